Background: an optimization exercise with open tools, aiming at small area, a short achievable clock period and few clock cycles. Do not read the settings as production practice. Only simulation tests tie the RTL to the original design; equivalence was not proved. The runs stand in the order in which they began. Some may have run side by side, so a run need not build on the results above it, and the first need not be the original design. Not every run is shown, and edits may drop behaviour that the tests do not exercise. No activity file was given, so power comes from the tool's default toggle rates.

==> flow/config.mk <==
export PLATFORM = sky130hd
export DESIGN_NAME = dense2_fc_top
export DESIGN_NICKNAME = dense2_fc_top
export VERILOG_FILES = /design/flow/design.v
export SDC_FILE = /design/flow/constraint.sdc
export NUM_CORES = 4
export LEC_CHECK = 0
export CAP_MARGIN = 20
export CORE_MARGIN = 2
export CORE_UTILIZATION = 40
export SLEW_MARGIN = 20
export SYNTH_MEMORY_MAX_BITS = 65536
==> flow/constraint.sdc <==
create_clock -name core_clock -period 15.0 [get_ports {clk}]
set_input_delay 3.0000 -clock core_clock [delete_from_list [all_inputs] [get_ports {clk}]]
set_output_delay 3.0000 -clock core_clock [all_outputs]
set_load 0.01 [all_outputs]
==> flow/design.v <==
module weights_rom_dense_layer_2x_128_to_9 (
    input wire [10:0] addr, 
    output reg signed [7:0] data) ;
    reg signed [7:0] rom [0:1151] ; 
    initial
        begin
            rom[0] = 8'hce ;
            rom[1] = 8'hd2 ;
            rom[2] = 8'h29 ;
            rom[3] = 8'he6 ;
            rom[4] = 8'h37 ;
            rom[5] = 8'h35 ;
            rom[6] = 8'h40 ;
            rom[7] = 8'h38 ;
            rom[8] = 8'hc6 ;
            rom[9] = 8'hbc ;
            rom[10] = 8'h37 ;
            rom[11] = 8'h97 ;
            rom[12] = 8'h30 ;
            rom[13] = 8'h3e ;
            rom[14] = 8'h35 ;
            rom[15] = 8'h46 ;
            rom[16] = 8'h49 ;
            rom[17] = 8'hed ;
            rom[18] = 8'h95 ;
            rom[19] = 8'ha8 ;
            rom[20] = 8'h20 ;
            rom[21] = 8'had ;
            rom[22] = 8'hea ;
            rom[23] = 8'he0 ;
            rom[24] = 8'hcf ;
            rom[25] = 8'he5 ;
            rom[26] = 8'h2c ;
            rom[27] = 8'h15 ;
            rom[28] = 8'hd4 ;
            rom[29] = 8'h14 ;
            rom[30] = 8'hb2 ;
            rom[31] = 8'h35 ;
            rom[32] = 8'h15 ;
            rom[33] = 8'hd0 ;
            rom[34] = 8'h29 ;
            rom[35] = 8'hc6 ;
            rom[36] = 8'hf7 ;
            rom[37] = 8'h12 ;
            rom[38] = 8'hd6 ;
            rom[39] = 8'h30 ;
            rom[40] = 8'h41 ;
            rom[41] = 8'hfe ;
            rom[42] = 8'h40 ;
            rom[43] = 8'he3 ;
            rom[44] = 8'h05 ;
            rom[45] = 8'he1 ;
            rom[46] = 8'hf7 ;
            rom[47] = 8'h09 ;
            rom[48] = 8'h47 ;
            rom[49] = 8'hf2 ;
            rom[50] = 8'h31 ;
            rom[51] = 8'h03 ;
            rom[52] = 8'h2e ;
            rom[53] = 8'h43 ;
            rom[54] = 8'h3d ;
            rom[55] = 8'h35 ;
            rom[56] = 8'hd9 ;
            rom[57] = 8'hf4 ;
            rom[58] = 8'hcf ;
            rom[59] = 8'hed ;
            rom[60] = 8'hdf ;
            rom[61] = 8'h36 ;
            rom[62] = 8'hea ;
            rom[63] = 8'he3 ;
            rom[64] = 8'hdc ;
            rom[65] = 8'he4 ;
            rom[66] = 8'h4c ;
            rom[67] = 8'hdb ;
            rom[68] = 8'h52 ;
            rom[69] = 8'heb ;
            rom[70] = 8'hde ;
            rom[71] = 8'h68 ;
            rom[72] = 8'hdf ;
            rom[73] = 8'hdd ;
            rom[74] = 8'hee ;
            rom[75] = 8'hf1 ;
            rom[76] = 8'he8 ;
            rom[77] = 8'he0 ;
            rom[78] = 8'hec ;
            rom[79] = 8'h56 ;
            rom[80] = 8'h00 ;
            rom[81] = 8'h05 ;
            rom[82] = 8'he7 ;
            rom[83] = 8'hea ;
            rom[84] = 8'hda ;
            rom[85] = 8'h2f ;
            rom[86] = 8'h40 ;
            rom[87] = 8'hc8 ;
            rom[88] = 8'he1 ;
            rom[89] = 8'h1f ;
            rom[90] = 8'hc3 ;
            rom[91] = 8'hb7 ;
            rom[92] = 8'h1c ;
            rom[93] = 8'h1e ;
            rom[94] = 8'h35 ;
            rom[95] = 8'h48 ;
            rom[96] = 8'hd8 ;
            rom[97] = 8'h36 ;
            rom[98] = 8'hcf ;
            rom[99] = 8'hca ;
            rom[100] = 8'he5 ;
            rom[101] = 8'h37 ;
            rom[102] = 8'he1 ;
            rom[103] = 8'h47 ;
            rom[104] = 8'hec ;
            rom[105] = 8'h3d ;
            rom[106] = 8'he0 ;
            rom[107] = 8'hef ;
            rom[108] = 8'h51 ;
            rom[109] = 8'h42 ;
            rom[110] = 8'h13 ;
            rom[111] = 8'h54 ;
            rom[112] = 8'h33 ;
            rom[113] = 8'hdd ;
            rom[114] = 8'h13 ;
            rom[115] = 8'hd4 ;
            rom[116] = 8'hd8 ;
            rom[117] = 8'hda ;
            rom[118] = 8'hd9 ;
            rom[119] = 8'hf0 ;
            rom[120] = 8'hc5 ;
            rom[121] = 8'hb6 ;
            rom[122] = 8'h30 ;
            rom[123] = 8'h31 ;
            rom[124] = 8'h3f ;
            rom[125] = 8'h32 ;
            rom[126] = 8'hb4 ;
            rom[127] = 8'h33 ;
            rom[128] = 8'hc9 ;
            rom[129] = 8'hd1 ;
            rom[130] = 8'haf ;
            rom[131] = 8'ha4 ;
            rom[132] = 8'h08 ;
            rom[133] = 8'hd3 ;
            rom[134] = 8'h1a ;
            rom[135] = 8'h17 ;
            rom[136] = 8'hd0 ;
            rom[137] = 8'h17 ;
            rom[138] = 8'hbd ;
            rom[139] = 8'h97 ;
            rom[140] = 8'hf1 ;
            rom[141] = 8'h43 ;
            rom[142] = 8'he3 ;
            rom[143] = 8'hde ;
            rom[144] = 8'hcd ;
            rom[145] = 8'hdc ;
            rom[146] = 8'h2f ;
            rom[147] = 8'hee ;
            rom[148] = 8'h30 ;
            rom[149] = 8'hed ;
            rom[150] = 8'hf6 ;
            rom[151] = 8'h97 ;
            rom[152] = 8'h18 ;
            rom[153] = 8'h25 ;
            rom[154] = 8'hd5 ;
            rom[155] = 8'h1c ;
            rom[156] = 8'h1e ;
            rom[157] = 8'hd9 ;
            rom[158] = 8'ha1 ;
            rom[159] = 8'h9f ;
            rom[160] = 8'h1f ;
            rom[161] = 8'hcd ;
            rom[162] = 8'h0e ;
            rom[163] = 8'h17 ;
            rom[164] = 8'hd1 ;
            rom[165] = 8'h19 ;
            rom[166] = 8'hed ;
            rom[167] = 8'hd4 ;
            rom[168] = 8'hc5 ;
            rom[169] = 8'h90 ;
            rom[170] = 8'h37 ;
            rom[171] = 8'h44 ;
            rom[172] = 8'he4 ;
            rom[173] = 8'hde ;
            rom[174] = 8'hdb ;
            rom[175] = 8'h29 ;
            rom[176] = 8'hc9 ;
            rom[177] = 8'hf6 ;
            rom[178] = 8'h39 ;
            rom[179] = 8'hbd ;
            rom[180] = 8'he4 ;
            rom[181] = 8'h4a ;
            rom[182] = 8'hfd ;
            rom[183] = 8'h21 ;
            rom[184] = 8'hf1 ;
            rom[185] = 8'h29 ;
            rom[186] = 8'hd8 ;
            rom[187] = 8'h3b ;
            rom[188] = 8'h58 ;
            rom[189] = 8'he3 ;
            rom[190] = 8'h19 ;
            rom[191] = 8'hb8 ;
            rom[192] = 8'h1e ;
            rom[193] = 8'h18 ;
            rom[194] = 8'hb9 ;
            rom[195] = 8'h24 ;
            rom[196] = 8'he0 ;
            rom[197] = 8'h21 ;
            rom[198] = 8'hcc ;
            rom[199] = 8'h9a ;
            rom[200] = 8'hdc ;
            rom[201] = 8'hbb ;
            rom[202] = 8'h29 ;
            rom[203] = 8'hf2 ;
            rom[204] = 8'h1d ;
            rom[205] = 8'h1b ;
            rom[206] = 8'hb6 ;
            rom[207] = 8'hfd ;
            rom[208] = 8'h43 ;
            rom[209] = 8'hd5 ;
            rom[210] = 8'hee ;
            rom[211] = 8'h00 ;
            rom[212] = 8'hca ;
            rom[213] = 8'ha0 ;
            rom[214] = 8'hdd ;
            rom[215] = 8'ha9 ;
            rom[216] = 8'hc6 ;
            rom[217] = 8'h04 ;
            rom[218] = 8'h81 ;
            rom[219] = 8'h04 ;
            rom[220] = 8'h2f ;
            rom[221] = 8'hed ;
            rom[222] = 8'h35 ;
            rom[223] = 8'h2e ;
            rom[224] = 8'h21 ;
            rom[225] = 8'h14 ;
            rom[226] = 8'hd3 ;
            rom[227] = 8'hb0 ;
            rom[228] = 8'h39 ;
            rom[229] = 8'hd5 ;
            rom[230] = 8'he1 ;
            rom[231] = 8'hc7 ;
            rom[232] = 8'hba ;
            rom[233] = 8'h15 ;
            rom[234] = 8'h1d ;
            rom[235] = 8'h1a ;
            rom[236] = 8'h1d ;
            rom[237] = 8'hc2 ;
            rom[238] = 8'hb2 ;
            rom[239] = 8'hb9 ;
            rom[240] = 8'h2c ;
            rom[241] = 8'h52 ;
            rom[242] = 8'h29 ;
            rom[243] = 8'hea ;
            rom[244] = 8'h4c ;
            rom[245] = 8'hf3 ;
            rom[246] = 8'hf4 ;
            rom[247] = 8'h47 ;
            rom[248] = 8'he5 ;
            rom[249] = 8'h3c ;
            rom[250] = 8'hf5 ;
            rom[251] = 8'hf8 ;
            rom[252] = 8'hfe ;
            rom[253] = 8'h33 ;
            rom[254] = 8'h42 ;
            rom[255] = 8'hf1 ;
            rom[256] = 8'h3e ;
            rom[257] = 8'h01 ;
            rom[258] = 8'hff ;
            rom[259] = 8'h57 ;
            rom[260] = 8'h2c ;
            rom[261] = 8'hee ;
            rom[262] = 8'h35 ;
            rom[263] = 8'hf0 ;
            rom[264] = 8'h38 ;
            rom[265] = 8'he6 ;
            rom[266] = 8'h38 ;
            rom[267] = 8'hd6 ;
            rom[268] = 8'h35 ;
            rom[269] = 8'he4 ;
            rom[270] = 8'hd7 ;
            rom[271] = 8'hb5 ;
            rom[272] = 8'h2d ;
            rom[273] = 8'hcd ;
            rom[274] = 8'h2e ;
            rom[275] = 8'h1c ;
            rom[276] = 8'hda ;
            rom[277] = 8'h28 ;
            rom[278] = 8'hcb ;
            rom[279] = 8'hc6 ;
            rom[280] = 8'h41 ;
            rom[281] = 8'h0c ;
            rom[282] = 8'hd3 ;
            rom[283] = 8'hdd ;
            rom[284] = 8'h4d ;
            rom[285] = 8'hdf ;
            rom[286] = 8'hd3 ;
            rom[287] = 8'hec ;
            rom[288] = 8'h3e ;
            rom[289] = 8'h27 ;
            rom[290] = 8'h16 ;
            rom[291] = 8'hc5 ;
            rom[292] = 8'hb6 ;
            rom[293] = 8'hd3 ;
            rom[294] = 8'h1b ;
            rom[295] = 8'h03 ;
            rom[296] = 8'hc5 ;
            rom[297] = 8'h17 ;
            rom[298] = 8'hb0 ;
            rom[299] = 8'h08 ;
            rom[300] = 8'h4c ;
            rom[301] = 8'h46 ;
            rom[302] = 8'hef ;
            rom[303] = 8'hc6 ;
            rom[304] = 8'hc8 ;
            rom[305] = 8'hd2 ;
            rom[306] = 8'hbd ;
            rom[307] = 8'hc3 ;
            rom[308] = 8'h01 ;
            rom[309] = 8'h42 ;
            rom[310] = 8'hf6 ;
            rom[311] = 8'hd6 ;
            rom[312] = 8'h2a ;
            rom[313] = 8'h3e ;
            rom[314] = 8'hd8 ;
            rom[315] = 8'h35 ;
            rom[316] = 8'h05 ;
            rom[317] = 8'h2d ;
            rom[318] = 8'heb ;
            rom[319] = 8'hb3 ;
            rom[320] = 8'hef ;
            rom[321] = 8'h02 ;
            rom[322] = 8'he9 ;
            rom[323] = 8'hcf ;
            rom[324] = 8'hd8 ;
            rom[325] = 8'hd4 ;
            rom[326] = 8'heb ;
            rom[327] = 8'he3 ;
            rom[328] = 8'h5e ;
            rom[329] = 8'h43 ;
            rom[330] = 8'h32 ;
            rom[331] = 8'hcd ;
            rom[332] = 8'h38 ;
            rom[333] = 8'h04 ;
            rom[334] = 8'h3c ;
            rom[335] = 8'hde ;
            rom[336] = 8'h3c ;
            rom[337] = 8'hcc ;
            rom[338] = 8'he7 ;
            rom[339] = 8'hf4 ;
            rom[340] = 8'hdf ;
            rom[341] = 8'hc1 ;
            rom[342] = 8'h3f ;
            rom[343] = 8'h2a ;
            rom[344] = 8'h4e ;
            rom[345] = 8'hff ;
            rom[346] = 8'h41 ;
            rom[347] = 8'hcb ;
            rom[348] = 8'had ;
            rom[349] = 8'hf5 ;
            rom[350] = 8'hcb ;
            rom[351] = 8'hd5 ;
            rom[352] = 8'hc6 ;
            rom[353] = 8'h32 ;
            rom[354] = 8'h35 ;
            rom[355] = 8'h3b ;
            rom[356] = 8'hcf ;
            rom[357] = 8'h2a ;
            rom[358] = 8'hd2 ;
            rom[359] = 8'h24 ;
            rom[360] = 8'hc7 ;
            rom[361] = 8'hba ;
            rom[362] = 8'h1e ;
            rom[363] = 8'h1f ;
            rom[364] = 8'hca ;
            rom[365] = 8'h17 ;
            rom[366] = 8'h29 ;
            rom[367] = 8'h04 ;
            rom[368] = 8'h2c ;
            rom[369] = 8'had ;
            rom[370] = 8'hde ;
            rom[371] = 8'hc5 ;
            rom[372] = 8'hd5 ;
            rom[373] = 8'h3b ;
            rom[374] = 8'h34 ;
            rom[375] = 8'h35 ;
            rom[376] = 8'hec ;
            rom[377] = 8'h3d ;
            rom[378] = 8'hcf ;
            rom[379] = 8'hc0 ;
            rom[380] = 8'h0b ;
            rom[381] = 8'ha0 ;
            rom[382] = 8'h24 ;
            rom[383] = 8'h13 ;
            rom[384] = 8'h1a ;
            rom[385] = 8'hbc ;
            rom[386] = 8'h18 ;
            rom[387] = 8'hbe ;
            rom[388] = 8'h42 ;
            rom[389] = 8'hb8 ;
            rom[390] = 8'hf8 ;
            rom[391] = 8'hef ;
            rom[392] = 8'hff ;
            rom[393] = 8'h04 ;
            rom[394] = 8'hfe ;
            rom[395] = 8'h49 ;
            rom[396] = 8'hed ;
            rom[397] = 8'h48 ;
            rom[398] = 8'hfc ;
            rom[399] = 8'h42 ;
            rom[400] = 8'hfb ;
            rom[401] = 8'h54 ;
            rom[402] = 8'hfa ;
            rom[403] = 8'heb ;
            rom[404] = 8'hf1 ;
            rom[405] = 8'hf5 ;
            rom[406] = 8'h69 ;
            rom[407] = 8'heb ;
            rom[408] = 8'h23 ;
            rom[409] = 8'h62 ;
            rom[410] = 8'hed ;
            rom[411] = 8'hf5 ;
            rom[412] = 8'hf6 ;
            rom[413] = 8'h27 ;
            rom[414] = 8'he4 ;
            rom[415] = 8'h43 ;
            rom[416] = 8'he3 ;
            rom[417] = 8'h53 ;
            rom[418] = 8'hf1 ;
            rom[419] = 8'h41 ;
            rom[420] = 8'h23 ;
            rom[421] = 8'hd6 ;
            rom[422] = 8'h2a ;
            rom[423] = 8'hde ;
            rom[424] = 8'h29 ;
            rom[425] = 8'hed ;
            rom[426] = 8'h1d ;
            rom[427] = 8'hcc ;
            rom[428] = 8'hc4 ;
            rom[429] = 8'h0e ;
            rom[430] = 8'h21 ;
            rom[431] = 8'h03 ;
            rom[432] = 8'h26 ;
            rom[433] = 8'hfd ;
            rom[434] = 8'hb4 ;
            rom[435] = 8'hce ;
            rom[436] = 8'h1d ;
            rom[437] = 8'hcd ;
            rom[438] = 8'hb1 ;
            rom[439] = 8'h25 ;
            rom[440] = 8'h0c ;
            rom[441] = 8'hca ;
            rom[442] = 8'hfa ;
            rom[443] = 8'h2f ;
            rom[444] = 8'h06 ;
            rom[445] = 8'hcf ;
            rom[446] = 8'h2e ;
            rom[447] = 8'hfc ;
            rom[448] = 8'h2b ;
            rom[449] = 8'hcc ;
            rom[450] = 8'h06 ;
            rom[451] = 8'hcd ;
            rom[452] = 8'h2e ;
            rom[453] = 8'hd7 ;
            rom[454] = 8'he9 ;
            rom[455] = 8'h36 ;
            rom[456] = 8'hd4 ;
            rom[457] = 8'h1d ;
            rom[458] = 8'hdf ;
            rom[459] = 8'hd0 ;
            rom[460] = 8'he5 ;
            rom[461] = 8'hd6 ;
            rom[462] = 8'hf8 ;
            rom[463] = 8'h31 ;
            rom[464] = 8'h2c ;
            rom[465] = 8'h37 ;
            rom[466] = 8'h44 ;
            rom[467] = 8'hca ;
            rom[468] = 8'hd0 ;
            rom[469] = 8'hcf ;
            rom[470] = 8'hbd ;
            rom[471] = 8'h02 ;
            rom[472] = 8'hd5 ;
            rom[473] = 8'h2c ;
            rom[474] = 8'hdf ;
            rom[475] = 8'hc3 ;
            rom[476] = 8'he3 ;
            rom[477] = 8'h09 ;
            rom[478] = 8'h2f ;
            rom[479] = 8'h29 ;
            rom[480] = 8'hb9 ;
            rom[481] = 8'hc7 ;
            rom[482] = 8'h35 ;
            rom[483] = 8'hf9 ;
            rom[484] = 8'h36 ;
            rom[485] = 8'h19 ;
            rom[486] = 8'h39 ;
            rom[487] = 8'h38 ;
            rom[488] = 8'hb3 ;
            rom[489] = 8'hc2 ;
            rom[490] = 8'he2 ;
            rom[491] = 8'h58 ;
            rom[492] = 8'he8 ;
            rom[493] = 8'hef ;
            rom[494] = 8'he4 ;
            rom[495] = 8'he4 ;
            rom[496] = 8'hd4 ;
            rom[497] = 8'he9 ;
            rom[498] = 8'h66 ;
            rom[499] = 8'h5a ;
            rom[500] = 8'h56 ;
            rom[501] = 8'h44 ;
            rom[502] = 8'he6 ;
            rom[503] = 8'hf1 ;
            rom[504] = 8'hd6 ;
            rom[505] = 8'h0a ;
            rom[506] = 8'h3a ;
            rom[507] = 8'hdb ;
            rom[508] = 8'h3f ;
            rom[509] = 8'hf6 ;
            rom[510] = 8'hcc ;
            rom[511] = 8'h42 ;
            rom[512] = 8'hdb ;
            rom[513] = 8'heb ;
            rom[514] = 8'h2d ;
            rom[515] = 8'hde ;
            rom[516] = 8'h33 ;
            rom[517] = 8'hda ;
            rom[518] = 8'h3e ;
            rom[519] = 8'h07 ;
            rom[520] = 8'h21 ;
            rom[521] = 8'h19 ;
            rom[522] = 8'h0a ;
            rom[523] = 8'hc3 ;
            rom[524] = 8'h1b ;
            rom[525] = 8'hc5 ;
            rom[526] = 8'hfe ;
            rom[527] = 8'ha2 ;
            rom[528] = 8'he7 ;
            rom[529] = 8'hc0 ;
            rom[530] = 8'h35 ;
            rom[531] = 8'hf0 ;
            rom[532] = 8'hea ;
            rom[533] = 8'hd7 ;
            rom[534] = 8'h1e ;
            rom[535] = 8'he5 ;
            rom[536] = 8'hfd ;
            rom[537] = 8'h43 ;
            rom[538] = 8'h51 ;
            rom[539] = 8'h0a ;
            rom[540] = 8'hf0 ;
            rom[541] = 8'hde ;
            rom[542] = 8'h21 ;
            rom[543] = 8'h1d ;
            rom[544] = 8'hd9 ;
            rom[545] = 8'hc8 ;
            rom[546] = 8'hf0 ;
            rom[547] = 8'h2c ;
            rom[548] = 8'h01 ;
            rom[549] = 8'h0f ;
            rom[550] = 8'ha6 ;
            rom[551] = 8'hc4 ;
            rom[552] = 8'h31 ;
            rom[553] = 8'h2f ;
            rom[554] = 8'h2d ;
            rom[555] = 8'h2d ;
            rom[556] = 8'h38 ;
            rom[557] = 8'hcd ;
            rom[558] = 8'hbe ;
            rom[559] = 8'heb ;
            rom[560] = 8'hf6 ;
            rom[561] = 8'hb0 ;
            rom[562] = 8'h04 ;
            rom[563] = 8'h38 ;
            rom[564] = 8'h4b ;
            rom[565] = 8'h44 ;
            rom[566] = 8'hd0 ;
            rom[567] = 8'h2f ;
            rom[568] = 8'h21 ;
            rom[569] = 8'h43 ;
            rom[570] = 8'he5 ;
            rom[571] = 8'hcc ;
            rom[572] = 8'hc7 ;
            rom[573] = 8'h26 ;
            rom[574] = 8'hdf ;
            rom[575] = 8'h2e ;
            rom[576] = 8'hc0 ;
            rom[577] = 8'h29 ;
            rom[578] = 8'h03 ;
            rom[579] = 8'h3e ;
            rom[580] = 8'h1c ;
            rom[581] = 8'h34 ;
            rom[582] = 8'h2d ;
            rom[583] = 8'hdc ;
            rom[584] = 8'hb1 ;
            rom[585] = 8'hd8 ;
            rom[586] = 8'hc8 ;
            rom[587] = 8'h2a ;
            rom[588] = 8'hfd ;
            rom[589] = 8'h37 ;
            rom[590] = 8'h32 ;
            rom[591] = 8'h45 ;
            rom[592] = 8'hff ;
            rom[593] = 8'h30 ;
            rom[594] = 8'h1b ;
            rom[595] = 8'h35 ;
            rom[596] = 8'hc3 ;
            rom[597] = 8'hb0 ;
            rom[598] = 8'hc7 ;
            rom[599] = 8'h44 ;
            rom[600] = 8'h27 ;
            rom[601] = 8'h2a ;
            rom[602] = 8'hfe ;
            rom[603] = 8'hf8 ;
            rom[604] = 8'hd8 ;
            rom[605] = 8'h06 ;
            rom[606] = 8'h31 ;
            rom[607] = 8'h4d ;
            rom[608] = 8'h3a ;
            rom[609] = 8'he9 ;
            rom[610] = 8'h21 ;
            rom[611] = 8'h28 ;
            rom[612] = 8'hc5 ;
            rom[613] = 8'he2 ;
            rom[614] = 8'hb6 ;
            rom[615] = 8'h1c ;
            rom[616] = 8'hd2 ;
            rom[617] = 8'h1b ;
            rom[618] = 8'hb8 ;
            rom[619] = 8'h22 ;
            rom[620] = 8'hdf ;
            rom[621] = 8'hd2 ;
            rom[622] = 8'h31 ;
            rom[623] = 8'hf9 ;
            rom[624] = 8'h1a ;
            rom[625] = 8'h3b ;
            rom[626] = 8'h32 ;
            rom[627] = 8'hdc ;
            rom[628] = 8'h3e ;
            rom[629] = 8'hde ;
            rom[630] = 8'h15 ;
            rom[631] = 8'h01 ;
            rom[632] = 8'hd0 ;
            rom[633] = 8'hc2 ;
            rom[634] = 8'hba ;
            rom[635] = 8'hba ;
            rom[636] = 8'hbb ;
            rom[637] = 8'h19 ;
            rom[638] = 8'hb8 ;
            rom[639] = 8'h07 ;
            rom[640] = 8'h2f ;
            rom[641] = 8'hc2 ;
            rom[642] = 8'h23 ;
            rom[643] = 8'h1b ;
            rom[644] = 8'h32 ;
            rom[645] = 8'h0d ;
            rom[646] = 8'hca ;
            rom[647] = 8'hc5 ;
            rom[648] = 8'hfa ;
            rom[649] = 8'hed ;
            rom[650] = 8'he5 ;
            rom[651] = 8'h17 ;
            rom[652] = 8'h28 ;
            rom[653] = 8'hec ;
            rom[654] = 8'h2c ;
            rom[655] = 8'hc3 ;
            rom[656] = 8'h0c ;
            rom[657] = 8'hd6 ;
            rom[658] = 8'he1 ;
            rom[659] = 8'h00 ;
            rom[660] = 8'hf8 ;
            rom[661] = 8'h44 ;
            rom[662] = 8'h53 ;
            rom[663] = 8'he1 ;
            rom[664] = 8'hd7 ;
            rom[665] = 8'h02 ;
            rom[666] = 8'h40 ;
            rom[667] = 8'he0 ;
            rom[668] = 8'hfa ;
            rom[669] = 8'h4a ;
            rom[670] = 8'he2 ;
            rom[671] = 8'h61 ;
            rom[672] = 8'hf9 ;
            rom[673] = 8'hee ;
            rom[674] = 8'he4 ;
            rom[675] = 8'he4 ;
            rom[676] = 8'hfb ;
            rom[677] = 8'hd7 ;
            rom[678] = 8'he3 ;
            rom[679] = 8'h61 ;
            rom[680] = 8'h0c ;
            rom[681] = 8'hc1 ;
            rom[682] = 8'h0b ;
            rom[683] = 8'h1c ;
            rom[684] = 8'hcf ;
            rom[685] = 8'h20 ;
            rom[686] = 8'h16 ;
            rom[687] = 8'hd2 ;
            rom[688] = 8'hc0 ;
            rom[689] = 8'hd5 ;
            rom[690] = 8'he3 ;
            rom[691] = 8'h47 ;
            rom[692] = 8'hdf ;
            rom[693] = 8'hec ;
            rom[694] = 8'hdc ;
            rom[695] = 8'hd6 ;
            rom[696] = 8'hd8 ;
            rom[697] = 8'hde ;
            rom[698] = 8'hd2 ;
            rom[699] = 8'h3f ;
            rom[700] = 8'hec ;
            rom[701] = 8'h3c ;
            rom[702] = 8'hc9 ;
            rom[703] = 8'h03 ;
            rom[704] = 8'h35 ;
            rom[705] = 8'he8 ;
            rom[706] = 8'hba ;
            rom[707] = 8'hd9 ;
            rom[708] = 8'h26 ;
            rom[709] = 8'hea ;
            rom[710] = 8'h01 ;
            rom[711] = 8'h47 ;
            rom[712] = 8'h3d ;
            rom[713] = 8'h11 ;
            rom[714] = 8'he3 ;
            rom[715] = 8'h40 ;
            rom[716] = 8'h36 ;
            rom[717] = 8'hf0 ;
            rom[718] = 8'hf8 ;
            rom[719] = 8'hf2 ;
            rom[720] = 8'hdc ;
            rom[721] = 8'hfc ;
            rom[722] = 8'h25 ;
            rom[723] = 8'h0c ;
            rom[724] = 8'h32 ;
            rom[725] = 8'h40 ;
            rom[726] = 8'hd9 ;
            rom[727] = 8'h49 ;
            rom[728] = 8'hd5 ;
            rom[729] = 8'h1f ;
            rom[730] = 8'hbb ;
            rom[731] = 8'hce ;
            rom[732] = 8'h26 ;
            rom[733] = 8'h25 ;
            rom[734] = 8'hd4 ;
            rom[735] = 8'h13 ;
            rom[736] = 8'h34 ;
            rom[737] = 8'h2b ;
            rom[738] = 8'hcd ;
            rom[739] = 8'hbd ;
            rom[740] = 8'h02 ;
            rom[741] = 8'h2c ;
            rom[742] = 8'hdd ;
            rom[743] = 8'he0 ;
            rom[744] = 8'h4e ;
            rom[745] = 8'hd7 ;
            rom[746] = 8'hef ;
            rom[747] = 8'h29 ;
            rom[748] = 8'hd6 ;
            rom[749] = 8'h15 ;
            rom[750] = 8'hb9 ;
            rom[751] = 8'hbb ;
            rom[752] = 8'h0e ;
            rom[753] = 8'hfe ;
            rom[754] = 8'hd0 ;
            rom[755] = 8'hc8 ;
            rom[756] = 8'h13 ;
            rom[757] = 8'h1f ;
            rom[758] = 8'h17 ;
            rom[759] = 8'hde ;
            rom[760] = 8'hfe ;
            rom[761] = 8'h02 ;
            rom[762] = 8'h2d ;
            rom[763] = 8'hda ;
            rom[764] = 8'hd8 ;
            rom[765] = 8'h08 ;
            rom[766] = 8'h13 ;
            rom[767] = 8'hd9 ;
            rom[768] = 8'h10 ;
            rom[769] = 8'hf1 ;
            rom[770] = 8'h3e ;
            rom[771] = 8'h47 ;
            rom[772] = 8'hea ;
            rom[773] = 8'hdb ;
            rom[774] = 8'hd0 ;
            rom[775] = 8'he0 ;
            rom[776] = 8'hc5 ;
            rom[777] = 8'h58 ;
            rom[778] = 8'h4d ;
            rom[779] = 8'h4d ;
            rom[780] = 8'h08 ;
            rom[781] = 8'h44 ;
            rom[782] = 8'h40 ;
            rom[783] = 8'he5 ;
            rom[784] = 8'h27 ;
            rom[785] = 8'hda ;
            rom[786] = 8'h3c ;
            rom[787] = 8'h2f ;
            rom[788] = 8'hdb ;
            rom[789] = 8'hed ;
            rom[790] = 8'hcd ;
            rom[791] = 8'hfa ;
            rom[792] = 8'hc8 ;
            rom[793] = 8'h1e ;
            rom[794] = 8'hdd ;
            rom[795] = 8'hda ;
            rom[796] = 8'h24 ;
            rom[797] = 8'he9 ;
            rom[798] = 8'h13 ;
            rom[799] = 8'he2 ;
            rom[800] = 8'h21 ;
            rom[801] = 8'he8 ;
            rom[802] = 8'h25 ;
            rom[803] = 8'h05 ;
            rom[804] = 8'hcc ;
            rom[805] = 8'hde ;
            rom[806] = 8'h33 ;
            rom[807] = 8'hc4 ;
            rom[808] = 8'hc2 ;
            rom[809] = 8'hfd ;
            rom[810] = 8'hcd ;
            rom[811] = 8'h3e ;
            rom[812] = 8'h34 ;
            rom[813] = 8'h19 ;
            rom[814] = 8'hf1 ;
            rom[815] = 8'hfe ;
            rom[816] = 8'he6 ;
            rom[817] = 8'hb7 ;
            rom[818] = 8'hec ;
            rom[819] = 8'h41 ;
            rom[820] = 8'hdb ;
            rom[821] = 8'hda ;
            rom[822] = 8'hcf ;
            rom[823] = 8'h06 ;
            rom[824] = 8'h1f ;
            rom[825] = 8'h24 ;
            rom[826] = 8'h3a ;
            rom[827] = 8'h2f ;
            rom[828] = 8'hca ;
            rom[829] = 8'hc1 ;
            rom[830] = 8'he4 ;
            rom[831] = 8'hcd ;
            rom[832] = 8'h3b ;
            rom[833] = 8'he9 ;
            rom[834] = 8'h2c ;
            rom[835] = 8'h37 ;
            rom[836] = 8'h3c ;
            rom[837] = 8'he2 ;
            rom[838] = 8'he0 ;
            rom[839] = 8'he9 ;
            rom[840] = 8'hcd ;
            rom[841] = 8'h39 ;
            rom[842] = 8'he1 ;
            rom[843] = 8'hdb ;
            rom[844] = 8'hce ;
            rom[845] = 8'hd2 ;
            rom[846] = 8'h2e ;
            rom[847] = 8'hc4 ;
            rom[848] = 8'hdc ;
            rom[849] = 8'h49 ;
            rom[850] = 8'hda ;
            rom[851] = 8'h1d ;
            rom[852] = 8'hc7 ;
            rom[853] = 8'h2a ;
            rom[854] = 8'hce ;
            rom[855] = 8'hee ;
            rom[856] = 8'hca ;
            rom[857] = 8'hc0 ;
            rom[858] = 8'heb ;
            rom[859] = 8'hd3 ;
            rom[860] = 8'hea ;
            rom[861] = 8'h3d ;
            rom[862] = 8'hec ;
            rom[863] = 8'hdb ;
            rom[864] = 8'h39 ;
            rom[865] = 8'he7 ;
            rom[866] = 8'h22 ;
            rom[867] = 8'he1 ;
            rom[868] = 8'h10 ;
            rom[869] = 8'hfc ;
            rom[870] = 8'hbf ;
            rom[871] = 8'h87 ;
            rom[872] = 8'h92 ;
            rom[873] = 8'hf1 ;
            rom[874] = 8'hef ;
            rom[875] = 8'h3f ;
            rom[876] = 8'h15 ;
            rom[877] = 8'hfe ;
            rom[878] = 8'hd2 ;
            rom[879] = 8'hbe ;
            rom[880] = 8'hd9 ;
            rom[881] = 8'hf0 ;
            rom[882] = 8'he8 ;
            rom[883] = 8'hcd ;
            rom[884] = 8'hd9 ;
            rom[885] = 8'heb ;
            rom[886] = 8'hdc ;
            rom[887] = 8'he7 ;
            rom[888] = 8'h4e ;
            rom[889] = 8'h3f ;
            rom[890] = 8'h51 ;
            rom[891] = 8'h7b ;
            rom[892] = 8'h15 ;
            rom[893] = 8'h2d ;
            rom[894] = 8'h65 ;
            rom[895] = 8'h77 ;
            rom[896] = 8'hf8 ;
            rom[897] = 8'hdd ;
            rom[898] = 8'h49 ;
            rom[899] = 8'h58 ;
            rom[900] = 8'he1 ;
            rom[901] = 8'hcd ;
            rom[902] = 8'hcb ;
            rom[903] = 8'hec ;
            rom[904] = 8'hf0 ;
            rom[905] = 8'hd7 ;
            rom[906] = 8'h26 ;
            rom[907] = 8'h29 ;
            rom[908] = 8'hc5 ;
            rom[909] = 8'h12 ;
            rom[910] = 8'hd8 ;
            rom[911] = 8'h45 ;
            rom[912] = 8'h4e ;
            rom[913] = 8'h27 ;
            rom[914] = 8'h1b ;
            rom[915] = 8'h69 ;
            rom[916] = 8'h75 ;
            rom[917] = 8'h5a ;
            rom[918] = 8'h63 ;
            rom[919] = 8'h32 ;
            rom[920] = 8'h1c ;
            rom[921] = 8'ha3 ;
            rom[922] = 8'h25 ;
            rom[923] = 8'h22 ;
            rom[924] = 8'h2a ;
            rom[925] = 8'h73 ;
            rom[926] = 8'h91 ;
            rom[927] = 8'h17 ;
            rom[928] = 8'h70 ;
            rom[929] = 8'h79 ;
            rom[930] = 8'h27 ;
            rom[931] = 8'h32 ;
            rom[932] = 8'h16 ;
            rom[933] = 8'hd5 ;
            rom[934] = 8'h66 ;
            rom[935] = 8'hbf ;
            rom[936] = 8'hd3 ;
            rom[937] = 8'haa ;
            rom[938] = 8'h2c ;
            rom[939] = 8'hce ;
            rom[940] = 8'h31 ;
            rom[941] = 8'he3 ;
            rom[942] = 8'hdc ;
            rom[943] = 8'he8 ;
            rom[944] = 8'h39 ;
            rom[945] = 8'hed ;
            rom[946] = 8'hfe ;
            rom[947] = 8'h43 ;
            rom[948] = 8'h24 ;
            rom[949] = 8'hc1 ;
            rom[950] = 8'h39 ;
            rom[951] = 8'h05 ;
            rom[952] = 8'hf8 ;
            rom[953] = 8'hee ;
            rom[954] = 8'h35 ;
            rom[955] = 8'h04 ;
            rom[956] = 8'hda ;
            rom[957] = 8'h27 ;
            rom[958] = 8'hce ;
            rom[959] = 8'hc2 ;
            rom[960] = 8'h0d ;
            rom[961] = 8'hac ;
            rom[962] = 8'hb5 ;
            rom[963] = 8'h22 ;
            rom[964] = 8'hc6 ;
            rom[965] = 8'hf3 ;
            rom[966] = 8'hac ;
            rom[967] = 8'h0e ;
            rom[968] = 8'h14 ;
            rom[969] = 8'hd2 ;
            rom[970] = 8'h34 ;
            rom[971] = 8'hde ;
            rom[972] = 8'h35 ;
            rom[973] = 8'hda ;
            rom[974] = 8'hca ;
            rom[975] = 8'hdf ;
            rom[976] = 8'h2e ;
            rom[977] = 8'hd5 ;
            rom[978] = 8'h3b ;
            rom[979] = 8'he5 ;
            rom[980] = 8'h4b ;
            rom[981] = 8'h52 ;
            rom[982] = 8'hd8 ;
            rom[983] = 8'he1 ;
            rom[984] = 8'hd2 ;
            rom[985] = 8'hd8 ;
            rom[986] = 8'hd4 ;
            rom[987] = 8'hc4 ;
            rom[988] = 8'h4e ;
            rom[989] = 8'h5a ;
            rom[990] = 8'hb0 ;
            rom[991] = 8'h00 ;
            rom[992] = 8'h10 ;
            rom[993] = 8'hc0 ;
            rom[994] = 8'h15 ;
            rom[995] = 8'h07 ;
            rom[996] = 8'hf4 ;
            rom[997] = 8'h19 ;
            rom[998] = 8'haf ;
            rom[999] = 8'haa ;
            rom[1000] = 8'hc9 ;
            rom[1001] = 8'h52 ;
            rom[1002] = 8'hf0 ;
            rom[1003] = 8'hd6 ;
            rom[1004] = 8'he7 ;
            rom[1005] = 8'hdc ;
            rom[1006] = 8'hf3 ;
            rom[1007] = 8'h08 ;
            rom[1008] = 8'h5c ;
            rom[1009] = 8'h58 ;
            rom[1010] = 8'h4e ;
            rom[1011] = 8'h4e ;
            rom[1012] = 8'hd4 ;
            rom[1013] = 8'hd5 ;
            rom[1014] = 8'hd9 ;
            rom[1015] = 8'hc5 ;
            rom[1016] = 8'he7 ;
            rom[1017] = 8'hc7 ;
            rom[1018] = 8'h59 ;
            rom[1019] = 8'h52 ;
            rom[1020] = 8'hae ;
            rom[1021] = 8'hca ;
            rom[1022] = 8'h14 ;
            rom[1023] = 8'hdd ;
            rom[1024] = 8'hbd ;
            rom[1025] = 8'h0c ;
            rom[1026] = 8'h0e ;
            rom[1027] = 8'h1f ;
            rom[1028] = 8'hca ;
            rom[1029] = 8'h2c ;
            rom[1030] = 8'he4 ;
            rom[1031] = 8'he7 ;
            rom[1032] = 8'hed ;
            rom[1033] = 8'hff ;
            rom[1034] = 8'h3d ;
            rom[1035] = 8'hfd ;
            rom[1036] = 8'h0a ;
            rom[1037] = 8'h46 ;
            rom[1038] = 8'h14 ;
            rom[1039] = 8'he9 ;
            rom[1040] = 8'hdf ;
            rom[1041] = 8'h2d ;
            rom[1042] = 8'hd7 ;
            rom[1043] = 8'hd3 ;
            rom[1044] = 8'hfb ;
            rom[1045] = 8'h16 ;
            rom[1046] = 8'he1 ;
            rom[1047] = 8'hce ;
            rom[1048] = 8'h57 ;
            rom[1049] = 8'hcb ;
            rom[1050] = 8'h2b ;
            rom[1051] = 8'hb7 ;
            rom[1052] = 8'h39 ;
            rom[1053] = 8'hf2 ;
            rom[1054] = 8'h29 ;
            rom[1055] = 8'hd1 ;
            rom[1056] = 8'hf3 ;
            rom[1057] = 8'he0 ;
            rom[1058] = 8'h34 ;
            rom[1059] = 8'he4 ;
            rom[1060] = 8'h0c ;
            rom[1061] = 8'hae ;
            rom[1062] = 8'he4 ;
            rom[1063] = 8'he9 ;
            rom[1064] = 8'h21 ;
            rom[1065] = 8'h11 ;
            rom[1066] = 8'hca ;
            rom[1067] = 8'hd3 ;
            rom[1068] = 8'h33 ;
            rom[1069] = 8'hb1 ;
            rom[1070] = 8'hdc ;
            rom[1071] = 8'hfd ;
            rom[1072] = 8'hdc ;
            rom[1073] = 8'hf0 ;
            rom[1074] = 8'h1c ;
            rom[1075] = 8'h29 ;
            rom[1076] = 8'h53 ;
            rom[1077] = 8'h33 ;
            rom[1078] = 8'hfa ;
            rom[1079] = 8'hd9 ;
            rom[1080] = 8'h02 ;
            rom[1081] = 8'h21 ;
            rom[1082] = 8'hf0 ;
            rom[1083] = 8'h1a ;
            rom[1084] = 8'hc6 ;
            rom[1085] = 8'hfb ;
            rom[1086] = 8'ha9 ;
            rom[1087] = 8'hc9 ;
            rom[1088] = 8'h04 ;
            rom[1089] = 8'hf7 ;
            rom[1090] = 8'he0 ;
            rom[1091] = 8'h50 ;
            rom[1092] = 8'h37 ;
            rom[1093] = 8'h46 ;
            rom[1094] = 8'hed ;
            rom[1095] = 8'h06 ;
            rom[1096] = 8'h42 ;
            rom[1097] = 8'h07 ;
            rom[1098] = 8'hec ;
            rom[1099] = 8'hc2 ;
            rom[1100] = 8'heb ;
            rom[1101] = 8'hc9 ;
            rom[1102] = 8'h13 ;
            rom[1103] = 8'hd3 ;
            rom[1104] = 8'hc5 ;
            rom[1105] = 8'h14 ;
            rom[1106] = 8'hce ;
            rom[1107] = 8'h0c ;
            rom[1108] = 8'h37 ;
            rom[1109] = 8'h34 ;
            rom[1110] = 8'hde ;
            rom[1111] = 8'h35 ;
            rom[1112] = 8'he8 ;
            rom[1113] = 8'h3d ;
            rom[1114] = 8'he0 ;
            rom[1115] = 8'h21 ;
            rom[1116] = 8'he3 ;
            rom[1117] = 8'h36 ;
            rom[1118] = 8'hc1 ;
            rom[1119] = 8'h2d ;
            rom[1120] = 8'h3d ;
            rom[1121] = 8'h2d ;
            rom[1122] = 8'hcd ;
            rom[1123] = 8'h01 ;
            rom[1124] = 8'hcb ;
            rom[1125] = 8'hdd ;
            rom[1126] = 8'h49 ;
            rom[1127] = 8'hd2 ;
            rom[1128] = 8'h0e ;
            rom[1129] = 8'h38 ;
            rom[1130] = 8'hc5 ;
            rom[1131] = 8'h44 ;
            rom[1132] = 8'hf2 ;
            rom[1133] = 8'hea ;
            rom[1134] = 8'hf2 ;
            rom[1135] = 8'h23 ;
            rom[1136] = 8'h22 ;
            rom[1137] = 8'hdc ;
            rom[1138] = 8'hd9 ;
            rom[1139] = 8'h44 ;
            rom[1140] = 8'h32 ;
            rom[1141] = 8'h1d ;
            rom[1142] = 8'hda ;
            rom[1143] = 8'hee ;
            rom[1144] = 8'h2b ;
            rom[1145] = 8'hc7 ;
            rom[1146] = 8'hdd ;
            rom[1147] = 8'hba ;
            rom[1148] = 8'hba ;
            rom[1149] = 8'h2f ;
            rom[1150] = 8'he4 ;
            rom[1151] = 8'hdb ;
        end
    always
        @(*)
        begin
            data <=  rom[addr] ;
        end
endmodule
module biases_rom_dense_layer_2x_128_to_9 (
    input wire [3:0] addr, 
    output reg signed [7:0] data) ;
    reg signed [7:0] rom [0:8] ; 
    initial
        begin
            rom[0] = 8'h22 ;
            rom[1] = 8'h94 ;
            rom[2] = 8'h4b ;
            rom[3] = 8'h7f ;
            rom[4] = 8'h08 ;
            rom[5] = 8'h00 ;
            rom[6] = 8'h7f ;
            rom[7] = 8'hd3 ;
            rom[8] = 8'hb5 ;
        end
    always
        @(*)
        begin
            data = rom[addr] ;
        end
endmodule
module dense_layer_2x_128_to_9 (
    input wire clk, 
    input wire resetn, 
    input wire start, 
    input wire [3:0] read_addr, 
    output wire [31:0] read_data, 
    output reg done, 
    output reg dense_start, 
    output reg [6:0] dense_read_addr, 
    input wire [3:0] dense_read_data, 
    input wire dense_done, 
    output wire [10:0] weight_addr, 
    input wire signed [7:0] weight_data, 
    output reg [3:0] bias_addr, 
    input wire signed [7:0] bias_data) ;
    localparam IDLE = 4'd0 ;  
    localparam LOAD_BIASES = 4'd1 ; 
    localparam LOAD_WEIGHTS = 4'd2 ; 
    localparam WAIT_PREV = 4'd3 ; 
    localparam LOAD_INPUT = 4'd4 ; 
    localparam COMPUTE = 4'd5 ; 
    localparam STORE = 4'd6 ; 
    localparam DONE_STATE = 4'd7 ; 
    reg [3:0] state ;  
    localparam IN_DIM = 128 ; 
    localparam OUT_DIM = 9 ; 
    localparam TOTAL_WEIGHTS = (IN_DIM * OUT_DIM) ;  
    reg signed [7:0] biases [0:(OUT_DIM - 1)] ; 
    reg signed [7:0] input_vector [0:(IN_DIM - 1)] ; 
    reg [31:0] output_bram [0:(OUT_DIM - 1)] ;  
    integer i ; 
    reg [3:0] load_bias_idx ; 
    reg [3:0] out_idx ; 
    reg [7:0] in_idx ; 
    reg signed [31:0] sum ;  
    assign read_data = output_bram[read_addr] ;  
    assign weight_addr = ((out_idx * IN_DIM) + in_idx) ;  
    always
        @(posedge clk)
        begin
            if ((!resetn)) 
                begin
                    state <=  IDLE ;
                    done <=  0 ;
                    load_bias_idx <=  0 ;
                    dense_start <=  0 ;
                    dense_read_addr <=  0 ;
                    out_idx <=  0 ;
                    in_idx <=  0 ;
                    sum <=  0 ;
                    bias_addr <=  0 ;
                    for (i = 0 ; (i < IN_DIM) ; i = (i + 1))
                        input_vector[i] <=  0 ;
                    for (i = 0 ; (i < OUT_DIM) ; i = (i + 1))
                        output_bram[i] <=  32'd0 ;
                end
            else
                begin
                    case (state)
                    IDLE : 
                        begin
                            done <=  0 ;
                            if (start) 
                                begin
                                    load_bias_idx <=  0 ;
                                    bias_addr <=  0 ;
                                    state <=  LOAD_BIASES ;
                                end
                        end
                    LOAD_BIASES : 
                        begin
                            bias_addr <=  (load_bias_idx + 1) ;
                            biases[load_bias_idx] <=  bias_data ;
                            if ((load_bias_idx == (OUT_DIM - 1))) 
                                begin
                                    dense_start <=  1 ;
                                    state <=  WAIT_PREV ;
                                end
                            else
                                begin
                                    load_bias_idx <=  (load_bias_idx + 1) ;
                                end
                        end
                    WAIT_PREV : 
                        begin
                            dense_start <=  0 ;
                            if (dense_done) 
                                begin
                                    in_idx <=  0 ;
                                    dense_read_addr <=  0 ;
                                    state <=  LOAD_INPUT ;
                                end
                        end
                    LOAD_INPUT : 
                        begin
                            if ((in_idx < IN_DIM)) 
                                begin
                                    dense_read_addr <=  (in_idx + 1) ;
                                    input_vector[in_idx] <=  dense_read_data ;
                                    in_idx <=  (in_idx + 1) ;
                                end
                            else
                                begin
                                    in_idx <=  0 ;
                                    out_idx <=  0 ;
                                    state <=  COMPUTE ;
                                end
                        end
                    COMPUTE : 
                        begin
                            if ((out_idx < OUT_DIM)) 
                                begin
                                    if ((in_idx < IN_DIM)) 
                                        begin
                                            sum <=  (((in_idx == 0) ? biases[out_idx] : sum) + (weight_data * input_vector[in_idx])) ;
                                            in_idx <=  (in_idx + 1) ;
                                        end
                                    else
                                        begin
                                            output_bram[out_idx] <=  sum ;
                                            out_idx <=  (out_idx + 1) ;
                                            in_idx <=  0 ;
                                        end
                                end
                            else
                                begin
                                    state <=  STORE ;
                                end
                        end
                    STORE : 
                        begin
                            done <=  1 ;
                            state <=  DONE_STATE ;
                        end
                    DONE_STATE : 
                        begin
                            done <=  1 ;
                            if (start) 
                                begin
                                    done <=  0 ;
                                    load_bias_idx <=  0 ;
                                    bias_addr <=  0 ;
                                    state <=  LOAD_BIASES ;
                                end
                        end
                    default : 
                        state <=  IDLE ;
                    endcase 
                end
        end
endmodule
module dense2_fc_top (
    input  wire        clk,
    input  wire        resetn,
    input  wire        start,
    input  wire [3:0]  read_addr,
    output wire [31:0] read_data,
    output wire        done,
    output wire        dense_start,
    input  wire        dense_done,
    output wire [6:0]  dense_read_addr,
    input  wire [3:0]  dense_read_data
);
    wire [10:0] weight_addr;
    wire signed [7:0] weight_data;
    wire [3:0] bias_addr;
    wire signed [7:0] bias_data;
    dense_layer_2x_128_to_9 u_dense (
        .clk(clk),
        .resetn(resetn),
        .start(start),
        .read_addr(read_addr),
        .read_data(read_data),
        .done(done),
        .dense_start(dense_start),
        .dense_read_addr(dense_read_addr),
        .dense_read_data(dense_read_data),
        .dense_done(dense_done),
        .weight_addr(weight_addr),
        .weight_data(weight_data),
        .bias_addr(bias_addr),
        .bias_data(bias_data)
    );
    weights_rom_dense_layer_2x_128_to_9 u_wrom (
        .addr(weight_addr),
        .data(weight_data)
    );
    biases_rom_dense_layer_2x_128_to_9 u_brom (
        .addr(bias_addr),
        .data(bias_data)
    );
endmodule
==> flow/run.sh <==
#!/bin/bash
# synth_recipe.tcl (not shown) runs the flow's synth.tcl, then flattens the netlist and writes it again
# the make line also repeats each setting of config.mk as NAME=value (left out here)
make -C /OpenROAD-flow-scripts/flow DESIGN_CONFIG=/design/flow/config.mk WORK_HOME=/design/flow/orfs CLKGATE_MAP_FILE= SYNTH_SCRIPT=/design/flow/synth_recipe.tcl finish
==> impl_metrics.csv, run 1 <==
group,metric,value,unit
routing,wl,287,mm
power_and_ir_drop,p_int,5.94,mW
routing,drtPass1Iterations,9,
timing,hold_violations,0,
grt,use_met1,44.1,%
cells_and_area,nFillCells,14900,
grt,met3_usage,12.4,%
die,die_w,406,um
place,gp_congestion,1.14,
power_and_ir_drop,power,8.20,mW
clocking,postCtsSetupRepairBufs,0,
worst_setup_path,r2r_start,"u_dense.in_idx[1]",
worst_setup_path,rrSetupSlack,1.90,ns
power_and_ir_drop,clockPowerShare,35.3,%
timing,finalCritPeriodShare,87.3,%
die,io_pins,53,
clocking,cts_buffers,119,
job,cap_violations,0,
die,num_rows,147,
worst_setup_path,cp_common_cell,"ha_1",
place,io_buffers,52,
routing,drtIter0Drc,7906,
grt,grt_max_degree,121,
worst_hold_path,hp-start,"u_dense.bias_addr[0]",
worst_hold_path,hold_end,"u_dense.bias_addr[0]",
power_and_ir_drop,p_leak,24.5,nW
power_and_ir_drop,power_frac_comb,18.0,%
die,chipHeight,406,um
worst_setup_path,cp.arrival,13.70,ns
logic_synthesis,yosysSeqAreaShare,53.4,%
timing,rsz0062_at_grt,"no",
cells_and_area,num-nets-final,5691,
routing,antenna_violating_nets_post_route,0,
timing,max_freq,76.3,MHz
logic_synthesis,synth_flop_cell,"edfxtp_1",
worst_setup_path,cp-end-kind,"register",
worst_setup_path,critPathRequiredTime,15.60,ns
cells_and_area,syn_to_final_growth,11.3,%
logic_synthesis,ys_ff_latch,1179,
timing,fin_skew,0.0919,ns
die,fp.coreArea,161000,um^2
timing,fin_crit,13.10,ns
logic_synthesis,syn_area_per_cell,11.5,um^2
worst_hold_path,min_path_type,"register to register",
clocking,cts_tree,"done",
power_and_ir_drop,p_switching,2.26,mW
timing,slew-limit-headroom,7.46,%
power_and_ir_drop,power_density,114,nW/um^2
logic_synthesis,synth_cells,5632,
worst_setup_path,r2r-end,"u_dense.sum[28]",
worst_setup_path,startpoint_type,"register",
grt,grt_busiest_layer,"met2",
worst_setup_path,path_class,"register to register",
clocking,clock_path_buffers,3,
grt,first_global_vias,49800,
worst_setup_path,max_stage_delay,0.96,ns
worst_hold_path,hold_depth,2,
logic_synthesis,yosysWarnings,3,
logic_synthesis,syn_area,64700,um^2
timing,tightestPinTransition,1.39,ns
timing,slew_viol_final,0,
cells_and_area,layout_commonest_cell,"edfxtp_1",
logic_synthesis,synth_edf_count,1096,
routing,viasPerCell,6.63,
cells_and_area,drive_gt1_share,15.1,%
timing,setup_viol_count_final,0,
place,dp_hpwl,191,mm
grt,grt_usage,34.7,%
clocking,clock_latency,0.79,ns
routing,post_drt_wl_per_cell,36.6,um
clocking,htree_levels,3,
grt,grt_pass1_wl,399,mm
worst_setup_path,worstSetupStartpoint,"u_dense.in_idx[1]",
cells_and_area,layout_common_cells,"1096 x edfxtp_1, 792 x nor2_1, 429 x o21ai_0",
die,dieArea,165000,um^2
routing,drc_errors,0,
status,run_status,"timing/DRC/antenna clean",
power_and_ir_drop,seq_power_share,46.7,%
power_and_ir_drop,p_sw_share,27.6,%
grt,grt_overflow_total,0,
clocking,clock-root-buffer,"clkbuf_16",
worst_setup_path,slowest_stage,"a2111oi_1",
worst_setup_path,crit_fanout,20,
power_and_ir_drop,irDropWorstVdd,0.000104,V
logic_synthesis,async_flop_share,0,%
logic_synthesis,synth_cell_types,87,
clocking,cts.sinks,1179,
clocking,cts_resized,0,
grt,grtUsageMet2,51.0,%
grt,antenna_found_initial,24,
worst_setup_path,r2r_cells,40,
timing,fin_setup_tns,0,ns
clocking,clk_pin_slew_worst_paths,0.08,ns
clocking,holdBufCountCts,0,
routing,via_count,52000,
die,start_util,40.3,%
## worst max path at each step
stage / to / slack, ns / cells after the start
final: u_dense.sum[28] / 1.90 / 40
after global routing: u_dense.sum[28] / 1.96 / 40
after CTS: u_dense.sum[28] / 2.99 / 40
after detailed placement: u_dense.sum[28] / 3.04 / 40
after global placement: u_dense.sum[28] / 2.49 / 40
after floorplan: u_dense.sum[27] / 5.00 / 40
## layout make-up
class | count | area [um^2] | share of cell area [%]
Clock inverter | 72 | 661 | 0.918
Clock buffer | 152 | 3140 | 4.37
Multi-Input combinational cell | 3933 | 28400 | 39.5
Antenna cell | 24 | 60.1 | 0.0834
Sequential cell | 1179 | 34600 | 48.1
Inverter | 82 | 309 | 0.429
Timing Repair Buffer | 245 | 2060 | 2.87
Tap cell | 2160 | 2700 | 3.75
## sequential cells by signal (all words and copies together) (netlist names), named ones only
signal	count
u_dense.input_vector	512
u_dense.output_bram	512
u_dense.biases	72
u_dense.sum	32
u_dense.bias_data	8
u_dense.in_idx	8
u_dense.dense_read_addr	7
u_dense.bias_addr	4
u_dense.load_bias_idx	4
u_dense.out_idx	4
u_dense.state	3
u_dense.dense_start	1
u_dense.done	1
## cells by family (layout without fill, tap and decap cells)
group | after synthesis | in the layout | synth area share (%)
other | 1 | 152 | 0.00580
buffers and inverters | 647 | 551 | 3.82
AO/OA/AOI/OAI | 1293 | 1293 | 12.7
flip-flops | 1179 | 1179 | 53.4
adder cells (fa/ha/maj) | 120 | 120 | 2.54
multiplexers | 387 | 387 | 13.0
XOR/XNOR | 47 | 47 | 0.636
AND/OR/NAND/NOR | 1958 | 1958 | 13.9
## per-layer routing
layer,wire length (um),share of wire [%]
met4,20700,7.2
met1,109000,38
met5,119,0.041
met3,33500,12
met2,124000,43
## stage by stage
| step | hold slack, ns | std cells | cell area, um^2 | util, % | setup slack, ns |
|---|---|---|---|---|---|
| after CTS | 0.542 | 7814 | 71800 | 44.7 | 2.99 |
| after detailed placement | 0.526 | 7590 | 67900 | 42.3 | 3.04 |
| after global routing | 0.586 | 7824 | 71900 | 44.8 | 1.96 |
| after global placement | 0.513 | 7589 | 67900 | 42.3 | 2.49 |
| final | 0.527 | 7847 | 72000 | 44.8 | 1.90 |
| after floorplan | 0.470 | 5759 | 65200 | - | 5.00 |
## power groups by stage
stage	logic, mW	clock network (mW)	registers (mW)
final	1.48	2.90	3.83
after global routing	1.59	3.07	3.84
after CTS	1.45	2.94	3.83
after detailed placement	1.44	0	3.90
after global placement	1.45	0	3.89
after floorplan	1.06	0	3.85
## critical path: cells and delay by family (launching register included)
family / cells / cell delay, ns
mux: 1 / 0.22
flops: 1 / 0.37
buf+inv: 4 / 1.28
xor+xnor: 1 / 0.15
compound gates: 17 / 5.03
simple gates: 10 / 3.07
fa+ha+maj: 7 / 2.73
## Yosys cell counts, drive strengths merged (46+ instances only)
cell type	n	area, um^2
a211oi	55	423
a21oi	274	1370
a31oi	83	534
and2	59	369
and3	317	1990
buf	97	404
clkbuf	468	1760
dfxtp	83	1660
edfxtp	1096	32900
ha	100	1250
inv	79	297
mux4	360	8110
nand2	428	1610
nand2b	46	288
nand3	98	490
nor2	805	3020
nor2b	51	319
nor3	76	385
o211ai	67	508
o21ai	438	2190
Testbench counts, summed over its fixed seeds: cycles 31,272.
==> run 2: changes to the inputs <==
==> flow/design.v (replaced) <==
module weights_rom_dense_layer_2x_128_to_9 (
    input  wire [6:0]  addr,
    output reg  [71:0] data);
    always @(*) begin
        case (addr)
        7'd0: data = 72'hbdf8102fdb1a3ec9ce;
        7'd1: data = 72'h0cddf1c2ebbc01d1d2;
        7'd2: data = 72'h0e493e232d18ffaf29;
        7'd3: data = 72'h1f58471bdebe57a4e6;
        7'd4: data = 72'hcae1ea3233422c0837;
        7'd5: data = 72'h2ccddb0ddab8eed335;
        7'd6: data = 72'he4cbd0ca3ef8351a40;
        7'd7: data = 72'he7ece0c507eff01738;
        7'd8: data = 72'hedf0c5fa21ff38d0c6;
        7'd9: data = 72'hffd758ed1904e617bc;
        7'd10: data = 72'h3d264de50afe38bd37;
        7'd11: data = 72'hfd294d17c349d69797;
        7'd12: data = 72'h0ac508281bed35f130;
        7'd13: data = 72'h461244ecc548e4433e;
        7'd14: data = 72'h14d8402cfefcd7e335;
        7'd15: data = 72'he945e5c3a242b5de46;
        7'd16: data = 72'hdf4e270ce7fb2dcd49;
        7'd17: data = 72'h2d27dad6c054cddced;
        7'd18: data = 72'hd71b3ce135fa2e2f95;
        7'd19: data = 72'hd3692f00f0eb1ceea8;
        7'd20: data = 72'hfb75dbf8eaf1da3020;
        7'd21: data = 72'h165aed44d7f528edad;
        7'd22: data = 72'he163cd531e69cbf6ea;
        7'd23: data = 72'hce32fae1e5ebc697e0;
        7'd24: data = 72'h571cc8d7fd234118cf;
        7'd25: data = 72'hcba31e0243620c25e5;
        7'd26: data = 72'h2b25dd4051edd3d52c;
        7'd27: data = 72'hb722dae00af5dd1c15;
        7'd28: data = 72'h392a24faf0f64d1ed4;
        7'd29: data = 72'hf273e94ade27dfd914;
        7'd30: data = 72'h299113e221e4d3a1b2;
        7'd31: data = 72'hd117e2611d43ec9f35;
        7'd32: data = 72'hf37021f9d9e33e1f15;
        7'd33: data = 72'he079e8eec85327cdd0;
        7'd34: data = 72'h342725e4f0f1160e29;
        7'd35: data = 72'he43205e42c41c517c6;
        7'd36: data = 72'h0c16ccfb0123b6d1f7;
        7'd37: data = 72'haed5ded70fd6d31912;
        7'd38: data = 72'he46633e3a62a1bedd6;
        7'd39: data = 72'he9bfc461c4de03d430;
        7'd40: data = 72'h21d3c20c3129c5c541;
        7'd41: data = 72'h11aafdc12fed1790fe;
        7'd42: data = 72'hca2ccd0b2d1db03740;
        7'd43: data = 72'hd3ce3e1c2dcc0844e3;
        7'd44: data = 72'h333134cf38c44ce405;
        7'd45: data = 72'hb1e31920cd0e46dee1;
        7'd46: data = 72'hdcdcf116be21efdbf7;
        7'd47: data = 72'hfde8fed2eb03c62909;
        7'd48: data = 72'hdc39e6c0f626c8c947;
        7'd49: data = 72'hf0edb7d5b0fdd2f6f2;
        7'd50: data = 72'h1cfeece304b4bd3931;
        7'd51: data = 72'h2943414738cec3bd03;
        7'd52: data = 72'h5324dbdf4b1d01e42e;
        7'd53: data = 72'h33c1daec44cd424a43;
        7'd54: data = 72'hfa39cfdcd0b1f6fd3d;
        7'd55: data = 72'hd90506d62f25d62135;
        7'd56: data = 72'h02f81fd8210c2af1d9;
        7'd57: data = 72'h21ee24de43ca3e29f4;
        7'd58: data = 72'hf0353ad2e5fad8d8cf;
        7'd59: data = 72'h1a042f3fcc2f353bed;
        7'd60: data = 72'hc6dacaecc7060558df;
        7'd61: data = 72'hfb27c13c26cf2de336;
        7'd62: data = 72'ha9cee4c9df2eeb19ea;
        7'd63: data = 72'hc9c2cd032efcb3b8e3;
        7'd64: data = 72'h040d3b35c02bef1edc;
        7'd65: data = 72'hf7ace9e829cc0218e4;
        7'd66: data = 72'he0b52cba0306e9b94c;
        7'd67: data = 72'h502237d93ecdcf24db;
        7'd68: data = 72'h37c63c261c2ed8e052;
        7'd69: data = 72'h46f3e2ea34d7d421eb;
        7'd70: data = 72'hedace0012de9ebccde;
        7'd71: data = 72'h060ee947dc36e39a68;
        7'd72: data = 72'h4214cd3db1d45edcdf;
        7'd73: data = 72'h07d23911d81d43bbdd;
        7'd74: data = 72'hec34e1e3c8df3229ee;
        7'd75: data = 72'hc2dedb402ad0cdf2f1;
        7'd76: data = 72'heb35ce36fde5381de8;
        7'd77: data = 72'hc9dad2f037d6041be0;
        7'd78: data = 72'h13ca2ef832f83cb6ec;
        7'd79: data = 72'hd3dfc4f24531defd56;
        7'd80: data = 72'hc52edcdcff2c3c4300;
        7'd81: data = 72'h14d549fc3037ccd505;
        7'd82: data = 72'hce3bda251b44e7eee7;
        7'd83: data = 72'h0ce51d0c35caf400ea;
        7'd84: data = 72'h374bc732c3d0dfcada;
        7'd85: data = 72'h34522a40b0cfc1a02f;
        7'd86: data = 72'hded8ced9c7bd3fdd40;
        7'd87: data = 72'h35e1ee4944022aa9c8;
        7'd88: data = 72'he8d2cad527d54ec6e1;
        7'd89: data = 72'h3dd8c01f2a2cff041f;
        7'd90: data = 72'he0d4ebbbfedf4181c3;
        7'd91: data = 72'h21c4d3cef8c3cb04b7;
        7'd92: data = 72'he34eea26d8e3ad2f1c;
        7'd93: data = 72'h365a3d250609f5ed1e;
        7'd94: data = 72'hc1b0ecd4312fcb3535;
        7'd95: data = 72'h2d00db134d29d52e48;
        7'd96: data = 72'h3d1039343ab9c621d8;
        7'd97: data = 72'h2dc0e72be9c7321436;
        7'd98: data = 72'hcd1522cd213535d3cf;
        7'd99: data = 72'h0107e1bd28f93bb0ca;
        7'd100: data = 72'hcbf41002c536cf39e5;
        7'd101: data = 72'hdd19fc2ce2192ad537;
        7'd102: data = 72'h49afbfddb639d2e1e1;
        7'd103: data = 72'hd2aa87e01c3824c747;
        7'd104: data = 72'h0ec9924ed2b3c7baec;
        7'd105: data = 72'h3852f1d71bc2ba153d;
        7'd106: data = 72'hc5f0efefb8e21e1de0;
        7'd107: data = 72'h44d63f2922581f1aef;
        7'd108: data = 72'hf2e715d6dfe8ca1d51;
        7'd109: data = 72'headcfe15d2ef17c242;
        7'd110: data = 72'hf2f3d2b931e429b213;
        7'd111: data = 72'h2308bebbf9e404b954;
        7'd112: data = 72'h225cd90e1ad42c2c33;
        7'd113: data = 72'hdc58f0fe3be9ad52dd;
        7'd114: data = 72'hd94ee8d03266de2913;
        7'd115: data = 72'h444ecdc8dc5ac5ead4;
        7'd116: data = 72'h32d4d9133e56d54cd8;
        7'd117: data = 72'h1dd5eb1fde443bf3da;
        7'd118: data = 72'hdad9dc1715e634f4d9;
        7'd119: data = 72'heec5e7de01f13547f0;
        7'd120: data = 72'h2be74efed0d6ece5c5;
        7'd121: data = 72'hc7c73f02c20a3d3cb6;
        7'd122: data = 72'hdd59512dba3acff530;
        7'd123: data = 72'hba527bdabadbc0f831;
        7'd124: data = 72'hbaae15d8bb3f0bfe3f;
        7'd125: data = 72'h2fca2d0819f6a03332;
        7'd126: data = 72'he4146513b8cc2442b4;
        7'd127: data = 72'hdbdd77d9074213f133;
        default: data = 72'h0;
        endcase
    end
endmodule
module biases_rom_dense_layer_2x_128_to_9 (
    output wire [71:0] data);
    assign data = 72'hb5d37f00087f4b9422;
endmodule
module dense_layer_2x_128_to_9 (
    input  wire        clk,
    input  wire        resetn,
    input  wire        start,
    input  wire [3:0]  read_addr,
    output wire [31:0] read_data,
    output reg         done,
    output reg         dense_start,
    output wire [6:0]  dense_read_addr,
    input  wire [3:0]  dense_read_data,
    input  wire        dense_done,
    output wire [6:0]  weight_addr,
    input  wire [71:0] weight_data,
    input  wire [71:0] bias_data);
    localparam AW = 17;
    reg        waiting;    
    reg        running;    
    reg  [6:0] idx;        
    wire go    = start & ~waiting & ~running;
    wire step  = running | (waiting & dense_done);
    wire last  = (idx == 7'd127);
    assign dense_read_addr = idx;
    assign weight_addr     = idx;
    always @(posedge clk) begin
        if (!resetn) begin
            waiting     <= 1'b0;
            running     <= 1'b0;
            done        <= 1'b0;
            dense_start <= 1'b0;
            idx         <= 7'd0;
        end else begin
            dense_start <= go;
            if (go)
                waiting <= 1'b1;
            else if (dense_done)
                waiting <= 1'b0;
            if (waiting & dense_done)
                running <= 1'b1;
            else if (last)
                running <= 1'b0;
            if (go)
                done <= 1'b0;
            else if (step & last)
                done <= 1'b1;
            if (step)
                idx <= idx + 7'd1;
        end
    end
    wire signed [4:0] x = {1'b0, dense_read_data & {4{waiting | running}}};
    wire load = go | (waiting & ~dense_done);
    wire signed [AW-1:0] acc [0:8];
    genvar o;
    generate
        for (o = 0; o < 9; o = o + 1) begin : g_out
            wire signed [7:0] w = weight_data[8*o +: 8];
            wire signed [7:0] b = bias_data[8*o +: 8];
            reg  signed [AW-1:0] sum;
            always @(posedge clk)
                if (load)
                    sum <= b;
                else
                    sum <= sum + w * x;
            assign acc[o] = sum;
        end
    endgenerate
    wire signed [AW-1:0] sel = read_addr[3] ? acc[8] : acc[read_addr[2:0]];
    assign read_data = {{(32-AW){sel[AW-1]}}, sel};
endmodule
module dense2_fc_top (
    input  wire        clk,
    input  wire        resetn,
    input  wire        start,
    input  wire [3:0]  read_addr,
    output wire [31:0] read_data,
    output wire        done,
    output wire        dense_start,
    input  wire        dense_done,
    output wire [6:0]  dense_read_addr,
    input  wire [3:0]  dense_read_data
);
    wire [6:0]  weight_addr;
    wire [71:0] weight_data;
    wire [71:0] bias_data;
    dense_layer_2x_128_to_9 u_dense (
        .clk(clk),
        .resetn(resetn),
        .start(start),
        .read_addr(read_addr),
        .read_data(read_data),
        .done(done),
        .dense_start(dense_start),
        .dense_read_addr(dense_read_addr),
        .dense_read_data(dense_read_data),
        .dense_done(dense_done),
        .weight_addr(weight_addr),
        .weight_data(weight_data),
        .bias_data(bias_data)
    );
    weights_rom_dense_layer_2x_128_to_9 u_wrom (
        .addr(weight_addr),
        .data(weight_data)
    );
    biases_rom_dense_layer_2x_128_to_9 u_brom (
        .data(bias_data)
    );
endmodule
==> run 2 against run 1 <==
Compared with the run above:
- count of clock-buffer cells in the layout is 105 lower
- clock power down 72%
- still clean
- power shrank 47%
- non-clock buffer count shrank 54
- wire length decreased by 31%
==> impl_metrics.csv, run 2 <==
group,metric,value,unit
logic_synthesis,yosysTopAreaCell,"ha_1",
logic_synthesis,synthTopCellsByArea,"ha_1 15%, dfxtp_1 14%, fa_1 9.4%, a21oi_1 5.2%, nand2_1 4.5%",
power_and_ir_drop,p_leak,16.8,nW
logic_synthesis,synth_cells,4569,
routing,via_count,37400,
worst_setup_path,rrSetupSlack,8.28,ns
logic_synthesis,synth_top_area_share,14.6,%
place,io_buffers,52,
die,fp.coreArea,85400,um^2
timing,setup_viol_count_final,0,
worst_setup_path,crit_fanout,41,
cells_and_area,syn_to_final_growth,8.47,%
grt,grt_usage,43.5,%
cells_and_area,num-nets-final,5071,
logic_synthesis,synth_top_family_by_area,"compound AO/OA/AOI/OAI gates",
logic_synthesis,synth_compound_area_share,27.2,%
die,num_rows,107,
clocking,clk_pin_slew_worst_paths,0.05,ns
logic_synthesis,muxShareOfSynthArea,1.75,%
power_and_ir_drop,power,4.34,mW
clocking,holdBufCountCts,0,
worst_setup_path,max_stage_delay,0.69,ns
logic_synthesis,yosysWarnings,2,
die,die_w,298,um
place,gp_congestion,1.13,
cells_and_area,largest_reg_flops,153,
cells_and_area,layout_commonest_cell,"nand2_1",
worst_setup_path,path_cells,"buf_2 > nor2_1 > nand2_1 > o21ai_0 > o21ai_1 > clkdlybuf4s50_1",
timing,slew-limit-headroom,6.96,%
clocking,clock_latency,0.59,ns
timing,slew_viol_final,0,
clocking,clock-root-buffer,"clkbuf_16",
timing,hold_violations,0,
power_and_ir_drop,p_sw_share,46.5,%
logic_synthesis,synthXorXnorAreaFrac,5.42,%
logic_synthesis,async_flop_share,0,%
power_and_ir_drop,clockPowerShare,18.9,%
worst_setup_path,cp-end-kind,"output port",
routing,drtPass1Iterations,9,
routing,drc_errors,0,
worst_setup_path,path_class,"input pin to output port",
power_and_ir_drop,p_switching,2.02,mW
routing,antenna_violating_nets_post_route,0,
clocking,htree_levels,2,
timing,rsz0062_at_grt,"no",
worst_setup_path,slowest_stage,"clkdlybuf4s50_1",
cells_and_area,fin_cells,5675,
cells_and_area,nFillCells,9000,
logic_synthesis,yosysSeqAreaShare,13.7,%
timing,max_freq,111,MHz
timing,fin_setup_tns,0,ns
clocking,cts_buffers,34,
routing,post_drt_wl_per_cell,34.7,um
timing,finalCritPeriodShare,60.1,%
logic_synthesis,synth_flop_cell,"dfxtp_1",
die,start_util,40.5,%
logic_synthesis,syn_area,34600,um^2
power_and_ir_drop,seq_power_share,22.9,%
worst_setup_path,cp.arrival,6.01,ns
grt,grt_pass1_wl,276,mm
worst_setup_path,startpoint_type,"input pin",
clocking,cts_tree,"done",
grt,grt_max_degree,139,
logic_synthesis,ys_ff_latch,236,
worst_setup_path,critPathRequiredTime,12.00,ns
clocking,postCtsSetupRepairBufs,0,
timing,fin_skew,0.0574,ns
timing,setup_slack,5.99,ns
power_and_ir_drop,p_int,2.32,mW
place,placedCellCount,5594,
place,dp_hpwl,142,mm
cells_and_area,drive_gt1_share,7.35,%
die,io_pins,53,
logic_synthesis,synth_most_common_cell,"nand2_1",
job,cap_violations,0,
clocking,cts_resized,0,
logic_synthesis,synth_edf_count,0,
clocking,cts.sinks,236,
cells_and_area,layout_common_cells,"418 x nand2_1, 401 x ha_1, 388 x inv_1",
grt,antenna_found_initial,27,
power_and_ir_drop,irDropWorstVdd,0.000103,V
power_and_ir_drop,power_density,116,nW/um^2
logic_synthesis,synthAdderAreaFrac,24.0,%
grt,grt_overflow_total,0,
power_and_ir_drop,power_frac_comb,58.2,%
die,dieArea,88700,um^2
cells_and_area,regMostFlops,"u_dense.g_out.sum",
clocking,clock_path_buffers,3,
worst_hold_path,min_path_type,"register to register",
timing,tightestPinTransition,1.38,ns
logic_synthesis,yosys-top-cells-count,"418 x nand2_1, 403 x ha_1, 388 x inv_1",
timing,fin_crit,9.01,ns
die,chipHeight,298,um
routing,drtIter0Drc,4986,
status,run_status,"timing/DRC/antenna clean",
logic_synthesis,syn_area_per_cell,7.56,um^2
routing,wl,197,mm
routing,viasPerCell,6.60,
logic_synthesis,synth_cell_types,94,
logic_synthesis,synth_simple_gate_area_share,19.3,%
place,dp_slack,5.70,ns
grt,first_global_vias,35400,
## run 2: cell types whose count changed after synthesis, sizes merged, moves of 303 or more
cell / previous run / this run
clkbuf: 468 / 123
edfxtp: 1096 / 0
ha: 100 / 403
inv: 79 / 396
mux4: 360 / 16
nor2: 805 / 314
## run 2: final timing paths
check,startpoint,to,depth (start not counted)
worst max-delay path,read_addr[2],read_data[20],6
worst min-delay path,u_dense.done,u_dense.done,2
worst max register to register,u_dense.waiting,u_dense.g_out[3].sum[16],21
worst min register to register,u_dense.done,u_dense.done,2
## run 2: stage by stage
| stage | utilization (%) | hold slack (ns) | cell area, um^2 |
|---|---|---|---|
| after global routing | 43.8 | 0.503 | 37400 |
| final | 43.9 | 0.481 | 37500 |
| after detailed placement | 42.4 | 0.474 | 36200 |
| after global placement | 42.4 | 0.464 | 36200 |
| after CTS | 43.7 | 0.487 | 37300 |
| after floorplan | - | 0.521 | 34600 |
## run 2: per-layer routing
layer | track usage, % | vias to the layer above | routed length [um]
met3 | 17.7 | 943 | 23900
met5 | 0.271 | - | 135
met1 | 51.6 | 17800 | 74300
li1 | - | 16200 | -
met4 | 35.3 | 22 | 20400
met2 | 61.3 | 2440 | 78100
## run 2: layout make-up
cell class	instances	area, um^2	share of cell area (%)
clock inverter	11	151	0.404
inverter	396	1500	4.00
tap	1144	1430	3.82
timing repair buffer	191	1600	4.26
multi-input combinational	3635	27100	72.3
antenna	15	37.5	0.100
sequential	236	4720	12.6
clock buffer	47	930	2.48
## run 2: worst max-delay path, delay by kind of cell
family,cells,cell delay [ns]
AND/OR/NAND/NOR,2,0.80
buffers and inverters,2,1.33
AO/OA/AOI/OAI,2,0.86
## run 2: power groups by stage
stage	Combinational (mW)	Clock, mW	Sequential [mW]
2_1_floorplan	1.83	0	0.894
3_3_place_gp	2.43	0	1.00
3_5_place_dp	2.45	0	1.01
4_1_cts	2.47	0.841	0.993
5_1_grt	2.80	0.863	1.00
6_report	2.52	0.822	0.991
## run 2: kinds of logic (layout without fill, tap and decap cells)
group,Yosys count,after routing
AO/OA/AOI/OAI,1440,1440
XOR/XNOR,213,213
adder cells (fa/ha/maj),565,565
buffers and inverters,698,645
flip-flops,236,236
multiplexers,40,40
other,0,15
AND/OR/NAND/NOR,1377,1377
Testbench counts for the RTL of run 2, summed over its fixed seeds: cycles 3,096.
==> run 3: changes to the inputs <==
--- a/flow/design.v
+++ b/flow/design.v
@@ -157,6 +157,7 @@
     reg        waiting;    
     reg        running;    
+    reg        fin;        
     reg  [6:0] idx;        
-    wire go    = start & ~waiting & ~running;
+    wire go    = start & ~waiting & ~running & ~fin;
     wire step  = running | (waiting & dense_done);
     wire last  = (idx == 7'd127);
@@ -167,4 +168,5 @@
             waiting     <= 1'b0;
             running     <= 1'b0;
+            fin         <= 1'b0;
             done        <= 1'b0;
             dense_start <= 1'b0;
@@ -180,7 +182,8 @@
             else if (last)
                 running <= 1'b0;
+            fin <= step & last;
             if (go)
                 done <= 1'b0;
-            else if (step & last)
+            else if (fin)
                 done <= 1'b1;
             if (step)
@@ -188,18 +191,24 @@
         end
     end
-    wire signed [4:0] x = {1'b0, dense_read_data & {4{waiting | running}}};
-    wire load = go | (waiting & ~dense_done);
+    reg  [3:0]  x_r;
+    reg  [71:0] w_r;
+    always @(posedge clk) begin
+        x_r <= step ? dense_read_data : 4'd0;
+        w_r <= weight_data;
+    end
     wire signed [AW-1:0] acc [0:8];
     genvar o;
     generate
         for (o = 0; o < 9; o = o + 1) begin : g_out
-            wire signed [7:0] w = weight_data[8*o +: 8];
+            wire signed [7:0] w = w_r[8*o +: 8];
             wire signed [7:0] b = bias_data[8*o +: 8];
             reg  signed [AW-1:0] sum;
+            wire [AW-1:0] next;
+            mac_unit u_mac (.acc(sum), .w(w), .x(x_r), .y(next));
             always @(posedge clk)
-                if (load)
+                if (go)
                     sum <= b;
                 else
-                    sum <= sum + w * x;
+                    sum <= next;
             assign acc[o] = sum;
         end
@@ -208,4 +217,132 @@
     assign read_data = {{(32-AW){sel[AW-1]}}, sel};
 endmodule
+module mac_unit (
+    input  wire [16:0] acc,
+    input  wire [7:0]  w,
+    input  wire [3:0]  x,
+    output wire [16:0] y);
+    wire pp0_0 = w[0] & x[0];
+    wire pp0_1 = w[1] & x[0];
+    wire pp0_2 = w[2] & x[0];
+    wire pp0_3 = w[3] & x[0];
+    wire pp0_4 = w[4] & x[0];
+    wire pp0_5 = w[5] & x[0];
+    wire pp0_6 = w[6] & x[0];
+    wire pn0 = ~(w[7] & x[0]);
+    wire pp1_0 = w[0] & x[1];
+    wire pp1_1 = w[1] & x[1];
+    wire pp1_2 = w[2] & x[1];
+    wire pp1_3 = w[3] & x[1];
+    wire pp1_4 = w[4] & x[1];
+    wire pp1_5 = w[5] & x[1];
+    wire pp1_6 = w[6] & x[1];
+    wire pn1 = ~(w[7] & x[1]);
+    wire pp2_0 = w[0] & x[2];
+    wire pp2_1 = w[1] & x[2];
+    wire pp2_2 = w[2] & x[2];
+    wire pp2_3 = w[3] & x[2];
+    wire pp2_4 = w[4] & x[2];
+    wire pp2_5 = w[5] & x[2];
+    wire pp2_6 = w[6] & x[2];
+    wire pn2 = ~(w[7] & x[2]);
+    wire pp3_0 = w[0] & x[3];
+    wire pp3_1 = w[1] & x[3];
+    wire pp3_2 = w[2] & x[3];
+    wire pp3_3 = w[3] & x[3];
+    wire pp3_4 = w[4] & x[3];
+    wire pp3_5 = w[5] & x[3];
+    wire pp3_6 = w[6] & x[3];
+    wire pn3 = ~(w[7] & x[3]);
+    wire s1 = pp0_3 ^ pp1_2;
+    wire c2 = pp0_3 & pp1_2;
+    wire s3 = pp0_4 ^ pp1_3 ^ pp2_2;
+    wire c4 = (pp0_4 & pp1_3) | (pp0_4 & pp2_2) | (pp1_3 & pp2_2);
+    wire s5 = pp0_5 ^ pp1_4 ^ pp2_3;
+    wire c6 = (pp0_5 & pp1_4) | (pp0_5 & pp2_3) | (pp1_4 & pp2_3);
+    wire s7 = pp0_6 ^ pp1_5 ^ pp2_4;
+    wire c8 = (pp0_6 & pp1_5) | (pp0_6 & pp2_4) | (pp1_5 & pp2_4);
+    wire s9 = pn0 ^ pp1_6 ^ pp2_5;
+    wire c10 = (pn0 & pp1_6) | (pn0 & pp2_5) | (pp1_6 & pp2_5);
+    wire s11 = pp3_4 ^ acc[7];
+    wire c12 = pp3_4 & acc[7];
+    wire s13 = pn1 ^ pp2_6 ^ pp3_5;
+    wire c14 = (pn1 & pp2_6) | (pn1 & pp3_5) | (pp2_6 & pp3_5);
+    wire s15 = pp0_2 ^ pp1_1;
+    wire c16 = pp0_2 & pp1_1;
+    wire s17 = s1 ^ pp2_1 ^ pp3_0;
+    wire c18 = (s1 & pp2_1) | (s1 & pp3_0) | (pp2_1 & pp3_0);
+    wire s19 = c2 ^ s3 ^ pp3_1;
+    wire c20 = (c2 & s3) | (c2 & pp3_1) | (s3 & pp3_1);
+    wire s21 = c4 ^ s5 ^ pp3_2;
+    wire c22 = (c4 & s5) | (c4 & pp3_2) | (s5 & pp3_2);
+    wire s23 = c6 ^ s7 ^ pp3_3;
+    wire c24 = (c6 & s7) | (c6 & pp3_3) | (s7 & pp3_3);
+    wire s25 = c8 ^ s9 ^ s11;
+    wire c26 = (c8 & s9) | (c8 & s11) | (s9 & s11);
+    wire s27 = c10 ^ c12 ^ s13;
+    wire c28 = (c10 & c12) | (c10 & s13) | (c12 & s13);
+    wire s29 = c14 ^ pn2 ^ pp3_6;
+    wire c30 = (c14 & pn2) | (c14 & pp3_6) | (pn2 & pp3_6);
+    wire s31 = pp0_1 ^ pp1_0;
+    wire c32 = pp0_1 & pp1_0;
+    wire s33 = s15 ^ pp2_0 ^ acc[2];
+    wire c34 = (s15 & pp2_0) | (s15 & acc[2]) | (pp2_0 & acc[2]);
+    wire s35 = c16 ^ s17 ^ acc[3];
+    wire c36 = (c16 & s17) | (c16 & acc[3]) | (s17 & acc[3]);
+    wire s37 = c18 ^ s19 ^ acc[4];
+    wire c38 = (c18 & s19) | (c18 & acc[4]) | (s19 & acc[4]);
+    wire s39 = c20 ^ s21 ^ acc[5];
+    wire c40 = (c20 & s21) | (c20 & acc[5]) | (s21 & acc[5]);
+    wire s41 = c22 ^ s23 ^ acc[6];
+    wire c42 = (c22 & s23) | (c22 & acc[6]) | (s23 & acc[6]);
+    wire s43 = c24 ^ s25 ^ 1'b1;
+    wire c44 = (c24 & s25) | (c24 & 1'b1) | (s25 & 1'b1);
+    wire s45 = c26 ^ s27 ^ acc[8];
+    wire c46 = (c26 & s27) | (c26 & acc[8]) | (s27 & acc[8]);
+    wire s47 = c28 ^ s29 ^ acc[9];
+    wire c48 = (c28 & s29) | (c28 & acc[9]) | (s29 & acc[9]);
+    wire s49 = c30 ^ pn3 ^ acc[10];
+    wire c50 = (c30 & pn3) | (c30 & acc[10]) | (pn3 & acc[10]);
+    wire s51 = pp0_0 ^ acc[0];
+    wire c52 = pp0_0 & acc[0];
+    wire s53 = s31 ^ acc[1] ^ c52;
+    wire c54 = (s31 & acc[1]) | (s31 & c52) | (acc[1] & c52);
+    wire s55 = c32 ^ s33 ^ c54;
+    wire c56 = (c32 & s33) | (c32 & c54) | (s33 & c54);
+    wire s57 = c34 ^ s35 ^ c56;
+    wire c58 = (c34 & s35) | (c34 & c56) | (s35 & c56);
+    wire s59 = c36 ^ s37 ^ c58;
+    wire c60 = (c36 & s37) | (c36 & c58) | (s37 & c58);
+    wire s61 = c38 ^ s39 ^ c60;
+    wire c62 = (c38 & s39) | (c38 & c60) | (s39 & c60);
+    wire s63 = c40 ^ s41 ^ c62;
+    wire c64 = (c40 & s41) | (c40 & c62) | (s41 & c62);
+    wire s65 = c42 ^ s43 ^ c64;
+    wire c66 = (c42 & s43) | (c42 & c64) | (s43 & c64);
+    wire s67 = c44 ^ s45 ^ c66;
+    wire c68 = (c44 & s45) | (c44 & c66) | (s45 & c66);
+    wire s69 = c46 ^ s47 ^ c68;
+    wire c70 = (c46 & s47) | (c46 & c68) | (s47 & c68);
+    wire s71 = c48 ^ s49 ^ c70;
+    wire c72 = (c48 & s49) | (c48 & c70) | (s49 & c70);
+    wire [5:0] hi   = acc[16:11];
+    wire [5:0] hi_p, hi_m;
+    assign hi_p[0] = ~hi[0];
+    assign hi_m[0] = ~hi[0];
+    assign hi_p[1] = hi[1] ^ (&hi[0:0]);
+    assign hi_m[1] = hi[1] ^ ~(|hi[0:0]);
+    assign hi_p[2] = hi[2] ^ (&hi[1:0]);
+    assign hi_m[2] = hi[2] ^ ~(|hi[1:0]);
+    assign hi_p[3] = hi[3] ^ (&hi[2:0]);
+    assign hi_m[3] = hi[3] ^ ~(|hi[2:0]);
+    assign hi_p[4] = hi[4] ^ (&hi[3:0]);
+    assign hi_m[4] = hi[4] ^ ~(|hi[3:0]);
+    assign hi_p[5] = hi[5] ^ (&hi[4:0]);
+    assign hi_m[5] = hi[5] ^ ~(|hi[4:0]);
+    wire up   = c50 & c72;
+    wire hold = c50 ^ c72;
+    wire [5:0] hi_n = up ? hi_p : hold ? hi : hi_m;
+    assign y = {hi_n, s71, s69, s67, s65, s63, s61, s59, s57, s55, s53, s51};
+endmodule
 module dense2_fc_top (
     input  wire        clk,
--- a/flow/config.mk
+++ b/flow/config.mk
@@ -6,4 +6,5 @@
 export NUM_CORES = 4
 export LEC_CHECK = 0
+export ABC_AREA = 1
 export CAP_MARGIN = 20
 export CORE_MARGIN = 2
==> run 3 against run 2 <==
Compared with the run above:
- sequential share of layout area is 3.7 points higher
- die area decreased by 20%
- via count fell by 14%
- register-to-register slack lost 0.04 ns
- clock skew shrank 0.043 ns
- wire length fell by 18%
- clock power decreased by 5.8%
- critical path type unchanged
- critical endpoint is now read_data[18]
==> impl_metrics.csv, run 3 <==
group,metric,value,unit
cells_and_area,layout_common_cells,"1480 x nand2_1, 690 x inv_1, 495 x nand3_1",
timing,setup_viol_count_final,0,
logic_synthesis,synth_cell_types,39,
worst_setup_path,worstSetupStartpoint,"read_addr[0]",
cells_and_area,regMostFlops,"u_dense.g_out.sum",
timing,fin_setup_tns,0,ns
clocking,cts.sinks,241,
worst_setup_path,rrSetupSlack,8.24,ns
routing,post_drt_wl_per_cell,30.3,um
logic_synthesis,synth_most_common_cell,"nand2_1",
logic_synthesis,synth_top_area_share,20.0,%
worst_setup_path,startpoint_type,"input pin",
power_and_ir_drop,power_density,142,nW/um^2
grt,first_global_vias,30000,
logic_synthesis,yosysWarnings,2,
routing,antenna_violating_nets_post_route,0,
routing,drtPass1Iterations,10,
worst_setup_path,cp-end-kind,"output port",
routing,drtIter0Drc,5509,
place,io_buffers,52,
timing,tightestPinTransition,1.14,ns
routing,routed-wl-met2,59.3,mm
grt,grt_usage,44.9,%
worst_setup_path,r2r_start,"u_dense.x_r[0]",
logic_synthesis,async_flop_share,0,%
clocking,clk_pin_slew_worst_paths,0.06,ns
clocking,cts_buffers,31,
worst_setup_path,critPathRequiredTime,12.00,ns
status,run_status,"timing/DRC/antenna clean",
die,fp.coreArea,68600,um^2
timing,whs,0.460,ns
clocking,htree_levels,1,
logic_synthesis,synth_flop_cell,"dfxtp_1",
logic_synthesis,synthTopCellsByArea,"nand2_1 20%, fa_1 20%, dfxtp_1 17%, inv_1 9.4%, nand3_1 8.9%",
grt,grt_pass1_wl,225,mm
die,num_rows,96,
worst_setup_path,cp_common_cell,"clkdlybuf4s50_1",
routing,wl_met3,25.2,mm
grt,grt_max_degree,114,
worst_setup_path,max_stage_delay,0.81,ns
die,die_w,267,um
die,start_util,40.4,%
cells_and_area,num-nets-final,4741,
logic_synthesis,yosysSeqAreaShare,17.4,%
timing,slew_viol_final,0,
routing,viasPerCell,6.00,
power_and_ir_drop,p_leak,16.0,nW
die,chipHeight,267,um
cells_and_area,design_area,29700,um^2
clocking,cts_tree,"done",
job,cap_violations,0,
worst_setup_path,critPathBufInv,3,
worst_setup_path,crit_fanout,26,
power_and_ir_drop,power,4.22,mW
worst_setup_path,slowest_stage,"clkdlybuf4s50_1",
cells_and_area,layout_commonest_cell,"nand2_1",
worst_setup_path,cp.arrival,6.55,ns
worst_hold_path,hold_end,"u_dense.g_out[1].sum[16]",
timing,max_freq,105,MHz
worst_hold_path,hold_depth,2,
worst_setup_path,path_cells,"clkdlybuf4s50_1 > nor2_1 > nand2_1 > o21ai_0 > o22ai_1 > clkbuf_4 > clkdlybuf4s50_1",
die,dieArea,71400,um^2
worst_setup_path,path_class,"input pin to output port",
place,place_area,28600,um^2
cells_and_area,drive_gt1_share,4.26,%
grt,grt_overflow_total,0,
logic_synthesis,synth_edf_count,0,
clocking,postCtsSetupRepairBufs,0,
routing,drc_errors,0,
clocking,holdBufCountCts,0,
clocking,clock_path_buffers,3,
cells_and_area,largest_reg_flops,153,
routing,wl_met1,65.5,mm
timing,fin_skew,0.0146,ns
place,dp_hpwl,122,mm
timing,fin_crit,9.55,ns
logic_synthesis,syn_area,27700,um^2
timing,hold_violations,0,
worst_setup_path,cp_top_family,"buffers and inverters",
cells_and_area,syn_to_final_growth,7.08,%
worst_setup_path,r2r_cells,27,
routing,via_count,32000,
worst_setup_path,r2r-end,"u_dense.g_out[7].sum[14]",
clocking,clock_latency,0.59,ns
routing,routed.top_layer,"met5",
logic_synthesis,syn_area_per_cell,6.19,um^2
worst_hold_path,min_path_type,"register to register",
timing,setup_slack,5.45,ns
power_and_ir_drop,irDropWorstVdd,0.000170,V
grt,antenna_found_initial,14,
routing,wl,162,mm
clocking,cts_resized,0,
worst_hold_path,hp-start,"u_dense.g_out[1].sum[16]",
logic_synthesis,yosys-top-cells-count,"1480 x nand2_1, 692 x inv_1, 495 x nand3_1",
logic_synthesis,ys_ff_latch,241,
die,io_pins,53,
timing,slew-limit-headroom,24.0,%
logic_synthesis,yosysTopAreaCell,"nand2_1",
timing,rsz0062_at_grt,"no",
place,dp_slack,5.21,ns
place,gp_congestion,1.16,
clocking,clock-root-buffer,"clkbuf_16",
cells_and_area,nFillCells,7632,
timing,finalCritPeriodShare,63.6,%
logic_synthesis,synth_cells,4476,
run 3: cell count changes after synthesis, sizes merged, moves of 122 or more:
| cell | delta |
|---|---|
| xnor2 | -125 |
| inv | +304 |
| and2 | -237 |
| nand2 | +1085 |
| a21oi | -207 |
| nand3 | +382 |
| nor2 | +165 |
| nor3 | -122 |
| o21ai | -175 |
| ha | -312 |
run 3: final cells by class:
cell class / count / area, um^2 / area share (%)
clock inverter: 13 / 164 / 0.552
inverter: 701 / 2650 / 8.91
multi-input combinational: 3297 / 19100 / 64.3
clock buffer: 43 / 881 / 2.97
tap: 931 / 1160 / 3.93
timing repair buffer: 96 / 876 / 2.95
sequential: 241 / 4840 / 16.3
antenna: 12 / 30.0 / 0.101
run 3: power breakdown:
part,switching (mW),internal (mW),leakage [nW]
clock network,0.313,0.460,0.496
registers,0.229,0.853,2.01
logic,1.55,0.808,13.5
run 3: cells by family (layout without fill, tap and decap cells):
family                     Yosys count  count (layout)  share of synthesized area, %
buffers and inverters              938             853                          13.8
other                                0              12                             0
adders and majority gates          361             361                          23.6
AOI/OAI and AO/OA                  365             365                          6.89
and+or+nand+nor                   2571            2571                          38.3
DFF                                241             241                          17.4
run 3: stage by stage:
stage | util (%) | cells
6_report | 43.3 | 5334
3_3_place_gp | 41.7 | 5265
4_1_cts | 43.2 | 5321
3_5_place_dp | 41.7 | 5265
2_1_floorplan | - | 4476
5_1_grt | 43.2 | 5322
run 3: worst max path at each step:
stage          depth (start not counted)             to
4_1_cts                                9  read_data[18]
2_1_floorplan                         10  read_data[17]
3_3_place_gp                           9  read_data[28]
6_report                               7  read_data[18]
3_5_place_dp                           9  read_data[18]
5_1_grt                                7  read_data[29]
run 3: worst min-delay path: cells and delay by family (launching register included):
kind	cells	cell delay [ns]
flip-flops	1	0.33
AND/OR/NAND/NOR	2	0.10
run 3: per-layer routing:
| layer | up-vias | track usage, % |
|---|---|---|
| li1 | 13500 | - |
| met1 | 15400 | 60.2 |
| met2 | 2489 | 57.8 |
| met3 | 598 | 21.9 |
| met4 | 24 | 23.7 |
| met5 | - | 4.44 |
Testbench counts for the RTL of run 3, summed over its fixed seeds: cycles 3,120.
==> run 4: changes to the inputs <==
==> flow/design.v (replaced) <==
module weights_rom_dense_layer_2x_128_to_9 (
    input  wire [6:0]  addr,
    output reg  [71:0] data);
    wire [6:0] naddr = ~addr;
    always @(*) begin
        case (naddr)
        7'd127: data = 72'hbdf8102fdb1a3ec9ce;
        7'd126: data = 72'h0cddf1c2ebbc01d1d2;
        7'd125: data = 72'h0e493e232d18ffaf29;
        7'd124: data = 72'h1f58471bdebe57a4e6;
        7'd123: data = 72'hcae1ea3233422c0837;
        7'd122: data = 72'h2ccddb0ddab8eed335;
        7'd121: data = 72'he4cbd0ca3ef8351a40;
        7'd120: data = 72'he7ece0c507eff01738;
        7'd119: data = 72'hedf0c5fa21ff38d0c6;
        7'd118: data = 72'hffd758ed1904e617bc;
        7'd117: data = 72'h3d264de50afe38bd37;
        7'd116: data = 72'hfd294d17c349d69797;
        7'd115: data = 72'h0ac508281bed35f130;
        7'd114: data = 72'h461244ecc548e4433e;
        7'd113: data = 72'h14d8402cfefcd7e335;
        7'd112: data = 72'he945e5c3a242b5de46;
        7'd111: data = 72'hdf4e270ce7fb2dcd49;
        7'd110: data = 72'h2d27dad6c054cddced;
        7'd109: data = 72'hd71b3ce135fa2e2f95;
        7'd108: data = 72'hd3692f00f0eb1ceea8;
        7'd107: data = 72'hfb75dbf8eaf1da3020;
        7'd106: data = 72'h165aed44d7f528edad;
        7'd105: data = 72'he163cd531e69cbf6ea;
        7'd104: data = 72'hce32fae1e5ebc697e0;
        7'd103: data = 72'h571cc8d7fd234118cf;
        7'd102: data = 72'hcba31e0243620c25e5;
        7'd101: data = 72'h2b25dd4051edd3d52c;
        7'd100: data = 72'hb722dae00af5dd1c15;
        7'd99: data = 72'h392a24faf0f64d1ed4;
        7'd98: data = 72'hf273e94ade27dfd914;
        7'd97: data = 72'h299113e221e4d3a1b2;
        7'd96: data = 72'hd117e2611d43ec9f35;
        7'd95: data = 72'hf37021f9d9e33e1f15;
        7'd94: data = 72'he079e8eec85327cdd0;
        7'd93: data = 72'h342725e4f0f1160e29;
        7'd92: data = 72'he43205e42c41c517c6;
        7'd91: data = 72'h0c16ccfb0123b6d1f7;
        7'd90: data = 72'haed5ded70fd6d31912;
        7'd89: data = 72'he46633e3a62a1bedd6;
        7'd88: data = 72'he9bfc461c4de03d430;
        7'd87: data = 72'h21d3c20c3129c5c541;
        7'd86: data = 72'h11aafdc12fed1790fe;
        7'd85: data = 72'hca2ccd0b2d1db03740;
        7'd84: data = 72'hd3ce3e1c2dcc0844e3;
        7'd83: data = 72'h333134cf38c44ce405;
        7'd82: data = 72'hb1e31920cd0e46dee1;
        7'd81: data = 72'hdcdcf116be21efdbf7;
        7'd80: data = 72'hfde8fed2eb03c62909;
        7'd79: data = 72'hdc39e6c0f626c8c947;
        7'd78: data = 72'hf0edb7d5b0fdd2f6f2;
        7'd77: data = 72'h1cfeece304b4bd3931;
        7'd76: data = 72'h2943414738cec3bd03;
        7'd75: data = 72'h5324dbdf4b1d01e42e;
        7'd74: data = 72'h33c1daec44cd424a43;
        7'd73: data = 72'hfa39cfdcd0b1f6fd3d;
        7'd72: data = 72'hd90506d62f25d62135;
        7'd71: data = 72'h02f81fd8210c2af1d9;
        7'd70: data = 72'h21ee24de43ca3e29f4;
        7'd69: data = 72'hf0353ad2e5fad8d8cf;
        7'd68: data = 72'h1a042f3fcc2f353bed;
        7'd67: data = 72'hc6dacaecc7060558df;
        7'd66: data = 72'hfb27c13c26cf2de336;
        7'd65: data = 72'ha9cee4c9df2eeb19ea;
        7'd64: data = 72'hc9c2cd032efcb3b8e3;
        7'd63: data = 72'h040d3b35c02bef1edc;
        7'd62: data = 72'hf7ace9e829cc0218e4;
        7'd61: data = 72'he0b52cba0306e9b94c;
        7'd60: data = 72'h502237d93ecdcf24db;
        7'd59: data = 72'h37c63c261c2ed8e052;
        7'd58: data = 72'h46f3e2ea34d7d421eb;
        7'd57: data = 72'hedace0012de9ebccde;
        7'd56: data = 72'h060ee947dc36e39a68;
        7'd55: data = 72'h4214cd3db1d45edcdf;
        7'd54: data = 72'h07d23911d81d43bbdd;
        7'd53: data = 72'hec34e1e3c8df3229ee;
        7'd52: data = 72'hc2dedb402ad0cdf2f1;
        7'd51: data = 72'heb35ce36fde5381de8;
        7'd50: data = 72'hc9dad2f037d6041be0;
        7'd49: data = 72'h13ca2ef832f83cb6ec;
        7'd48: data = 72'hd3dfc4f24531defd56;
        7'd47: data = 72'hc52edcdcff2c3c4300;
        7'd46: data = 72'h14d549fc3037ccd505;
        7'd45: data = 72'hce3bda251b44e7eee7;
        7'd44: data = 72'h0ce51d0c35caf400ea;
        7'd43: data = 72'h374bc732c3d0dfcada;
        7'd42: data = 72'h34522a40b0cfc1a02f;
        7'd41: data = 72'hded8ced9c7bd3fdd40;
        7'd40: data = 72'h35e1ee4944022aa9c8;
        7'd39: data = 72'he8d2cad527d54ec6e1;
        7'd38: data = 72'h3dd8c01f2a2cff041f;
        7'd37: data = 72'he0d4ebbbfedf4181c3;
        7'd36: data = 72'h21c4d3cef8c3cb04b7;
        7'd35: data = 72'he34eea26d8e3ad2f1c;
        7'd34: data = 72'h365a3d250609f5ed1e;
        7'd33: data = 72'hc1b0ecd4312fcb3535;
        7'd32: data = 72'h2d00db134d29d52e48;
        7'd31: data = 72'h3d1039343ab9c621d8;
        7'd30: data = 72'h2dc0e72be9c7321436;
        7'd29: data = 72'hcd1522cd213535d3cf;
        7'd28: data = 72'h0107e1bd28f93bb0ca;
        7'd27: data = 72'hcbf41002c536cf39e5;
        7'd26: data = 72'hdd19fc2ce2192ad537;
        7'd25: data = 72'h49afbfddb639d2e1e1;
        7'd24: data = 72'hd2aa87e01c3824c747;
        7'd23: data = 72'h0ec9924ed2b3c7baec;
        7'd22: data = 72'h3852f1d71bc2ba153d;
        7'd21: data = 72'hc5f0efefb8e21e1de0;
        7'd20: data = 72'h44d63f2922581f1aef;
        7'd19: data = 72'hf2e715d6dfe8ca1d51;
        7'd18: data = 72'headcfe15d2ef17c242;
        7'd17: data = 72'hf2f3d2b931e429b213;
        7'd16: data = 72'h2308bebbf9e404b954;
        7'd15: data = 72'h225cd90e1ad42c2c33;
        7'd14: data = 72'hdc58f0fe3be9ad52dd;
        7'd13: data = 72'hd94ee8d03266de2913;
        7'd12: data = 72'h444ecdc8dc5ac5ead4;
        7'd11: data = 72'h32d4d9133e56d54cd8;
        7'd10: data = 72'h1dd5eb1fde443bf3da;
        7'd9: data = 72'hdad9dc1715e634f4d9;
        7'd8: data = 72'heec5e7de01f13547f0;
        7'd7: data = 72'h2be74efed0d6ece5c5;
        7'd6: data = 72'hc7c73f02c20a3d3cb6;
        7'd5: data = 72'hdd59512dba3acff530;
        7'd4: data = 72'hba527bdabadbc0f831;
        7'd3: data = 72'hbaae15d8bb3f0bfe3f;
        7'd2: data = 72'h2fca2d0819f6a03332;
        7'd1: data = 72'he4146513b8cc2442b4;
        7'd0: data = 72'hdbdd77d9074213f133;
        default: data = 72'h0;
        endcase
    end
endmodule
module biases_rom_dense_layer_2x_128_to_9 (
    output wire [71:0] data);
    assign data = 72'hb5d37f00087f4b9422;
endmodule
module dense_layer_2x_128_to_9 (
    input  wire        clk,
    input  wire        resetn,
    input  wire        start,
    input  wire [3:0]  read_addr,
    output wire [31:0] read_data,
    output reg         done,
    output reg         dense_start,
    output wire [6:0]  dense_read_addr,
    input  wire [3:0]  dense_read_data,
    input  wire        dense_done,
    output wire [6:0]  weight_addr,
    input  wire [71:0] weight_data,
    input  wire [71:0] bias_data);
    localparam AW = 17;
    reg        waiting;    
    reg        running;    
    reg        fin;        
    reg  [6:0] idx;        
    reg  [6:0] a_r;        
    wire go    = start & ~waiting & ~running & ~fin;
    wire step  = running | (waiting & dense_done);
    wire last  = (idx == 7'd127);
    assign dense_read_addr = idx;
    assign weight_addr     = a_r;
    always @(posedge clk) begin
        if (!resetn) begin
            waiting     <= 1'b0;
            running     <= 1'b0;
            fin         <= 1'b0;
            done        <= 1'b0;
            dense_start <= 1'b0;
            idx         <= 7'd0;
        end else begin
            dense_start <= go;
            if (go)
                waiting <= 1'b1;
            else if (dense_done)
                waiting <= 1'b0;
            if (waiting & dense_done)
                running <= 1'b1;
            else if (last)
                running <= 1'b0;
            fin <= step & last;
            if (go)
                done <= 1'b0;
            else if (fin)
                done <= 1'b1;
            if (step)
                idx <= idx + 7'd1;
        end
    end
    reg  [3:0]  x_r;
    always @(posedge clk) begin
        x_r <= step ? dense_read_data : 4'd0;
        a_r <= idx;
    end
    wire signed [AW-1:0] acc [0:8];
    genvar o;
    generate
        for (o = 0; o < 9; o = o + 1) begin : g_out
            wire signed [7:0] w = weight_data[8*o +: 8];
            wire signed [7:0] b = bias_data[8*o +: 8];
            reg  signed [AW-1:0] sum;
            wire [AW-1:0] next;
            mac_unit u_mac (.acc(sum), .w(w), .x(x_r), .y(next));
            always @(posedge clk)
                if (go)
                    sum <= b;
                else
                    sum <= next;
            assign acc[o] = sum;
        end
    endgenerate
    wire signed [AW-1:0] sel = read_addr[3] ? acc[8] : acc[read_addr[2:0]];
    assign read_data = {{(32-AW){sel[AW-1]}}, sel};
endmodule
module mac_unit (
    input  wire [16:0] acc,
    input  wire [7:0]  w,
    input  wire [3:0]  x,
    output wire [16:0] y);
    wire pp0_0 = w[0] & x[0];
    wire pp0_1 = w[1] & x[0];
    wire pp0_2 = w[2] & x[0];
    wire pp0_3 = w[3] & x[0];
    wire pp0_4 = w[4] & x[0];
    wire pp0_5 = w[5] & x[0];
    wire pp0_6 = w[6] & x[0];
    wire pn0 = ~(w[7] & x[0]);
    wire pp1_0 = w[0] & x[1];
    wire pp1_1 = w[1] & x[1];
    wire pp1_2 = w[2] & x[1];
    wire pp1_3 = w[3] & x[1];
    wire pp1_4 = w[4] & x[1];
    wire pp1_5 = w[5] & x[1];
    wire pp1_6 = w[6] & x[1];
    wire pn1 = ~(w[7] & x[1]);
    wire pp2_0 = w[0] & x[2];
    wire pp2_1 = w[1] & x[2];
    wire pp2_2 = w[2] & x[2];
    wire pp2_3 = w[3] & x[2];
    wire pp2_4 = w[4] & x[2];
    wire pp2_5 = w[5] & x[2];
    wire pp2_6 = w[6] & x[2];
    wire pn2 = ~(w[7] & x[2]);
    wire pp3_0 = w[0] & x[3];
    wire pp3_1 = w[1] & x[3];
    wire pp3_2 = w[2] & x[3];
    wire pp3_3 = w[3] & x[3];
    wire pp3_4 = w[4] & x[3];
    wire pp3_5 = w[5] & x[3];
    wire pp3_6 = w[6] & x[3];
    wire pn3 = ~(w[7] & x[3]);
    wire s1 = pp0_3 ^ pp1_2;
    wire c2 = pp0_3 & pp1_2;
    wire s3 = pp0_4 ^ pp1_3 ^ pp2_2;
    wire c4 = (pp0_4 & pp1_3) | (pp0_4 & pp2_2) | (pp1_3 & pp2_2);
    wire s5 = pp0_5 ^ pp1_4 ^ pp2_3;
    wire c6 = (pp0_5 & pp1_4) | (pp0_5 & pp2_3) | (pp1_4 & pp2_3);
    wire s7 = pp0_6 ^ pp1_5 ^ pp2_4;
    wire c8 = (pp0_6 & pp1_5) | (pp0_6 & pp2_4) | (pp1_5 & pp2_4);
    wire s9 = pn0 ^ pp1_6 ^ pp2_5;
    wire c10 = (pn0 & pp1_6) | (pn0 & pp2_5) | (pp1_6 & pp2_5);
    wire s11 = pp3_4 ^ acc[7];
    wire c12 = pp3_4 & acc[7];
    wire s13 = pn1 ^ pp2_6 ^ pp3_5;
    wire c14 = (pn1 & pp2_6) | (pn1 & pp3_5) | (pp2_6 & pp3_5);
    wire s15 = pp0_2 ^ pp1_1;
    wire c16 = pp0_2 & pp1_1;
    wire s17 = s1 ^ pp2_1 ^ pp3_0;
    wire c18 = (s1 & pp2_1) | (s1 & pp3_0) | (pp2_1 & pp3_0);
    wire s19 = c2 ^ s3 ^ pp3_1;
    wire c20 = (c2 & s3) | (c2 & pp3_1) | (s3 & pp3_1);
    wire s21 = c4 ^ s5 ^ pp3_2;
    wire c22 = (c4 & s5) | (c4 & pp3_2) | (s5 & pp3_2);
    wire s23 = c6 ^ s7 ^ pp3_3;
    wire c24 = (c6 & s7) | (c6 & pp3_3) | (s7 & pp3_3);
    wire s25 = c8 ^ s9 ^ s11;
    wire c26 = (c8 & s9) | (c8 & s11) | (s9 & s11);
    wire s27 = c10 ^ c12 ^ s13;
    wire c28 = (c10 & c12) | (c10 & s13) | (c12 & s13);
    wire s29 = c14 ^ pn2 ^ pp3_6;
    wire c30 = (c14 & pn2) | (c14 & pp3_6) | (pn2 & pp3_6);
    wire s31 = pp0_1 ^ pp1_0;
    wire c32 = pp0_1 & pp1_0;
    wire s33 = s15 ^ pp2_0 ^ acc[2];
    wire c34 = (s15 & pp2_0) | (s15 & acc[2]) | (pp2_0 & acc[2]);
    wire s35 = c16 ^ s17 ^ acc[3];
    wire c36 = (c16 & s17) | (c16 & acc[3]) | (s17 & acc[3]);
    wire s37 = c18 ^ s19 ^ acc[4];
    wire c38 = (c18 & s19) | (c18 & acc[4]) | (s19 & acc[4]);
    wire s39 = c20 ^ s21 ^ acc[5];
    wire c40 = (c20 & s21) | (c20 & acc[5]) | (s21 & acc[5]);
    wire s41 = c22 ^ s23 ^ acc[6];
    wire c42 = (c22 & s23) | (c22 & acc[6]) | (s23 & acc[6]);
    wire s43 = c24 ^ s25 ^ 1'b1;
    wire c44 = (c24 & s25) | (c24 & 1'b1) | (s25 & 1'b1);
    wire s45 = c26 ^ s27 ^ acc[8];
    wire c46 = (c26 & s27) | (c26 & acc[8]) | (s27 & acc[8]);
    wire s47 = c28 ^ s29 ^ acc[9];
    wire c48 = (c28 & s29) | (c28 & acc[9]) | (s29 & acc[9]);
    wire s49 = c30 ^ pn3 ^ acc[10];
    wire c50 = (c30 & pn3) | (c30 & acc[10]) | (pn3 & acc[10]);
    wire g0_0 = pp0_0 & acc[0];
    wire p0_0 = pp0_0 ^ acc[0];
    wire g1_1 = s31 & acc[1];
    wire p1_1 = s31 ^ acc[1];
    wire g2_2 = c32 & s33;
    wire p2_2 = c32 ^ s33;
    wire g3_3 = c34 & s35;
    wire p3_3 = c34 ^ s35;
    wire g4_4 = c36 & s37;
    wire p4_4 = c36 ^ s37;
    wire g5_5 = c38 & s39;
    wire p5_5 = c38 ^ s39;
    wire g6_6 = c40 & s41;
    wire p6_6 = c40 ^ s41;
    wire g7_7 = c42 & s43;
    wire p7_7 = c42 ^ s43;
    wire g8_8 = c44 & s45;
    wire p8_8 = c44 ^ s45;
    wire g9_9 = c46 & s47;
    wire p9_9 = c46 ^ s47;
    wire g10_10 = c48 & s49;
    wire p10_10 = c48 ^ s49;
    wire g1_0 = g1_1 | (p1_1 & g0_0);
    wire g3_2 = g3_3 | (p3_3 & g2_2);
    wire p3_2 = p3_3 & p2_2;
    wire g5_4 = g5_5 | (p5_5 & g4_4);
    wire p5_4 = p5_5 & p4_4;
    wire g7_6 = g7_7 | (p7_7 & g6_6);
    wire p7_6 = p7_7 & p6_6;
    wire g9_8 = g9_9 | (p9_9 & g8_8);
    wire p9_8 = p9_9 & p8_8;
    wire g3_0 = g3_2 | (p3_2 & g1_0);
    wire g7_4 = g7_6 | (p7_6 & g5_4);
    wire p7_4 = p7_6 & p5_4;
    wire g7_0 = g7_4 | (p7_4 & g3_0);
    wire g5_0 = g5_4 | (p5_4 & g3_0);
    wire g9_0 = g9_8 | (p9_8 & g7_0);
    wire g2_0 = g2_2 | (p2_2 & g1_0);
    wire g4_0 = g4_4 | (p4_4 & g3_0);
    wire g6_0 = g6_6 | (p6_6 & g5_0);
    wire g8_0 = g8_8 | (p8_8 & g7_0);
    wire g10_0 = g10_10 | (p10_10 & g9_0);
    wire [5:0] hi   = acc[16:11];
    wire up = c50 & g10_0;
    wire dn = ~(c50 | g10_0);
    wire [5:0] hi_n;
    assign hi_n[0] = hi[0] ^ (up | dn);
    assign hi_n[1] = hi[1] ^ ((up & (&hi[0:0])) | (dn & ~(|hi[0:0])));
    assign hi_n[2] = hi[2] ^ ((up & (&hi[1:0])) | (dn & ~(|hi[1:0])));
    assign hi_n[3] = hi[3] ^ ((up & (&hi[2:0])) | (dn & ~(|hi[2:0])));
    assign hi_n[4] = hi[4] ^ ((up & (&hi[3:0])) | (dn & ~(|hi[3:0])));
    assign hi_n[5] = hi[5] ^ ((up & (&hi[4:0])) | (dn & ~(|hi[4:0])));
    assign y = {hi_n, (p10_10 ^ g9_0), (p9_9 ^ g8_0), (p8_8 ^ g7_0), (p7_7 ^ g6_0), (p6_6 ^ g5_0), (p5_5 ^ g4_0), (p4_4 ^ g3_0), (p3_3 ^ g2_0), (p2_2 ^ g1_0), (p1_1 ^ g0_0), (p0_0)};
endmodule
module dense2_fc_top (
    input  wire        clk,
    input  wire        resetn,
    input  wire        start,
    input  wire [3:0]  read_addr,
    output wire [31:0] read_data,
    output wire        done,
    output wire        dense_start,
    input  wire        dense_done,
    output wire [6:0]  dense_read_addr,
    input  wire [3:0]  dense_read_data
);
    wire [6:0]  weight_addr;
    wire [71:0] weight_data;
    wire [71:0] bias_data;
    dense_layer_2x_128_to_9 u_dense (
        .clk(clk),
        .resetn(resetn),
        .start(start),
        .read_addr(read_addr),
        .read_data(read_data),
        .done(done),
        .dense_start(dense_start),
        .dense_read_addr(dense_read_addr),
        .dense_read_data(dense_read_data),
        .dense_done(dense_done),
        .weight_addr(weight_addr),
        .weight_data(weight_data),
        .bias_data(bias_data)
    );
    weights_rom_dense_layer_2x_128_to_9 u_wrom (
        .addr(weight_addr),
        .data(weight_data)
    );
    biases_rom_dense_layer_2x_128_to_9 u_brom (
        .data(bias_data)
    );
endmodule
==> flow/flow/run.sh (new file) <==
#!/bin/bash
# Layout flow: the standard synthesis, then netopt.py removes inverters
# that the adder extraction left around full adders (a full adder is
# self-dual, so inverting all its pins keeps its function); then the standard
# floorplan-to-finish steps, with repair_timing aiming for extra setup margin
# on the worst path (TNS_END_PERCENT 0 in config.mk keeps it to that path).
set -euo pipefail
R=$PWD/orfs/results/${FLOW_PLATFORM}/dense2_fc_top/base
bash standard.sh synth > synth.log 2>&1
cp $R/1_2_yosys.v 1_2_yosys.orig.v
python3 flow/netopt.py 1_2_yosys.orig.v $R/1_2_yosys.v > netopt.log 2>&1
rm -f $R/1_synth.odb
bash standard.sh synth > synth_odb.log 2>&1
export SETUP_SLACK_MARGIN=10
bash standard.sh > layout.log 2>&1
==> flow/flow/netopt.py (new file) <==
#!/usr/bin/env python3
"""Remove redundant inverters around full adders in a mapped sky130hd netlist.

A full adder is self-dual: fa(~a, ~b, ~c) = (~cout, ~sum). Where inverting all of
an adder's inputs and outputs saves inverters, the adder is flipped. Inverters
fed by inverters are bypassed and inverters without loads are removed. The
function of every register input and output port is unchanged.

usage: netopt.py IN.v OUT.v
"""
import re, sys
from collections import defaultdict

src = open(sys.argv[1]).read()
cell_re = re.compile(r'^([ \t]*)(sky130_fd_sc_hd__\w+)\s+(\S+)\s*\((.*?)\);[ \t]*\n', re.S | re.M)
pin_re = re.compile(r'\.(\w+)\(\s*(.*?)\s*\)\s*(?:,|$)', re.S)
OUTPINS = {'X', 'Y', 'Q', 'Q_N', 'SUM', 'COUT', 'HI', 'LO'}

cells = []
segs = []
pos = 0
for m in cell_re.finditer(src):
    segs.append(src[pos:m.start()])
    segs.append(len(cells))
    cells.append({'type': m.group(2), 'name': m.group(3), 'indent': m.group(1),
                  'pins': dict(pin_re.findall(m.group(4))), 'order': [p for p, _ in pin_re.findall(m.group(4))],
                  'alive': True})
    pos = m.end()
tail = src[pos:]

# nets that are module ports keep their values
port_names = set()
for m in re.finditer(r'^\s*(?:output|input)\s+(?:wire\s+)?(?:\[[^\]]*\]\s*)?(.+?);', src, re.M):
    for n in m.group(1).split(','):
        port_names.add(n.strip())
def protected(n):
    base = n.split('[')[0].strip()
    return base in port_names or n.strip() in port_names

drv = {}
loads = defaultdict(set)
for i, c in enumerate(cells):
    for p, n in c['pins'].items():
        if p in OUTPINS:
            drv[n] = (i, p)
        else:
            loads[n].add((i, p))

def connect(i, p, n):
    old = cells[i]['pins'][p]
    if p in OUTPINS:
        if drv.get(old) == (i, p):
            del drv[old]
        drv[n] = (i, p)
    else:
        loads[old].discard((i, p))
        loads[n].add((i, p))
    cells[i]['pins'][p] = n

def kill(i):
    c = cells[i]
    c['alive'] = False
    for p, n in c['pins'].items():
        if p in OUTPINS:
            if drv.get(n) == (i, p):
                del drv[n]
        else:
            loads[n].discard((i, p))

def is_inv(i):
    c = cells[i]
    return c['alive'] and re.match(r'sky130_fd_sc_hd__(clk)?inv_\d+$', c['type']) is not None

cnt = [0]
def fresh():
    cnt[0] += 1
    return '_netopt_n%d_' % cnt[0]

def new_inv(a, y):
    cnt[0] += 1
    i = len(cells)
    cells.append({'type': 'sky130_fd_sc_hd__inv_1', 'name': '_netopt_i%d_' % cnt[0], 'indent': '  ',
                  'pins': {'A': a, 'Y': y}, 'order': ['A', 'Y'], 'alive': True})
    segs.append(i)
    drv[y] = (i, 'Y')
    loads[a].add((i, 'A'))
    return i

def complement(n):
    d = drv.get(n)
    if d and is_inv(d[0]):
        return cells[d[0]]['pins']['A']
    for i, p in loads.get(n, ()):
        if is_inv(i):
            return cells[i]['pins']['Y']
    return None

def out_invs_only(n):
    ls = loads.get(n, set())
    if protected(n) or not ls:
        return None
    if not all(is_inv(i) for i, _ in ls):
        return None
    if any(protected(cells[i]['pins']['Y']) for i, _ in ls):
        return None
    return [i for i, _ in ls]

def gain(i):
    c = cells[i]
    g = 0
    for p in ('A', 'B', 'CIN'):
        n = c['pins'][p]
        d = drv.get(n)
        k = complement(n)
        if k is None:
            g -= 1
        elif d and is_inv(d[0]) and len(loads[n]) == 1 and not protected(n):
            g += 1
    for p in ('COUT', 'SUM'):
        invs = out_invs_only(c['pins'][p])
        g += len(invs) if invs else -1
    return g

def flip(i):
    c = cells[i]
    for p in ('A', 'B', 'CIN'):
        n = c['pins'][p]
        k = complement(n)
        if k is None:
            k = fresh()
            new_inv(n, k)
        connect(i, p, k)
        d = drv.get(n)
        if d and is_inv(d[0]) and not loads[n] and not protected(n):
            kill(d[0])
    for p in ('COUT', 'SUM'):
        n = c['pins'][p]
        invs = out_invs_only(n)
        m = fresh()
        connect(i, p, m)
        if invs:
            for j in invs:
                y = cells[j]['pins']['Y']
                kill(j)
                for (l, q) in list(loads[y]):
                    connect(l, q, m)
        else:
            new_inv(m, n)

flips = 0
changed = True
while changed:
    changed = False
    for i in range(len(cells)):
        c = cells[i]
        if c['alive'] and c['type'].startswith('sky130_fd_sc_hd__fa_') and gain(i) > 0:
            flip(i)
            flips += 1
            changed = True

# bypass inverter pairs, drop dead inverters
changed = True
while changed:
    changed = False
    for i in range(len(cells)):
        if not is_inv(i):
            continue
        a, y = cells[i]['pins']['A'], cells[i]['pins']['Y']
        if not loads.get(y) and not protected(y):
            kill(i); changed = True; continue
        d = drv.get(a)
        if d and is_inv(d[0]) and not protected(y):
            s = cells[d[0]]['pins']['A']
            for (l, q) in list(loads[y]):
                connect(l, q, s)
            kill(i); changed = True

out = []
newwires = set()
for s in segs:
    if isinstance(s, str):
        out.append(s); continue
    c = cells[s]
    if not c['alive']:
        continue
    for p, n in c['pins'].items():
        if n.startswith('_netopt_n'):
            newwires.add(n)
    body = ',\n'.join('    .%s(%s%s)' % (p, c['pins'][p], ' ' if c['pins'][p].startswith('\\') else '')
                       for p in c['order'])
    out.append('%s%s %s (\n%s\n  );\n' % (c['indent'], c['type'], c['name'], body))
text = ''.join(out)
# new cells went after the last original one, before endmodule
text = text + tail
decl = ''.join('  wire %s;\n' % w for w in sorted(newwires))
text = re.sub(r'(module\s+\S+\s*\([^;]*\);\n)', lambda m: m.group(1) + decl, text, count=1)
open(sys.argv[2], 'w').write(text)
sys.stderr.write('netopt: %d adders flipped, %d inverters left of %d\n' % (
    flips, sum(1 for i in range(len(cells)) if is_inv(i)),
    sum(1 for c in cells if re.match(r'sky130_fd_sc_hd__(clk)?inv_\d+$', c['type']) and not c['name'].startswith('_netopt'))))
==> flow/standard.sh (new file) <==
#!/bin/bash
# synth_recipe.tcl (not shown) runs the flow's synth.tcl, then flattens the netlist and writes it again
# the make line also repeats each setting of config.mk as NAME=value (left out here)
make -C /OpenROAD-flow-scripts/flow DESIGN_CONFIG=/design/flow/config.mk WORK_HOME=/design/flow/orfs CLKGATE_MAP_FILE= SYNTH_SCRIPT=/design/flow/synth_recipe.tcl "${@:-finish}"
--- a/flow/config.mk
+++ b/flow/config.mk
@@ -12,2 +12,3 @@
 export SLEW_MARGIN = 20
 export SYNTH_MEMORY_MAX_BITS = 65536
+export TNS_END_PERCENT = 0
removed: flow/run.sh
==> run 4 against run 3 <==
Compared with the run above:
- critical path depth is 5 higher
- setup slack improved by 2.3 ns
- count of clock-buffer cells in the layout decreased by 25
- cell count decreased by 6.4%
- maximum frequency up 31%
- sequential share of layout area fell by 4.0 points
- clock skew is 0.015 ns higher
- global-route usage increased by 6.0 points
- die area shrank 5.4%
- register-to-register slack got worse by 0.46 ns
- wire length grew 6.7%
- first-iteration DRC count is 1.8% lower
==> impl_metrics.csv, run 4 <==
group,metric,value,unit
worst_hold_path,min_path_type,"register to register",
cells_and_area,syn_to_final_growth,9.51,%
die,io_pins,53,
status,run_status,"timing/DRC/antenna clean",
worst_setup_path,cp.arrival,4.26,ns
routing,antenna_violating_nets_post_route,0,
timing,fin_crit,7.26,ns
timing,slew-limit-headroom,15.4,%
grt,grt_usage,50.9,%
die,fp.coreArea,64600,um^2
routing,routed-wl-met2,63.6,mm
die,die_w,260,um
place,gp_congestion,1.23,
cells_and_area,num-nets-final,4530,
cells_and_area,layout_commonest_cell,"nand2_1",
routing,via_count,32200,
routing,drtIter0Drc,5409,
worst_setup_path,slowest_stage,"clkinvlp_4",
timing,rsz0062_at_grt,"yes",
clocking,clock-root-buffer,"clkbuf_16",
logic_synthesis,yosysWarnings,2,
die,chipHeight,260,um
logic_synthesis,synth_cells,4167,
timing,setup_viol_count_final,0,
logic_synthesis,syn_area_per_cell,6.28,um^2
timing,max_freq,138,MHz
job,cap_violations,0,
cells_and_area,regMostFlops,"u_dense.g_out.sum",
place,dp_hpwl,131,mm
grt,first_global_vias,30000,
grt,grt_pass1_wl,237,mm
die,start_util,40.5,%
clocking,holdBufCountCts,0,
grt,antenna_found_initial,22,
routing,post_drt_wl_per_cell,34.6,um
worst_setup_path,cp_common_cell,"nand2_1",
timing,fin_setup_tns,0,ns
cells_and_area,layout_common_cells,"1219 x nand2_1, 594 x nand3_1, 459 x inv_1",
worst_setup_path,path_class,"input pin to output port",
die,num_rows,93,
routing,drtPass1Iterations,8,
clocking,clock_path_buffers,2,
timing,tightestPinTransition,1.27,ns
routing,wl_met3,28.8,mm
cells_and_area,nFillCells,7025,
clocking,htree_levels,4,
cells_and_area,largest_reg_flops,153,
place,io_buffers,52,
die,dieArea,67500,um^2
routing,wl_met1,64.1,mm
clocking,clock_latency,0.50,ns
power_and_ir_drop,p_leak,14.0,nW
timing,slew_viol_final,0,
routing,routed.top_layer,"met5",
worst_setup_path,cp-end-kind,"output port",
timing,hold_violations,0,
timing,whs,0.395,ns
power_and_ir_drop,power_density,130,nW/um^2
worst_setup_path,crit_fanout,5,
timing,fin_skew,0.0297,ns
routing,viasPerCell,6.45,
cells_and_area,drive_gt1_share,7.93,%
worst_setup_path,startpoint_type,"input pin",
grt,grt_max_degree,72,
grt,grt_overflow_total,0,
clocking,cts.sinks,176,
cells_and_area,utilization,44.4,%
clocking,cts_tree,"done",
routing,drc_errors,0,
worst_setup_path,critPathRequiredTime,12.00,ns
clocking,cts_buffers,17,
worst_setup_path,max_stage_delay,0.18,ns
logic_synthesis,syn_area,26200,um^2
routing,wl,173,mm
clocking,clk_pin_slew_worst_paths,0.09,ns
power_and_ir_drop,irDropWorstVdd,0.000127,V
worst_setup_path,path_cells,"buf_12 > clkinvlp_4 > nand3_4 > buf_6 > inv_8 > nand2_4 > o21ai_2 > nor2_1 > nand4_1 > nand2_1 > nand2_1 > buf_2",
timing,finalCritPeriodShare,48.4,%
## run 4: per-stage QoR
step,std cells,setup WS (ns),area (um^2),power [mW]
after floorplan,4167,7.96,26400,2.36
after global placement,4912,6.63,27300,3.09
final,4990,7.74,28700,3.72
after CTS,4967,7.76,28200,3.64
after global routing,4979,7.71,28600,4.03
after detailed placement,4912,6.59,27300,3.14
## run 4: worst max-delay path: cells and delay by family
family | cells | cell delay (ns)
AND/OR/NAND/NOR | 6 | 0.62
AO/OA/AOI/OAI | 1 | 0.04
buffers and inverters | 5 | 0.58
## run 4: cell type report
class                   count  area, um^2  share of cell area [%]
diodes                     14        35.0                   0.122
repair buffers            141        1230                    4.28
clock buffers              18         439                    1.53
repair inverters            2        16.3                  0.0567
multi-input cells        3283       20300                    70.7
clock inverters            14         163                   0.567
inverters                 487        1910                    6.65
well taps                 855        1070                    3.73
flip-flops and latches    176        3540                    12.3
## run 4: path summary, 6_finish.rpt
check / start / to / slack, ns / depth (start not counted)
max: read_addr[0] / read_data[7] / 7.74 / 12
min: u_dense.idx[6] / u_dense.a_r[6] / 0.39 / 0
max reg2reg: u_dense.a_r[2] / u_dense.g_out[0].sum[15] / 7.78 / 31
min reg2reg: u_dense.idx[6] / u_dense.a_r[6] / 0.39 / 0
## run 4: routing by layer
metal	up-vias	GRT usage, %
li1	13300	-
met5	-	2.92
met4	24	34.6
met2	2766	66.3
met3	845	29.1
met1	15300	62.2
## run 4: timing repair
action | in CTS | in global routing
gates resized for setup | 185 | 131
endpoints found under the setup margin | 169 | 167
pin swaps | 17 | 19
setup buffers | 18 | 9
cloned | 5 | 0
## run 4: where the power goes
group | internal, mW | total (mW) | switching, mW
clock network | 0.242 | 0.488 | 0.245
registers | 0.653 | 0.843 | 0.190
logic | 0.853 | 2.39 | 1.53
total | 1.75 | 3.72 | 1.97
Testbench counts for the RTL of run 4, summed over its fixed seeds: cycles 3,120.
==> run 5: changes to the inputs <==
--- a/flow/design.v
+++ b/flow/design.v
@@ -160,10 +160,9 @@
     reg        fin;        
     reg  [6:0] idx;        
-    reg  [6:0] a_r;        
     wire go    = start & ~waiting & ~running & ~fin;
     wire step  = running | (waiting & dense_done);
-    wire last  = (idx == 7'd127);
-    assign dense_read_addr = idx;
-    assign weight_addr     = a_r;
+    wire last  = (idx == 7'd126);
+    assign dense_read_addr = idx + 7'd1;
+    assign weight_addr     = idx;
     always @(posedge clk) begin
         if (!resetn) begin
@@ -173,5 +172,5 @@
             done        <= 1'b0;
             dense_start <= 1'b0;
-            idx         <= 7'd0;
+            idx         <= 7'd127;
         end else begin
             dense_start <= go;
@@ -194,8 +193,6 @@
     end
     reg  [3:0]  x_r;
-    always @(posedge clk) begin
+    always @(posedge clk)
         x_r <= step ? dense_read_data : 4'd0;
-        a_r <= idx;
-    end
     wire signed [AW-1:0] acc [0:8];
     genvar o;
--- a/flow/config.mk
+++ b/flow/config.mk
@@ -9,5 +9,5 @@
 export CAP_MARGIN = 20
 export CORE_MARGIN = 2
-export CORE_UTILIZATION = 40
+export CORE_UTILIZATION = 60
 export SLEW_MARGIN = 20
 export SYNTH_MEMORY_MAX_BITS = 65536
==> run 5 against run 4 <==
Compared with the run above:
- the run now fails in global routing (5_1_grt)
- synthesized cell count decreased by 2.4%
- synthesized area down 2.0%
==> impl_metrics.csv, run 5 <==
group,metric,value,unit
status,run_status,"stopped before the end",
status,stop_stage,"global routing (5_1_grt)",
status,first-error,"[ERROR GRT-0116] Global routing finished with congestion. Check the congestion regions in the DRC Viewer.",
logic_synthesis,synth_cells,4065,
place,io_buffers,52,
die,io_pins,53,
clocking,holdBufCountCts,0,
place,dp_hpwl,110,mm
grt,grt_usage,74.5,%
clocking,clock-root-buffer,"clkbuf_16",
place,dp_slack,6.07,ns
die,chipHeight,211,um
grt,grt_overflow_total,95,
die,num_rows,75,
clocking,htree_levels,4,
grt,grt_max_degree,84,
clocking,cts_buffers,17,
logic_synthesis,syn_area_per_cell,6.31,um^2
logic_synthesis,yosysWarnings,2,
grt,grt_pass1_wl,241,mm
clocking,clock_path_buffers,2,
die,start_util,61.0,%
grt,first_global_vias,35300,
logic_synthesis,syn_area,25700,um^2
die,die_w,211,um
place,gp_congestion,1.48,
==> run 5: worst min-delay path by stage <==
stage | cells past startpoint | endpoint | slack, ns | start
3_5_place_dp | 1 | u_dense.g_out[6].sum[15] | 0.45 | u_dense.g_out[6].sum[15]
3_3_place_gp | 1 | u_dense.g_out[5].sum[15] | 0.44 | u_dense.g_out[5].sum[15]
2_1_floorplan | 1 | u_dense.g_out[5].sum[14] | 0.42 | u_dense.g_out[5].sum[14]
4_1_cts | 1 | u_dense.g_out[6].sum[15] | 0.46 | u_dense.g_out[6].sum[15]
==> run 5: what timing repair did <==
item,4_1_cts
resized for setup,243
setup endpoints to repair,172
cloned,2
pin swaps,9
buffers inserted,26
==> run 5: per-stage QoR <==
stage / power, mW / area [um^2] / std cells / utilization (%)
2_1_floorplan: 3.18 / 25900 / 4065 / -
3_3_place_gp: 4.21 / 26300 / 4483 / 62.6
3_5_place_dp: 4.47 / 26300 / 4483 / 62.6
4_1_cts: 5.03 / 27300 / 4543 / 64.8
==> run 5: routing by layer <==
layer | overflow | global-route usage (%)
met4 | 32 | 67.5
met3 | 5 | 61.4
met1 | 2 | 75.5
met2 | 56 | 90.2
met5 | 0 | 40.5
==> run 5: power by group through the flow <==
stage / clock network, mW / logic [mW] / registers (mW)
after floorplan: 0 / 2.45 / 0.727
after global placement: 0 / 3.42 / 0.790
after detailed placement: 0 / 3.67 / 0.800
after CTS: 0.462 / 3.77 / 0.795
Testbench counts for the RTL of run 5, summed over its fixed seeds: cycles 3,120.
==> run 6: changes to the inputs <==
--- a/flow/design.v
+++ b/flow/design.v
@@ -160,9 +160,10 @@
     reg        fin;        
     reg  [6:0] idx;        
+    reg  [6:0] a_r;        
     wire go    = start & ~waiting & ~running & ~fin;
     wire step  = running | (waiting & dense_done);
-    wire last  = (idx == 7'd126);
-    assign dense_read_addr = idx + 7'd1;
-    assign weight_addr     = idx;
+    wire last  = (idx == 7'd127);
+    assign dense_read_addr = idx;
+    assign weight_addr     = a_r;
     always @(posedge clk) begin
         if (!resetn) begin
@@ -172,5 +173,5 @@
             done        <= 1'b0;
             dense_start <= 1'b0;
-            idx         <= 7'd127;
+            idx         <= 7'd0;
         end else begin
             dense_start <= go;
@@ -193,6 +194,8 @@
     end
     reg  [3:0]  x_r;
-    always @(posedge clk)
+    always @(posedge clk) begin
         x_r <= step ? dense_read_data : 4'd0;
+        a_r <= idx;
+    end
     wire signed [AW-1:0] acc [0:8];
     genvar o;
==> run 6 against run 5 <==
Compared with the run above:
- the flow again stops in global routing (5_1_grt)
- synthesized cell count is 2.5% higher
- synthesized area is 2.1% higher
==> impl_metrics.csv, run 6 <==
group,metric,value,unit
status,run_status,"stopped before the end",
status,stop_stage,"global routing (5_1_grt)",
status,first-error,"[ERROR GRT-0116] Global routing finished with congestion. Check the congestion regions in the DRC Viewer.",
logic_synthesis,yosysWarnings,2,
die,io_pins,53,
die,die_w,213,um
grt,first_global_vias,34700,
place,gp_congestion,1.41,
die,chipHeight,213,um
place,dp_slack,6.52,ns
grt,grt_overflow_total,26,
logic_synthesis,syn_area_per_cell,6.28,um^2
place,dp_hpwl,113,mm
die,num_rows,76,
logic_synthesis,syn_area,26200,um^2
logic_synthesis,synth_cells,4167,
clocking,htree_levels,4,
clocking,clock_path_buffers,2,
clocking,clock-root-buffer,"clkbuf_16",
clocking,holdBufCountCts,0,
clocking,cts_buffers,17,
place,io_buffers,52,
grt,grt_pass1_wl,243,mm
die,start_util,60.8,%
grt,grt_usage,74.7,%
grt,grt_max_degree,77,
-- run 6: timing repair --
| item | in CTS |
|---|---|
| endpoints found under the setup margin | 165 |
| gates cloned | 4 |
| setup buffers | 27 |
| resized for setup | 233 |
| pin swaps | 10 |
-- run 6: metal layers --
layer	GRT usage [%]	GRT overflow
met5	44.7	0
met4	67.5	13
met3	60.5	2
met2	88.7	11
met1	77.4	0
-- run 6: worst max path at each step --
stage | from | to | slack, ns | cells past startpoint
2_1_floorplan | read_addr[1] | read_data[17] | 7.96 | 9
3_3_place_gp | read_addr[1] | read_data[13] | 6.56 | 8
3_5_place_dp | read_addr[1] | read_data[13] | 6.52 | 8
4_1_cts | read_addr[0] | read_data[6] | 7.84 | 10
-- run 6: metrics by stage --
| step | hold WS, ns | power, mW | instance area, um^2 | instances | util [%] |
|---|---|---|---|---|---|
| 3_3_place_gp | 0.378 | 2.99 | 26800 | 4622 | 62.2 |
| 3_5_place_dp | 0.376 | 3.18 | 26800 | 4622 | 62.2 |
| 4_1_cts | 0.386 | 3.72 | 27800 | 4685 | 64.6 |
| 2_1_floorplan | 0.393 | 2.36 | 26400 | 4167 | - |
-- run 6: power by group through the flow --
stage | Sequential, mW | Combinational, mW | Clock, mW
after CTS | 0.826 | 2.45 | 0.445
after detailed placement | 0.829 | 2.35 | 0
after global placement | 0.825 | 2.16 | 0
after floorplan | 0.742 | 1.62 | 0
Testbench counts for the RTL of run 6, summed over its fixed seeds: cycles 3,120.
==> run 7: changes to the inputs <==
--- a/flow/design.v
+++ b/flow/design.v
@@ -160,10 +160,9 @@
     reg        fin;        
     reg  [6:0] idx;        
-    reg  [6:0] a_r;        
     wire go    = start & ~waiting & ~running & ~fin;
     wire step  = running | (waiting & dense_done);
     wire last  = (idx == 7'd127);
     assign dense_read_addr = idx;
-    assign weight_addr     = a_r;
+    assign weight_addr     = idx;
     always @(posedge clk) begin
         if (!resetn) begin
@@ -194,7 +193,8 @@
     end
     reg  [3:0]  x_r;
+    reg  [71:0] w_r;
     always @(posedge clk) begin
         x_r <= step ? dense_read_data : 4'd0;
-        a_r <= idx;
+        w_r <= weight_data;
     end
     wire signed [AW-1:0] acc [0:8];
@@ -202,5 +202,5 @@
     generate
         for (o = 0; o < 9; o = o + 1) begin : g_out
-            wire signed [7:0] w = weight_data[8*o +: 8];
+            wire signed [7:0] w = w_r[8*o +: 8];
             wire signed [7:0] b = bias_data[8*o +: 8];
             reg  signed [AW-1:0] sum;
@@ -305,49 +305,29 @@
     wire s49 = c30 ^ pn3 ^ acc[10];
     wire c50 = (c30 & pn3) | (c30 & acc[10]) | (pn3 & acc[10]);
-    wire g0_0 = pp0_0 & acc[0];
-    wire p0_0 = pp0_0 ^ acc[0];
-    wire g1_1 = s31 & acc[1];
-    wire p1_1 = s31 ^ acc[1];
-    wire g2_2 = c32 & s33;
-    wire p2_2 = c32 ^ s33;
-    wire g3_3 = c34 & s35;
-    wire p3_3 = c34 ^ s35;
-    wire g4_4 = c36 & s37;
-    wire p4_4 = c36 ^ s37;
-    wire g5_5 = c38 & s39;
-    wire p5_5 = c38 ^ s39;
-    wire g6_6 = c40 & s41;
-    wire p6_6 = c40 ^ s41;
-    wire g7_7 = c42 & s43;
-    wire p7_7 = c42 ^ s43;
-    wire g8_8 = c44 & s45;
-    wire p8_8 = c44 ^ s45;
-    wire g9_9 = c46 & s47;
-    wire p9_9 = c46 ^ s47;
-    wire g10_10 = c48 & s49;
-    wire p10_10 = c48 ^ s49;
-    wire g1_0 = g1_1 | (p1_1 & g0_0);
-    wire g3_2 = g3_3 | (p3_3 & g2_2);
-    wire p3_2 = p3_3 & p2_2;
-    wire g5_4 = g5_5 | (p5_5 & g4_4);
-    wire p5_4 = p5_5 & p4_4;
-    wire g7_6 = g7_7 | (p7_7 & g6_6);
-    wire p7_6 = p7_7 & p6_6;
-    wire g9_8 = g9_9 | (p9_9 & g8_8);
-    wire p9_8 = p9_9 & p8_8;
-    wire g3_0 = g3_2 | (p3_2 & g1_0);
-    wire g7_4 = g7_6 | (p7_6 & g5_4);
-    wire p7_4 = p7_6 & p5_4;
-    wire g7_0 = g7_4 | (p7_4 & g3_0);
-    wire g5_0 = g5_4 | (p5_4 & g3_0);
-    wire g9_0 = g9_8 | (p9_8 & g7_0);
-    wire g2_0 = g2_2 | (p2_2 & g1_0);
-    wire g4_0 = g4_4 | (p4_4 & g3_0);
-    wire g6_0 = g6_6 | (p6_6 & g5_0);
-    wire g8_0 = g8_8 | (p8_8 & g7_0);
-    wire g10_0 = g10_10 | (p10_10 & g9_0);
+    wire s51 = pp0_0 ^ acc[0];
+    wire c52 = pp0_0 & acc[0];
+    wire s53 = s31 ^ acc[1] ^ c52;
+    wire c54 = (s31 & acc[1]) | (s31 & c52) | (acc[1] & c52);
+    wire s55 = c32 ^ s33 ^ c54;
+    wire c56 = (c32 & s33) | (c32 & c54) | (s33 & c54);
+    wire s57 = c34 ^ s35 ^ c56;
+    wire c58 = (c34 & s35) | (c34 & c56) | (s35 & c56);
+    wire s59 = c36 ^ s37 ^ c58;
+    wire c60 = (c36 & s37) | (c36 & c58) | (s37 & c58);
+    wire s61 = c38 ^ s39 ^ c60;
+    wire c62 = (c38 & s39) | (c38 & c60) | (s39 & c60);
+    wire s63 = c40 ^ s41 ^ c62;
+    wire c64 = (c40 & s41) | (c40 & c62) | (s41 & c62);
+    wire s65 = c42 ^ s43 ^ c64;
+    wire c66 = (c42 & s43) | (c42 & c64) | (s43 & c64);
+    wire s67 = c44 ^ s45 ^ c66;
+    wire c68 = (c44 & s45) | (c44 & c66) | (s45 & c66);
+    wire s69 = c46 ^ s47 ^ c68;
+    wire c70 = (c46 & s47) | (c46 & c68) | (s47 & c68);
+    wire s71 = c48 ^ s49 ^ c70;
+    wire c72 = (c48 & s49) | (c48 & c70) | (s49 & c70);
     wire [5:0] hi   = acc[16:11];
-    wire up = c50 & g10_0;
-    wire dn = ~(c50 | g10_0);
+    wire up = c50 & c72;
+    wire dn = ~(c50 | c72);
     wire [5:0] hi_n;
     assign hi_n[0] = hi[0] ^ (up | dn);
@@ -357,5 +337,5 @@
     assign hi_n[4] = hi[4] ^ ((up & (&hi[3:0])) | (dn & ~(|hi[3:0])));
     assign hi_n[5] = hi[5] ^ ((up & (&hi[4:0])) | (dn & ~(|hi[4:0])));
-    assign y = {hi_n, (p10_10 ^ g9_0), (p9_9 ^ g8_0), (p8_8 ^ g7_0), (p7_7 ^ g6_0), (p6_6 ^ g5_0), (p5_5 ^ g4_0), (p4_4 ^ g3_0), (p3_3 ^ g2_0), (p2_2 ^ g1_0), (p1_1 ^ g0_0), (p0_0)};
+    assign y = {hi_n, s71, s69, s67, s65, s63, s61, s59, s57, s55, s53, s51};
 endmodule
 module dense2_fc_top (
==> flow/flow/run.sh (replaced) <==
#!/bin/bash
# Layout flow: the standard synthesis, then two netlist clean-ups that keep
# every register and the logic function:
#  - netopt.py removes inverters that the adder extraction left around full
#    adders (a full adder is self-dual, so inverting all its pins keeps its
#    function);
#  - remap_rom.tcl re-maps the weight ROM's logic (the cone feeding the w_r
#    registers) with a stronger area script (rom.abc);
# then the standard floorplan-to-finish steps, with repair_timing aiming for
# extra setup margin on the worst path (TNS_END_PERCENT 0 in config.mk keeps it
# to that path).
set -euo pipefail
R=$PWD/orfs/results/${FLOW_PLATFORM}/dense2_fc_top/base
L=$PWD/orfs/logs/${FLOW_PLATFORM}/dense2_fc_top/base
YOSYS=$(command -v yosys || echo $FLOW_HOME/../tools/install/yosys/bin/yosys)
bash standard.sh synth > synth.log 2>&1
cp $R/1_2_yosys.v 1_2_yosys.orig.v
python3 flow/netopt.py 1_2_yosys.orig.v 1_2_yosys.netopt.v > netopt.log 2>&1
export LIB=$FLOW_HOME/platforms/${FLOW_PLATFORM}/lib/sky130_fd_sc_hd__tt_025C_1v80.lib
export DONT_USE="$(grep -o -- '-dont_use [^ ]*' $L/1_2_yosys.log | sort -u | tr '\n' ' ')"
export ROM_ABC=$PWD/flow/rom.abc IN_V=1_2_yosys.netopt.v OUT_V=$R/1_2_yosys.v
$YOSYS -c flow/remap_rom.tcl > remap_rom.log 2>&1
rm -f $R/1_synth.odb
bash standard.sh synth > synth_odb.log 2>&1
export SETUP_SLACK_MARGIN=10
bash standard.sh > layout.log 2>&1
==> flow/flow/remap_rom.tcl (new file) <==
# Re-map the weight ROM's logic (the cone that feeds the w_r registers, up to
# the address registers) with a stronger area-oriented ABC script. Every other
# cell, all registers included, is kept as it is.
yosys read_liberty -ignore_miss_func $::env(LIB)
yosys read_verilog $::env(IN_V)
yosys hierarchy -top $::env(FLOW_TOP)
yosys cd $::env(FLOW_TOP)
yosys select -set wr t:sky130_fd_sc_hd__dfxtp_1 n:*w_r* %i
yosys select -set dn @wr %ci:+\[D\] @wr %d
yosys select -set cone @dn %ci*:-sky130_fd_sc_hd__dfxtp_1\[D,CLK\] t:* %i t:sky130_fd_sc_hd__dfxtp_1 %d
yosys select -count @cone
yosys select -set keep t:* @cone %d
yosys setattr -set keep_hierarchy 1 @keep
yosys cd ..
yosys flatten
yosys opt_clean -purge
yosys abc -liberty $::env(LIB) {*}$::env(DONT_USE) -script $::env(ROM_ABC) $::env(FLOW_TOP)/t:\$_*
yosys opt_clean -purge
yosys hilomap -singleton -hicell sky130_fd_sc_hd__conb_1 HI -locell sky130_fd_sc_hd__conb_1 LO
yosys opt_clean -purge
yosys stat -liberty $::env(LIB)
yosys select $::env(FLOW_TOP)
yosys write_verilog -noattr -noexpr -nohex -nodec -selected $::env(OUT_V)
==> flow/flow/rom.abc (new file) <==
strash
&get -n
&fraig -x
&put
dc2
dch -f
map -a
strash
dch -f
map -a
topo
--- a/flow/config.mk
+++ b/flow/config.mk
@@ -9,5 +9,5 @@
 export CAP_MARGIN = 20
 export CORE_MARGIN = 2
-export CORE_UTILIZATION = 60
+export CORE_UTILIZATION = 40
 export SLEW_MARGIN = 20
 export SYNTH_MEMORY_MAX_BITS = 65536
==> run 7 against run 6 <==
Compared with the run above:
- now clean on timing, DRC and antenna
- synthesized area down 8.3%
- synthesized cell count fell by 19%
==> impl_metrics.csv, run 7 <==
group,metric,value,unit
clocking,cts_buffers,31,
clocking,clock_latency,0.65,ns
clocking,cts_tree,"done",
routing,post_drt_wl_per_cell,38.4,um
timing,fin_crit,7.21,ns
timing,slew-limit-headroom,12.7,%
die,start_util,40.6,%
timing,fin_setup_tns,0,ns
timing,rsz0062_at_grt,"yes",
worst_setup_path,critPathRequiredTime,12.00,ns
worst_setup_path,cp_common_cell,"nand2_1",
timing,slew_viol_final,0,
worst_hold_path,min_path_type,"register to register",
worst_setup_path,r2r_start,"u_dense.x_r[1]",
cells_and_area,nFillCells,6005,
cells_and_area,fin_cells,4352,
grt,grt_usage,53.6,%
power_and_ir_drop,power_density,146,nW/um^2
worst_hold_path,hold_depth,1,
logic_synthesis,syn_area,24000,um^2
cells_and_area,design_area,28000,um^2
place,placedCellCount,4219,
cells_and_area,regMostFlops,"u_dense.g_out.sum",
worst_setup_path,worstSetupStartpoint,"read_addr[2]",
clocking,clock_path_buffers,3,
routing,viasPerCell,6.82,
timing,max_freq,139,MHz
clocking,cts.sinks,241,
timing,finalCritPeriodShare,48.1,%
place,io_buffers,52,
timing,tightestPinTransition,1.30,ns
die,die_w,249,um
job,cap_violations,0,
routing,drtPass1Iterations,14,
worst_setup_path,max_stage_delay,0.22,ns
worst_setup_path,startpoint_type,"input pin",
routing,drtIter0Drc,5455,
cells_and_area,syn_to_final_growth,16.6,%
grt,antenna_found_initial,30,
timing,setup_viol_count_final,0,
timing,fin_skew,0.0455,ns
logic_synthesis,syn_area_per_cell,7.11,um^2
worst_hold_path,hp-start,"u_dense.g_out[6].sum[14]",
routing,wl,167,mm
cells_and_area,drive_gt1_share,9.73,%
timing,setup_slack,7.79,ns
worst_setup_path,slowest_stage,"clkdlybuf4s15_2",
cells_and_area,layout_commonest_cell,"nand2_1",
routing,antenna_violating_nets_post_route,0,
cells_and_area,layout_common_cells,"605 x nand2_1, 461 x nor2_1, 412 x inv_1",
grt,grt_max_degree,72,
power_and_ir_drop,p_leak,12.0,nW
worst_setup_path,crit_fanout,8,
place,dp_slack,6.19,ns
worst_setup_path,path_class,"input pin to output port",
status,run_status,"timing/DRC/antenna clean",
routing,via_count,29700,
place,place_area,26000,um^2
worst_setup_path,r2r_cells,24,
die,io_pins,53,
routing,drc_errors,0,
logic_synthesis,synth_cells,3378,
timing,hold_violations,0,
clocking,clk_pin_slew_worst_paths,0.06,ns
clocking,holdBufCountCts,0,
die,dieArea,62000,um^2
worst_setup_path,cp-end-kind,"output port",
worst_setup_path,path_cells,"buf_16 > inv_12 > nand3_4 > buf_12 > nor2_2 > nor3_2 > nand3_2 > nand2_1 > nand2_1 > clkdlybuf4s15_2",
worst_setup_path,cp.arrival,4.21,ns
clocking,clock-root-buffer,"clkbuf_16",
die,num_rows,89,
die,chipHeight,249,um
cells_and_area,utilization,47.4,%
logic_synthesis,yosysWarnings,2,
grt,grt_overflow_total,0,
grt,grt_pass1_wl,230,mm
place,gp_congestion,1.26,
grt,first_global_vias,28500,
power_and_ir_drop,irDropWorstVdd,0.000150,V
cells_and_area,largest_reg_flops,153,
cells_and_area,num-nets-final,3894,
die,fp.coreArea,59100,um^2
place,dp_hpwl,121,mm
clocking,htree_levels,1,
[run 7: final cells by class]
cell class / count / area [um^2] / area share, %
Clock buffer: 37 / 828 / 2.96
Tap cell: 773 / 967 / 3.45
Timing Repair inverter: 1 / 8.76 / 0.0313
Inverter: 600 / 2290 / 8.19
Sequential cell: 241 / 4840 / 17.3
Multi-Input combinational cell: 2460 / 17000 / 60.6
Antenna cell: 23 / 57.6 / 0.206
Clock inverter: 21 / 295 / 1.05
Timing Repair Buffer: 196 / 1740 / 6.21
[run 7: repair_timing]
item                                    CTS  global route
endpoints found under the hold margin     0             0
endpoints found under the setup margin  120           151
pin swaps                                27             7
resized for setup                       218            16
gates cloned                              7             0
setup buffers                            36             4
[run 7: power by group]
part | internal [mW] | switching (mW)
Clock | 0.501 | 0.336
Sequential | 0.855 | 0.241
Combinational | 0.750 | 1.40
Total | 2.11 | 1.98
[run 7: path summary, 6_finish.rpt]
check	endpoint	slack, ns
worst max-delay path	read_data[1]	7.79
worst min register to register	u_dense.g_out[6].sum[14]	0.45
worst max register to register	u_dense.g_out[4].sum[16]	8.18
worst min-delay path	u_dense.g_out[6].sum[14]	0.45
[run 7: layer usage]
| layer | share of wire, % | wire (um) | global-route usage [%] | vias to the layer above |
|---|---|---|---|---|
| li1 | - | - | - | 11500 |
| met5 | 0.63 | 1060 | 12.2 | - |
| met1 | 33 | 55800 | 58.2 | 14200 |
| met4 | 12 | 20600 | 47.7 | 40 |
| met3 | 16 | 27200 | 33.3 | 1202 |
| met2 | 37 | 62400 | 70.7 | 2791 |
[run 7: stage by stage]
stage / hold slack [ns] / total power [mW]
after global placement: 0.440 / 3.04
after global routing: 0.492 / 4.31
after floorplan: 0.422 / 2.28
after detailed placement: 0.444 / 3.08
after CTS: 0.452 / 3.95
final: 0.455 / 4.08
[run 7: critical path, delay by kind of cell]
family / cells / cell delay [ns]
simple gates: 6 / 0.68
buf+inv: 4 / 0.53
Testbench counts for the RTL of run 7, summed over its fixed seeds: cycles 3,120.
==> run 8: changes to the inputs <==
--- a/flow/config.mk
+++ b/flow/config.mk
@@ -9,5 +9,5 @@
 export CAP_MARGIN = 20
 export CORE_MARGIN = 2
-export CORE_UTILIZATION = 40
+export CORE_UTILIZATION = 60
 export SLEW_MARGIN = 20
 export SYNTH_MEMORY_MAX_BITS = 65536
==> run 8 against run 7 <==
Compared with the run above:
- synthesized area is the same
- synthesized cell count is the same
- the run now fails in global routing (5_1_grt)
==> impl_metrics.csv, run 8 <==
group,metric,value,unit
grt,grt_overflow_total,153,
die,io_pins,53,
clocking,clock_path_buffers,3,
status,stop_stage,"global routing (5_1_grt)",
logic_synthesis,yosysWarnings,2,
status,run_status,"stopped before the end",
grt,grt_usage,80.2,%
place,io_buffers,52,
clocking,htree_levels,1,
clocking,clock-root-buffer,"clkbuf_16",
logic_synthesis,syn_area,24000,um^2
grt,grt_max_degree,85,
clocking,cts_buffers,27,
status,first-error,"[ERROR GRT-0116] Global routing finished with congestion. Check the congestion regions in the DRC Viewer.",
die,num_rows,73,
grt,first_global_vias,34600,
place,gp_congestion,1.54,
grt,grt_pass1_wl,242,mm
place,dp_hpwl,104,mm
die,die_w,204,um
die,start_util,60.6,%
logic_synthesis,syn_area_per_cell,7.11,um^2
logic_synthesis,synth_cells,3378,
die,chipHeight,204,um
## run 8: worst max-delay path by stage
stage                 start            end  depth (start not counted)
2_1_floorplan  read_addr[1]  read_data[17]                          9
3_3_place_gp   read_addr[2]  read_data[10]                          9
3_5_place_dp   read_addr[2]   read_data[6]                          9
4_1_cts        read_addr[0]   read_data[8]                          9
## run 8: routing by layer
metal	track usage, %	GRT overflow
met5	43.0	4
met4	75.0	58
met3	69.2	18
met2	93.5	59
met1	81.4	14
## run 8: timing repair
action,4_1_cts
gates resized for setup,248
hold buffers,0
setup buffers,35
gates cloned,12
pin swaps,29
endpoints found under the setup margin,117
## run 8: power groups by stage
stage	Clock [mW]	Sequential, mW	Combinational [mW]
floorplan	0	0.965	1.31
detailed placement	0	1.07	2.00
CTS	0.693	1.07	2.09
global placement	0	1.06	1.83
## run 8: through the flow
stage	setup slack, ns	cell area, um^2	total power, mW	cells
CTS	7.87	27100	3.85	4045
detailed placement	6.15	25500	3.07	3950
global placement	6.28	25500	2.89	3950
floorplan	7.94	24200	2.28	3378

==> port drivers added, routing unchanged <==
The flow's constraints put no driver on any port. The routed layouts listed below were extracted and timed again, unchanged, in two steps. Step 1 assumes that a clkbuf_16 drives the clock port and a buf_2 every other input. Step 2 moves the port delays by t, midway between the first and last clock arrival at a register: inputs arrive t later, outputs are due t later. That takes back most of the time a late clock gives input paths. a / b / c = ideal / step 1 / step 2; a / b = the first two.
run	t (ns)	slack for setup (ns)	worst hold slack (ns)	worst register clock-pin slew, ns	worst slew at a driven data input, ns
run 1	0.821	1.900 / 1.900 / 1.900	0.527 / 0.527 / 0.527	0.08 / 0.08	0.06
run 2	0.626	5.989 / 5.965 / 5.557	0.481 / 0.481 / 0.481	0.10 / 0.10	0.03
run 3	0.647	5.455 / 5.425 / 5.425	0.460 / 0.460 / 0.460	0.07 / 0.07	0.06
run 4	0.548	7.740 / 7.678 / 7.678	0.395 / 0.395 / 0.395	0.09 / 0.09	0.06
run 7	0.695	7.787 / 7.616 / 7.616	0.455 / 0.455 / 0.455	0.07 / 0.07	0.18
After both steps every run listed still meets setup and hold. For run 2, which loses most, drivers alone change the setup slack by -0.024 ns; drivers and shift together by -0.432 ns.
